This is an optimization exercise on Yosys and OpenROAD, whose aim is small area and a short achievable clock period, not a production implementation.
At most, simulation tests tie the RTL to the original design; equivalence was not proved.
Order is by start time. A run may have started before the one above it ended, and the first run may already hold edits.
Not every run is shown, and edits may drop behaviour that the tests do not exercise.
The RTL of runs 1 to 5 and 8 to 10 was laid out without a check of its function.

`design.v`:
```
`timescale 1ns / 1ps
module dipole(clk_in, reset, clk_out, r_vga, g_vga, b_vga, h_sync, v_sync, h_c, v_c, cw, ccw, start, stop, led, led2);
	input clk_in;
	input reset;
	output reg clk_out;
	input cw;
	input ccw;
	input start;
	input stop;
	output reg [7:0] r_vga;
	output reg [7:0] g_vga;
	output reg [7:0] b_vga;
	output reg h_sync;
	output reg v_sync;
	output [9:0] h_c;
	output [9:0] v_c;
	output reg led;
	output reg led2;
	reg clk_op;
	parameter h_end = 800;
	parameter h_on = 640;
	parameter h_fp = 16;
	parameter h_bp = 48;
	parameter h_sp = 96;
	parameter h_p = 0;
	parameter v_end = 525;
	parameter v_on = 480;
	parameter v_fp = 10;
	parameter v_bp = 33;
	parameter v_sp = 2;
	parameter v_p = 0;
	parameter tick_div = 4;
	parameter second_div = 9;
	reg [9:0] h_count;
	reg [9:0] v_count;
	assign h_c = h_count;
	assign v_c = v_count;
	reg vga_out;
	reg circle;
	reg block1;
	reg block2;
	reg block3;
	reg block4;
	reg redball;
	reg blueball;
	always @ (posedge clk_in)
		begin
			if (reset)
				begin
					clk_out <= 1'b0;
					clk_op <= 1'b0;
				end
			else
				begin
					clk_out <= ~clk_out;
					clk_op <= ~clk_op;
				end
		end
	always @ (posedge clk_in)
		begin
			if (reset)
				begin
					h_count <= 0;
					v_count <= 0;
				end
			else if (!clk_op)
				begin
					if (h_count == (h_end - 1))
						begin
							h_count <= 0;
							if (v_count == (v_end - 1))
								v_count <= 0;
							else
								v_count <= v_count + 1;
						end
					else
						h_count <= h_count + 1;
				end
		end
	always @*
		begin
			if (h_count>=0 && h_count<h_on && v_count>=0 && v_count<v_on)
				vga_out = 1;
			else
				vga_out = 0;
			if (h_count >= (h_on + h_fp) && h_count < (h_on + h_fp + h_sp))
				h_sync = h_p;
			else
				h_sync = ~h_p;
			if (v_count >= (v_on + v_fp) && v_count < (v_on + v_fp + v_sp))
				v_sync = v_p;
			else
				v_sync = ~v_p;
		end
	reg a1,b1,c1,d1,e1,f1,g1;
	reg a1_rgb,b1_rgb,c1_rgb,d1_rgb,e1_rgb,f1_rgb,g1_rgb;
	reg a2,b2,c2,d2,e2,f2,g2;
	reg a2_rgb,b2_rgb,c2_rgb,d2_rgb,e2_rgb,f2_rgb,g2_rgb;
	reg a3,b3,c3,d3,e3,f3,g3;
	reg a3_rgb,b3_rgb,c3_rgb,d3_rgb,e3_rgb,f3_rgb,g3_rgb;
	reg a4,b4,c4,d4,e4,f4,g4;
	reg a4_rgb,b4_rgb,c4_rgb,d4_rgb,e4_rgb,f4_rgb,g4_rgb;
	reg T_rgb_T,T_rgb_I,S_rgb_b,S_rgb_l,S_rgb_m,S_rgb_r,S_rgb_t;
	always @ (posedge clk_in)
		begin
			if (reset)
				begin
					r_vga <= 8'b00000000;
					g_vga <= 8'b00000000;
					b_vga <= 8'b00000000;
				end
			else if (vga_out)
				begin
					if (block1 || block2 || block3 || block4)
						begin
							r_vga <= 8'b00000000;
							g_vga <= 8'b11111111;
							b_vga <= 8'b00000000;
						end
					else if (redball)
						begin
							r_vga <= 8'b11111111;
							g_vga <= 8'b00000000;
							b_vga <= 8'b00000000;
						end
					else if (blueball)
						begin
							r_vga <= 8'b00000000;
							g_vga <= 8'b00000000;
							b_vga <= 8'b11111111;
						end
					else if (circle || a1_rgb || b1_rgb || c1_rgb || d1_rgb || e1_rgb || f1_rgb || g1_rgb || a2_rgb || b2_rgb || c2_rgb || d2_rgb || e2_rgb || f2_rgb || g2_rgb ||
					a3_rgb || b3_rgb || c3_rgb || d3_rgb || e3_rgb || f3_rgb || g3_rgb ||a4_rgb || b4_rgb || c4_rgb || d4_rgb || e4_rgb || f4_rgb || g4_rgb || T_rgb_I || T_rgb_T ||
					S_rgb_b || S_rgb_l || S_rgb_m || S_rgb_r || S_rgb_t)
						begin
							r_vga <= 8'b11111111;
							g_vga <= 8'b11111111;
							b_vga <= 8'b11111111;
						end
					else
						begin
							r_vga <= 8'b00000000;
							g_vga <= 8'b00000000;
							b_vga <= 8'b00000000;
						end
				end
			else
				begin
					r_vga <= 8'b00000000;
					g_vga <= 8'b00000000;
					b_vga <= 8'b00000000;
				end
		end
	always @ (posedge clk_in)
		begin
			if (reset)
				begin
					{a1_rgb,b1_rgb,c1_rgb,d1_rgb,e1_rgb,f1_rgb,g1_rgb} <= 7'b0;
					{a2_rgb,b2_rgb,c2_rgb,d2_rgb,e2_rgb,f2_rgb,g2_rgb} <= 7'b0;
					{a3_rgb,b3_rgb,c3_rgb,d3_rgb,e3_rgb,f3_rgb,g3_rgb} <= 7'b0;
					{a4_rgb,b4_rgb,c4_rgb,d4_rgb,e4_rgb,f4_rgb,g4_rgb} <= 7'b0;
				end
			else
				begin
					if (a1==1) a1_rgb <= (h_count<=49 && h_count>=42 && v_count>=20 && v_count<=21);
					if (b1==1) b1_rgb <= (h_count<=51 && h_count>=50 && v_count>=22 && v_count<=29);
					if (c1==1) c1_rgb <= (h_count<=51 && h_count>=50 && v_count>=32 && v_count<=39);
					if (d1==1) d1_rgb <= (h_count<=49 && h_count>=42 && v_count>=40 && v_count<=41);
					if (e1==1) e1_rgb <= (h_count<=41 && h_count>=40 && v_count>=32 && v_count<=39);
					if (f1==1) f1_rgb <= (h_count<=41 && h_count>=40 && v_count>=22 && v_count<=29);
					if (g1==1) g1_rgb <= (h_count<=49 && h_count>=42 && v_count>=30 && v_count<=31);
					if (a2==1) a2_rgb <= (h_count<=69 && h_count>=62 && v_count>=20 && v_count<=21);
					if (b2==1) b2_rgb <= (h_count<=71 && h_count>=70 && v_count>=22 && v_count<=29);
					if (c2==1) c2_rgb <= (h_count<=71 && h_count>=70 && v_count>=32 && v_count<=39);
					if (d2==1) d2_rgb <= (h_count<=69 && h_count>=62 && v_count>=40 && v_count<=41);
					if (e2==1) e2_rgb <= (h_count<=61 && h_count>=60 && v_count>=32 && v_count<=39);
					if (f2==1) f2_rgb <= (h_count<=61 && h_count>=60 && v_count>=22 && v_count<=29);
					if (g2==1) g2_rgb <= (h_count<=69 && h_count>=62 && v_count>=30 && v_count<=31);
					if (a3==1) a3_rgb <= (h_count<=49 && h_count>=42 && v_count>=60 && v_count<=61);
					if (b3==1) b3_rgb <= (h_count<=51 && h_count>=50 && v_count>=62 && v_count<=69);
					if (c3==1) c3_rgb <= (h_count<=51 && h_count>=50 && v_count>=72 && v_count<=79);
					if (d3==1) d3_rgb <= (h_count<=49 && h_count>=42 && v_count>=80 && v_count<=81);
					if (e3==1) e3_rgb <= (h_count<=41 && h_count>=40 && v_count>=72 && v_count<=79);
					if (f3==1) f3_rgb <= (h_count<=41 && h_count>=40 && v_count>=62 && v_count<=69);
					if (g3==1) g3_rgb <= (h_count<=49 && h_count>=42 && v_count>=70 && v_count<=71);
					if (a4==1) a4_rgb <= (h_count<=69 && h_count>=62 && v_count>=60 && v_count<=61);
					if (b4==1) b4_rgb <= (h_count<=71 && h_count>=70 && v_count>=62 && v_count<=69);
					if (c4==1) c4_rgb <= (h_count<=71 && h_count>=70 && v_count>=72 && v_count<=79);
					if (d4==1) d4_rgb <= (h_count<=69 && h_count>=62 && v_count>=80 && v_count<=81);
					if (e4==1) e4_rgb <= (h_count<=61 && h_count>=60 && v_count>=72 && v_count<=79);
					if (f4==1) f4_rgb <= (h_count<=61 && h_count>=60 && v_count>=62 && v_count<=69);
					if (g4==1) g4_rgb <= (h_count<=69 && h_count>=62 && v_count>=70 && v_count<=71);
				end
		end
	always @ (posedge clk_in)
		begin
			if (reset)
				{T_rgb_T,T_rgb_I,S_rgb_b,S_rgb_l,S_rgb_m,S_rgb_r,S_rgb_t} <= 7'b0;
			else
				begin
					T_rgb_T <= (h_count<=32 && h_count>=20 && v_count>=20 && v_count<=22);
					T_rgb_I <= (h_count<=27 && h_count>=25 && v_count>=22 && v_count<=42);
					S_rgb_t <= (h_count<=32 && h_count>=20 && v_count>=60 && v_count<=62);
					S_rgb_l <= (h_count<=22 && h_count>=20 && v_count>=62 && v_count<=70);
					S_rgb_m <= (h_count<=32 && h_count>=20 && v_count>=70 && v_count<=72);
					S_rgb_r <= (h_count<=32 && h_count>=30 && v_count>=72 && v_count<=80);
					S_rgb_b <= (h_count<=32 && h_count>=20 && v_count>=80 && v_count<=82);
				end
		end
	reg zeroT,oneT,twoT,threeT,fourT,fiveT,sixT,sevenT,eightT,nineT,tenT,elevenT,twentyT,thirdteenT;
	always @ (posedge clk_in)
		begin
			if (reset)
				begin
					{a1,b1,c1,d1,e1,f1,g1} <= 7'b1111110;
					{a2,b2,c2,d2,e2,f2,g2} <= 7'b1111110;
					{a3,b3,c3,d3,e3,f3,g3} <= 7'b1111110;
					{a4,b4,c4,d4,e4,f4,g4} <= 7'b1111110;
				end
			else if	(zeroT)
				begin
				a1 <= 1; b1 <= 1; c1 <= 1; d1 <= 1; e1 <= 1; f1 <= 1; g1 <= 0;
				a2 <= 1; b2 <= 1; c2 <= 1; d2 <= 1; e2 <= 1; f2 <= 1; g2 <= 0;
				end
			else if (oneT)
				begin
				a1 <= 1; b1 <= 1; c1 <= 1;
				a2 <= 0; b2 <= 1; c2 <= 1;
				d1 <= 0; e1 <= 0; f1 <= 0; g1 <= 0;
				end
			else if (twoT)
				begin
				a1 <= 1; b1 <= 1; c1 <= 1; d1 <= 1; e1 <= 1; f1 <= 1; g1 <= 0;
				a2 <= 1; b2 <= 1; c2 <= 0; d2 <= 1; e2 <= 1; f2 <= 0; g2 <= 1;
				end
			else if (threeT)
				begin
				a1 <= 1; b1 <= 1; c1 <= 1; d1 <= 1; e1 <= 1; f1 <= 1; g1 <= 0;
				a2 <= 1; b2 <= 1; c2 <= 1; d2 <= 1; e2 <= 0; f2 <= 0; g2 <= 1;
				end
			else if (fourT)
				begin
				a1 <= 1; b1 <= 1; c1 <= 1; d1 <= 1; e1 <= 1; f1 <= 1; g1 <= 0;
				a2 <= 0; b2 <= 1; c2 <= 1; d2 <= 0; e2 <= 0; f2 <= 1; g2 <= 1;
				end
			else if (fiveT)
				begin
				a1 <= 1; b1 <= 1; c1 <= 1; d1 <= 1; e1 <= 1; f1 <= 1; g1 <= 0;
				a2 <= 1; b2 <= 0; c2 <= 1; d2 <= 1; e2 <= 0; f2 <= 1; g2 <= 1;
				end
			else if (sixT)
				begin
				a1 <= 1; b1 <= 1; c1 <= 1; d1 <= 1; e1 <= 1; f1 <= 1; g1 <= 0;
				a2 <= 1; b2 <= 0; c2 <= 1; d2 <= 1; e2 <= 1; f2 <= 1; g2 <= 1;
				end
			else if (sevenT)
				begin
				a1 <= 1; b1 <= 1; c1 <= 1; d1 <= 1; e1 <= 1; f1 <= 1; g1 <= 0;
				a2 <= 1; b2 <= 1; c2 <= 1; d2 <= 0; e2 <= 0; f2 <= 0; g2 <= 0;
				end
			else if (eightT)
				begin
				a1 <= 1; b1 <= 1; c1 <= 1; d1 <= 1; e1 <= 1; f1 <= 1; g1 <= 0;
				a2 <= 1; b2 <= 1; c2 <= 1; d2 <= 1; e2 <= 1; f2 <= 1; g2 <= 1;
				end
			else if (nineT)
				begin
				a1 <= 1; b1 <= 1; c1 <= 1; d1 <= 1; e1 <= 1; f1 <= 1; g1 <= 0;
				a2 <= 1; b2 <= 1; c2 <= 1; d2 <= 1; e2 <= 0; f2 <= 1; g2 <= 1;
				end
			else if (tenT)
				begin
				a1 <= 0; b1 <= 1; c1 <= 1; d1 <= 0; e1 <= 0; f1 <= 0;
				a2 <= 1; b2 <= 1; c2 <= 1; d2 <= 1; e2 <= 1; f2 <= 1; g2 <= 0;
				end
			else if (elevenT)
				begin
				a1 <= 0; b1 <= 1; c1 <= 1; d1 <= 0; e1 <= 0; f1 <= 0; g1 <= 0;
				a2 <= 0; b2 <= 1; c2 <= 1; d2 <= 0; e2 <= 0; f2 <= 0; g2 <= 0;
				end
			else if (twentyT)
				begin
				a1 <= 0; b1 <= 1; c1 <= 1; d1 <= 0; e1 <= 0; f1 <= 0; g1 <= 0;
				a2 <= 1; b2 <= 1; c2 <= 0; d2 <= 1; e2 <= 1; f2 <= 0; g2 <= 1;
				end
			else if (thirdteenT)
				begin
				a1 <= 0; b1 <= 1; c1 <= 1; d1 <= 0; e1 <= 0; f1 <= 0; g1 <= 0;
				a2 <= 1; b2 <= 1; c2 <= 1; d2 <= 1; e2 <= 0; f2 <= 0; g2 <= 1;
				end
			else
				begin
				a1 <= 1; a2 <= 1; a3 <= 1; a4 <= 1;
				b1 <= 1; b2 <= 1; b3 <= 1; b4 <= 1;
				c1 <= 1; c2 <= 1; c3 <= 1; c4 <= 1;
				d1 <= 1; d2 <= 1; d3 <= 1; d4 <= 1;
				e1 <= 1; e2 <= 1; e3 <= 1; e4 <= 1;
				f1 <= 1; f2 <= 1; f3 <= 1; f4 <= 1;
				g1 <= 0; g2 <= 0; g3 <= 0; g4 <= 0;
				end
		end
	reg [8:0] block1_x;
	reg [8:0] block2_x;
	reg [8:0] block3_x;
	reg [8:0] block4_x;
	wire [8:0] block_at_right = 390;
	wire [8:0] block_at_left = 250;
	wire [8:0] block_at_center = 320;
	reg [9:0] top_screen;
	wire [9:0] block1_y = top_screen[9:0] - 100;
	wire [9:0] block2_y = top_screen[9:0] - 250;
	wire [9:0] block3_y = top_screen[9:0] - 400;
	wire [9:0] block4_y = top_screen[9:0] - 500;
	wire [8:0] circle_mx = 320;
	wire [8:0] circle_my = 400;
	reg [9:0] redball_mx;
	reg [9:0] blueball_mx;
	reg [9:0] blueball_my;
	reg [9:0] redball_my;
	reg b_speed;
	reg circle_speed;
	reg clk_10000hz;
	reg mixed;
	reg [11:0] count1;
	reg [9:0] count2;
	reg [9:0] count3;
	wire tick_10000hz = (count1 >= tick_div) && !clk_10000hz;
	wire tick_b_speed = tick_10000hz && (count2 >= 99) && !b_speed;
	wire tick_mixed = tick_b_speed && (count3 >= second_div) && !mixed;
	wire tick_circle = tick_b_speed && !circle_speed;
	always @ (posedge clk_in)
		begin
			if (reset)
				begin
					count1 <= 0;
					clk_10000hz <= 0;
				end
			else if (count1 < tick_div)
				count1 <= count1 + 1;
			else
				begin
					count1 <= 0;
					clk_10000hz <= ~clk_10000hz;
				end
		end
	always @ (posedge clk_in)
		begin
			if (reset)
				begin
					count2 <= 0;
					b_speed <= 0;
				end
			else if (tick_10000hz)
				begin
					if (count2 < 99)
						count2 <= count2 + 1;
					else
						begin
							count2 <= 0;
							b_speed <= ~b_speed;
						end
				end
		end
	always @ (posedge clk_in)
		begin
			if (reset)
				begin
					count3 <= 0;
					mixed <= 0;
				end
			else if (tick_b_speed)
				begin
					if (count3 < second_div)
						count3 <= count3 + 1;
					else
						begin
							count3 <= 0;
							mixed <= ~mixed;
						end
				end
		end
	reg [3:0] block_rand;
	reg [4:0] second;
	reg on;
	reg rst;
	always @ (posedge clk_in)
		begin
			if (reset)
				begin
					block_rand <= 0;
					second <= 0;
				end
			else if (tick_mixed)
				begin
					block_rand <= (block_rand + 3) % 8;
					if (on == 1 && rst == 0)
						second <= second + 1;
					else if (on == 0 && rst == 1)
						second <= 0;
				end
		end
	always @ (posedge clk_in)
		begin
			if (reset)
				{zeroT,oneT,twoT,threeT,fourT,fiveT,sixT,sevenT,eightT,nineT,tenT,elevenT,twentyT,thirdteenT} <= 14'b0;
			else
				begin
					zeroT <= (second == 0);
					oneT <= (second == 1);
					twoT <= (second == 2);
					threeT <= (second == 3);
					fourT <= (second == 4);
					fiveT <= (second == 5);
					sixT <= (second == 6);
					sevenT <= (second == 7);
					eightT <= (second == 8);
					nineT <= (second == 9);
				end
		end
	always @ (posedge clk_in)
		begin
			if (reset)
				begin
					block1_x <= 0;
					block2_x <= 0;
					block3_x <= 0;
					block4_x <= 0;
				end
			else if (top_screen <20)
				begin
					case (block_rand)
						0:begin
							block1_x <= block_at_right;
							block2_x <= block_at_left;
							block3_x <= block_at_center;
							block4_x <= block_at_center;
						end
						1:begin
							block1_x <= block_at_left;
							block2_x <= block_at_right;
							block3_x <= block_at_right;
							block4_x <= block_at_left;
						end
						2:begin
							block1_x <= block_at_right;
							block2_x <= block_at_left;
							block3_x <= block_at_right;
							block4_x <= block_at_left;
						end
						3:begin
							block1_x <= block_at_left;
							block2_x <= block_at_right;
							block3_x <= block_at_left;
							block4_x <= block_at_right;
						end
						4:begin
							block1_x <= block_at_right;
							block2_x <= block_at_left;
							block3_x <= block_at_left;
							block4_x <= block_at_right;
						end
						5:begin
							block1_x <= block_at_left;
							block2_x <= block_at_right;
							block3_x <= block_at_center;
							block4_x <= block_at_center;
						end
						6:begin
							block1_x <= block_at_left;
							block2_x <= block_at_right;
							block3_x <= block_at_center;
							block4_x <= block_at_right;
						end
						7:begin
							block1_x <= block_at_right;
							block2_x <= block_at_left;
							block3_x <= block_at_left;
							block4_x <= block_at_center;
						end
						default:begin
						end
					endcase
				end
		end
	always @ (posedge clk_in)
		begin
			if (reset)
				begin
					block1 <= 0;
					block2 <= 0;
					block3 <= 0;
					block4 <= 0;
					circle <= 0;
					redball <= 0;
					blueball <= 0;
				end
			else
				begin
					block2 <= (h_count<=block2_x+70 && h_count>=block2_x-70 && v_count>=block2_y-20 && v_count<=block2_y+20);
					block1 <= (h_count<=block1_x+70 && h_count>=block1_x-70 && v_count>=block1_y-20 && v_count<=block1_y+20);
					block3 <= (h_count<=block3_x+20 && h_count>=block3_x-20 && v_count>=block3_y-20 && v_count<=block3_y+20);
					block4 <= (h_count<=block4_x+20 && h_count>=block4_x-20 && v_count>=block4_y-20 && v_count<=block4_y+20);
					circle <= (5041 >= ((((h_count-circle_mx)*(h_count-circle_mx)) + ((v_count-circle_my)*(v_count-circle_my)))) && (4761 <= ((h_count-circle_mx)*(h_count-circle_mx)) + ((v_count-circle_my)*(v_count-circle_my))));
					redball <= (225 >= ((h_count-redball_mx)*(h_count-redball_mx)) + ((v_count-redball_my)*(v_count-redball_my)));
					blueball <= (225 >= ((h_count - blueball_mx)*(h_count - blueball_mx) + (v_count - blueball_my)*(v_count - blueball_my)));
				end
		end
	reg [1:0] state;
	always @ (posedge clk_in)
		begin
			if (reset)
				begin
					top_screen <= 0;
					circle_speed <= 0;
				end
			else if (tick_b_speed)
				begin
					case (state)
						0: top_screen <= 0;
						1: top_screen <= top_screen + 3;
						2: top_screen <= top_screen + 6;
						3: top_screen <= top_screen + 9;
					endcase
					circle_speed <= ~circle_speed;
				end
		end
	always @ (posedge clk_in)
		begin
			if (reset)
				begin
					on <= 0;
					rst <= 0;
					led <= 0;
					led2 <= 0;
				end
			else if (!start)
				begin
					on <= 1;
					rst <= 0;
					led <= 1;
					led2 <= 0;
				end
			else if (!stop)
				begin
					rst <= 1;
					on <= 0;
					led2 <= 1;
					led <= 0;
				end
		end
	always @ (posedge clk_in)
		begin
			if (reset)
				state <= 0;
			else if (on == 1 && rst == 0)
				begin
					if (((redball_mx - 10 >= block1_x - 70) && (redball_mx - 10 <= block1_x + 70) && (redball_my - 10 <= block1_y + 20) && (redball_my + 10 >= block1_y - 20)) ||
					((blueball_mx - 10 >= block1_x - 70) && (blueball_mx - 10 <= block1_x + 70) && (blueball_my - 10 <= block1_y + 20) && (blueball_my + 10 >= block1_y - 20)) ||
					((redball_mx - 10 >= block3_x - 20) && (redball_mx - 10 <= block3_x + 20) && (redball_my - 10 <= block3_y + 20) && (redball_my + 10 >= block3_y - 20)) ||
					((blueball_mx - 10 >= block3_x - 20) && (blueball_mx - 10 <= block3_x + 20) && (blueball_my - 10 <= block3_y + 20) && (blueball_my + 10 >= block3_y - 20)) ||
					((redball_mx - 10 >= block2_x - 70) && (redball_mx - 10 <= block2_x + 70) && (redball_my - 10 <= block2_y + 20) && (redball_my + 10 >= block2_y - 20)) ||
					((blueball_mx - 10 >= block2_x - 70) && (blueball_mx - 10 <= block2_x + 70) && (blueball_my - 10 <= block2_y + 20) && (blueball_my + 10 >= block2_y - 20)) ||
					((redball_mx - 10 >= block4_x - 20) && (redball_mx - 10 <= block4_x + 20) && (redball_my - 10 <= block4_y + 20) && (redball_my + 10 >= block4_y - 20)) ||
					((blueball_mx - 10 >= block4_x - 20) && (blueball_mx - 10 <= block4_x + 20) && (blueball_my - 10 <= block4_y + 20) && (blueball_my + 10 >= block4_y - 20)))
						state <= 0;
					else if (second<=5)
						state <= 1;
					else if (second >= 6 && second <= 15)
						state <= 2;
					else if (second >= 16)
						state <= 3;
				end
			else if (on == 0 && rst == 1)
				state <= 0;
		end
	reg [12:0] y;
	reg [7:0] my;
	reg [7:0] my1;
	reg [7:0] my2;
	reg [7:0] my3;
	reg [7:0] my4;
	reg [7:0] my5;
	reg [7:0] my6;
	reg [8:0] mx;
	reg [9:0] n_redball_mx;
	reg [9:0] n_redball_my;
	reg [9:0] n_blueball_mx;
	reg [9:0] n_blueball_my;
	always @*
		begin
			n_redball_mx = redball_mx;
			n_redball_my = redball_my;
			n_blueball_mx = blueball_mx;
			n_blueball_my = blueball_my;
			mx = 0;
			y = 0;
			my6 = 0;
			my5 = 0;
			my4 = 0;
			my3 = 0;
			my2 = 0;
			my1 = 0;
			my = 0;
			if (!cw)
				begin
					if (redball_mx>=250 && redball_mx<=390)
						begin
							if (redball_mx == 250)
								begin
									n_redball_my = 375;
									n_redball_mx = 260;
									n_blueball_my = 425;
									n_blueball_mx = 380;
								end
							else if (redball_mx == 390)
								begin
									n_redball_my = 425;
									n_redball_mx = 380;
									n_blueball_my = 375;
									n_blueball_mx = 260;
								end
							else
								begin
									if (redball_my < 400 && redball_mx > 389)
										begin
											n_redball_my = 400;
											n_redball_mx = 390;
											n_blueball_my = 400;
											n_blueball_mx = 250;
										end
									else if (redball_my < 400 && redball_mx <= 389)
										begin
											mx = redball_mx + 10;
											y = 4900 - (320 - mx)*(320 - mx);
											my6 = 70 - (4900-y)/140;
											my5 = my6 - (my6*my6 - y)/(my6+my6);
											my4 = my5 - (my5*my5 - y)/(my5+my5);
											my3 = my4 - (my4*my4 - y)/(my4+my4);
											my2 = my3 - (my3*my3 - y)/(my3+my3);
											my1 = my2 - (my2*my2 - y)/(my2+my2);
											my = my1 - (my1*my1 - y)/(my1+my1);
											n_redball_my = 400 - my - (my*my-y)/(2*my);
											n_redball_mx = redball_mx + 10;
											n_blueball_mx = 640 - n_redball_mx;
											n_blueball_my = 800 - n_redball_my;
										end
									else if (redball_my > 400 && redball_mx < 251)
										begin
											n_redball_my = 400;
											n_redball_mx = 250;
											n_blueball_mx = 390;
											n_blueball_my = 400;
										end
									else if (redball_my > 400 && redball_mx >= 251)
										begin
											mx = redball_mx - 10;
											y = 4900 - (320 - mx)*(320 - mx);
											my6 = 70 - (4900-y)/140;
											my5 = my6 - (my6*my6 - y)/(my6+my6);
											my4 = my5 - (my5*my5 - y)/(my5+my5);
											my3 = my4 - (my4*my4 - y)/(my4+my4);
											my2 = my3 - (my3*my3 - y)/(my3+my3);
											my1 = my2 - (my2*my2 - y)/(my2+my2);
											my = my1 - (my1*my1 - y)/(my1+my1);
											n_redball_my = 400 + my - (my*my-y)/(2*my);
											n_redball_mx = redball_mx - 10;
											n_blueball_mx = 640 - n_redball_mx;
											n_blueball_my = 800 - n_redball_my;
										end
								end
						end
				end
			else if (!ccw)
				begin
					if (redball_mx>=250 && redball_mx<=390)
						begin
							if (redball_mx == 250)
								begin
									n_redball_my = 425;
									n_redball_mx = 260;
									n_blueball_my = 375;
									n_blueball_mx = 380;
								end
							else if (redball_mx == 390)
								begin
									n_redball_my = 375;
									n_redball_mx = 380;
									n_blueball_my = 425;
									n_blueball_mx = 260;
								end
							else
								begin
									if (redball_my < 400 && redball_mx < 251)
										begin
											n_redball_my = 400;
											n_redball_mx = 390;
											n_blueball_my = 400;
											n_blueball_mx = 250;
										end
									else if (redball_my < 400 && redball_mx >= 251)
										begin
											mx = redball_mx - 10;
											y = 4900 - (320 - mx)*(320 - mx);
											my6 = 70 - (4900-y)/140;
											my5 = my6 - (my6*my6 - y)/(my6+my6);
											my4 = my5 - (my5*my5 - y)/(my5+my5);
											my3 = my4 - (my4*my4 - y)/(my4+my4);
											my2 = my3 - (my3*my3 - y)/(my3+my3);
											my1 = my2 - (my2*my2 - y)/(my2+my2);
											my = my1 - (my1*my1 - y)/(my1+my1);
											n_redball_my = 400 - my - (my*my-y)/(2*my);
											n_redball_mx = redball_mx - 10;
											n_blueball_mx = 640 - n_redball_mx;
											n_blueball_my = 800 - n_redball_my;
										end
									else if (redball_my > 400 && redball_mx > 389)
										begin
											n_redball_my = 400;
											n_redball_mx = 250;
											n_blueball_mx = 390;
											n_blueball_my = 400;
										end
									else if (redball_my > 400 && redball_mx <= 389)
										begin
											mx = redball_mx + 10;
											y = 4900 - (320 - mx)*(320 - mx);
											my6 = 70 - (4900-y)/140;
											my5 = my6 - (my6*my6 - y)/(my6+my6);
											my4 = my5 - (my5*my5 - y)/(my5+my5);
											my3 = my4 - (my4*my4 - y)/(my4+my4);
											my2 = my3 - (my3*my3 - y)/(my3+my3);
											my1 = my2 - (my2*my2 - y)/(my2+my2);
											my = my1 - (my1*my1 - y)/(my1+my1);
											n_redball_my = 400 + my - (my*my-y)/(2*my);
											n_redball_mx = redball_mx + 10;
											n_blueball_mx = 640 - n_redball_mx;
											n_blueball_my = 800 - n_redball_my;
										end
								end
						end
				end
		end
	always @ (posedge clk_in)
		begin
			if (reset)
				begin
					redball_mx <= 250;
					redball_my <= 400;
					blueball_mx <= 390;
					blueball_my <= 400;
				end
			else if (tick_circle)
				begin
					redball_mx <= n_redball_mx;
					redball_my <= n_redball_my;
					blueball_mx <= n_blueball_mx;
					blueball_my <= n_blueball_my;
				end
		end
endmodule
```
`run.sh`:
```
#!/bin/bash
# synth_recipe.tcl (not shown) runs the flow's synth.tcl, then flattens the netlist and writes it again
# the make line also repeats each setting of config.mk as NAME=value (left out here)
make -C /OpenROAD-flow-scripts/flow DESIGN_CONFIG=/design/flow/config.mk WORK_HOME=/design/flow/orfs CLKGATE_MAP_FILE= SYNTH_SCRIPT=/design/flow/synth_recipe.tcl finish
```
`config.mk`:
```
export PLATFORM = sky130hd
export DESIGN_NAME = dipole
export DESIGN_NICKNAME = dipole
export VERILOG_FILES = /design/flow/design.v
export SDC_FILE = /design/flow/constraint.sdc
export NUM_CORES = 4
export LEC_CHECK = 0
export CAP_MARGIN = 20
export CORE_MARGIN = 2
export CORE_UTILIZATION = 40
export SLEW_MARGIN = 20
```
`constraint.sdc`:
```
create_clock -name core_clock -period 400.0 [get_ports {clk_in}]
set_input_delay 80.0000 -clock core_clock [delete_from_list [all_inputs] [get_ports {clk_in}]]
set_output_delay 80.0000 -clock core_clock [all_outputs]
set_load 0.01 [all_outputs]
```
==> flow_metrics.env, run 1 <==
export IMPL_cp_slowest_cell="nor3_1"
export IMPL_critPathTopFamily="compound AO/OA/AOI/OAI gates"
export IMPL_ys_types=168
export IMPL_antenna_found_initial=4
export IMPL_grtUsageTotal=0.227
export IMPL_tightest_slew_ps=1150
export IMPL_status="timing/DRC/antenna clean"
export IMPL_setup_viol=0
export IMPL_slew_headroom=0.227
export IMPL_grt_pass1_vias=133000
export IMPL_die_x_um=620
export IMPL_path_max_fanout=42
export IMPL_worstRegToRegCells=1285
export IMPL_instances_no_fill=24500
export IMPL_remaining_drc_errors=0
export IMPL_ctsResizeCount=0
export IMPL_drt_total_wl_um=443000
export IMPL_path_class="reg -> reg"
export IMPL_whs_endpoint="c2$_SDFF_PP1_"
export IMPL_critPathCapture="blueball_my[9]$_SDFFE_PP0P_"
export IMPL_ctsHoldBuffers=0
export IMPL_synth_simple_gate_area_frac=0.198
export IMPL_globalplace_congestion=0.940
export IMPL_maxCapViolations=0
export IMPL_synth_flop_cell="dfxtp_1"
export IMPL_postCtsSetupBuffers=0
export IMPL_syn_area_mm2=0.152
export IMPL_synth_cells=19600
export IMPL_ys_seq_elements=190
export IMPL_clk_latency_ps=530
export IMPL_grt_pass1_wl_um=717000
export IMPL_cpMostUsedCell="o21a_1"
export IMPL_wl_per_cell_um=18.1
export IMPL_seq_area_mm2=0.00381
export IMPL_fillCellCount=38600
export IMPL_r2r_slack_ps=111730
export IMPL_fin_ws_ps=111730
export IMPL_via_count=138000
export IMPL_synth_fa_ha_area_frac=0.390
export IMPL_hold_class="reg -> reg"
export IMPL_hold_ws_ps=451
export IMPL_seq_area_frac_synth=0.0251
export IMPL_cp_arrival_ps=288710
export IMPL_hold_viol_final=0
export IMPL_ioPinCount=55
export IMPL_num_rows=226
export IMPL_yosysWarnings=1
export IMPL_multi_input_area_mm2=0.137
export IMPL_drt_iter0_markers=9404
export IMPL_path_clk_slew_ps=90
export IMPL_grt_max_degree=62
export IMPL_setup_tns_ps=0
export IMPL_cp_depth=810
export IMPL_period_share=0.721
export IMPL_initial_core_util=0.401
export IMPL_cts_made_buffers=17
export IMPL_hold_path_depth=1
export IMPL_crit_path_end_kind="flop"
export IMPL_synth_top_family_by_area="adder cells"
export IMPL_layout_min_cycle_time_ps=288270
export IMPL_drive_above_1_share=0.0475
export IMPL_regToRegStartpoint="blueball_mx[1]$_SDFFE_PP1P_"
export IMPL_grt_overflow_total=0
export IMPL_place_hpwl_um=366000
export IMPL_post_place_ws_ps=113070
export IMPL_cts_sink_count=190
export IMPL_final_nets=23400
export IMPL_area_growth_pct=5.16
export IMPL_r2r_end="blueball_my[9]$_SDFFE_PP0P_"
export IMPL_worst_ep_required_time_ps=400430
export IMPL_cts_tree="yes"
export IMPL_startpoint="blueball_mx[1]$_SDFFE_PP1P_"
export IMPL_slowest_delay_ps=920
export IMPL_synth_edf_count=0
export IMPL_core_area_mm2=0.378
export IMPL_cts_htree_levels=4
export IMPL_avgSynthCellArea_um2=7.74
export IMPL_ant_nets=0
export IMPL_fmax_mhz=3.47
export IMPL_worst_path_buf_inv=50
export IMPL_dp_cells=24500
export IMPL_clock_root_buffer="clkbuf_16"
export IMPL_die_y_um=620
export IMPL_synth_mux_area_fraction=0.0242
export IMPL_startpoint_type="flop"
export IMPL_finClkSkew_ps=23.2
export IMPL_avgViaCountPerCell=5.64
export IMPL_cts_buffer_depth=2
export IMPL_final_max_slew_violation_count=0
export IMPL_async_flop_share=0
export IMPL_num_antenna_cells=0
export IMPL_synth_xor_area_frac=0.0655
export IMPL_synth_compound_area_frac=0.225
export IMPL_hp_start="twoT$_SDFF_PP0_"
export IMPL_dieArea_mm2=0.384
export IMPL_portBuffers=54
export IMPL_dr_pass1_iters=7
export IMPL_rsz0062_at_grt="false"
## through the flow
step | utilization | area (um^2)
detailed placement | 0.420 | 159000
CTS | 0.422 | 159000
finish | 0.422 | 159000
floorplan | - | 152000
global route | 0.422 | 159000
global placement | 0.420 | 159000
## flip-flops by register name, indices dropped and copies added (netlist names), 2 cells and up
| register | cells |
|---|---|
| v_count | 10 |
| redball_mx | 8 |
| block3_x | 5 |
| count3 | 10 |
| blueball_my | 9 |
| block_rand | 3 |
| h_count | 10 |
| blueball_mx | 10 |
| state | 2 |
| count2 | 10 |
| top_screen | 10 |
| block4_x | 5 |
| block2_x | 3 |
| count1 | 12 |
| redball_my | 10 |
| second | 5 |
## layout make-up
class,count,area share
sequential,190,0.0239
clock inverter,14,0.00129
tap,5016,0.0394
timing repair buffer,287,0.0143
inverter,2413,0.0569
clock buffer,18,0.00275
multi-input combinational,16600,0.861
## cell usage in the layout (no fill, tap or decap), drive strengths merged, types with 48 or more instances in the layout
cell type	instances
ha	2565
inv	2376
nor2	1626
nand2	1547
fa	1348
a21oi	1187
nor3	1001
o21a	881
o21ai	859
xnor2	781
o31ai	501
xor2	339
a21o	315
nand2b	298
nand3	286
nor2b	242
buf	233
nand4	217
and2	195
dfxtp	190
mux2	189
o21bai	164
or3	157
mux2i	151
a211oi	128
nor4	127
or2	120
a31oi	110
and3	102
o211ai	85
o22ai	70
conb	68
a21boi	54
clkdlybuf4s50	53
clkinv	50
o31a	48
## kinds of logic (layout without fill, tap and decap cells)
group / after synthesis / count (layout)
compound gates: 4999 / 4999
flops: 190 / 190
simple gates: 6154 / 6154
mux: 340 / 340
other cells: 2 / 68
fa+ha+maj: 3922 / 3922
xor+xnor: 1122 / 1122
buf+inv: 2855 / 2732
## routing by layer
metal	vias to the layer above	share of wire	track usage
met4	2	0.023	0.0477
li1	68900	-	-
met2	3049	0.47	0.392
met1	66100	0.47	0.309
met3	425	0.042	0.0138
met5	-	0.000027	0
## synthesized netlist by cell type, drive strengths merged, types with 195 or more instances
library cell / count / area share
ha: 2565 / 0.21
inv: 2368 / 0.059
nor2: 1626 / 0.040
nand2: 1547 / 0.038
fa: 1348 / 0.18
a21oi: 1187 / 0.040
nor3: 1001 / 0.034
o21a: 881 / 0.044
o21ai: 859 / 0.029
xnor2: 781 / 0.045
o31ai: 501 / 0.025
xor2: 339 / 0.020
a21o: 315 / 0.016
clkbuf: 311 / 0.0077
nand2b: 298 / 0.012
nand3: 286 / 0.0097
nor2b: 242 / 0.010
nand4: 217 / 0.0091
and2: 195 / 0.0081
Power of run 1 is not shown: the default activity estimate is doubtful for this run.
==> inputs of run 2 (changes only) <==
==> design.v (replaced) <==
`timescale 1ns / 1ps
module dipole(clk_in, reset, clk_out, r_vga, g_vga, b_vga, h_sync, v_sync, h_c, v_c, cw, ccw, start, stop, led, led2);
	input clk_in;
	input reset;
	output reg clk_out;
	input cw;
	input ccw;
	input start;
	input stop;
	output [7:0] r_vga;
	output [7:0] g_vga;
	output [7:0] b_vga;
	output h_sync;
	output v_sync;
	output [9:0] h_c;
	output [9:0] v_c;
	output led;
	output led2;
	reg [9:0] h_count;
	reg [9:0] v_count;
	reg [2:0] vm5;    
	reg [2:0] vd5;    
	assign h_c = h_count;
	assign v_c = v_count;
	wire h_last = h_count[9] & h_count[8] & (&h_count[4:0]);    
	wire v_last = v_count[9] & v_count[3] & v_count[2];         
	wire vm5_last = vm5[2];
	wire vd5_last = vd5[2];
	always @ (posedge clk_in)
		if (reset)
			clk_out <= 1'b0;
		else
			clk_out <= ~clk_out;
	always @ (posedge clk_in)
		begin
			if (reset)
				begin
					h_count <= 0;
					v_count <= 0;
					vm5 <= 0;
					vd5 <= 0;
				end
			else if (!clk_out)
				begin
					if (h_last)
						begin
							h_count <= 0;
							if (v_last)
								v_count <= 0;
							else
								v_count <= v_count + 1'b1;
							if (vm5_last)
								begin
									vm5 <= 0;
									vd5 <= vd5_last ? 3'd0 : vd5 + 1'b1;
								end
							else
								vm5 <= vm5 + 1'b1;
						end
					else
						h_count <= h_count + 1'b1;
				end
		end
	wire vga_out = (h_count < 640) && (v_count < 480);
	assign h_sync = ~(h_count >= 656 && h_count < 752);
	assign v_sync = ~(v_count >= 490 && v_count < 492);
	wire tick_b = !clk_out && (
		(vm5 == 3'd0 && h_count == 10'd497) ||
		(vm5 == 3'd1 && h_count == 10'd697) ||
		(vm5 == 3'd3 && h_count == 10'd97) ||
		(vm5 == 3'd4 && h_count == 10'd297));
	wire tick_circle = tick_b && (vm5 == 3'd0 || vm5 == 3'd3);
	wire tick_mixed = tick_b && vm5 == 3'd1 && vd5 == 3'd2;
	wire recent_mixed = (h_count == 10'd698) && vm5 == 3'd1 && vd5 == 3'd2;
	reg on;
	reg rst;
	assign led = on;
	assign led2 = rst;
	always @ (posedge clk_in)
		begin
			if (reset)
				begin
					on <= 0;
					rst <= 0;
				end
			else if (!start)
				begin
					on <= 1;
					rst <= 0;
				end
			else if (!stop)
				begin
					on <= 0;
					rst <= 1;
				end
		end
	reg [2:0] block_rand;
	reg [4:0] second;
	reg [4:0] second_prev;
	always @ (posedge clk_in)
		begin
			if (reset)
				begin
					block_rand <= 0;
					second <= 0;
					second_prev <= 0;
				end
			else if (tick_mixed)
				begin
					block_rand <= block_rand + 3'd3;
					second_prev <= second;
					if (on)
						second <= second + 1'b1;
					else if (rst)
						second <= 0;
				end
		end
	reg [9:0] top_screen;
	reg [1:0] state;
	reg [2:0] pat;
	reg pv;
	always @ (posedge clk_in)
		begin
			if (reset)
				top_screen <= 0;
			else if (tick_b)
				case (state)
					2'd0: top_screen <= 0;
					2'd1: top_screen <= top_screen + 10'd3;
					2'd2: top_screen <= top_screen + 10'd6;
					2'd3: top_screen <= top_screen + 10'd9;
				endcase
		end
	always @ (posedge clk_in)
		begin
			if (reset)
				begin
					pat <= 0;
					pv <= 0;
				end
			else if (top_screen < 20)
				begin
					pat <= block_rand;
					pv <= 1;
				end
		end
	wire b1r = (pat == 0) || (pat == 2) || (pat == 4) || (pat == 7);
	reg [1:0] b3x, b4x;
	always @*
		begin
			case (pat)
				3'd0: begin b3x = 2'd1; b4x = 2'd1; end
				3'd1: begin b3x = 2'd2; b4x = 2'd0; end
				3'd2: begin b3x = 2'd2; b4x = 2'd0; end
				3'd3: begin b3x = 2'd0; b4x = 2'd2; end
				3'd4: begin b3x = 2'd0; b4x = 2'd2; end
				3'd5: begin b3x = 2'd1; b4x = 2'd1; end
				3'd6: begin b3x = 2'd1; b4x = 2'd2; end
				default: begin b3x = 2'd0; b4x = 2'd1; end
			endcase
		end
	reg bs;
	reg [3:0] bi;
	reg be;
	reg [6:0] ball_y;    
	always @*
		case (bi)
			4'd0, 4'd14: ball_y = be ? 7'd0 : 7'd1;
			4'd1, 4'd13: ball_y = be ? 7'd25 : 7'd37;
			4'd2, 4'd12: ball_y = 7'd49;
			4'd3, 4'd11: ball_y = 7'd58;
			4'd4, 4'd10: ball_y = 7'd64;
			4'd5, 4'd9:  ball_y = 7'd68;
			default:     ball_y = 7'd70;
		endcase
	reg n_bs;
	reg [3:0] n_bi;
	reg n_be;
	wire up = (!cw && !bs) || (cw && !ccw && bs);    
	always @*
		begin
			n_bs = bs;
			n_bi = bi;
			n_be = be;
			if (!cw || !ccw)
				begin
					if (bi == 0)
						begin
							n_bi = 1;
							n_bs = cw;
							n_be = 1;
						end
					else if (bi == 14)
						begin
							n_bi = 13;
							n_bs = !cw;
							n_be = 1;
						end
					else
						begin
							n_bi = up ? bi + 1'b1 : bi - 1'b1;
							n_be = 0;
						end
				end
		end
	always @ (posedge clk_in)
		begin
			if (reset)
				begin
					bs <= 0;
					bi <= 0;
					be <= 1;
				end
			else if (tick_circle)
				begin
					bs <= n_bs;
					bi <= n_bi;
					be <= n_be;
				end
		end
	wire [9:0] red_mx = 10'd250 + bi * 10'd10;
	wire [9:0] blue_mx = 10'd390 - bi * 10'd10;
	wire [9:0] red_my = bs ? 10'd400 + ball_y : 10'd400 - ball_y;
	wire [9:0] blue_my = bs ? 10'd400 - ball_y : 10'd400 + ball_y;
	function xhit;
		input [9:0] mx;
		input wide;
		input [1:0] bx;
		begin
			if (wide)
				xhit = (bx == 0) ? (mx <= 330) : (mx >= 330);
			else
				case (bx)
					2'd0: xhit = (mx <= 280);
					2'd1: xhit = (mx >= 310 && mx <= 350);
					default: xhit = (mx >= 380);
				endcase
		end
	endfunction
	function [3:0] ywin;
		input [9:0] t;
		begin
			ywin[0] = (t >= 70 && t <= 130);
			ywin[1] = (t >= 220 && t <= 280);
			ywin[2] = (t >= 370 && t <= 430);
			ywin[3] = (t >= 470 && t <= 530);
		end
	endfunction
	wire [9:0] red_t = top_screen - red_my;
	wire [9:0] blue_t = top_screen - blue_my;
	wire [3:0] red_yw = ywin(red_t);
	wire [3:0] blue_yw = ywin(blue_t);
	wire coll = pv && (
		(xhit(red_mx, 1'b1, b1r ? 2'd2 : 2'd0) && red_yw[0]) ||
		(xhit(blue_mx, 1'b1, b1r ? 2'd2 : 2'd0) && blue_yw[0]) ||
		(xhit(red_mx, 1'b1, b1r ? 2'd0 : 2'd2) && red_yw[1]) ||
		(xhit(blue_mx, 1'b1, b1r ? 2'd0 : 2'd2) && blue_yw[1]) ||
		(xhit(red_mx, 1'b0, b3x) && red_yw[2]) ||
		(xhit(blue_mx, 1'b0, b3x) && blue_yw[2]) ||
		(xhit(red_mx, 1'b0, b4x) && red_yw[3]) ||
		(xhit(blue_mx, 1'b0, b4x) && blue_yw[3]));
	always @ (posedge clk_in)
		begin
			if (reset)
				state <= 0;
			else if (on)
				begin
					if (coll)
						state <= 0;
					else if (second <= 5)
						state <= 1;
					else if (second <= 15)
						state <= 2;
					else
						state <= 3;
				end
			else if (rst)
				state <= 0;
		end
	function hwin;
		input [9:0] h;
		input wide;
		input [1:0] bx;
		begin
			if (wide)
				hwin = (bx == 0) ? (h >= 180 && h <= 320) : (h >= 320 && h <= 460);
			else
				case (bx)
					2'd0: hwin = (h >= 230 && h <= 270);
					2'd1: hwin = (h >= 300 && h <= 340);
					default: hwin = (h >= 370 && h <= 410);
				endcase
		end
	endfunction
	wire [9:0] vz = v_count - top_screen;
	wire vw1 = (vz >= 904 && vz <= 944) && (top_screen >= 120 && top_screen <= 644);
	wire vw2 = (vz >= 754 && vz <= 794) && (top_screen >= 270 && top_screen <= 794);
	wire vw3 = (vz >= 604 && vz <= 644) && (top_screen >= 420 && top_screen <= 944);
	wire vw4 = (vz >= 504 && vz <= 544) && (top_screen >= 520 || top_screen <= 20);
	wire blocks = pv && (
		(hwin(h_count, 1'b1, b1r ? 2'd2 : 2'd0) && vw1) ||
		(hwin(h_count, 1'b1, b1r ? 2'd0 : 2'd2) && vw2) ||
		(hwin(h_count, 1'b0, b3x) && vw3) ||
		(hwin(h_count, 1'b0, b4x) && vw4));
	function ball_in;
		input [10:0] dx;
		input [10:0] dy;
		reg [3:0] ax, ay, lim;
		begin
			ax = dx[10] ? -dx[3:0] : dx[3:0];
			ay = dy[10] ? -dy[3:0] : dy[3:0];
			case (ay)
				4'd0: lim = 15;
				4'd1, 4'd2, 4'd3, 4'd4, 4'd5: lim = 14;
				4'd6, 4'd7: lim = 13;
				4'd8, 4'd9: lim = 12;
				4'd10: lim = 11;
				4'd11: lim = 10;
				4'd12: lim = 9;
				4'd13: lim = 7;
				4'd14: lim = 5;
				default: lim = 0;
			endcase
			ball_in = ((dx[10:4] == 7'h00) || (dx[10:4] == 7'h7f && dx[3:0] != 0)) &&
				((dy[10:4] == 7'h00) || (dy[10:4] == 7'h7f && dy[3:0] != 0)) &&
				(ax <= lim);
		end
	endfunction
	wire redball = ball_in({1'b0, h_count} - {1'b0, red_mx}, {1'b0, v_count} - {1'b0, red_my});
	wire blueball = ball_in({1'b0, h_count} - {1'b0, blue_mx}, {1'b0, v_count} - {1'b0, blue_my});
	wire [10:0] cdx = {1'b0, h_count} - 11'd320;
	wire [10:0] cdy = {1'b0, v_count} - 11'd400;
	wire [10:0] cax = cdx[10] ? -cdx : cdx;
	wire [10:0] cay = cdy[10] ? -cdy : cdy;
	wire [13:0] csum = cax[6:0] * cax[6:0] + cay[6:0] * cay[6:0];
	wire circle = (cax <= 71) && (cay <= 71) && (csum >= 4761) && (csum <= 5041);
	wire white = circle ||
		(h_count<=49 && h_count>=42 && v_count>=20 && v_count<=21) ||
		(h_count<=51 && h_count>=50 && v_count>=22 && v_count<=29) ||
		(h_count<=51 && h_count>=50 && v_count>=32 && v_count<=39) ||
		(h_count<=49 && h_count>=42 && v_count>=60 && v_count<=61) ||
		(h_count<=51 && h_count>=50 && v_count>=62 && v_count<=69) ||
		(h_count<=51 && h_count>=50 && v_count>=72 && v_count<=79) ||
		(h_count<=49 && h_count>=42 && v_count>=80 && v_count<=81) ||
		(h_count<=41 && h_count>=40 && v_count>=72 && v_count<=79) ||
		(h_count<=41 && h_count>=40 && v_count>=62 && v_count<=69) ||
		(h_count<=69 && h_count>=62 && v_count>=60 && v_count<=61) ||
		(h_count<=71 && h_count>=70 && v_count>=62 && v_count<=69) ||
		(h_count<=71 && h_count>=70 && v_count>=72 && v_count<=79) ||
		(h_count<=69 && h_count>=62 && v_count>=80 && v_count<=81) ||
		(h_count<=61 && h_count>=60 && v_count>=72 && v_count<=79) ||
		(h_count<=61 && h_count>=60 && v_count>=62 && v_count<=69) ||
		(h_count<=32 && h_count>=20 && v_count>=20 && v_count<=22) ||
		(h_count<=27 && h_count>=25 && v_count>=22 && v_count<=42) ||
		(h_count<=32 && h_count>=20 && v_count>=60 && v_count<=62) ||
		(h_count<=22 && h_count>=20 && v_count>=62 && v_count<=70) ||
		(h_count<=32 && h_count>=20 && v_count>=70 && v_count<=72) ||
		(h_count<=32 && h_count>=30 && v_count>=72 && v_count<=80) ||
		(h_count<=32 && h_count>=20 && v_count>=80 && v_count<=82);
	wire [4:0] shown = recent_mixed ? second_prev : second;
	wire seg_def1 = (shown != 1);
	wire seg_a2 = !(shown == 1 || shown == 4);
	wire seg_b2 = !(shown == 5 || shown == 6);
	wire seg_c2 = !(shown == 2);
	wire seg_d2 = !(shown == 4 || shown == 7);
	wire seg_e2 = !(shown == 3 || shown == 4 || shown == 5 || shown == 7 || shown == 9);
	wire seg_f2 = !(shown == 2 || shown == 3 || shown == 7);
	wire seg_g2 = (shown >= 2 && shown <= 6) || shown == 8 || shown == 9;
	reg def1_rgb, a2_rgb, b2_rgb, c2_rgb, d2_rgb, e2_rgb, f2_rgb, g2_rgb;
	reg blocks_q, red_q, blue_q, white_q;
	always @ (posedge clk_in)
		begin
			if (reset)
				begin
					{def1_rgb, a2_rgb, b2_rgb, c2_rgb, d2_rgb, e2_rgb, f2_rgb, g2_rgb} <= 8'b0;
					{blocks_q, red_q, blue_q, white_q} <= 4'b0;
				end
			else
				begin
					if (seg_def1) def1_rgb <= (h_count<=49 && h_count>=42 && v_count>=40 && v_count<=41) ||
						(h_count<=41 && h_count>=40 && v_count>=32 && v_count<=39) ||
						(h_count<=41 && h_count>=40 && v_count>=22 && v_count<=29);
					if (seg_a2) a2_rgb <= (h_count<=69 && h_count>=62 && v_count>=20 && v_count<=21);
					if (seg_b2) b2_rgb <= (h_count<=71 && h_count>=70 && v_count>=22 && v_count<=29);
					if (seg_c2) c2_rgb <= (h_count<=71 && h_count>=70 && v_count>=32 && v_count<=39);
					if (seg_d2) d2_rgb <= (h_count<=69 && h_count>=62 && v_count>=40 && v_count<=41);
					if (seg_e2) e2_rgb <= (h_count<=61 && h_count>=60 && v_count>=32 && v_count<=39);
					if (seg_f2) f2_rgb <= (h_count<=61 && h_count>=60 && v_count>=22 && v_count<=29);
					if (seg_g2) g2_rgb <= (h_count<=69 && h_count>=62 && v_count>=30 && v_count<=31);
					blocks_q <= blocks;
					red_q <= redball;
					blue_q <= blueball;
					white_q <= white;
				end
		end
	wire white_any = white_q || def1_rgb || a2_rgb || b2_rgb || c2_rgb || d2_rgb || e2_rgb || f2_rgb || g2_rgb;
	reg r_q, g_q, b_q;
	always @ (posedge clk_in)
		begin
			if (reset)
				{r_q, g_q, b_q} <= 3'b0;
			else if (vga_out)
				begin
					r_q <= !blocks_q && (red_q || (!blue_q && white_any));
					g_q <= blocks_q || (!red_q && !blue_q && white_any);
					b_q <= !blocks_q && !red_q && (blue_q || white_any);
				end
			else
				{r_q, g_q, b_q} <= 3'b0;
		end
	assign r_vga = {8{r_q}};
	assign g_vga = {8{g_q}};
	assign b_vga = {8{b_q}};
endmodule
==> flow_metrics.env, run 2 <==
export IMPL_status="timing/DRC/antenna clean"
export IMPL_worst_path_buf_inv=2
export IMPL_synth_edf_count=0
export IMPL_setup_viol=0
export IMPL_period_share=0.207
export IMPL_ant_nets=0
export IMPL_synth_cells=2015
export IMPL_grtUsageTotal=0.238
export IMPL_dp_cells=2438
export IMPL_synth_most_common_cell="nor2_1"
export IMPL_portBuffers=54
export IMPL_drive_above_1_share=0.0403
export IMPL_postCtsSetupBuffers=0
export IMPL_cts_sink_count=79
export IMPL_avgViaCountPerCell=5.98
export IMPL_fillCellCount=3743
export IMPL_drt_total_wl_um=46000
export IMPL_async_flop_share=0
export IMPL_seq_area_frac_synth=0.108
export IMPL_final_nets=2220
export IMPL_cts_buffer_depth=2
export IMPL_layout_min_cycle_time_ps=82680
export IMPL_cts_tree="yes"
export IMPL_die_x_um=196
export IMPL_dieArea_mm2=0.0383
export IMPL_yosysWarnings=1
export IMPL_setup_tns_ps=0
export IMPL_cts_made_buffers=9
export IMPL_synthTopCellsByCount="nor2_1 (214), ha_1 (176), inv_1 (156), a21oi_1 (152), nand2_1 (145)"
export IMPL_worstRegToRegCells=27
export IMPL_place_hpwl_um=35900
export IMPL_initial_core_util=0.404
export IMPL_area_growth_pct=6.80
export IMPL_synth_flop_cell="dfxtp_1"
export IMPL_hold_viol_final=0
export IMPL_startpoint_type="flop"
export IMPL_wl_per_cell_um=18.8
export IMPL_ys_seq_elements=79
export IMPL_antenna_found_initial=0
export IMPL_cp_arrival_ps=2680
export IMPL_slowest_delay_ps=700
export IMPL_via_count=14700
export IMPL_drt_iter0_markers=1401
export IMPL_ys_types=94
export IMPL_grt_pass1_vias=13600
export IMPL_final_max_slew_violation_count=0
export IMPL_regToRegStartpoint="h_count[7]$_SDFFE_PP0N_"
export IMPL_path_class="reg -> out"
export IMPL_die_y_um=196
export IMPL_final_cell_mix="nor2_1 (214), ha_1 (176), inv_1 (156)"
export IMPL_syn_area_mm2=0.0147
export IMPL_avgSynthCellArea_um2=7.30
export IMPL_fmax_mhz=12.1
export IMPL_core_area_mm2=0.0364
export IMPL_rsz0062_at_grt="false"
export IMPL_clk_latency_ps=370
export IMPL_reg_largest_list="h_count (10), top_screen (10), v_count (10)"
export IMPL_worst_ep_required_time_ps=320000
export IMPL_grt_max_degree=68
export IMPL_whs_endpoint="a2_rgb$_SDFFE_PP0N_"
export IMPL_cts_htree_levels=3
export IMPL_r2r_end="white_q$_SDFF_PP0_"
export IMPL_hold_path_depth=2
export IMPL_tightest_slew_ps=1030
export IMPL_layout_commonest_cell="nor2_1"
export IMPL_remaining_drc_errors=0
export IMPL_grt_overflow_total=0
export IMPL_maxCapViolations=0
export IMPL_grt_pass1_wl_um=73300
export IMPL_num_rows=70
export IMPL_slew_headroom=0.307
export IMPL_cp_slowest_cell="dfxtp_1"
export IMPL_instances_no_fill=2454
export IMPL_r2r_slack_ps=391130
export IMPL_synthTopCellsByArea="ha_1 (15%), dfxtp_1 (11%), fa_1 (7.8%)"
export IMPL_crit_path_end_kind="primary output"
export IMPL_path_clk_slew_ps=70
export IMPL_path_cells="inv_1 -> ha_1 -> nor2b_1 -> o21ai_0 -> clkdlybuf4s50_1"
export IMPL_yosys_area_top_type="ha_1"
export IMPL_yosys_area_top_type_share=0.150
export IMPL_num_antenna_cells=0
export IMPL_hold_class="reg -> reg"
export IMPL_hp_start="a2_rgb$_SDFFE_PP0N_"
export IMPL_clock_root_buffer="clkbuf_16"
export IMPL_dr_pass1_iters=6
export IMPL_globalplace_congestion=0.912
export IMPL_path_max_fanout=15
export IMPL_ctsResizeCount=0
export IMPL_ctsHoldBuffers=0
export IMPL_finClkSkew_ps=19.2
export IMPL_critPathTopFamily="buffers and inverters"
export IMPL_ioPinCount=55
[run 2: cell count changes after synthesis, sizes merged, moves of 269 or more]
cell    change
ha       -2389
inv      -2210
nor2     -1410
nand2    -1402
fa       -1291
a21oi    -1034
nor3      -930
o21a      -861
o21ai     -739
xnor2     -692
o31ai     -486
xor2      -304
a21o      -291
nand2b    -269
[run 2: area by class of cell]
class / count / area (um^2) / area share
multi-input combinational: 1657 / 11900 / 0.761
sequential: 79 / 1580 / 0.101
timing repair buffer: 75 / 693 / 0.0441
inverter: 159 / 597 / 0.0380
tap: 468 / 586 / 0.0373
clock buffer: 9 / 225 / 0.0143
clock inverter: 7 / 76.3 / 0.00486
[run 2: worst max-delay path by stage]
stage                             from      to  depth (start not counted)
3_5_place_dp   h_count[6]$_SDFFE_PP0N_  h_sync                          5
2_1_floorplan  h_count[6]$_SDFFE_PP0N_  h_sync                          5
5_1_grt        h_count[6]$_SDFFE_PP0N_  h_sync                          5
6_report       h_count[6]$_SDFFE_PP0N_  h_sync                          5
4_1_cts        h_count[6]$_SDFFE_PP0N_  h_sync                          5
3_3_place_gp   h_count[6]$_SDFFE_PP0N_  h_sync                          5
[run 2: worst reg2reg max path: stages, from the launching register on]
cell and delay [ps]:
dfxtp_1 740, inv_1 320, ha_1 420, nor2b_4 180
or2_0 340, a21oi_1 100, xnor2_1 620, inv_1 290
nand2_1 230, fa_1 440, fa_1 500, fa_1 510
inv_1 50, fa_1 470, inv_1 60, fa_1 500
fa_1 510, inv_1 40, ha_1 320, a21oi_1 220
nor2b_1 90, o31a_1 270, nor3_1 230, or2_2 170
mux2i_1 230, nand4_1 180, or4_1 620, a31oi_1 150
[run 2: per-layer routing]
layer / wire [um] / vias up / global-route usage
met2: 20500 / 509 / 0.382
met1: 21400 / 6980 / 0.337
met5: 0 / - / 0
met4: 1030 / 0 / 0.0629
met3: 3070 / 77 / 0.0299
li1: - / 7107 / -
[run 2: cells by family (layout without fill, tap and decap cells)]
kind of cell | after synthesis | after routing | share of synthesized area
simple gates | 728 | 728 | 0.248
fa+ha+maj | 235 | 235 | 0.229
compound gates | 537 | 537 | 0.237
xor+xnor | 124 | 124 | 0.0762
mux | 33 | 33 | 0.0231
buf+inv | 279 | 250 | 0.0801
flops | 79 | 79 | 0.108
[run 2: metrics by stage]
stage	utilization	hold WS (ps)	worst slack (ps)	instance area, um^2
detailed placement	0.423	451	317710	15400
floorplan	-	422	318460	14700
global route	0.431	481	317200	15700
finish	0.431	457	317320	15700
CTS	0.431	461	317290	15700
global placement	0.423	443	317740	15400
Power of run 2 is not shown: the default activity estimate is doubtful for this run.
==> inputs of run 3 (changes only) <==
==> design.v (replaced) <==
`timescale 1ns / 1ps
module dipole(clk_in, reset, clk_out, r_vga, g_vga, b_vga, h_sync, v_sync, h_c, v_c, cw, ccw, start, stop, led, led2);
	input clk_in;
	input reset;
	output reg clk_out;
	input cw;
	input ccw;
	input start;
	input stop;
	output [7:0] r_vga;
	output [7:0] g_vga;
	output [7:0] b_vga;
	output reg h_sync;
	output reg v_sync;
	output [9:0] h_c;
	output [9:0] v_c;
	output led;
	output led2;
	reg [9:0] h_count;
	reg [9:0] v_count;
	reg [2:0] vm5;    
	reg [2:0] vd5;    
	assign h_c = h_count;
	assign v_c = v_count;
	wire h_last = h_count[9] & h_count[8] & (&h_count[4:0]);    
	wire v_last = v_count[9] & v_count[3] & v_count[2];         
	wire h_step = !clk_out;
	wire v_step = h_step && h_last;
	always @ (posedge clk_in)
		if (reset)
			clk_out <= 1'b0;
		else
			clk_out <= ~clk_out;
	always @ (posedge clk_in)
		begin
			if (reset)
				begin
					h_count <= 0;
					v_count <= 0;
					vm5 <= 0;
					vd5 <= 0;
				end
			else if (h_step)
				begin
					if (h_last)
						begin
							h_count <= 0;
							if (v_last)
								v_count <= 0;
							else
								v_count <= v_count + 1'b1;
							if (vm5[2])
								begin
									vm5 <= 0;
									vd5 <= vd5[2] ? 3'd0 : vd5 + 1'b1;
								end
							else
								vm5 <= vm5 + 1'b1;
						end
					else
						h_count <= h_count + 1'b1;
				end
		end
	always @ (posedge clk_in)
		begin
			if (reset)
				begin
					h_sync <= 1'b1;
					v_sync <= 1'b1;
				end
			else
				begin
					if (h_step)
						h_sync <= ~(h_count >= 655 && h_count < 751);
					else
						h_sync <= ~(h_count >= 656 && h_count < 752);
					if (v_step)
						v_sync <= ~(v_count >= 489 && v_count < 491);
					else
						v_sync <= ~(v_count >= 490 && v_count < 492);
				end
		end
	wire vga_out = (h_count < 640) && (v_count < 480);
	wire tick_b = h_step && (
		(vm5 == 3'd0 && h_count == 10'd497) ||
		(vm5 == 3'd1 && h_count == 10'd697) ||
		(vm5 == 3'd3 && h_count == 10'd97) ||
		(vm5 == 3'd4 && h_count == 10'd297));
	wire tick_circle = tick_b && (vm5 == 3'd0 || vm5 == 3'd3);
	wire tick_mixed = tick_b && vm5 == 3'd1 && vd5 == 3'd2;
	reg on;
	reg rst;
	assign led = on;
	assign led2 = rst;
	always @ (posedge clk_in)
		begin
			if (reset)
				begin
					on <= 0;
					rst <= 0;
				end
			else if (!start)
				begin
					on <= 1;
					rst <= 0;
				end
			else if (!stop)
				begin
					on <= 0;
					rst <= 1;
				end
		end
	reg [2:0] block_rand;
	reg [4:0] second;
	always @ (posedge clk_in)
		begin
			if (reset)
				begin
					block_rand <= 0;
					second <= 0;
				end
			else if (tick_mixed)
				begin
					block_rand <= block_rand + 3'd3;
					if (on)
						second <= second + 1'b1;
					else if (rst)
						second <= 0;
				end
		end
	reg [9:0] top_screen;
	reg [1:0] state;
	reg [2:0] pat;
	reg pv;
	always @ (posedge clk_in)
		begin
			if (reset)
				top_screen <= 0;
			else if (tick_b)
				case (state)
					2'd0: top_screen <= 0;
					2'd1: top_screen <= top_screen + 10'd3;
					2'd2: top_screen <= top_screen + 10'd6;
					2'd3: top_screen <= top_screen + 10'd9;
				endcase
		end
	always @ (posedge clk_in)
		begin
			if (reset)
				begin
					pat <= 0;
					pv <= 0;
				end
			else if (top_screen < 20)
				begin
					pat <= block_rand;
					pv <= 1;
				end
		end
	wire b1r = (pat == 0) || (pat == 2) || (pat == 4) || (pat == 7);
	reg [1:0] b3x, b4x;
	always @*
		begin
			case (pat)
				3'd0: begin b3x = 2'd1; b4x = 2'd1; end
				3'd1: begin b3x = 2'd2; b4x = 2'd0; end
				3'd2: begin b3x = 2'd2; b4x = 2'd0; end
				3'd3: begin b3x = 2'd0; b4x = 2'd2; end
				3'd4: begin b3x = 2'd0; b4x = 2'd2; end
				3'd5: begin b3x = 2'd1; b4x = 2'd1; end
				3'd6: begin b3x = 2'd1; b4x = 2'd2; end
				default: begin b3x = 2'd0; b4x = 2'd1; end
			endcase
		end
	reg bs;
	reg [3:0] bi;
	reg be;
	reg [6:0] ball_y;
	always @*
		case (bi)
			4'd0, 4'd14: ball_y = be ? 7'd0 : 7'd1;
			4'd1, 4'd13: ball_y = be ? 7'd25 : 7'd37;
			4'd2, 4'd12: ball_y = 7'd49;
			4'd3, 4'd11: ball_y = 7'd58;
			4'd4, 4'd10: ball_y = 7'd64;
			4'd5, 4'd9:  ball_y = 7'd68;
			default:     ball_y = 7'd70;
		endcase
	reg [6:0] ball_x;
	always @*
		case (bi)
			4'd0, 4'd14: ball_x = 7'd70;
			4'd1, 4'd13: ball_x = 7'd60;
			4'd2, 4'd12: ball_x = 7'd50;
			4'd3, 4'd11: ball_x = 7'd40;
			4'd4, 4'd10: ball_x = 7'd30;
			4'd5, 4'd9:  ball_x = 7'd20;
			4'd6, 4'd8:  ball_x = 7'd10;
			default:     ball_x = 7'd0;
		endcase
	reg n_bs;
	reg [3:0] n_bi;
	reg n_be;
	wire right = bs ? (cw && !ccw) : !cw;
	always @*
		begin
			n_bs = bs;
			n_bi = bi;
			n_be = be;
			if (!cw || !ccw)
				begin
					if (bi == 0)
						begin
							n_bi = 1;
							n_bs = cw;
							n_be = 1;
						end
					else if (bi == 14)
						begin
							n_bi = 13;
							n_bs = !cw;
							n_be = 1;
						end
					else
						begin
							n_bi = right ? bi + 1'b1 : bi - 1'b1;
							n_be = 0;
						end
				end
		end
	always @ (posedge clk_in)
		begin
			if (reset)
				begin
					bs <= 0;
					bi <= 0;
					be <= 1;
				end
			else if (tick_circle)
				begin
					bs <= n_bs;
					bi <= n_bi;
					be <= n_be;
				end
		end
	wire [2:0] cp = h_count[2:0];
	wire cball = cp[0];
	wire [1:0] cblk = cp[2:1];
	wire [3:0] cix = cball ? 4'd14 - bi : bi;    
	wire cup = bs ^ cball;                        
	reg [1:0] cbx;
	always @*
		case (cblk)
			2'd0: cbx = b1r ? 2'd2 : 2'd0;
			2'd1: cbx = b1r ? 2'd0 : 2'd2;
			2'd2: cbx = b3x;
			default: cbx = b4x;
		endcase
	reg cxhit;
	always @*
		if (!cblk[1])
			cxhit = (cbx == 2'd0) ? (cix <= 8) : (cix >= 8);
		else
			case (cbx)
				2'd0: cxhit = (cix <= 3);
				2'd1: cxhit = (cix >= 6 && cix <= 10);
				default: cxhit = (cix >= 13);
			endcase
	wire [9:0] cu = cup ? top_screen - ball_y : top_screen + ball_y;
	reg cyhit;
	always @*
		case (cblk)
			2'd0: cyhit = (cu >= 470 && cu <= 530);
			2'd1: cyhit = (cu >= 620 && cu <= 680);
			2'd2: cyhit = (cu >= 770 && cu <= 830);
			default: cyhit = (cu >= 870 && cu <= 930);
		endcase
	wire chit = pv && cxhit && cyhit;
	reg cacc, coll;
	always @ (posedge clk_in)
		begin
			if (reset)
				begin
					cacc <= 0;
					coll <= 0;
				end
			else if (cp == 3'd7 && !clk_out)
				begin
					coll <= cacc || chit;
					cacc <= 0;
				end
			else
				cacc <= cacc || chit;
		end
	always @ (posedge clk_in)
		begin
			if (reset)
				state <= 0;
			else if (on)
				begin
					if (coll)
						state <= 0;
					else if (second <= 5)
						state <= 1;
					else if (second <= 15)
						state <= 2;
					else
						state <= 3;
				end
			else if (rst)
				state <= 0;
		end
	function hwin;
		input [9:0] h;
		input wide;
		input [1:0] bx;
		begin
			if (wide)
				hwin = (bx == 0) ? (h >= 180 && h <= 320) : (h >= 320 && h <= 460);
			else
				case (bx)
					2'd0: hwin = (h >= 230 && h <= 270);
					2'd1: hwin = (h >= 300 && h <= 340);
					default: hwin = (h >= 370 && h <= 410);
				endcase
		end
	endfunction
	wire [9:0] vz = v_count - top_screen;
	wire vw1 = (vz >= 904 && vz <= 944) && (top_screen >= 120 && top_screen <= 644);
	wire vw2 = (vz >= 754 && vz <= 794) && (top_screen >= 270 && top_screen <= 794);
	wire vw3 = (vz >= 604 && vz <= 644) && (top_screen >= 420 && top_screen <= 944);
	wire vw4 = (vz >= 504 && vz <= 544) && (top_screen >= 520 || top_screen <= 20);
	wire blocks = pv && (
		(hwin(h_count, 1'b1, b1r ? 2'd2 : 2'd0) && vw1) ||
		(hwin(h_count, 1'b1, b1r ? 2'd0 : 2'd2) && vw2) ||
		(hwin(h_count, 1'b0, b3x) && vw3) ||
		(hwin(h_count, 1'b0, b4x) && vw4));
	wire xneg = (h_count < 320);
	wire [6:0] dx7 = {~h_count[6], h_count[5:0]};           
	wire [6:0] cax = xneg ? -dx7 : dx7;                      
	wire xnear = (h_count >= 235 && h_count <= 405);
	wire yneg = (v_count < 400);
	wire [6:0] dy7 = v_count[6:0] - 7'd16;                   
	wire [6:0] cay = yneg ? -dy7 : dy7;                      
	wire ynear = (v_count >= 315 && v_count <= 485);
	reg [6:0] ring_lo, ring_hi;
	always @*
		case (cay)
			7'd0: begin ring_lo = 7'd69; ring_hi = 7'd71; end
			7'd1: begin ring_lo = 7'd69; ring_hi = 7'd70; end
			7'd2: begin ring_lo = 7'd69; ring_hi = 7'd70; end
			7'd3: begin ring_lo = 7'd69; ring_hi = 7'd70; end
			7'd4: begin ring_lo = 7'd69; ring_hi = 7'd70; end
			7'd5: begin ring_lo = 7'd69; ring_hi = 7'd70; end
			7'd6: begin ring_lo = 7'd69; ring_hi = 7'd70; end
			7'd7: begin ring_lo = 7'd69; ring_hi = 7'd70; end
			7'd8: begin ring_lo = 7'd69; ring_hi = 7'd70; end
			7'd9: begin ring_lo = 7'd69; ring_hi = 7'd70; end
			7'd10: begin ring_lo = 7'd69; ring_hi = 7'd70; end
			7'd11: begin ring_lo = 7'd69; ring_hi = 7'd70; end
			7'd12: begin ring_lo = 7'd68; ring_hi = 7'd69; end
			7'd13: begin ring_lo = 7'd68; ring_hi = 7'd69; end
			7'd14: begin ring_lo = 7'd68; ring_hi = 7'd69; end
			7'd15: begin ring_lo = 7'd68; ring_hi = 7'd69; end
			7'd16: begin ring_lo = 7'd68; ring_hi = 7'd69; end
			7'd17: begin ring_lo = 7'd67; ring_hi = 7'd68; end
			7'd18: begin ring_lo = 7'd67; ring_hi = 7'd68; end
			7'd19: begin ring_lo = 7'd67; ring_hi = 7'd68; end
			7'd20: begin ring_lo = 7'd67; ring_hi = 7'd68; end
			7'd21: begin ring_lo = 7'd66; ring_hi = 7'd67; end
			7'd22: begin ring_lo = 7'd66; ring_hi = 7'd67; end
			7'd23: begin ring_lo = 7'd66; ring_hi = 7'd67; end
			7'd24: begin ring_lo = 7'd65; ring_hi = 7'd66; end
			7'd25: begin ring_lo = 7'd65; ring_hi = 7'd66; end
			7'd26: begin ring_lo = 7'd64; ring_hi = 7'd66; end
			7'd27: begin ring_lo = 7'd64; ring_hi = 7'd65; end
			7'd28: begin ring_lo = 7'd64; ring_hi = 7'd65; end
			7'd29: begin ring_lo = 7'd63; ring_hi = 7'd64; end
			7'd30: begin ring_lo = 7'd63; ring_hi = 7'd64; end
			7'd31: begin ring_lo = 7'd62; ring_hi = 7'd63; end
			7'd32: begin ring_lo = 7'd62; ring_hi = 7'd63; end
			7'd33: begin ring_lo = 7'd61; ring_hi = 7'd62; end
			7'd34: begin ring_lo = 7'd61; ring_hi = 7'd62; end
			7'd35: begin ring_lo = 7'd60; ring_hi = 7'd61; end
			7'd36: begin ring_lo = 7'd59; ring_hi = 7'd61; end
			7'd37: begin ring_lo = 7'd59; ring_hi = 7'd60; end
			7'd38: begin ring_lo = 7'd58; ring_hi = 7'd59; end
			7'd39: begin ring_lo = 7'd57; ring_hi = 7'd59; end
			7'd40: begin ring_lo = 7'd57; ring_hi = 7'd58; end
			7'd41: begin ring_lo = 7'd56; ring_hi = 7'd57; end
			7'd42: begin ring_lo = 7'd55; ring_hi = 7'd57; end
			7'd43: begin ring_lo = 7'd54; ring_hi = 7'd56; end
			7'd44: begin ring_lo = 7'd54; ring_hi = 7'd55; end
			7'd45: begin ring_lo = 7'd53; ring_hi = 7'd54; end
			7'd46: begin ring_lo = 7'd52; ring_hi = 7'd54; end
			7'd47: begin ring_lo = 7'd51; ring_hi = 7'd53; end
			7'd48: begin ring_lo = 7'd50; ring_hi = 7'd52; end
			7'd49: begin ring_lo = 7'd49; ring_hi = 7'd51; end
			7'd50: begin ring_lo = 7'd48; ring_hi = 7'd50; end
			7'd51: begin ring_lo = 7'd47; ring_hi = 7'd49; end
			7'd52: begin ring_lo = 7'd46; ring_hi = 7'd48; end
			7'd53: begin ring_lo = 7'd45; ring_hi = 7'd47; end
			7'd54: begin ring_lo = 7'd43; ring_hi = 7'd46; end
			7'd55: begin ring_lo = 7'd42; ring_hi = 7'd44; end
			7'd56: begin ring_lo = 7'd41; ring_hi = 7'd43; end
			7'd57: begin ring_lo = 7'd39; ring_hi = 7'd42; end
			7'd58: begin ring_lo = 7'd38; ring_hi = 7'd40; end
			7'd59: begin ring_lo = 7'd36; ring_hi = 7'd39; end
			7'd60: begin ring_lo = 7'd35; ring_hi = 7'd37; end
			7'd61: begin ring_lo = 7'd33; ring_hi = 7'd36; end
			7'd62: begin ring_lo = 7'd31; ring_hi = 7'd34; end
			7'd63: begin ring_lo = 7'd29; ring_hi = 7'd32; end
			7'd64: begin ring_lo = 7'd26; ring_hi = 7'd30; end
			7'd65: begin ring_lo = 7'd24; ring_hi = 7'd28; end
			7'd66: begin ring_lo = 7'd21; ring_hi = 7'd26; end
			7'd67: begin ring_lo = 7'd17; ring_hi = 7'd23; end
			7'd68: begin ring_lo = 7'd12; ring_hi = 7'd20; end
			7'd69: begin ring_lo = 7'd0; ring_hi = 7'd16; end
			7'd70: begin ring_lo = 7'd0; ring_hi = 7'd11; end
			7'd71: begin ring_lo = 7'd0; ring_hi = 7'd0; end
			default: begin ring_lo = 7'd127; ring_hi = 7'd0; end
		endcase
	wire circle = xnear && ynear && (cax >= ring_lo) && (cax <= ring_hi) && (cax <= 71);
	wire red_sx = (bi >= 7) ? !xneg : xneg;      
	wire red_sy = bs ? !yneg : yneg;             
	wire [7:0] tx = {1'b0, cax} - {1'b0, ball_x};
	wire [7:0] ty = {1'b0, cay} - {1'b0, ball_y};
	wire nx_ok = (tx[7:4] == 4'h0) || (tx[7:4] == 4'hf && tx[3:0] != 0);
	wire ny_ok = (ty[7:4] == 4'h0) || (ty[7:4] == 4'hf && ty[3:0] != 0);
	wire [3:0] nx = tx[7] ? -tx[3:0] : tx[3:0];
	wire [3:0] ny = ty[7] ? -ty[3:0] : ty[3:0];
	wire fx_ok = (ball_x == 0) ? (cax <= 15) : (ball_x == 10) && (cax <= 5);
	wire fy_ok = (ball_y == 0) ? (cay <= 15) : (ball_y == 1) && (cay <= 14);
	wire [3:0] fx = (ball_x == 0) ? cax[3:0] : cax[3:0] + 4'd10;
	wire [3:0] fy = (ball_y == 0) ? cay[3:0] : cay[3:0] + 4'd1;
	function disc;
		input [3:0] ax;
		input [3:0] ay;
		reg [3:0] lim;
		begin
			case (ay)
				4'd0: lim = 15;
				4'd1, 4'd2, 4'd3, 4'd4, 4'd5: lim = 14;
				4'd6, 4'd7: lim = 13;
				4'd8, 4'd9: lim = 12;
				4'd10: lim = 11;
				4'd11: lim = 10;
				4'd12: lim = 9;
				4'd13: lim = 7;
				4'd14: lim = 5;
				default: lim = 0;
			endcase
			disc = (ax <= lim);
		end
	endfunction
	wire redball = xnear && ynear &&
		(red_sx ? nx_ok : fx_ok) && (red_sy ? ny_ok : fy_ok) &&
		disc(red_sx ? nx : fx, red_sy ? ny : fy);
	wire blueball = xnear && ynear &&
		(red_sx ? fx_ok : nx_ok) && (red_sy ? fy_ok : ny_ok) &&
		disc(red_sx ? fx : nx, red_sy ? fy : ny);
	wire fixed_white =
		(h_count<=49 && h_count>=42 && v_count>=20 && v_count<=21) ||
		(h_count<=51 && h_count>=50 && v_count>=22 && v_count<=29) ||
		(h_count<=51 && h_count>=50 && v_count>=32 && v_count<=39) ||
		(h_count<=49 && h_count>=42 && v_count>=60 && v_count<=61) ||
		(h_count<=51 && h_count>=50 && v_count>=62 && v_count<=69) ||
		(h_count<=51 && h_count>=50 && v_count>=72 && v_count<=79) ||
		(h_count<=49 && h_count>=42 && v_count>=80 && v_count<=81) ||
		(h_count<=41 && h_count>=40 && v_count>=72 && v_count<=79) ||
		(h_count<=41 && h_count>=40 && v_count>=62 && v_count<=69) ||
		(h_count<=69 && h_count>=62 && v_count>=60 && v_count<=61) ||
		(h_count<=71 && h_count>=70 && v_count>=62 && v_count<=69) ||
		(h_count<=71 && h_count>=70 && v_count>=72 && v_count<=79) ||
		(h_count<=69 && h_count>=62 && v_count>=80 && v_count<=81) ||
		(h_count<=61 && h_count>=60 && v_count>=72 && v_count<=79) ||
		(h_count<=61 && h_count>=60 && v_count>=62 && v_count<=69) ||
		(h_count<=32 && h_count>=20 && v_count>=20 && v_count<=22) ||
		(h_count<=27 && h_count>=25 && v_count>=22 && v_count<=42) ||
		(h_count<=32 && h_count>=20 && v_count>=60 && v_count<=62) ||
		(h_count<=22 && h_count>=20 && v_count>=62 && v_count<=70) ||
		(h_count<=32 && h_count>=20 && v_count>=70 && v_count<=72) ||
		(h_count<=32 && h_count>=30 && v_count>=72 && v_count<=80) ||
		(h_count<=32 && h_count>=20 && v_count>=80 && v_count<=82);
	wire seg_def1 = (second != 1);
	wire seg_a2 = !(second == 1 || second == 4);
	wire seg_b2 = !(second == 5 || second == 6);
	wire seg_c2 = !(second == 2);
	wire seg_d2 = !(second == 4 || second == 7);
	wire seg_e2 = !(second == 3 || second == 4 || second == 5 || second == 7 || second == 9);
	wire seg_f2 = !(second == 2 || second == 3 || second == 7);
	wire seg_g2 = (second >= 2 && second <= 6) || second == 8 || second == 9;
	wire digits =
		(seg_def1 && ((h_count<=49 && h_count>=42 && v_count>=40 && v_count<=41) ||
			(h_count<=41 && h_count>=40 && v_count>=32 && v_count<=39) ||
			(h_count<=41 && h_count>=40 && v_count>=22 && v_count<=29))) ||
		(seg_a2 && (h_count<=69 && h_count>=62 && v_count>=20 && v_count<=21)) ||
		(seg_b2 && (h_count<=71 && h_count>=70 && v_count>=22 && v_count<=29)) ||
		(seg_c2 && (h_count<=71 && h_count>=70 && v_count>=32 && v_count<=39)) ||
		(seg_d2 && (h_count<=69 && h_count>=62 && v_count>=40 && v_count<=41)) ||
		(seg_e2 && (h_count<=61 && h_count>=60 && v_count>=32 && v_count<=39)) ||
		(seg_f2 && (h_count<=61 && h_count>=60 && v_count>=22 && v_count<=29)) ||
		(seg_g2 && (h_count<=69 && h_count>=62 && v_count>=30 && v_count<=31));
	reg blocks_q, red_q, blue_q, white_q;
	always @ (posedge clk_in)
		begin
			if (reset)
				{blocks_q, red_q, blue_q, white_q} <= 4'b0;
			else
				begin
					blocks_q <= blocks;
					red_q <= redball;
					blue_q <= blueball;
					white_q <= circle || fixed_white || digits;
				end
		end
	reg r_q, g_q, b_q;
	always @ (posedge clk_in)
		begin
			if (reset || !vga_out)
				{r_q, g_q, b_q} <= 3'b0;
			else
				begin
					r_q <= !blocks_q && (red_q || (!blue_q && white_q));
					g_q <= blocks_q || (!red_q && !blue_q && white_q);
					b_q <= !blocks_q && !red_q && (blue_q || white_q);
				end
		end
	assign r_vga = {8{r_q}};
	assign g_vga = {8{g_q}};
	assign b_vga = {8{b_q}};
endmodule
--- a/config.mk
+++ b/config.mk
@@ -7,5 +7,6 @@
 export LEC_CHECK = 0
 export CAP_MARGIN = 20
 export CORE_MARGIN = 2
-export CORE_UTILIZATION = 40
+export CORE_UTILIZATION = 65
+export PLACE_DENSITY = 0.75
 export SLEW_MARGIN = 20
==> flow_metrics.env, run 3 <==
export IMPL_status="timing/DRC/antenna clean"
export IMPL_multi_input_area_mm2=0.00815
export IMPL_seq_area_mm2=0.00152
export IMPL_path_clk_slew_ps=70
export IMPL_async_flop_share=0
export IMPL_cts_made_buffers=9
export IMPL_num_antenna_cells=0
export IMPL_grt_max_degree=58
export IMPL_regToRegStartpoint="v_count[0]$_SDFFE_PP0P_"
export IMPL_maxCapViolations=0
export IMPL_cts_sink_count=76
export IMPL_yosys_area_top_type_share=0.145
export IMPL_cp_arrival_ps=82490
export IMPL_period_share=0.206
export IMPL_path_class="in -> reg"
export IMPL_rsz0062_at_grt="false"
export IMPL_synthTopCellsByCount="nor2_1 (161), a21oi_1 (122), ha_1 (111), nand2_1 (108), o21ai_0 (91)"
export IMPL_tightest_slew_ps=1040
export IMPL_setup_tns_ps=0
export IMPL_worstRegToRegCells=22
export IMPL_dr_pass1_iters=7
export IMPL_final_nets=1552
export IMPL_final_max_slew_violation_count=0
export IMPL_finClkSkew_ps=7.89
export IMPL_dp_cells=1635
export IMPL_fmax_mhz=12.2
export IMPL_cts_buffer_depth=2
export IMPL_place_hpwl_um=22200
export IMPL_ctsHoldBuffers=0
export IMPL_globalplace_congestion=0.987
export IMPL_hold_viol_final=0
export IMPL_ant_nets=0
export IMPL_hold_ws_ps=472
export IMPL_wl_per_cell_um=18.3
export IMPL_drt_total_wl_um=30200
export IMPL_die_y_um=131
export IMPL_reg_largest_list="h_count (10), top_screen (10), v_count (10)"
export IMPL_path_max_fanout=5
export IMPL_dpl_instance_area_mm2=0.0109
export IMPL_seq_area_frac_synth=0.145
export IMPL_cp_slowest_cell="clkdlybuf4s50_1"
export IMPL_synth_most_common_cell="nor2_1"
export IMPL_ys_types=89
export IMPL_drive_above_1_share=0.0516
export IMPL_slowest_delay_ps=470
export IMPL_synth_edf_count=0
export IMPL_ys_seq_elements=76
export IMPL_grtUsageTotal=0.351
export IMPL_die_x_um=131
export IMPL_clock_root_buffer="clkbuf_16"
export IMPL_hold_path_depth=1
export IMPL_clk_latency_ps=360
export IMPL_synth_cells=1456
export IMPL_setup_viol=0
export IMPL_synth_flop_cell="dfxtp_1"
export IMPL_ioPinCount=55
export IMPL_yosysWarnings=1
export IMPL_portBuffers=54
export IMPL_layout_min_cycle_time_ps=82240
export IMPL_syn_area_mm2=0.0105
export IMPL_via_count=10900
export IMPL_hp_start="red_q$_SDFF_PP0_"
export IMPL_whs_endpoint="b_q$_SDFF_PP0_"
export IMPL_ctsResizeCount=0
export IMPL_grt_pass1_wl_um=48000
export IMPL_layout_commonest_cell="nor2_1"
export IMPL_crit_path_end_kind="flop"
export IMPL_dieArea_mm2=0.0171
export IMPL_path_cells="clkdlybuf4s50_1 -> o21ai_0 -> xor2_1 -> nor3_1 -> a21oi_1 -> nor2_1 -> inv_1 -> ha_1 -> nor2b_1 -> a211o_1"
export IMPL_final_cell_mix="nor2_1 (161), a21oi_1 (122), ha_1 (111)"
export IMPL_avgSynthCellArea_um2=7.18
export IMPL_num_rows=46
export IMPL_remaining_drc_errors=0
export IMPL_area_growth_pct=6.89
export IMPL_hold_class="reg -> reg"
export IMPL_r2r_slack_ps=393700
export IMPL_cts_tree="yes"
export IMPL_cts_htree_levels=3
export IMPL_antenna_found_initial=0
export IMPL_instances_no_fill=1651
export IMPL_fillCellCount=1356
export IMPL_synthTopCellsByArea="dfxtp_1 (15%), ha_1 (13%), a21oi_1 (5.8%)"
export IMPL_slew_headroom=0.305
export IMPL_grt_overflow_total=0
export IMPL_yosys_area_top_type="dfxtp_1"
export IMPL_grt_pass1_vias=9627
export IMPL_fin_area_mm2=0.0112
export IMPL_drt_iter0_markers=1511
export IMPL_core_area_mm2=0.0158
export IMPL_avgViaCountPerCell=6.63
export IMPL_postCtsSetupBuffers=0
export IMPL_r2r_end="red_q$_SDFF_PP0_"
export IMPL_worst_ep_required_time_ps=400250
export IMPL_initial_core_util=0.661
export IMPL_startpoint_type="input pin"
## run 3: cell type report
class / instances / area share
multi-input combinational: 1196 / 0.729
sequential: 76 / 0.136
timing repair buffer: 68 / 0.0573
inverter: 79 / 0.0265
tap: 216 / 0.0242
clock buffer: 11 / 0.0217
clock inverter: 5 / 0.00548
## run 3: worst max-delay path, delay by kind of cell
| family | cells | cell delay, ps |
|---|---|---|
| AOI/OAI and AO/OA | 3 | 1050 |
| and+or+nand+nor | 3 | 330 |
| adders and majority gates | 1 | 260 |
| buffers and inverters | 2 | 640 |
| xor gates and xnor gates | 1 | 200 |
## run 3: layer usage
layer	routed length [um]	global-route usage	vias up
met4	993	0.156	0
met2	14000	0.574	528
met5	0	0	-
met1	13100	0.463	5094
li1	-	-	5241
met3	2110	0.0497	82
## run 3: through the flow
step / worst slack (ps) / utilization
2_1_floorplan: 318140 / -
3_3_place_gp: 317510 / 0.687
3_5_place_dp: 317430 / 0.687
4_1_cts: 317810 / 0.706
5_1_grt: 317570 / 0.706
6_report: 317760 / 0.706
## run 3: worst max-delay path by stage
stage | start | to | slack [ps] | cells after the start
after global routing | cw | ball_x[3]$_DFF_P_ | 317570 | 11
after CTS | cw | ball_x[3]$_DFF_P_ | 317810 | 11
after global placement | cw | ball_x[2]$_DFF_P_ | 317510 | 10
after floorplan | cw | ball_x[2]$_DFF_P_ | 318140 | 9
after detailed placement | cw | ball_x[3]$_DFF_P_ | 317430 | 11
final | cw | ball_x[2]$_DFF_P_ | 317760 | 10
## run 3: cells by family (layout without fill, tap and decap cells)
family,Yosys count,in the layout,synth area share
adder cells (fa/ha/maj),116,116,0.142
XOR/XNOR,80,80,0.0698
flip-flops,76,76,0.145
multiplexers,45,45,0.0451
AO/OA/AOI/OAI,445,445,0.279
AND/OR/NAND/NOR,510,510,0.242
buffers and inverters,184,163,0.0763
Power of run 3 is not shown: the default activity estimate is doubtful for this run.
==> inputs of run 4 (changes only) <==
--- a/config.mk
+++ b/config.mk
@@ -7,6 +7,5 @@
 export LEC_CHECK = 0
 export CAP_MARGIN = 20
 export CORE_MARGIN = 2
-export CORE_UTILIZATION = 65
-export PLACE_DENSITY = 0.75
+export CORE_UTILIZATION = 40
 export SLEW_MARGIN = 20
==> flow_metrics.env, run 4 <==
export IMPL_ioPinCount=55
export IMPL_rsz0062_at_grt="false"
export IMPL_crit_path_end_kind="flop"
export IMPL_ys_types=89
export IMPL_startpoint_type="input pin"
export IMPL_reg_largest_list="h_count (10), top_screen (10), v_count (10)"
export IMPL_remaining_drc_errors=0
export IMPL_setup_viol=0
export IMPL_portBuffers=54
export IMPL_place_hpwl_um=23700
export IMPL_r2r_end="red_q$_SDFF_PP0_"
export IMPL_yosys_area_top_type="dfxtp_1"
export IMPL_synth_cells=1456
export IMPL_drt_iter0_markers=953
export IMPL_ctsHoldBuffers=0
export IMPL_regToRegStartpoint="v_count[0]$_SDFFE_PP0P_"
export IMPL_r2r_slack_ps=393380
export IMPL_area_growth_pct=7.88
export IMPL_ant_nets=0
export IMPL_path_max_fanout=5
export IMPL_initial_core_util=0.405
export IMPL_ys_seq_elements=76
export IMPL_finClkSkew_ps=13.5
export IMPL_fmax_mhz=12.2
export IMPL_dr_pass1_iters=5
export IMPL_final_cell_mix="nor2_1 (161), a21oi_1 (122), ha_1 (111)"
export IMPL_whs_endpoint="vm5[1]$_SDFFE_PP0P_"
export IMPL_layout_commonest_cell="nor2_1"
export IMPL_dieArea_mm2=0.0275
export IMPL_hold_path_depth=2
export IMPL_tightest_slew_ps=1070
export IMPL_num_antenna_cells=0
export IMPL_yosysWarnings=1
export IMPL_synth_edf_count=0
export IMPL_globalplace_congestion=0.871
export IMPL_setup_tns_ps=0
export IMPL_antenna_found_initial=0
export IMPL_wl_per_cell_um=17.9
export IMPL_hold_class="reg -> reg"
export IMPL_cts_made_buffers=9
export IMPL_clock_root_buffer="clkbuf_16"
export IMPL_core_area_mm2=0.0258
export IMPL_worstRegToRegCells=22
export IMPL_ctsResizeCount=0
export IMPL_grtUsageTotal=0.228
export IMPL_worst_ep_required_time_ps=400210
export IMPL_cp_arrival_ps=82410
export IMPL_via_count=10500
export IMPL_layout_min_cycle_time_ps=82210
export IMPL_slew_headroom=0.287
export IMPL_postCtsSetupBuffers=0
export IMPL_hold_viol_final=0
export IMPL_synth_most_common_cell="nor2_1"
export IMPL_period_share=0.206
export IMPL_avgViaCountPerCell=5.98
export IMPL_cts_htree_levels=3
export IMPL_hp_start="vm5[1]$_SDFFE_PP0P_"
export IMPL_yosys_area_top_type_share=0.145
export IMPL_die_x_um=166
export IMPL_avgSynthCellArea_um2=7.18
export IMPL_drt_total_wl_um=31700
export IMPL_seq_area_frac_synth=0.145
export IMPL_syn_area_mm2=0.0105
export IMPL_final_nets=1548
export IMPL_path_clk_slew_ps=60
export IMPL_cts_buffer_depth=2
export IMPL_grt_max_degree=58
export IMPL_path_class="in -> reg"
export IMPL_clk_latency_ps=360
export IMPL_cts_tree="yes"
export IMPL_cts_sink_count=76
export IMPL_final_max_slew_violation_count=0
export IMPL_drive_above_1_share=0.0497
export IMPL_grt_pass1_vias=9730
export IMPL_num_rows=59
export IMPL_async_flop_share=0
export IMPL_synthTopCellsByArea="dfxtp_1 (15%), ha_1 (13%), a21oi_1 (5.8%)"
export IMPL_synthTopCellsByCount="nor2_1 (161), a21oi_1 (122), ha_1 (111), nand2_1 (108), o21ai_0 (91)"
export IMPL_maxCapViolations=0
export IMPL_die_y_um=166
export IMPL_grt_overflow_total=0
export IMPL_grt_pass1_wl_um=52000
export IMPL_status="timing/DRC/antenna clean"
export IMPL_synth_flop_cell="dfxtp_1"
run 4: logic make-up (layout without fill, tap and decap cells):
logic type	Yosys count	count (layout)	synth area share
buffers and inverters	184	157	0.0763
and+or+nand+nor	510	510	0.242
DFF	76	76	0.145
muxes	45	45	0.0451
adders and majority gates	116	116	0.142
AOI/OAI and AO/OA	445	445	0.279
xor gates and xnor gates	80	80	0.0698
run 4: worst max-delay path by stage:
stage,to,start,slack (ps),depth (start not counted)
2_1_floorplan,ball_x[2]$_DFF_P_,cw,318140,9
3_3_place_gp,ball_x[2]$_DFF_P_,cw,317490,10
3_5_place_dp,ball_x[3]$_DFF_P_,cw,317430,11
4_1_cts,ball_x[3]$_DFF_P_,cw,317800,11
5_1_grt,ball_x[3]$_DFF_P_,cw,317580,11
6_report,ball_x[3]$_DFF_P_,cw,317790,11
run 4: final cells by class:
cell class	instances	area, um^2
well taps	335	419
clock inverters	3	22.5
repair buffers	64	611
fillers	2653	14600
multi-input cells	1196	8160
clock buffers	11	253
inverters	79	297
flip-flops and latches	76	1520
run 4: critical path: stages:
cell             delay [ps]
clkdlybuf4s50_1         470
a211o_1                 370
or2_1                   250
nor3_1                  200
a21oi_1                 120
nor2_1                  210
inv_1                   120
ha_1                    190
or2_2                   280
a21oi_1                 130
a211oi_1                 60
run 4: layer usage:
metal | vias to the layer above | routed length, um | global-route usage
met5 | - | 0 | 0
met1 | 4940 | 14500 | 0.316
met4 | 0 | 377 | 0.0563
li1 | 5226 | - | -
met2 | 351 | 14900 | 0.373
met3 | 30 | 1860 | 0.0327
run 4: through the flow:
step	utilization	setup slack, ps	hold slack, ps	area (um^2)	cells
after CTS	0.437	317800	479	11300	1764
after global routing	0.437	317580	506	11300	1764
after detailed placement	0.426	317430	469	11000	1750
after floorplan	-	318140	422	10500	1456
final	0.437	317790	480	11300	1764
after global placement	0.426	317490	460	11000	1750
Power of run 4 is not shown: the default activity estimate is doubtful for this run.
==> inputs of run 5 (changes only) <==
==> flow/run.sh (new file) <==
#!/bin/bash
# Own layout flow: the standard synthesis, then the combinational logic is
# mapped again with a stronger ABC script (the flip-flops, their names and cell
# types are kept as the standard synthesis made them), then the standard
# layout from that netlist.
set -euo pipefail
W=$(pwd)
R=$W/orfs/results/$FLOW_PLATFORM/dipole/base
L=$W/orfs/logs/$FLOW_PLATFORM/dipole/base
LIB=$FLOW_HOME/platforms/$FLOW_PLATFORM/lib/sky130_fd_sc_hd__tt_025C_1v80.lib
YOSYS=$(command -v yosys || echo "$FLOW_HOME/../tools/install/yosys/bin/yosys")

bash standard.sh synth > "$W/flow_synth.log" 2>&1
cp -p "$R/1_2_yosys.v" "$W/standard_1_2_yosys.v"

# the platform's don't-use cells, as the standard synthesis passed them to ABC
DONTUSE=$(grep -o -- "-dont_use [A-Za-z0-9_]*" "$L/1_2_yosys.log" | sort -u | tr '\n' ' ')

LIB="$LIB" IN="$W/standard_1_2_yosys.v" OUT="$W/resyn_1_2_yosys.v" \
  ABCSCRIPT="$W/flow/resyn.abc" DONTUSE="$DONTUSE" \
  "$YOSYS" -c "$W/flow/resyn.tcl" > "$W/flow_resyn.log" 2>&1

cp "$W/resyn_1_2_yosys.v" "$R/1_2_yosys.v"
touch "$R/1_2_yosys.v"

bash standard.sh > "$W/flow_layout.log" 2>&1
==> flow/resyn.abc (new file) <==
strash
&get -n
&deepsyn -T 60
&put
&get -n
&dch -f
&nf -R 1000
&put
==> flow/resyn.tcl (new file) <==
# Map the combinational logic of the standard synthesis's netlist again,
# keeping every flip-flop instance (name and cell type) as it is.
yosys -import
set lib $::env(LIB)
read_liberty -ignore_miss_func $lib
foreach m {dfxtp_1 dfxtp_2 dfxtp_4 dfrtp_1 dfrtp_2 dfrtp_4 dfstp_1 dfstp_2 dfstp_4
           dfxbp_1 dfxbp_2 dfrbp_1 dfrbp_2 dfsbp_1 dfsbp_2 dfbbn_1 dfbbn_2 dfbbp_1
           dfrtn_1 edfxtp_1 edfxbp_1 dlxtp_1 dlxtn_1 dlxtn_2 dlxtn_4 dlxbn_1 dlxbn_2
           dlxbp_1 dlrtp_1 dlrtp_2 dlrtp_4 dlrtn_1 dlrtn_2 dlrtn_4 dlrbn_1 dlrbn_2
           dlrbp_1 dlrbp_2 sdfxtp_1 sdfxtp_2 sdfxtp_4 conb_1} {
  catch { blackbox sky130_fd_sc_hd__$m }
}
read_verilog $::env(IN)
hierarchy -check -top dipole
flatten
opt_clean -purge
tee -o $::env(OUT).before.stat stat
abc -script $::env(ABCSCRIPT) -liberty $lib {*}$::env(DONTUSE)
opt_clean -purge
setundef -zero
hilomap -singleton -hicell sky130_fd_sc_hd__conb_1 HI -locell sky130_fd_sc_hd__conb_1 LO
insbuf -buf sky130_fd_sc_hd__buf_4 A X
splitnets
opt_clean -purge
tee -o $::env(OUT).stat stat -liberty $lib
# the cells' own models (from read_liberty) are not written, only the design
write_verilog -noattr -nohex -nodec $::env(OUT)
==> standard.sh (new file) <==
#!/bin/bash
# synth_recipe.tcl (not shown) runs the flow's synth.tcl, then flattens the netlist and writes it again
# the make line also repeats each setting of config.mk as NAME=value (left out here)
make -C /OpenROAD-flow-scripts/flow DESIGN_CONFIG=/design/flow/config.mk WORK_HOME=/design/flow/orfs CLKGATE_MAP_FILE= SYNTH_SCRIPT=/design/flow/synth_recipe.tcl "${@:-finish}"
removed: run.sh
==> flow_metrics.env, run 5 <==
export IMPL_worstRegToRegCells=26
export IMPL_grt_pass1_vias=7316
export IMPL_cts_tree="yes"
export IMPL_die_x_um=139
export IMPL_wl_per_cell_um=18.0
export IMPL_area_growth_pct=13.1
export IMPL_drt_total_wl_um=24300
export IMPL_cts_htree_levels=3
export IMPL_antenna_found_initial=0
export IMPL_final_max_slew_violation_count=0
export IMPL_busiest_layer="met2"
export IMPL_hold_viol_final=0
export IMPL_avgSynthCellArea_um2=6.78
export IMPL_grt_overflow_total=0
export IMPL_hold_path_depth=1
export IMPL_path_clk_slew_ps=70
export IMPL_cts_buffer_depth=2
export IMPL_initial_core_util=0.406
export IMPL_worst_ep_required_time_ps=400290
export IMPL_reg_largest_list="h_count (10), top_screen (10), v_count (10)"
export IMPL_layout_min_cycle_time_ps=82120
export IMPL_period_share=0.205
export IMPL_startpoint="reset"
export IMPL_hold_class="reg -> reg"
export IMPL_num_antenna_cells=0
export IMPL_finClkSkew_ps=10.0
export IMPL_setup_viol=0
export IMPL_regToRegStartpoint="v_count[6]$_SDFFE_PP0P_"
export IMPL_path_class="in -> reg"
export IMPL_slew_headroom=0.242
export IMPL_remaining_drc_errors=0
export IMPL_clock_root_buffer="clkbuf_16"
export IMPL_core_area_mm2=0.0179
export IMPL_whs_endpoint="block_rand[2]$_SDFFE_PP0P_"
export IMPL_path_max_fanout=23
export IMPL_crit_path_end_kind="flop"
export IMPL_dr_pass1_iters=5
export IMPL_avgViaCountPerCell=6.10
export IMPL_drive_above_1_share=0.0322
export IMPL_grt_pass1_wl_um=38600
export IMPL_postCtsSetupBuffers=0
export IMPL_die_y_um=139
export IMPL_ctsHoldBuffers=0
export IMPL_cts_sink_count=76
export IMPL_portBuffers=54
export IMPL_r2r_end="blue_q$_SDFF_PP0_"
export IMPL_setup_tns_ps=0
export IMPL_syn_area_mm2=0.00727
export IMPL_dieArea_mm2=0.0193
export IMPL_clk_latency_ps=360
export IMPL_num_rows=49
export IMPL_cts_made_buffers=9
export IMPL_ctsResizeCount=0
export IMPL_startpoint_type="input pin"
export IMPL_layout_commonest_cell="nor2_1"
export IMPL_grt_max_degree=24
export IMPL_globalplace_congestion=0.960
export IMPL_final_nets=1119
export IMPL_yosysWarnings=1
export IMPL_ant_nets=0
export IMPL_ioPinCount=55
export IMPL_final_cell_mix="nor2_1 (169), nand2_1 (114), o21ai_0 (98)"
export IMPL_r2r_slack_ps=394160
export IMPL_fmax_mhz=12.2
export IMPL_maxCapViolations=0
export IMPL_grtUsageTotal=0.244
export IMPL_synth_cells=1072
export IMPL_grt_met1_usage=0.340
export IMPL_tightest_slew_ps=1130
export IMPL_met3_usage=0.0470
export IMPL_grt_use_met2=0.381
export IMPL_rsz0062_at_grt="false"
export IMPL_hp_start="block_rand[2]$_SDFFE_PP0P_"
export IMPL_place_hpwl_um=18000
export IMPL_status="timing/DRC/antenna clean"
export IMPL_cp_arrival_ps=82400
export IMPL_via_count=8216
export IMPL_drt_iter0_markers=897
run 5: cell count changes in the layout (fill, tap and decap cells not counted), moves of 13 or more:
cell      change
clkinv_1     +23
nand2b_1     -13
a21oi_1      -31
xnor2_1      +33
mux2i_1      -32
and2_0       +15
inv_1        -70
ha_1        -111
run 5: per-layer routing:
metal | up-vias | routed length, um
li1 | 3967 | -
met1 | 3800 | 10900
met2 | 378 | 10700
met3 | 71 | 1880
met4 | 0 | 767
met5 | - | 0
run 5: area by class of cell:
class	count	area (um^2)
clock buffer	9	225
clock inverter	7	81.3
fill	1898	9680
inverter	26	97.6
multi-input combinational	926	5320
sequential	76	1520
tap	229	287
timing repair buffer	74	691
run 5: worst max-delay path, cell delays in order:
cell and delay (ps):
clkdlybuf4s50_1 390, buf_4 220, nor2_1 240, o21ai_0 110, or4_1 460, a2111oi_0 590
o221ai_1 230, a21oi_1 160
run 5: metrics by stage:
step | setup slack [ps] | util | hold WS [ps] | cells | instance area, um^2
after global routing | 317640 | 0.460 | 474 | 1347 | 8230
after floorplan | 318360 | - | 417 | 1072 | 7270
after global placement | 317590 | 0.442 | 436 | 1331 | 7920
final | 317880 | 0.460 | 455 | 1347 | 8230
after CTS | 317870 | 0.460 | 454 | 1347 | 8230
after detailed placement | 317520 | 0.442 | 444 | 1331 | 7920
run 5: worst max path at each step:
stage / endpoint / cells past startpoint / slack [ps]
floorplan: ball_x[3]$_DFF_P_ / 8 / 318360
global placement: red_q$_SDFF_PP0_ / 8 / 317590
detailed placement: red_q$_SDFF_PP0_ / 8 / 317520
CTS: red_q$_SDFF_PP0_ / 8 / 317870
global route: red_q$_SDFF_PP0_ / 8 / 317640
finish: red_q$_SDFF_PP0_ / 8 / 317880
Power of run 5 is not shown: the default activity estimate is doubtful for this run.
==> inputs of run 6 (changes only) <==
--- a/design.v
+++ b/design.v
@@ -186,48 +186,16 @@
 			4'd5, 4'd9:  ball_y = 7'd68;
 			default:     ball_y = 7'd70;
 		endcase
-	reg [6:0] ball_x;
-	always @*
-		case (bi)
-			4'd0, 4'd14: ball_x = 7'd70;
-			4'd1, 4'd13: ball_x = 7'd60;
-			4'd2, 4'd12: ball_x = 7'd50;
-			4'd3, 4'd11: ball_x = 7'd40;
-			4'd4, 4'd10: ball_x = 7'd30;
-			4'd5, 4'd9:  ball_x = 7'd20;
-			4'd6, 4'd8:  ball_x = 7'd10;
-			default:     ball_x = 7'd0;
-		endcase
-	reg n_bs;
-	reg [3:0] n_bi;
-	reg n_be;
-	wire right = bs ? (cw && !ccw) : !cw;
-	always @*
-		begin
-			n_bs = bs;
-			n_bi = bi;
-			n_be = be;
-			if (!cw || !ccw)
-				begin
-					if (bi == 0)
-						begin
-							n_bi = 1;
-							n_bs = cw;
-							n_be = 1;
-						end
-					else if (bi == 14)
-						begin
-							n_bi = 13;
-							n_bs = !cw;
-							n_be = 1;
-						end
-					else
-						begin
-							n_bi = right ? bi + 1'b1 : bi - 1'b1;
-							n_be = 0;
-						end
-				end
-		end
+	wire [2:0] bk = bi[3] ? bi[2:0] + 3'd1 : ~bi[2:0];    
+	wire [6:0] ball_x = {bk, 1'b0} + {bk, 3'b000};
+	wire at_left = (bi == 0);
+	wire at_right = (bi == 14);
+	wire [3:0] bi_inc = bi + 1'b1;
+	wire [3:0] bi_dec = bi - 1'b1;
+	wire [5:0] st_cw = at_left ? {1'b0, 4'd1, 1'b1} : at_right ? {1'b1, 4'd13, 1'b1} :
+		{bs, bs ? bi_dec : bi_inc, 1'b0};
+	wire [5:0] st_ccw = at_left ? {1'b1, 4'd1, 1'b1} : at_right ? {1'b0, 4'd13, 1'b1} :
+		{bs, bs ? bi_inc : bi_dec, 1'b0};
 	always @ (posedge clk_in)
 		begin
 			if (reset)
@@ -238,9 +206,10 @@
 				end
 			else if (tick_circle)
 				begin
-					bs <= n_bs;
-					bi <= n_bi;
-					be <= n_be;
+					if (!cw)
+						{bs, bi, be} <= st_cw;
+					else if (!ccw)
+						{bs, bi, be} <= st_ccw;
 				end
 		end
 	wire [2:0] cp = h_count[2:0];
==> flow_metrics.env, run 6 <==
export IMPL_status="timing/DRC/antenna clean"
export IMPL_startpoint_type="input pin"
export IMPL_slowest_delay_ps=430
export IMPL_cts_htree_levels=3
export IMPL_area_growth_pct=12.6
export IMPL_slew_headroom=0.411
export IMPL_cts_sink_count=70
export IMPL_fin_ws_ps=317580
export IMPL_ctsHoldBuffers=0
export IMPL_maxCapViolations=0
export IMPL_antenna_found_initial=0
export IMPL_setup_viol=0
export IMPL_cp_slowest_cell="nor4_1"
export IMPL_portBuffers=54
export IMPL_yosysWarnings=1
export IMPL_drive_above_1_share=0.0274
export IMPL_final_max_slew_violation_count=0
export IMPL_ant_nets=0
export IMPL_drt_iter0_markers=958
export IMPL_reg_largest_list="h_count (10), top_screen (10), v_count (10)"
export IMPL_final_cell_mix="nor2_1 (165), nand2_1 (120), a21oi_1 (113)"
export IMPL_cts_tree="yes"
export IMPL_syn_area_mm2=0.00708
export IMPL_drt_total_wl_um=23500
export IMPL_dieArea_mm2=0.0188
export IMPL_worst_ep_required_time_ps=400290
export IMPL_cts_buffer_depth=2
export IMPL_r2r_end="coll$_SDFFE_PP0P_"
export IMPL_period_share=0.206
export IMPL_critPathCapture="red_q$_SDFF_PP0_"
export IMPL_ioPinCount=55
export IMPL_path_max_fanout=26
export IMPL_layout_commonest_cell="nor2_1"
export IMPL_synth_cells=1055
export IMPL_cp_arrival_ps=82710
export IMPL_hold_class="reg -> reg"
export IMPL_worstRegToRegCells=25
export IMPL_grtUsageTotal=0.252
export IMPL_path_clk_slew_ps=70
export IMPL_crit_path_end_kind="flop"
export IMPL_grt_pass1_vias=6966
export IMPL_cts_made_buffers=9
export IMPL_hold_ws_ps=464
export IMPL_path_cells="clkdlybuf4s50_1 -> buf_4 -> nor2_1 -> nand2_1 -> nor4_1 -> o2111ai_1 -> a31oi_1 -> o21ai_0 -> a221o_1 -> nor2_1 -> o221ai_1 -> a31o_1 -> a31oi_1"
export IMPL_tightest_slew_ps=873
export IMPL_setup_tns_ps=0
export IMPL_initial_core_util=0.409
export IMPL_fmax_mhz=12.1
export IMPL_globalplace_congestion=0.946
export IMPL_die_x_um=137
export IMPL_ctsResizeCount=0
export IMPL_path_class="in -> reg"
export IMPL_clock_root_buffer="clkbuf_16"
export IMPL_rsz0062_at_grt="false"
export IMPL_die_y_um=137
export IMPL_fillCellCount=1781
export IMPL_startpoint="reset"
export IMPL_hold_viol_final=0
export IMPL_finClkSkew_ps=10.6
export IMPL_grt_max_degree=29
export IMPL_grt_overflow_total=0
export IMPL_regToRegStartpoint="bi[3]$_SDFFE_PP0P_"
export IMPL_dr_pass1_iters=9
export IMPL_avgSynthCellArea_um2=6.71
export IMPL_grt_pass1_wl_um=37300
export IMPL_layout_min_cycle_time_ps=82420
export IMPL_final_nets=1096
export IMPL_via_count=7942
export IMPL_avgViaCountPerCell=6.02
export IMPL_core_area_mm2=0.0173
export IMPL_clk_latency_ps=350
export IMPL_remaining_drc_errors=0
export IMPL_place_hpwl_um=17700
export IMPL_num_rows=48
export IMPL_r2r_slack_ps=393750
export IMPL_num_antenna_cells=0
export IMPL_post_place_ws_ps=317230
export IMPL_postCtsSetupBuffers=0
export IMPL_wl_per_cell_um=17.8
## run 6: worst min-delay path by stage
| stage | startpoint | to | slack [ps] | depth (start not counted) |
|---|---|---|---|---|
| 4_1_cts | block_rand[2]$_SDFFE_PP0P_ | block_rand[2]$_SDFFE_PP0P_ | 470 | 1 |
| 5_1_grt | block_rand[2]$_SDFFE_PP0P_ | block_rand[2]$_SDFFE_PP0P_ | 490 | 1 |
| 2_1_floorplan | block_rand[2]$_SDFFE_PP0P_ | block_rand[2]$_SDFFE_PP0P_ | 420 | 1 |
| 6_report | block_rand[2]$_SDFFE_PP0P_ | block_rand[2]$_SDFFE_PP0P_ | 460 | 1 |
| 3_5_place_dp | block_rand[2]$_SDFFE_PP0P_ | block_rand[2]$_SDFFE_PP0P_ | 460 | 1 |
| 3_3_place_gp | block_rand[2]$_SDFFE_PP0P_ | block_rand[2]$_SDFFE_PP0P_ | 440 | 1 |
## run 6: final cells by class
cell class | instances | area (um^2) | share of cell area
flip-flops and latches | 70 | 1400 | 0.176
clock buffers | 9 | 225 | 0.0283
clock inverters | 7 | 67.6 | 0.00848
well taps | 225 | 282 | 0.0353
multi-input cells | 913 | 5240 | 0.658
inverters | 28 | 105 | 0.0132
repair buffers | 68 | 646 | 0.0810
## run 6: worst max-delay path: cells and delay by family
kind            cells  cell delay, ps
simple gates        4             840
buf+inv             2             620
compound gates      7            1230
## run 6: stage by stage
stage          instance area [um^2]  utilization  cells
6_report                       7970        0.461   1320
5_1_grt                        7970        0.461   1320
4_1_cts                        7970        0.461   1320
3_5_place_dp                   7670        0.444   1304
3_3_place_gp                   7670        0.444   1304
2_1_floorplan                  7080            -   1055
## run 6: metal layers
layer  vias up  GRT usage  part of all wire
li1       3908          -                 -
met1      3671      0.347              0.47
met2       319      0.405              0.45
met3        44     0.0315             0.057
met4         0     0.0830             0.028
met5         -          0                 0
Power of run 6 is not shown: the default activity estimate is doubtful for this run.
==> inputs of run 7 (changes only) <==
--- a/flow/run.sh
+++ b/flow/run.sh
@@ -23,4 +23,5 @@
 cp "$W/resyn_1_2_yosys.v" "$R/1_2_yosys.v"
 touch "$R/1_2_yosys.v"
 
-bash standard.sh > "$W/flow_layout.log" 2>&1
+# ports get the smallest buffer rather than a delay cell
+bash standard.sh "BUFFER_PORTS_ARGS=-buffer_cell sky130_fd_sc_hd__buf_1" finish > "$W/flow_layout.log" 2>&1
--- a/config.mk
+++ b/config.mk
@@ -7,5 +7,7 @@
 export LEC_CHECK = 0
 export CAP_MARGIN = 20
 export CORE_MARGIN = 2
-export CORE_UTILIZATION = 40
+export CORE_UTILIZATION = 60
+export CTS_BUF_LIST = sky130_fd_sc_hd__clkbuf_2 sky130_fd_sc_hd__clkbuf_4
+export PLACE_DENSITY = 0.7
 export SLEW_MARGIN = 20
==> flow_metrics.env, run 7 <==
export IMPL_place_hpwl_um=16400
export IMPL_clock_root_buffer="clkbuf_4"
export IMPL_fillCellCount=1143
export IMPL_avgSynthCellArea_um2=6.71
export IMPL_area_growth_pct=3.39
export IMPL_worst_ep_required_time_ps=400410
export IMPL_yosysWarnings=1
export IMPL_clk_latency_ps=470
export IMPL_via_count=7987
export IMPL_cts_htree_levels=3
export IMPL_cts_tree="yes"
export IMPL_grt_pass1_vias=6894
export IMPL_num_antenna_cells=0
export IMPL_finClkSkew_ps=19.0
export IMPL_avgViaCountPerCell=6.48
export IMPL_drive_above_1_share=0.0193
export IMPL_num_rows=39
export IMPL_path_max_fanout=26
export IMPL_final_nets=1091
export IMPL_grtUsageTotal=0.345
export IMPL_ioPinCount=55
export IMPL_cp_arrival_ps=82460
export IMPL_grt_pass1_wl_um=35500
export IMPL_die_y_um=113
export IMPL_startpoint_type="input pin"
export IMPL_dieArea_mm2=0.0127
export IMPL_dr_pass1_iters=6
export IMPL_hold_class="reg -> reg"
export IMPL_path_class="in -> reg"
export IMPL_ant_nets=0
export IMPL_core_area_mm2=0.0115
export IMPL_hold_viol_final=0
export IMPL_portBuffers=54
export IMPL_drt_total_wl_um=22000
export IMPL_maxCapViolations=0
export IMPL_postCtsSetupBuffers=0
export IMPL_regToRegStartpoint="bi[0]$_SDFFE_PP0P_"
export IMPL_globalplace_congestion=0.978
export IMPL_cts_made_buffers=9
export IMPL_cts_sink_count=70
export IMPL_setup_viol=0
export IMPL_drt_iter0_markers=1097
export IMPL_reg_largest_list="h_count (10), top_screen (10), v_count (10)"
export IMPL_path_clk_slew_ps=120
export IMPL_cts_buffer_depth=2
export IMPL_hp_start="block_rand[2]$_SDFFE_PP0P_"
export IMPL_final_max_slew_violation_count=0
export IMPL_grt_overflow_total=0
export IMPL_layout_commonest_cell="nor2_1"
export IMPL_status="timing/DRC/antenna clean"
export IMPL_period_share=0.205
export IMPL_setup_tns_ps=0
export IMPL_rsz0062_at_grt="false"
export IMPL_antenna_found_initial=0
export IMPL_syn_area_mm2=0.00708
export IMPL_wl_per_cell_um=17.8
export IMPL_initial_core_util=0.617
export IMPL_slew_headroom=0.364
export IMPL_remaining_drc_errors=0
export IMPL_ctsHoldBuffers=0
export IMPL_synth_cells=1055
export IMPL_fmax_mhz=12.2
export IMPL_grt_max_degree=30
export IMPL_tightest_slew_ps=950
export IMPL_startpoint="reset"
export IMPL_final_cell_mix="nor2_1 (165), nand2_1 (120), a21oi_1 (113)"
export IMPL_die_x_um=113
export IMPL_ctsResizeCount=0
export IMPL_crit_path_end_kind="flop"
export IMPL_layout_min_cycle_time_ps=82050
-- run 7: final cells by class --
| cell class | count | area, um^2 | area share |
|---|---|---|---|
| well taps | 143 | 179 | 0.0244 |
| multi-input cells | 913 | 5240 | 0.716 |
| repair buffers | 63 | 270 | 0.0369 |
| clock buffers | 9 | 67.6 | 0.00923 |
| inverters | 28 | 105 | 0.0144 |
| flip-flops and latches | 70 | 1400 | 0.191 |
| clock inverters | 6 | 53.8 | 0.00735 |
-- run 7: through the flow --
| step | utilization | std cells | worst slack [ps] | area (um^2) | hold WS (ps) |
|---|---|---|---|---|---|
| final | 0.638 | 1232 | 317950 | 7320 | 468 |
| after global routing | 0.638 | 1232 | 317800 | 7320 | 499 |
| after CTS | 0.638 | 1232 | 318030 | 7320 | 467 |
| after detailed placement | 0.628 | 1217 | 317540 | 7200 | 453 |
| after global placement | 0.628 | 1217 | 317580 | 7200 | 438 |
| after floorplan | - | 1055 | 318310 | 7080 | 424 |
-- run 7: worst paths after layout --
path,end,cells past startpoint,slack (ps)
min,block_rand[2]$_SDFFE_PP0P_,1,470
min reg2reg,block_rand[2]$_SDFFE_PP0P_,1,470
max,red_q$_SDFF_PP0_,13,317950
max reg2reg,coll$_SDFFE_PP0P_,24,393140
-- run 7: critical path, stage by stage --
cell and delay [ps]:
buf_1 70, buf_4 230, nor2_1 170, nand2_1 90, nor4_1 510, o2111ai_1 210
a31oi_1 180, o21ai_0 110, a221o_1 300, nor2_1 120, o221ai_1 130, a31o_1 210
a31oi_1 120
-- run 7: per-layer routing --
layer  vias to the layer above  global-route usage  wire (um)
li1                       3900                   -          -
met1                      3587               0.469       9480
met2                       416               0.527       9490
met3                        84              0.0610       1940
met4                         0               0.166       1070
met5                         -                   0          0
Power of run 7 is not shown: the default activity estimate is doubtful for this run.
==> inputs of run 8 (changes only) <==
--- a/design.v
+++ b/design.v
@@ -129,33 +129,30 @@
 				end
 		end
 	reg [9:0] top_screen;
-	reg [1:0] state;
+	reg go;    
 	reg [2:0] pat;
-	reg pv;
 	always @ (posedge clk_in)
 		begin
 			if (reset)
 				top_screen <= 0;
 			else if (tick_b)
-				case (state)
-					2'd0: top_screen <= 0;
-					2'd1: top_screen <= top_screen + 10'd3;
-					2'd2: top_screen <= top_screen + 10'd6;
-					2'd3: top_screen <= top_screen + 10'd9;
-				endcase
+				begin
+					if (!go)
+						top_screen <= 0;
+					else if (second <= 5)
+						top_screen <= top_screen + 10'd3;
+					else if (second <= 15)
+						top_screen <= top_screen + 10'd6;
+					else
+						top_screen <= top_screen + 10'd9;
+				end
 		end
 	always @ (posedge clk_in)
 		begin
 			if (reset)
-				begin
-					pat <= 0;
-					pv <= 0;
-				end
+				pat <= 0;
 			else if (top_screen < 20)
-				begin
-					pat <= block_rand;
-					pv <= 1;
-				end
+				pat <= block_rand;
 		end
 	wire b1r = (pat == 0) || (pat == 2) || (pat == 4) || (pat == 7);
 	reg [1:0] b3x, b4x;
@@ -212,7 +209,7 @@
 						{bs, bi, be} <= st_ccw;
 				end
 		end
-	wire [2:0] cp = h_count[2:0];
+	wire [2:0] cp = h_count[2:0] - 3'd2;
 	wire cball = cp[0];
 	wire [1:0] cblk = cp[2:1];
 	wire [3:0] cix = cball ? 4'd14 - bi : bi;    
@@ -244,41 +241,22 @@
 			2'd2: cyhit = (cu >= 770 && cu <= 830);
 			default: cyhit = (cu >= 870 && cu <= 930);
 		endcase
-	wire chit = pv && cxhit && cyhit;
-	reg cacc, coll;
+	wire chit = cxhit && cyhit;
+	reg cacc;
 	always @ (posedge clk_in)
 		begin
 			if (reset)
-				begin
-					cacc <= 0;
-					coll <= 0;
-				end
-			else if (cp == 3'd7 && !clk_out)
-				begin
-					coll <= cacc || chit;
-					cacc <= 0;
-				end
+				cacc <= 0;
+			else if (cp == 3'd0 && clk_out)
+				cacc <= chit;
 			else
 				cacc <= cacc || chit;
 		end
 	always @ (posedge clk_in)
-		begin
-			if (reset)
-				state <= 0;
-			else if (on)
-				begin
-					if (coll)
-						state <= 0;
-					else if (second <= 5)
-						state <= 1;
-					else if (second <= 15)
-						state <= 2;
-					else
-						state <= 3;
-				end
-			else if (rst)
-				state <= 0;
-		end
+		if (reset)
+			go <= 0;
+		else
+			go <= on && !(cacc || chit);
 	function hwin;
 		input [9:0] h;
 		input wide;
@@ -294,12 +272,12 @@
 				endcase
 		end
 	endfunction
-	wire [9:0] vz = v_count - top_screen;
-	wire vw1 = (vz >= 904 && vz <= 944) && (top_screen >= 120 && top_screen <= 644);
-	wire vw2 = (vz >= 754 && vz <= 794) && (top_screen >= 270 && top_screen <= 794);
-	wire vw3 = (vz >= 604 && vz <= 644) && (top_screen >= 420 && top_screen <= 944);
-	wire vw4 = (vz >= 504 && vz <= 544) && (top_screen >= 520 || top_screen <= 20);
-	wire blocks = pv && (
+	wire [10:0] vz = {1'b0, v_count} - {1'b0, top_screen};
+	wire vw1 = (top_screen >= 120) && (vz >= 11'd1928 && vz <= 11'd1968);
+	wire vw2 = (top_screen >= 270) && (vz >= 11'd1778 && vz <= 11'd1818);
+	wire vw3 = (top_screen >= 420) && (vz >= 11'd1628 && vz <= 11'd1668);
+	wire vw4 = ((top_screen >= 520) && (vz >= 11'd1528 && vz <= 11'd1568)) || (vz >= 11'd504 && vz <= 11'd544);
+	wire blocks = (
 		(hwin(h_count, 1'b1, b1r ? 2'd2 : 2'd0) && vw1) ||
 		(hwin(h_count, 1'b1, b1r ? 2'd0 : 2'd2) && vw2) ||
 		(hwin(h_count, 1'b0, b3x) && vw3) ||
@@ -312,84 +290,86 @@
 	wire [6:0] dy7 = v_count[6:0] - 7'd16;                   
 	wire [6:0] cay = yneg ? -dy7 : dy7;                      
 	wire ynear = (v_count >= 315 && v_count <= 485);
-	reg [6:0] ring_lo, ring_hi;
+	reg [6:0] ring_hi;
+	reg [4:0] ring_w;
 	always @*
 		case (cay)
-			7'd0: begin ring_lo = 7'd69; ring_hi = 7'd71; end
-			7'd1: begin ring_lo = 7'd69; ring_hi = 7'd70; end
-			7'd2: begin ring_lo = 7'd69; ring_hi = 7'd70; end
-			7'd3: begin ring_lo = 7'd69; ring_hi = 7'd70; end
-			7'd4: begin ring_lo = 7'd69; ring_hi = 7'd70; end
-			7'd5: begin ring_lo = 7'd69; ring_hi = 7'd70; end
-			7'd6: begin ring_lo = 7'd69; ring_hi = 7'd70; end
-			7'd7: begin ring_lo = 7'd69; ring_hi = 7'd70; end
-			7'd8: begin ring_lo = 7'd69; ring_hi = 7'd70; end
-			7'd9: begin ring_lo = 7'd69; ring_hi = 7'd70; end
-			7'd10: begin ring_lo = 7'd69; ring_hi = 7'd70; end
-			7'd11: begin ring_lo = 7'd69; ring_hi = 7'd70; end
-			7'd12: begin ring_lo = 7'd68; ring_hi = 7'd69; end
-			7'd13: begin ring_lo = 7'd68; ring_hi = 7'd69; end
-			7'd14: begin ring_lo = 7'd68; ring_hi = 7'd69; end
-			7'd15: begin ring_lo = 7'd68; ring_hi = 7'd69; end
-			7'd16: begin ring_lo = 7'd68; ring_hi = 7'd69; end
-			7'd17: begin ring_lo = 7'd67; ring_hi = 7'd68; end
-			7'd18: begin ring_lo = 7'd67; ring_hi = 7'd68; end
-			7'd19: begin ring_lo = 7'd67; ring_hi = 7'd68; end
-			7'd20: begin ring_lo = 7'd67; ring_hi = 7'd68; end
-			7'd21: begin ring_lo = 7'd66; ring_hi = 7'd67; end
-			7'd22: begin ring_lo = 7'd66; ring_hi = 7'd67; end
-			7'd23: begin ring_lo = 7'd66; ring_hi = 7'd67; end
-			7'd24: begin ring_lo = 7'd65; ring_hi = 7'd66; end
-			7'd25: begin ring_lo = 7'd65; ring_hi = 7'd66; end
-			7'd26: begin ring_lo = 7'd64; ring_hi = 7'd66; end
-			7'd27: begin ring_lo = 7'd64; ring_hi = 7'd65; end
-			7'd28: begin ring_lo = 7'd64; ring_hi = 7'd65; end
-			7'd29: begin ring_lo = 7'd63; ring_hi = 7'd64; end
-			7'd30: begin ring_lo = 7'd63; ring_hi = 7'd64; end
-			7'd31: begin ring_lo = 7'd62; ring_hi = 7'd63; end
-			7'd32: begin ring_lo = 7'd62; ring_hi = 7'd63; end
-			7'd33: begin ring_lo = 7'd61; ring_hi = 7'd62; end
-			7'd34: begin ring_lo = 7'd61; ring_hi = 7'd62; end
-			7'd35: begin ring_lo = 7'd60; ring_hi = 7'd61; end
-			7'd36: begin ring_lo = 7'd59; ring_hi = 7'd61; end
-			7'd37: begin ring_lo = 7'd59; ring_hi = 7'd60; end
-			7'd38: begin ring_lo = 7'd58; ring_hi = 7'd59; end
-			7'd39: begin ring_lo = 7'd57; ring_hi = 7'd59; end
-			7'd40: begin ring_lo = 7'd57; ring_hi = 7'd58; end
-			7'd41: begin ring_lo = 7'd56; ring_hi = 7'd57; end
-			7'd42: begin ring_lo = 7'd55; ring_hi = 7'd57; end
-			7'd43: begin ring_lo = 7'd54; ring_hi = 7'd56; end
-			7'd44: begin ring_lo = 7'd54; ring_hi = 7'd55; end
-			7'd45: begin ring_lo = 7'd53; ring_hi = 7'd54; end
-			7'd46: begin ring_lo = 7'd52; ring_hi = 7'd54; end
-			7'd47: begin ring_lo = 7'd51; ring_hi = 7'd53; end
-			7'd48: begin ring_lo = 7'd50; ring_hi = 7'd52; end
-			7'd49: begin ring_lo = 7'd49; ring_hi = 7'd51; end
-			7'd50: begin ring_lo = 7'd48; ring_hi = 7'd50; end
-			7'd51: begin ring_lo = 7'd47; ring_hi = 7'd49; end
-			7'd52: begin ring_lo = 7'd46; ring_hi = 7'd48; end
-			7'd53: begin ring_lo = 7'd45; ring_hi = 7'd47; end
-			7'd54: begin ring_lo = 7'd43; ring_hi = 7'd46; end
-			7'd55: begin ring_lo = 7'd42; ring_hi = 7'd44; end
-			7'd56: begin ring_lo = 7'd41; ring_hi = 7'd43; end
-			7'd57: begin ring_lo = 7'd39; ring_hi = 7'd42; end
-			7'd58: begin ring_lo = 7'd38; ring_hi = 7'd40; end
-			7'd59: begin ring_lo = 7'd36; ring_hi = 7'd39; end
-			7'd60: begin ring_lo = 7'd35; ring_hi = 7'd37; end
-			7'd61: begin ring_lo = 7'd33; ring_hi = 7'd36; end
-			7'd62: begin ring_lo = 7'd31; ring_hi = 7'd34; end
-			7'd63: begin ring_lo = 7'd29; ring_hi = 7'd32; end
-			7'd64: begin ring_lo = 7'd26; ring_hi = 7'd30; end
-			7'd65: begin ring_lo = 7'd24; ring_hi = 7'd28; end
-			7'd66: begin ring_lo = 7'd21; ring_hi = 7'd26; end
-			7'd67: begin ring_lo = 7'd17; ring_hi = 7'd23; end
-			7'd68: begin ring_lo = 7'd12; ring_hi = 7'd20; end
-			7'd69: begin ring_lo = 7'd0; ring_hi = 7'd16; end
-			7'd70: begin ring_lo = 7'd0; ring_hi = 7'd11; end
-			7'd71: begin ring_lo = 7'd0; ring_hi = 7'd0; end
-			default: begin ring_lo = 7'd127; ring_hi = 7'd0; end
+			7'd0: begin ring_hi = 7'd71; ring_w = 5'd2; end
+			7'd1: begin ring_hi = 7'd70; ring_w = 5'd1; end
+			7'd2: begin ring_hi = 7'd70; ring_w = 5'd1; end
+			7'd3: begin ring_hi = 7'd70; ring_w = 5'd1; end
+			7'd4: begin ring_hi = 7'd70; ring_w = 5'd1; end
+			7'd5: begin ring_hi = 7'd70; ring_w = 5'd1; end
+			7'd6: begin ring_hi = 7'd70; ring_w = 5'd1; end
+			7'd7: begin ring_hi = 7'd70; ring_w = 5'd1; end
+			7'd8: begin ring_hi = 7'd70; ring_w = 5'd1; end
+			7'd9: begin ring_hi = 7'd70; ring_w = 5'd1; end
+			7'd10: begin ring_hi = 7'd70; ring_w = 5'd1; end
+			7'd11: begin ring_hi = 7'd70; ring_w = 5'd1; end
+			7'd12: begin ring_hi = 7'd69; ring_w = 5'd1; end
+			7'd13: begin ring_hi = 7'd69; ring_w = 5'd1; end
+			7'd14: begin ring_hi = 7'd69; ring_w = 5'd1; end
+			7'd15: begin ring_hi = 7'd69; ring_w = 5'd1; end
+			7'd16: begin ring_hi = 7'd69; ring_w = 5'd1; end
+			7'd17: begin ring_hi = 7'd68; ring_w = 5'd1; end
+			7'd18: begin ring_hi = 7'd68; ring_w = 5'd1; end
+			7'd19: begin ring_hi = 7'd68; ring_w = 5'd1; end
+			7'd20: begin ring_hi = 7'd68; ring_w = 5'd1; end
+			7'd21: begin ring_hi = 7'd67; ring_w = 5'd1; end
+			7'd22: begin ring_hi = 7'd67; ring_w = 5'd1; end
+			7'd23: begin ring_hi = 7'd67; ring_w = 5'd1; end
+			7'd24: begin ring_hi = 7'd66; ring_w = 5'd1; end
+			7'd25: begin ring_hi = 7'd66; ring_w = 5'd1; end
+			7'd26: begin ring_hi = 7'd66; ring_w = 5'd2; end
+			7'd27: begin ring_hi = 7'd65; ring_w = 5'd1; end
+			7'd28: begin ring_hi = 7'd65; ring_w = 5'd1; end
+			7'd29: begin ring_hi = 7'd64; ring_w = 5'd1; end
+			7'd30: begin ring_hi = 7'd64; ring_w = 5'd1; end
+			7'd31: begin ring_hi = 7'd63; ring_w = 5'd1; end
+			7'd32: begin ring_hi = 7'd63; ring_w = 5'd1; end
+			7'd33: begin ring_hi = 7'd62; ring_w = 5'd1; end
+			7'd34: begin ring_hi = 7'd62; ring_w = 5'd1; end
+			7'd35: begin ring_hi = 7'd61; ring_w = 5'd1; end
+			7'd36: begin ring_hi = 7'd61; ring_w = 5'd2; end
+			7'd37: begin ring_hi = 7'd60; ring_w = 5'd1; end
+			7'd38: begin ring_hi = 7'd59; ring_w = 5'd1; end
+			7'd39: begin ring_hi = 7'd59; ring_w = 5'd2; end
+			7'd40: begin ring_hi = 7'd58; ring_w = 5'd1; end
+			7'd41: begin ring_hi = 7'd57; ring_w = 5'd1; end
+			7'd42: begin ring_hi = 7'd57; ring_w = 5'd2; end
+			7'd43: begin ring_hi = 7'd56; ring_w = 5'd2; end
+			7'd44: begin ring_hi = 7'd55; ring_w = 5'd1; end
+			7'd45: begin ring_hi = 7'd54; ring_w = 5'd1; end
+			7'd46: begin ring_hi = 7'd54; ring_w = 5'd2; end
+			7'd47: begin ring_hi = 7'd53; ring_w = 5'd2; end
+			7'd48: begin ring_hi = 7'd52; ring_w = 5'd2; end
+			7'd49: begin ring_hi = 7'd51; ring_w = 5'd2; end
+			7'd50: begin ring_hi = 7'd50; ring_w = 5'd2; end
+			7'd51: begin ring_hi = 7'd49; ring_w = 5'd2; end
+			7'd52: begin ring_hi = 7'd48; ring_w = 5'd2; end
+			7'd53: begin ring_hi = 7'd47; ring_w = 5'd2; end
+			7'd54: begin ring_hi = 7'd46; ring_w = 5'd3; end
+			7'd55: begin ring_hi = 7'd44; ring_w = 5'd2; end
+			7'd56: begin ring_hi = 7'd43; ring_w = 5'd2; end
+			7'd57: begin ring_hi = 7'd42; ring_w = 5'd3; end
+			7'd58: begin ring_hi = 7'd40; ring_w = 5'd2; end
+			7'd59: begin ring_hi = 7'd39; ring_w = 5'd3; end
+			7'd60: begin ring_hi = 7'd37; ring_w = 5'd2; end
+			7'd61: begin ring_hi = 7'd36; ring_w = 5'd3; end
+			7'd62: begin ring_hi = 7'd34; ring_w = 5'd3; end
+			7'd63: begin ring_hi = 7'd32; ring_w = 5'd3; end
+			7'd64: begin ring_hi = 7'd30; ring_w = 5'd4; end
+			7'd65: begin ring_hi = 7'd28; ring_w = 5'd4; end
+			7'd66: begin ring_hi = 7'd26; ring_w = 5'd5; end
+			7'd67: begin ring_hi = 7'd23; ring_w = 5'd6; end
+			7'd68: begin ring_hi = 7'd20; ring_w = 5'd8; end
+			7'd69: begin ring_hi = 7'd16; ring_w = 5'd16; end
+			7'd70: begin ring_hi = 7'd11; ring_w = 5'd11; end
+			7'd71: begin ring_hi = 7'd0; ring_w = 5'd0; end
+			default: begin ring_hi = 7'd0; ring_w = 5'd0; end
 		endcase
-	wire circle = xnear && ynear && (cax >= ring_lo) && (cax <= ring_hi) && (cax <= 71);
+	wire [7:0] ring_t = {1'b0, ring_hi} - {1'b0, cax};
+	wire circle = xnear && ynear && (cay <= 71) && !ring_t[7] && (ring_t[6:0] <= ring_w);
 	wire red_sx = (bi >= 7) ? !xneg : xneg;      
 	wire red_sy = bs ? !yneg : yneg;             
 	wire [7:0] tx = {1'b0, cax} - {1'b0, ball_x};
@@ -422,12 +402,15 @@
 			disc = (ax <= lim);
 		end
 	endfunction
-	wire redball = xnear && ynear &&
-		(red_sx ? nx_ok : fx_ok) && (red_sy ? ny_ok : fy_ok) &&
-		disc(red_sx ? nx : fx, red_sy ? ny : fy);
-	wire blueball = xnear && ynear &&
-		(red_sx ? fx_ok : nx_ok) && (red_sy ? fy_ok : ny_ok) &&
-		disc(red_sx ? fx : nx, red_sy ? fy : ny);
+	wire xdom = !(bi >= 6 && bi <= 8);
+	wire pick_red = xdom ? red_sx : red_sy;
+	wire near_x = xdom || (red_sx == pick_red);    
+	wire near_y = !xdom || (red_sy == pick_red);
+	wire in_ball = xnear && ynear &&
+		(near_x ? nx_ok : fx_ok) && (near_y ? ny_ok : fy_ok) &&
+		disc(near_x ? nx : fx, near_y ? ny : fy);
+	wire redball = in_ball && pick_red;
+	wire blueball = in_ball && !pick_red;
 	wire fixed_white =
 		(h_count<=49 && h_count>=42 && v_count>=20 && v_count<=21) ||
 		(h_count<=51 && h_count>=50 && v_count>=22 && v_count<=29) ||
@@ -470,29 +453,17 @@
 		(seg_e2 && (h_count<=61 && h_count>=60 && v_count>=32 && v_count<=39)) ||
 		(seg_f2 && (h_count<=61 && h_count>=60 && v_count>=22 && v_count<=29)) ||
 		(seg_g2 && (h_count<=69 && h_count>=62 && v_count>=30 && v_count<=31));
-	reg blocks_q, red_q, blue_q, white_q;
-	always @ (posedge clk_in)
-		begin
-			if (reset)
-				{blocks_q, red_q, blue_q, white_q} <= 4'b0;
-			else
-				begin
-					blocks_q <= blocks;
-					red_q <= redball;
-					blue_q <= blueball;
-					white_q <= circle || fixed_white || digits;
-				end
-		end
+	wire white = circle || fixed_white || digits;
 	reg r_q, g_q, b_q;
 	always @ (posedge clk_in)
 		begin
 			if (reset || !vga_out)
 				{r_q, g_q, b_q} <= 3'b0;
-			else
+			else if (!clk_out)
 				begin
-					r_q <= !blocks_q && (red_q || (!blue_q && white_q));
-					g_q <= blocks_q || (!red_q && !blue_q && white_q);
-					b_q <= !blocks_q && !red_q && (blue_q || white_q);
+					r_q <= !blocks && (redball || (!blueball && white));
+					g_q <= blocks || (!redball && !blueball && white);
+					b_q <= !blocks && !redball && (blueball || white);
 				end
 		end
 	assign r_vga = {8{r_q}};
--- a/config.mk
+++ b/config.mk
@@ -8,6 +8,6 @@
 export CAP_MARGIN = 20
 export CORE_MARGIN = 2
 export CORE_UTILIZATION = 60
-export CTS_BUF_LIST = sky130_fd_sc_hd__clkbuf_2 sky130_fd_sc_hd__clkbuf_4
+export CTS_BUF_LIST = sky130_fd_sc_hd__clkbuf_4
 export PLACE_DENSITY = 0.7
 export SLEW_MARGIN = 20
==> flow_metrics.env, run 8 <==
export IMPL_status="timing/DRC/antenna clean"
export IMPL_whs_endpoint="go$_SDFF_PP0_"
export IMPL_layout_min_cycle_time_ps=81490
export IMPL_drive_above_1_share=0.0199
export IMPL_ioPinCount=55
export IMPL_worstRegToRegCells=23
export IMPL_place_hpwl_um=15200
export IMPL_num_antenna_cells=0
export IMPL_grt_pass1_wl_um=32200
export IMPL_path_cells="buf_1"
export IMPL_r2r_end="go$_SDFF_PP0_"
export IMPL_num_rows=38
export IMPL_globalplace_congestion=1.01
export IMPL_layout_commonest_cell="nor2_1"
export IMPL_startpoint_type="flop"
export IMPL_via_count=7346
export IMPL_antenna_found_initial=0
export IMPL_cts_htree_levels=3
export IMPL_path_clk_slew_ps=120
export IMPL_fin_ws_ps=318520
export IMPL_hold_path_depth=1
export IMPL_tightest_slew_ps=976
export IMPL_die_y_um=109
export IMPL_ctsHoldBuffers=0
export IMPL_clock_root_buffer="clkbuf_4"
export IMPL_cts_made_buffers=9
export IMPL_slowest_delay_ps=830
export IMPL_rsz0062_at_grt="false"
export IMPL_fmax_mhz=12.3
export IMPL_clk_latency_ps=450
export IMPL_cp_depth=1
export IMPL_final_max_slew_violation_count=0
export IMPL_postCtsSetupBuffers=0
export IMPL_setup_tns_ps=0
export IMPL_worst_ep_required_time_ps=320000
export IMPL_grt_overflow_total=0
export IMPL_regToRegStartpoint="bi[0]$_SDFFE_PP0P_"
export IMPL_wl_per_cell_um=17.6
export IMPL_path_max_fanout=23
export IMPL_dr_pass1_iters=6
export IMPL_hold_class="reg -> reg"
export IMPL_crit_path_end_kind="primary output"
export IMPL_hold_viol_final=0
export IMPL_core_area_mm2=0.0107
export IMPL_hp_start="cacc$_SDFF_PP0_"
export IMPL_reg_largest_list="h_count (10), top_screen (10), v_count (10)"
export IMPL_period_share=0.204
export IMPL_path_class="reg -> out"
export IMPL_critPathTopFamily="flip-flops"
export IMPL_area_growth_pct=3.34
export IMPL_remaining_drc_errors=0
export IMPL_avgSynthCellArea_um2=6.72
export IMPL_post_place_ws_ps=318460
export IMPL_dieArea_mm2=0.0118
export IMPL_yosysWarnings=1
export IMPL_grt_max_degree=42
export IMPL_finClkSkew_ps=12.5
export IMPL_ctsResizeCount=0
export IMPL_avgViaCountPerCell=6.41
export IMPL_cts_sink_count=63
export IMPL_cp_slowest_cell="dfxtp_1"
export IMPL_final_cell_mix="nor2_1 (140), nand2_1 (110), a21oi_1 (72)"
export IMPL_r2r_slack_ps=393830
export IMPL_grt_pass1_vias=6574
export IMPL_initial_core_util=0.611
export IMPL_drt_iter0_markers=908
export IMPL_ant_nets=0
export IMPL_worst_path_buf_inv=1
export IMPL_cts_tree="yes"
export IMPL_final_nets=1007
export IMPL_die_x_um=109
export IMPL_drt_total_wl_um=20200
export IMPL_setup_viol=0
export IMPL_syn_area_mm2=0.00656
export IMPL_slew_headroom=0.347
export IMPL_maxCapViolations=0
export IMPL_portBuffers=54
export IMPL_cp_arrival_ps=1490
export IMPL_cts_buffer_depth=2
export IMPL_synth_cells=976
export IMPL_grtUsageTotal=0.345
==> run 8: metal layers <==
layer	global-route usage	part of all wire	vias to the layer above
li1	-	-	3540
met1	0.447	0.42	3348
met2	0.558	0.47	374
met3	0.0561	0.070	84
met4	0.161	0.042	0
met5	0	0	-
==> run 8: area by class of cell <==
class                           instances  area, um^2
Timing Repair Buffer                   58         234
Multi-Input combinational cell        842        4870
Sequential cell                        63        1260
Fill cell                            1016        3960
Tap cell                              140         175
Clock inverter                          7        72.6
Inverter                               27         101
Clock buffer                            9        67.6
==> run 8: how the worst max path moves through the flow <==
stage | start | endpoint
after global placement | reset | v_sync$_SDFF_PP1_
after CTS | v_count[2]$_SDFFE_PP0P_ | v_c[2]
after detailed placement | reset | v_sync$_SDFF_PP1_
final | v_count[2]$_SDFFE_PP0P_ | v_c[2]
after floorplan | cw | bi[2]$_SDFFE_PP0P_
after global routing | v_count[2]$_SDFFE_PP0P_ | v_c[2]
==> run 8: stage by stage <==
step | cells | hold slack [ps] | util | instance area (um^2)
CTS | 1146 | 465 | 0.631 | 6780
detailed placement | 1130 | 445 | 0.618 | 6640
floorplan | 976 | 397 | - | 6560
finish | 1146 | 464 | 0.631 | 6780
global placement | 1130 | 441 | 0.618 | 6640
global route | 1146 | 488 | 0.631 | 6780
Power of run 8 is not shown: the default activity estimate is doubtful for this run.
==> inputs of run 9 (changes only) <==
--- a/flow/run.sh
+++ b/flow/run.sh
@@ -23,5 +23,8 @@
 cp "$W/resyn_1_2_yosys.v" "$R/1_2_yosys.v"
 touch "$R/1_2_yosys.v"
 
-# ports get the smallest buffer rather than a delay cell
-bash standard.sh "BUFFER_PORTS_ARGS=-buffer_cell sky130_fd_sc_hd__buf_1" finish > "$W/flow_layout.log" 2>&1
+# ports get the smallest buffer rather than a delay cell; the clock tree uses
+# small buffers and no dummy loads
+bash standard.sh "BUFFER_PORTS_ARGS=-buffer_cell sky130_fd_sc_hd__buf_1" \
+  "CTS_ARGS=-sink_clustering_enable -repair_clock_nets -buf_list {sky130_fd_sc_hd__clkbuf_4 sky130_fd_sc_hd__clkbuf_8} -dont_use_dummy_load" \
+  finish > "$W/flow_layout.log" 2>&1
--- a/config.mk
+++ b/config.mk
@@ -7,7 +7,6 @@
 export LEC_CHECK = 0
 export CAP_MARGIN = 20
 export CORE_MARGIN = 2
-export CORE_UTILIZATION = 60
-export CTS_BUF_LIST = sky130_fd_sc_hd__clkbuf_4
-export PLACE_DENSITY = 0.7
+export CORE_UTILIZATION = 72
+export PLACE_DENSITY = 0.82
 export SLEW_MARGIN = 20
==> flow_metrics.env, run 9 <==
export IMPL_tightest_slew_ps=893
export IMPL_cts_htree_levels=3
export IMPL_syn_area_mm2=0.00656
export IMPL_die_y_um=99.5
export IMPL_layout_commonest_cell="nor2_1"
export IMPL_worst_path_buf_inv=1
export IMPL_multi_input_area_mm2=0.00487
export IMPL_cts_tree="yes"
export IMPL_ant_nets=0
export IMPL_place_hpwl_um=15000
export IMPL_postCtsSetupBuffers=0
export IMPL_avgViaCountPerCell=6.89
export IMPL_cts_buffer_depth=2
export IMPL_hold_ws_ps=460
export IMPL_reg_largest_list="h_count (10), top_screen (10), v_count (10)"
export IMPL_core_area_mm2=0.00876
export IMPL_final_nets=1006
export IMPL_final_cell_mix="nor2_1 (140), nand2_1 (110), a21oi_1 (72)"
export IMPL_ctsResizeCount=0
export IMPL_ctsHoldBuffers=0
export IMPL_path_max_fanout=23
export IMPL_fillCellCount=685
export IMPL_period_share=0.203
export IMPL_grt_max_degree=42
export IMPL_cp_arrival_ps=1360
export IMPL_antenna_found_initial=0
export IMPL_rsz0062_at_grt="false"
export IMPL_num_rows=34
export IMPL_synth_cells=976
export IMPL_dr_pass1_iters=6
export IMPL_cp_slowest_cell="dfxtp_1"
export IMPL_final_max_slew_violation_count=0
export IMPL_path_cells="buf_1"
export IMPL_regToRegStartpoint="bi[0]$_SDFFE_PP0P_"
export IMPL_portBuffers=54
export IMPL_via_count=7619
export IMPL_path_class="reg -> out"
export IMPL_initial_core_util=0.749
export IMPL_ioPinCount=55
export IMPL_num_antenna_cells=0
export IMPL_globalplace_congestion=1.11
export IMPL_fmax_mhz=12.3
export IMPL_slew_headroom=0.398
export IMPL_grtUsageTotal=0.407
export IMPL_avgSynthCellArea_um2=6.72
export IMPL_slowest_delay_ps=810
export IMPL_drive_above_1_share=0.0140
export IMPL_layout_min_cycle_time_ps=81360
export IMPL_grt_pass1_wl_um=33200
export IMPL_status="timing/DRC/antenna clean"
export IMPL_hold_class="reg -> reg"
export IMPL_clk_latency_ps=360
export IMPL_yosysWarnings=1
export IMPL_startpoint="v_count[2]$_SDFFE_PP0P_"
export IMPL_hold_viol_final=0
export IMPL_path_clk_slew_ps=80
export IMPL_cts_sink_count=63
export IMPL_grt_pass1_vias=7034
export IMPL_worst_ep_required_time_ps=320000
export IMPL_grt_overflow_total=0
export IMPL_die_x_um=99.5
export IMPL_cts_made_buffers=9
export IMPL_seq_area_mm2=0.00126
export IMPL_finClkSkew_ps=27.1
export IMPL_drt_iter0_markers=1102
export IMPL_dieArea_mm2=0.00989
export IMPL_setup_tns_ps=0
export IMPL_startpoint_type="flop"
export IMPL_hp_start="cacc$_SDFF_PP0_"
export IMPL_clock_root_buffer="clkbuf_8"
export IMPL_wl_per_cell_um=18.5
export IMPL_crit_path_end_kind="primary output"
export IMPL_area_growth_pct=2.44
export IMPL_postLayoutCoreUtil=0.767
export IMPL_setup_viol=0
export IMPL_critPathTopFamily="flip-flops"
export IMPL_drt_total_wl_um=20400
export IMPL_remaining_drc_errors=0
export IMPL_maxCapViolations=0
-- run 9: worst paths after layout --
kind                    to  slack (ps)  depth (start not counted)
min          go$_SDFF_PP0_         460                          1
min reg2reg  go$_SDFF_PP0_         460                          1
max                 v_c[2]      318640                          1
max reg2reg  go$_SDFF_PP0_      393690                         25
-- run 9: metal layers --
layer | part of all wire | wire length (um) | track usage
met2 | 0.46 | 9420 | 0.675
met5 | 0 | 0 | 0
met4 | 0.051 | 1050 | 0.204
met3 | 0.10 | 2090 | 0.0654
met1 | 0.39 | 7890 | 0.513
-- run 9: per-stage QoR --
| step | instance area (um^2) | worst slack (ps) | instances |
|---|---|---|---|
| finish | 6720 | 318640 | 1106 |
| global route | 6720 | 318590 | 1106 |
| CTS | 6720 | 318670 | 1106 |
| detailed placement | 6590 | 318510 | 1097 |
| global placement | 6590 | 318550 | 1097 |
| floorplan | 6560 | 319060 | 976 |
-- run 9: layout make-up --
| class | count | share of cell area |
|---|---|---|
| Multi-Input combinational cell | 842 | 0.725 |
| Sequential cell | 63 | 0.188 |
| Timing Repair Buffer | 57 | 0.0337 |
| Tap cell | 108 | 0.0201 |
| Clock buffer | 9 | 0.0184 |
| Inverter | 27 | 0.0151 |
Power of run 9 is not shown: the default activity estimate is doubtful for this run.
==> inputs of run 10 (changes only) <==
--- a/config.mk
+++ b/config.mk
@@ -7,6 +7,6 @@
 export LEC_CHECK = 0
 export CAP_MARGIN = 20
 export CORE_MARGIN = 2
-export CORE_UTILIZATION = 72
-export PLACE_DENSITY = 0.82
+export CORE_UTILIZATION = 60
+export PLACE_DENSITY = 0.7
 export SLEW_MARGIN = 20
==> flow_metrics.env, run 10 <==
export IMPL_wl_per_cell_um=17.8
export IMPL_final_cell_mix="nor2_1 (140), nand2_1 (110), a21oi_1 (72)"
export IMPL_clock_root_buffer="clkbuf_8"
export IMPL_cts_htree_levels=3
export IMPL_die_y_um=109
export IMPL_num_rows=38
export IMPL_drt_total_wl_um=20200
export IMPL_fmax_mhz=12.3
export IMPL_via_count=7342
export IMPL_worst_ep_required_time_ps=320000
export IMPL_hold_class="reg -> reg"
export IMPL_core_area_mm2=0.0107
export IMPL_clk_latency_ps=350
export IMPL_setup_viol=0
export IMPL_hold_path_depth=1
export IMPL_ctsHoldBuffers=0
export IMPL_final_nets=1007
export IMPL_ant_nets=0
export IMPL_slowest_delay_ps=800
export IMPL_critPathTopFamily="flip-flops"
export IMPL_final_max_slew_violation_count=0
export IMPL_cts_tree="yes"
export IMPL_path_class="reg -> out"
export IMPL_drt_iter0_markers=780
export IMPL_grt_pass1_wl_um=32100
export IMPL_ioPinCount=55
export IMPL_cts_made_buffers=9
export IMPL_startpoint_type="flop"
export IMPL_dieArea_mm2=0.0118
export IMPL_dr_pass1_iters=8
export IMPL_grt_use_met2=0.554
export IMPL_fin_area_mm2=0.00677
export IMPL_period_share=0.203
export IMPL_fillCellCount=1013
export IMPL_hp_start="cacc$_SDFF_PP0_"
export IMPL_area_growth_pct=3.09
export IMPL_r2r_end="go$_SDFF_PP0_"
export IMPL_worstRegToRegCells=23
export IMPL_synth_cells=976
export IMPL_r2r_slack_ps=393870
export IMPL_tightest_slew_ps=971
export IMPL_met3_usage=0.0488
export IMPL_hold_ws_ps=467
export IMPL_drive_above_1_share=0.0140
export IMPL_cp_slowest_cell="dfxtp_1"
export IMPL_postCtsSetupBuffers=0
export IMPL_grt_overflow_total=0
export IMPL_setup_tns_ps=0
export IMPL_regToRegStartpoint="bi[0]$_SDFFE_PP0P_"
export IMPL_globalplace_congestion=1.01
export IMPL_layout_commonest_cell="nor2_1"
export IMPL_path_clk_slew_ps=60
export IMPL_portBuffers=54
export IMPL_finClkSkew_ps=24.1
export IMPL_avgSynthCellArea_um2=6.72
export IMPL_place_hpwl_um=15200
export IMPL_die_x_um=109
export IMPL_cp_arrival_ps=1350
export IMPL_whs_endpoint="go$_SDFF_PP0_"
export IMPL_syn_area_mm2=0.00656
export IMPL_hold_viol_final=0
export IMPL_initial_core_util=0.611
export IMPL_avgViaCountPerCell=6.45
export IMPL_yosysWarnings=1
export IMPL_num_antenna_cells=0
export IMPL_crit_path_end_kind="primary output"
export IMPL_grtUsageTotal=0.342
export IMPL_dpl_instance_area_mm2=0.00664
export IMPL_cts_buffer_depth=2
export IMPL_path_max_fanout=23
export IMPL_grt_pass1_vias=6567
export IMPL_path_cells="buf_1"
export IMPL_layout_min_cycle_time_ps=81350
export IMPL_slew_headroom=0.350
export IMPL_status="timing/DRC/antenna clean"
export IMPL_rsz0062_at_grt="false"
export IMPL_remaining_drc_errors=0
export IMPL_grt_met1_usage=0.441
export IMPL_worst_path_buf_inv=1
export IMPL_grt_max_degree=42
export IMPL_reg_largest_list="h_count (10), top_screen (10), v_count (10)"
export IMPL_ctsResizeCount=0
export IMPL_busiest_layer="met2"
export IMPL_cts_sink_count=63
export IMPL_maxCapViolations=0
export IMPL_antenna_found_initial=0
[run 10: final cells by class]
type | instances | area (um^2) | area share
clock buffer | 9 | 124 | 0.0183
inverter | 27 | 101 | 0.0150
multi-input combinational | 842 | 4870 | 0.720
sequential | 63 | 1260 | 0.186
tap | 140 | 175 | 0.0259
timing repair buffer | 58 | 234 | 0.0346
[run 10: per-layer routing]
metal / up-vias / routed length (um)
met1: 3382 / 8440
met3: 76 / 1490
met5: - / 0
met2: 340 / 9350
li1: 3544 / -
met4: 0 / 943
[run 10: through the flow]
step           setup slack (ps)  instances  utilization
3_5_place_dp             318460       1130        0.618
5_1_grt                  318590       1139        0.630
4_1_cts                  318660       1139        0.630
6_report                 318650       1139        0.630
3_3_place_gp             318510       1130        0.618
2_1_floorplan            319060        976            -
[run 10: worst max path at each step]
stage,from,cells after the start,to
floorplan,cw,6,bi[2]$_SDFFE_PP0P_
global placement,reset,4,v_sync$_SDFF_PP1_
detailed placement,reset,4,v_sync$_SDFF_PP1_
CTS,v_count[2]$_SDFFE_PP0P_,1,v_c[2]
global route,v_count[2]$_SDFFE_PP0P_,1,v_c[2]
finish,v_count[2]$_SDFFE_PP0P_,1,v_c[2]
Power of run 10 is not shown: the default activity estimate is doubtful for this run.
==> inputs of run 11 (changes only) <==
--- a/design.v
+++ b/design.v
@@ -72,12 +72,8 @@
 				begin
 					if (h_step)
 						h_sync <= ~(h_count >= 655 && h_count < 751);
-					else
-						h_sync <= ~(h_count >= 656 && h_count < 752);
 					if (v_step)
 						v_sync <= ~(v_count >= 489 && v_count < 491);
-					else
-						v_sync <= ~(v_count >= 490 && v_count < 492);
 				end
 		end
 	wire vga_out = (h_count < 640) && (v_count < 480);
@@ -129,7 +125,8 @@
 				end
 		end
 	reg [9:0] top_screen;
-	reg go;    
+	reg cacc;           
+	wire go = !cacc;    
 	reg [2:0] pat;
 	always @ (posedge clk_in)
 		begin
@@ -242,21 +239,17 @@
 			default: cyhit = (cu >= 870 && cu <= 930);
 		endcase
 	wire chit = cxhit && cyhit;
-	reg cacc;
 	always @ (posedge clk_in)
 		begin
 			if (reset)
 				cacc <= 0;
 			else if (cp == 3'd0 && clk_out)
 				cacc <= chit;
+			else if (cp == 3'd7 && clk_out)
+				cacc <= cacc || chit || !on;
 			else
 				cacc <= cacc || chit;
 		end
-	always @ (posedge clk_in)
-		if (reset)
-			go <= 0;
-		else
-			go <= on && !(cacc || chit);
 	function hwin;
 		input [9:0] h;
 		input wide;
==> flow_metrics.env, run 11 <==
export IMPL_area_growth_pct=3.76
export IMPL_cts_tree="yes"
export IMPL_dieArea_mm2=0.0118
export IMPL_place_hpwl_um=15900
export IMPL_setup_viol=0
export IMPL_rsz0062_at_grt="false"
export IMPL_path_max_fanout=21
export IMPL_hold_viol_final=0
export IMPL_initial_core_util=0.611
export IMPL_drt_iter0_markers=902
export IMPL_ioPinCount=55
export IMPL_dr_pass1_iters=7
export IMPL_grt_pass1_wl_um=32800
export IMPL_grtUsageTotal=0.353
export IMPL_critPathTopFamily="flip-flops"
export IMPL_startpoint_type="flop"
export IMPL_clk_latency_ps=370
export IMPL_path_cells="buf_1"
export IMPL_fmax_mhz=12.3
export IMPL_cp_arrival_ps=1410
export IMPL_crit_path_end_kind="primary output"
export IMPL_post_place_ws_ps=318680
export IMPL_cts_htree_levels=3
export IMPL_die_x_um=109
export IMPL_slowest_delay_ps=840
export IMPL_period_share=0.204
export IMPL_worst_path_buf_inv=1
export IMPL_globalplace_congestion=1.01
export IMPL_avgViaCountPerCell=6.59
export IMPL_postLayoutCoreUtil=0.634
export IMPL_final_max_slew_violation_count=0
export IMPL_die_y_um=109
export IMPL_finClkSkew_ps=16.5
export IMPL_path_clk_slew_ps=80
export IMPL_drt_total_wl_um=21000
export IMPL_remaining_drc_errors=0
export IMPL_antenna_found_initial=0
export IMPL_via_count=7543
export IMPL_wl_per_cell_um=18.4
export IMPL_worst_ep_required_time_ps=320000
export IMPL_path_class="reg -> out"
export IMPL_final_nets=1012
export IMPL_instances_no_fill=1144
export IMPL_status="timing/DRC/antenna clean"
export IMPL_setup_tns_ps=0
export IMPL_cts_sink_count=62
export IMPL_final_cell_mix="nor2_1 (139), nand2_1 (116), xnor2_1 (82)"
export IMPL_cts_buffer_depth=2
export IMPL_slew_headroom=0.314
export IMPL_clock_root_buffer="clkbuf_8"
export IMPL_ctsResizeCount=0
export IMPL_avgSynthCellArea_um2=6.76
export IMPL_cts_made_buffers=9
export IMPL_maxCapViolations=0
export IMPL_grt_overflow_total=0
export IMPL_yosysWarnings=1
export IMPL_layout_commonest_cell="nor2_1"
export IMPL_core_area_mm2=0.0108
export IMPL_reg_largest_list="h_count (10), top_screen (10), v_count (10)"
export IMPL_num_antenna_cells=0
export IMPL_syn_area_mm2=0.00659
export IMPL_grt_pass1_vias=6506
export IMPL_cp_slowest_cell="dfxtp_1"
export IMPL_tightest_slew_ps=1020
export IMPL_fin_ws_ps=318590
export IMPL_hold_class="reg -> reg"
export IMPL_portBuffers=54
export IMPL_synth_cells=975
export IMPL_drive_above_1_share=0.0199
export IMPL_ctsHoldBuffers=0
export IMPL_layout_min_cycle_time_ps=81410
export IMPL_ant_nets=0
export IMPL_grt_max_degree=35
export IMPL_num_rows=38
export IMPL_postCtsSetupBuffers=0
export IMPL_dp_cells=1135
-- run 11: routing by layer --
layer	global-route usage	up-vias	share of wire
li1	-	3524	-
met1	0.467	3491	0.41
met2	0.569	456	0.45
met3	0.0610	72	0.10
met4	0.142	0	0.031
met5	0	-	0
-- run 11: final timing paths --
check,start,to,slack [ps],cells past startpoint
max,v_count[0]$_SDFFE_PP0P_,v_c[0],318590,1
min,block_rand[1]$_SDFFE_PP0P_,block_rand[1]$_SDFFE_PP0P_,500,1
max reg2reg,bi[0]$_SDFFE_PP0P_,cacc$_SDFF_PP0_,392710,23
min reg2reg,block_rand[1]$_SDFFE_PP0P_,block_rand[1]$_SDFFE_PP0P_,500,1
-- run 11: per-stage QoR --
step	hold WS [ps]	instance area, um^2
after global placement	463	6720
after floorplan	442	6590
final	503	6840
after global routing	513	6840
after detailed placement	489	6720
after CTS	501	6840
-- run 11: worst reg2reg max path: cells and delay by family (launching register included) --
kind | cells | cell delay (ps)
muxes | 2 | 770
AOI/OAI and AO/OA | 9 | 3050
and+or+nand+nor | 8 | 1630
xor gates and xnor gates | 4 | 1160
DFF | 1 | 600
-- run 11: cell type report --
type	instances	area [um^2]
Clock buffer	9	124
Fill cell	1026	3950
Inverter	22	82.6
Multi-Input combinational cell	847	4940
Sequential cell	62	1240
Tap cell	140	175
Timing Repair Buffer	64	278
Power of run 11 is not shown: the default activity estimate is doubtful for this run.
==> inputs of run 12 (changes only) <==
--- a/design.v
+++ b/design.v
@@ -277,7 +277,7 @@
 		(hwin(h_count, 1'b0, b4x) && vw4));
 	wire xneg = (h_count < 320);
 	wire [6:0] dx7 = {~h_count[6], h_count[5:0]};           
-	wire [6:0] cax = xneg ? -dx7 : dx7;                      
+	wire [6:0] xo = dx7 ^ {7{xneg}};                         
 	wire xnear = (h_count >= 235 && h_count <= 405);
 	wire yneg = (v_count < 400);
 	wire [6:0] dy7 = v_count[6:0] - 7'd16;                   
@@ -361,19 +361,20 @@
 			7'd71: begin ring_hi = 7'd0; ring_w = 5'd0; end
 			default: begin ring_hi = 7'd0; ring_w = 5'd0; end
 		endcase
-	wire [7:0] ring_t = {1'b0, ring_hi} - {1'b0, cax};
+	wire [7:0] ring_t = {1'b0, ring_hi} + {1'b1, ~xo} + {7'd0, !xneg};
 	wire circle = xnear && ynear && (cay <= 71) && !ring_t[7] && (ring_t[6:0] <= ring_w);
 	wire red_sx = (bi >= 7) ? !xneg : xneg;      
 	wire red_sy = bs ? !yneg : yneg;             
-	wire [7:0] tx = {1'b0, cax} - {1'b0, ball_x};
+	wire [6:0] ball_xn = xneg ? ball_x - 7'd1 : ball_x;      
+	wire [7:0] tx = {1'b0, xo} - {ball_xn == 7'h7f, ball_xn};   
 	wire [7:0] ty = {1'b0, cay} - {1'b0, ball_y};
 	wire nx_ok = (tx[7:4] == 4'h0) || (tx[7:4] == 4'hf && tx[3:0] != 0);
 	wire ny_ok = (ty[7:4] == 4'h0) || (ty[7:4] == 4'hf && ty[3:0] != 0);
 	wire [3:0] nx = tx[7] ? -tx[3:0] : tx[3:0];
 	wire [3:0] ny = ty[7] ? -ty[3:0] : ty[3:0];
-	wire fx_ok = (ball_x == 0) ? (cax <= 15) : (ball_x == 10) && (cax <= 5);
+	wire fx_ok = (ball_x == 0) ? (xo <= (xneg ? 14 : 15)) : (ball_x == 10) && (xo <= (xneg ? 4 : 5));
 	wire fy_ok = (ball_y == 0) ? (cay <= 15) : (ball_y == 1) && (cay <= 14);
-	wire [3:0] fx = (ball_x == 0) ? cax[3:0] : cax[3:0] + 4'd10;
+	wire [3:0] fx = xo[3:0] + (xneg ? 4'd1 : 4'd0) + ((ball_x == 0) ? 4'd0 : 4'd10);
 	wire [3:0] fy = (ball_y == 0) ? cay[3:0] : cay[3:0] + 4'd1;
 	function disc;
 		input [3:0] ax;
--- a/flow/run.sh
+++ b/flow/run.sh
@@ -26,5 +26,5 @@
 # ports get the smallest buffer rather than a delay cell; the clock tree uses
 # small buffers and no dummy loads
 bash standard.sh "BUFFER_PORTS_ARGS=-buffer_cell sky130_fd_sc_hd__buf_1" \
-  "CTS_ARGS=-sink_clustering_enable -repair_clock_nets -buf_list {sky130_fd_sc_hd__clkbuf_4 sky130_fd_sc_hd__clkbuf_8} -dont_use_dummy_load" \
+  "CTS_ARGS=-sink_clustering_enable -repair_clock_nets -buf_list {sky130_fd_sc_hd__clkbuf_4} -sink_clustering_size 8 -sink_clustering_max_diameter 50 -dont_use_dummy_load" \
   finish > "$W/flow_layout.log" 2>&1
==> flow_metrics.env, run 12 <==
export IMPL_dieArea_mm2=0.0116
export IMPL_maxCapViolations=0
export IMPL_final_cell_mix="nor2_1 (132), nand2_1 (118), a21oi_1 (97)"
export IMPL_slowest_delay_ps=870
export IMPL_ioPinCount=55
export IMPL_grt_max_degree=31
export IMPL_avgSynthCellArea_um2=6.65
export IMPL_setup_viol=0
export IMPL_remaining_drc_errors=0
export IMPL_worst_ep_required_time_ps=320000
export IMPL_final_max_slew_violation_count=0
export IMPL_core_area_mm2=0.0104
export IMPL_path_clk_slew_ps=90
export IMPL_clock_root_buffer="clkbuf_4"
export IMPL_slew_headroom=0.360
export IMPL_syn_area_mm2=0.00645
export IMPL_finClkSkew_ps=48.9
export IMPL_tightest_slew_ps=950
export IMPL_cp_arrival_ps=1490
export IMPL_hold_viol_final=0
export IMPL_drt_total_wl_um=21500
export IMPL_cp_slowest_cell="dfxtp_1"
export IMPL_grt_overflow_total=0
export IMPL_place_hpwl_um=16100
export IMPL_setup_tns_ps=0
export IMPL_layout_min_cycle_time_ps=81490
export IMPL_wl_per_cell_um=19.0
export IMPL_crit_path_end_kind="primary output"
export IMPL_ctsHoldBuffers=0
export IMPL_clk_latency_ps=420
export IMPL_die_x_um=108
export IMPL_final_nets=1007
export IMPL_area_growth_pct=2.87
export IMPL_ctsResizeCount=0
export IMPL_reg_largest_list="h_count (10), top_screen (10), v_count (10)"
export IMPL_postCtsSetupBuffers=0
export IMPL_status="timing/DRC/antenna clean"
export IMPL_critPathTopFamily="flip-flops"
export IMPL_hold_class="reg -> reg"
export IMPL_grt_pass1_wl_um=34600
export IMPL_worst_path_buf_inv=1
export IMPL_fmax_mhz=12.3
export IMPL_portBuffers=54
export IMPL_die_y_um=108
export IMPL_yosysWarnings=1
export IMPL_avgViaCountPerCell=6.74
export IMPL_cts_sink_count=62
export IMPL_cts_htree_levels=3
export IMPL_startpoint_type="flop"
export IMPL_grtUsageTotal=0.373
export IMPL_path_cells="buf_1"
export IMPL_cts_tree="yes"
export IMPL_dr_pass1_iters=6
export IMPL_cts_buffer_depth=2
export IMPL_num_rows=37
export IMPL_r2r_slack_ps=392960
export IMPL_globalplace_congestion=0.999
export IMPL_period_share=0.204
export IMPL_ant_nets=0
export IMPL_grt_pass1_vias=7046
export IMPL_synth_cells=970
export IMPL_rsz0062_at_grt="false"
export IMPL_num_antenna_cells=0
export IMPL_antenna_found_initial=0
export IMPL_drive_above_1_share=0.0190
export IMPL_layout_commonest_cell="nor2_1"
export IMPL_path_max_fanout=21
export IMPL_path_class="reg -> out"
export IMPL_initial_core_util=0.622
export IMPL_via_count=7653
export IMPL_cts_made_buffers=9
export IMPL_drt_iter0_markers=931
## run 12: cell count changes in the layout (fill, tap and decap cells not counted), moves of 8 or more
cell | before | now
a21oi_1 | 70 | 97
xnor2_1 | 82 | 54
clkinv_1 | 22 | 30
maj3_1 | 13 | 3
clkbuf_4 | 0 | 9
clkbuf_8 | 9 | 0
nand3_1 | 37 | 26
## run 12: layout make-up
| type | count | area [um^2] |
|---|---|---|
| Multi-Input combinational cell | 834 | 4770 |
| Timing Repair Buffer | 64 | 278 |
| Tap cell | 136 | 170 |
| Fill cell | 981 | 3730 |
| Clock buffer | 9 | 67.6 |
| Sequential cell | 62 | 1240 |
| Inverter | 30 | 113 |
## run 12: layer usage
layer	vias up	track usage	share of wire
met5	-	0	0
met4	0	0.183	0.039
met3	78	0.0678	0.11
met2	486	0.588	0.45
met1	3525	0.488	0.40
li1	3564	-	-
## run 12: path summary, 6_finish.rpt
path / startpoint / to / cells after the start
max reg2reg: v_count[6]$_SDFFE_PP0P_ / r_q$_SDFFE_PP0N_ / 26
max: v_count[7]$_SDFFE_PP0P_ / v_c[7] / 1
min reg2reg: block_rand[2]$_SDFFE_PP0P_ / block_rand[2]$_SDFFE_PP0P_ / 1
min: block_rand[2]$_SDFFE_PP0P_ / block_rand[2]$_SDFFE_PP0P_ / 1
## run 12: stage by stage
step | setup slack, ps | instance area, um^2 | hold WS, ps | instances | util
2_1_floorplan | 318820 | 6450 | 427 | 970 | -
3_3_place_gp | 318540 | 6570 | 442 | 1126 | 0.633
4_1_cts | 318520 | 6640 | 463 | 1135 | 0.640
3_5_place_dp | 318310 | 6570 | 451 | 1126 | 0.633
6_report | 318510 | 6640 | 459 | 1135 | 0.640
5_1_grt | 318430 | 6640 | 484 | 1135 | 0.640
Power of run 12 is not shown: the default activity estimate is doubtful for this run.
==> inputs of run 13 (changes only) <==
--- a/flow/run.sh
+++ b/flow/run.sh
@@ -26,5 +26,5 @@
 # ports get the smallest buffer rather than a delay cell; the clock tree uses
 # small buffers and no dummy loads
 bash standard.sh "BUFFER_PORTS_ARGS=-buffer_cell sky130_fd_sc_hd__buf_1" \
-  "CTS_ARGS=-sink_clustering_enable -repair_clock_nets -buf_list {sky130_fd_sc_hd__clkbuf_4} -sink_clustering_size 8 -sink_clustering_max_diameter 50 -dont_use_dummy_load" \
+  "CTS_ARGS=-sink_clustering_enable -repair_clock_nets -buf_list {sky130_fd_sc_hd__clkbuf_4} -root_buf sky130_fd_sc_hd__clkbuf_8 -dont_use_dummy_load" \
   finish > "$W/flow_layout.log" 2>&1
==> flow_metrics.env, run 13 <==
export IMPL_status="timing/DRC/antenna clean"
export IMPL_r2r_slack_ps=392980
export IMPL_avgSynthCellArea_um2=6.65
export IMPL_path_max_fanout=21
export IMPL_ant_nets=0
export IMPL_clock_root_buffer="clkbuf_8"
export IMPL_cts_buffer_depth=2
export IMPL_initial_core_util=0.622
export IMPL_slew_headroom=0.333
export IMPL_hold_path_depth=1
export IMPL_globalplace_congestion=0.999
export IMPL_final_nets=1007
export IMPL_fin_ws_ps=318590
export IMPL_worst_ep_required_time_ps=320000
export IMPL_drive_above_1_share=0.0190
export IMPL_postLayoutCoreUtil=0.645
export IMPL_setup_tns_ps=0
export IMPL_worstRegToRegCells=26
export IMPL_grtUsageTotal=0.376
export IMPL_cts_made_buffers=9
export IMPL_dr_pass1_iters=6
export IMPL_tightest_slew_ps=990
export IMPL_drt_total_wl_um=21700
export IMPL_num_rows=37
export IMPL_regToRegStartpoint="v_count[6]$_SDFFE_PP0P_"
export IMPL_drt_iter0_markers=870
export IMPL_post_place_ws_ps=318310
export IMPL_core_area_mm2=0.0104
export IMPL_antenna_found_initial=0
export IMPL_avgViaCountPerCell=6.80
export IMPL_finClkSkew_ps=31.0
export IMPL_grt_max_degree=31
export IMPL_cts_sink_count=62
export IMPL_busiest_layer="met2"
export IMPL_dp_cells=1126
export IMPL_grt_use_met2=0.597
export IMPL_crit_path_end_kind="primary output"
export IMPL_slowest_delay_ps=850
export IMPL_reg_largest_list="h_count (10), top_screen (10), v_count (10)"
export IMPL_die_y_um=108
export IMPL_via_count=7715
export IMPL_dieArea_mm2=0.0116
export IMPL_final_cell_mix="nor2_1 (132), nand2_1 (118), a21oi_1 (97)"
export IMPL_clk_latency_ps=350
export IMPL_remaining_drc_errors=0
export IMPL_rsz0062_at_grt="false"
export IMPL_r2r_end="r_q$_SDFFE_PP0N_"
export IMPL_final_max_slew_violation_count=0
export IMPL_num_antenna_cells=0
export IMPL_ctsHoldBuffers=0
export IMPL_worst_path_buf_inv=1
export IMPL_area_growth_pct=3.74
export IMPL_ioPinCount=55
export IMPL_hold_class="reg -> reg"
export IMPL_die_x_um=108
export IMPL_cts_tree="yes"
export IMPL_period_share=0.204
export IMPL_layout_min_cycle_time_ps=81410
export IMPL_met3_usage=0.0823
export IMPL_whs_endpoint="block_rand[2]$_SDFFE_PP0P_"
export IMPL_path_class="reg -> out"
export IMPL_cp_slowest_cell="dfxtp_1"
export IMPL_hp_start="block_rand[2]$_SDFFE_PP0P_"
export IMPL_instances_no_fill=1135
export IMPL_maxCapViolations=0
export IMPL_grt_pass1_vias=7064
export IMPL_grt_met1_usage=0.486
export IMPL_cts_htree_levels=3
export IMPL_setup_viol=0
export IMPL_grt_overflow_total=0
export IMPL_wl_per_cell_um=19.1
export IMPL_critPathTopFamily="flip-flops"
export IMPL_fillCellCount=975
export IMPL_fmax_mhz=12.3
export IMPL_path_clk_slew_ps=60
export IMPL_layout_commonest_cell="nor2_1"
export IMPL_path_cells="buf_1"
export IMPL_cp_arrival_ps=1410
export IMPL_postCtsSetupBuffers=0
export IMPL_syn_area_mm2=0.00645
export IMPL_place_hpwl_um=16100
export IMPL_ctsResizeCount=0
export IMPL_synth_cells=970
export IMPL_startpoint_type="flop"
export IMPL_grt_pass1_wl_um=34800
export IMPL_portBuffers=54
export IMPL_hold_viol_final=0
export IMPL_yosysWarnings=1
## run 13: layout make-up
| cell class | count | area [um^2] | area share |
|---|---|---|---|
| Inverter | 30 | 113 | 0.0168 |
| Timing Repair Buffer | 64 | 278 | 0.0415 |
| Clock buffer | 9 | 124 | 0.0185 |
| Tap cell | 136 | 170 | 0.0254 |
| Multi-Input combinational cell | 834 | 4770 | 0.712 |
| Sequential cell | 62 | 1240 | 0.185 |
## run 13: worst max-delay path by stage
| stage | cells after the start | slack (ps) | end | startpoint |
|---|---|---|---|---|
| floorplan | 7 | 318820 | bi[3]$_SDFFE_PP0P_ | ccw |
| global placement | 9 | 318540 | second[4]$_SDFFE_PP0P_ | reset |
| global route | 1 | 318510 | v_c[4] | v_count[4]$_SDFFE_PP0P_ |
| CTS | 1 | 318610 | v_c[7] | v_count[7]$_SDFFE_PP0P_ |
| finish | 1 | 318590 | v_c[7] | v_count[7]$_SDFFE_PP0P_ |
| detailed placement | 9 | 318310 | second[4]$_SDFFE_PP0P_ | reset |
## run 13: per-layer routing
layer	up-vias	routed length (um)
li1	3560	-
met2	499	9830
met5	-	0
met1	3584	8600
met3	72	2530
met4	0	748
## run 13: stage by stage
stage               hold WS (ps)  instance area, um^2
detailed placement           451                 6570
CTS                          459                 6690
global route                 479                 6690
floorplan                    427                 6450
finish                       459                 6690
global placement             442                 6570
Power of run 13 is not shown: the default activity estimate is doubtful for this run.
==> inputs of run 14 (changes only) <==
--- a/config.mk
+++ b/config.mk
@@ -5,8 +5,9 @@
 export SDC_FILE = /design/flow/constraint.sdc
 export NUM_CORES = 4
 export LEC_CHECK = 0
-export CAP_MARGIN = 20
+export CAP_MARGIN = 10
 export CORE_MARGIN = 2
 export CORE_UTILIZATION = 60
+export GPL_TIMING_DRIVEN = 0
 export PLACE_DENSITY = 0.7
-export SLEW_MARGIN = 20
+export SLEW_MARGIN = 10
==> flow_metrics.env, run 14 <==
export IMPL_status="timing/DRC/antenna clean"
export IMPL_period_share=0.204
export IMPL_final_cell_mix="nor2_1 (132), nand2_1 (118), a21oi_1 (97)"
export IMPL_clk_latency_ps=360
export IMPL_path_max_fanout=25
export IMPL_final_max_slew_violation_count=0
export IMPL_yosysWarnings=1
export IMPL_worst_ep_required_time_ps=320000
export IMPL_hold_ws_ps=465
export IMPL_place_hpwl_um=14700
export IMPL_setup_tns_ps=0
export IMPL_layout_commonest_cell="nor2_1"
export IMPL_avgViaCountPerCell=6.31
export IMPL_drt_total_wl_um=19800
export IMPL_clock_root_buffer="clkbuf_8"
export IMPL_num_antenna_cells=0
export IMPL_drive_above_1_share=0.0542
export IMPL_antenna_found_initial=0
export IMPL_final_nets=1042
export IMPL_reg_largest_list="h_count (10), top_screen (10), v_count (10)"
export IMPL_grtUsageTotal=0.342
export IMPL_num_rows=37
export IMPL_cts_buffer_depth=2
export IMPL_grt_max_degree=31
export IMPL_via_count=7388
export IMPL_synth_cells=970
export IMPL_hold_class="reg -> reg"
export IMPL_ctsHoldBuffers=0
export IMPL_fmax_mhz=12.2
export IMPL_crit_path_end_kind="primary output"
export IMPL_grt_overflow_total=0
export IMPL_startpoint_type="flop"
export IMPL_setup_viol=0
export IMPL_remaining_drc_errors=0
export IMPL_syn_area_mm2=0.00645
export IMPL_slew_headroom=0.324
export IMPL_ctsResizeCount=0
export IMPL_cts_tree="yes"
export IMPL_dieArea_mm2=0.0116
export IMPL_portBuffers=54
export IMPL_die_x_um=108
export IMPL_initial_core_util=0.622
export IMPL_core_area_mm2=0.0104
export IMPL_cts_htree_levels=3
export IMPL_postLayoutCoreUtil=0.672
export IMPL_tightest_slew_ps=1010
export IMPL_die_y_um=108
export IMPL_postCtsSetupBuffers=0
export IMPL_cts_made_buffers=9
export IMPL_hold_viol_final=0
export IMPL_ant_nets=0
export IMPL_rsz0062_at_grt="false"
export IMPL_cts_sink_count=62
export IMPL_dr_pass1_iters=5
export IMPL_grt_pass1_vias=6358
export IMPL_maxCapViolations=0
export IMPL_layout_min_cycle_time_ps=81720
export IMPL_area_growth_pct=7.95
export IMPL_drt_iter0_markers=759
export IMPL_finClkSkew_ps=22.1
export IMPL_path_clk_slew_ps=60
export IMPL_globalplace_congestion=1.01
export IMPL_grt_pass1_wl_um=31400
export IMPL_cp_arrival_ps=1720
export IMPL_wl_per_cell_um=16.9
export IMPL_avgSynthCellArea_um2=6.65
export IMPL_path_class="reg -> out"
export IMPL_ioPinCount=55
[run 14: cell type report]
type                    instances  area, um^2
fillers                      1014        3410
multi-input cells             834        4770
plain buffers                  44         330
well taps                     136         170
flip-flops and latches         62        1240
inverters                      30         113
repair buffers                 55         211
clock buffers                   9         124
[run 14: path summary, 6_finish.rpt]
kind / cells past startpoint / from / slack, ps / end
setup / recovery: 2 / h_count[2]$_SDFFE_PP0N_ / 318280 / h_c[2]
hold / removal: 1 / block_rand[2]$_SDFFE_PP0P_ / 460 / block_rand[2]$_SDFFE_PP0P_
setup reg to reg: 26 / v_count[5]$_SDFFE_PP0P_ / 393010 / r_q$_SDFFE_PP0N_
hold reg to reg: 1 / block_rand[2]$_SDFFE_PP0P_ / 460 / block_rand[2]$_SDFFE_PP0P_
[run 14: stage by stage]
| step | setup slack (ps) | instances | instance area [um^2] |
|---|---|---|---|
| after floorplan | 318820 | 970 | 6450 |
| after global placement | 317710 | 1160 | 6820 |
| after detailed placement | 318130 | 1160 | 6830 |
| after CTS | 318300 | 1169 | 6950 |
| after global routing | 318200 | 1170 | 6960 |
| final | 318280 | 1170 | 6960 |
[run 14: critical path, cell delays in order (launching register included)]
cell	delay, ps
dfxtp_1	990
buf_4	240
buf_1	150
[run 14: per-layer routing]
metal  wire length [um]  global-route usage
met1               8640               0.468
met2               8510               0.526
met5                  0                   0
met4                542               0.127
met3               2090              0.0732
Power of run 14 is not shown: the default activity estimate is doubtful for this run.
==> inputs of run 15 (changes only) <==
--- a/flow/run.sh
+++ b/flow/run.sh
@@ -26,5 +26,5 @@
 # ports get the smallest buffer rather than a delay cell; the clock tree uses
 # small buffers and no dummy loads
 bash standard.sh "BUFFER_PORTS_ARGS=-buffer_cell sky130_fd_sc_hd__buf_1" \
-  "CTS_ARGS=-sink_clustering_enable -repair_clock_nets -buf_list {sky130_fd_sc_hd__clkbuf_4} -root_buf sky130_fd_sc_hd__clkbuf_8 -dont_use_dummy_load" \
+  "CTS_ARGS=-sink_clustering_enable -repair_clock_nets -buf_list {sky130_fd_sc_hd__clkbuf_4} -dont_use_dummy_load" \
   finish > "$W/flow_layout.log" 2>&1
==> config.mk (replaced) <==
export PLATFORM = sky130hd
export DESIGN_NAME = dipole
export DESIGN_NICKNAME = dipole
export VERILOG_FILES = /design/flow/design.v
export SDC_FILE = /design/flow/constraint.sdc
export NUM_CORES = 4
export LEC_CHECK = 0
export CAP_MARGIN = 20
export CORE_MARGIN = 2
export CORE_UTILIZATION = 60
export PLACE_DENSITY = 0.7
export SLEW_MARGIN = 20
==> flow_metrics.env, run 15 <==
export IMPL_status="timing/DRC/antenna clean"
export IMPL_dr_pass1_iters=6
export IMPL_initial_core_util=0.622
export IMPL_cts_buffer_depth=2
export IMPL_path_clk_slew_ps=90
export IMPL_cp_arrival_ps=1490
export IMPL_grt_pass1_wl_um=34600
export IMPL_critPathTopFamily="flip-flops"
export IMPL_path_max_fanout=21
export IMPL_worst_ep_required_time_ps=320000
export IMPL_clk_latency_ps=420
export IMPL_final_nets=1007
export IMPL_remaining_drc_errors=0
export IMPL_wl_per_cell_um=19.0
export IMPL_ctsHoldBuffers=0
export IMPL_worst_path_buf_inv=1
export IMPL_portBuffers=54
export IMPL_layout_min_cycle_time_ps=81490
export IMPL_slew_headroom=0.360
export IMPL_cts_tree="yes"
export IMPL_place_hpwl_um=16100
export IMPL_num_rows=37
export IMPL_hold_class="reg -> reg"
export IMPL_path_cells="buf_1"
export IMPL_ant_nets=0
export IMPL_fillCellCount=981
export IMPL_setup_tns_ps=0
export IMPL_grt_pass1_vias=7046
export IMPL_finClkSkew_ps=48.9
export IMPL_clock_root_buffer="clkbuf_4"
export IMPL_num_antenna_cells=0
export IMPL_globalplace_congestion=0.999
export IMPL_slowest_delay_ps=870
export IMPL_drt_total_wl_um=21500
export IMPL_antenna_found_initial=0
export IMPL_maxCapViolations=0
export IMPL_fmax_mhz=12.3
export IMPL_die_y_um=108
export IMPL_tightest_slew_ps=950
export IMPL_avgViaCountPerCell=6.74
export IMPL_worstRegToRegCells=26
export IMPL_startpoint_type="flop"
export IMPL_layout_commonest_cell="nor2_1"
export IMPL_core_area_mm2=0.0104
export IMPL_cts_htree_levels=3
export IMPL_syn_area_mm2=0.00645
export IMPL_reg_largest_list="h_count (10), top_screen (10), v_count (10)"
export IMPL_drive_above_1_share=0.0190
export IMPL_avgSynthCellArea_um2=6.65
export IMPL_area_growth_pct=2.87
export IMPL_postCtsSetupBuffers=0
export IMPL_final_cell_mix="nor2_1 (132), nand2_1 (118), a21oi_1 (97)"
export IMPL_drt_iter0_markers=931
export IMPL_die_x_um=108
export IMPL_grt_overflow_total=0
export IMPL_grt_max_degree=31
export IMPL_final_max_slew_violation_count=0
export IMPL_hold_path_depth=1
export IMPL_regToRegStartpoint="v_count[6]$_SDFFE_PP0P_"
export IMPL_hp_start="block_rand[2]$_SDFFE_PP0P_"
export IMPL_dieArea_mm2=0.0116
export IMPL_via_count=7653
export IMPL_rsz0062_at_grt="false"
export IMPL_path_class="reg -> out"
export IMPL_cp_slowest_cell="dfxtp_1"
export IMPL_hold_viol_final=0
export IMPL_ioPinCount=55
export IMPL_synth_cells=970
export IMPL_cts_made_buffers=9
export IMPL_period_share=0.204
export IMPL_grtUsageTotal=0.373
export IMPL_yosysWarnings=1
export IMPL_cts_sink_count=62
export IMPL_startpoint="v_count[7]$_SDFFE_PP0P_"
export IMPL_crit_path_end_kind="primary output"
export IMPL_setup_viol=0
export IMPL_ctsResizeCount=0
export IMPL_cp_depth=1
-- run 15: path summary, 6_finish.rpt --
path / slack [ps] / to
worst max-delay path: 318510 / v_c[7]
worst min-delay path: 460 / block_rand[2]$_SDFFE_PP0P_
worst max register to register: 392960 / r_q$_SDFFE_PP0N_
worst min register to register: 460 / block_rand[2]$_SDFFE_PP0P_
-- run 15: metal layers --
layer | vias up | GRT usage | wire [um]
met5 | - | 0 | 0
met4 | 0 | 0.183 | 836
met3 | 78 | 0.0678 | 2420
met2 | 486 | 0.588 | 9650
met1 | 3525 | 0.488 | 8630
li1 | 3564 | - | -
-- run 15: through the flow --
stage / worst slack [ps] / hold WS (ps) / instance area (um^2) / util / std cells
floorplan: 318820 / 427 / 6450 / - / 970
global placement: 318540 / 442 / 6570 / 0.633 / 1126
detailed placement: 318310 / 451 / 6570 / 0.633 / 1126
CTS: 318520 / 463 / 6640 / 0.640 / 1135
global route: 318430 / 484 / 6640 / 0.640 / 1135
finish: 318510 / 459 / 6640 / 0.640 / 1135
-- run 15: final cells by class --
| type | instances | area, um^2 | share of cell area |
|---|---|---|---|
| repair buffers | 64 | 278 | 0.0419 |
| multi-input cells | 834 | 4770 | 0.718 |
| inverters | 30 | 113 | 0.0170 |
| flip-flops and latches | 62 | 1240 | 0.187 |
| clock buffers | 9 | 67.6 | 0.0102 |
| well taps | 136 | 170 | 0.0256 |
Power of run 15 is not shown: the default activity estimate is doubtful for this run.

port drivers added, routing unchanged:
No port has a modelled driver above. Below, the same layouts with a new extraction and two added sets of constraints.
Step 1 (the two cells are an assumption about what drives the block):
set clk [get_ports {clk_in}]
set_driving_cell -lib_cell sky130_fd_sc_hd__clkbuf_16 $clk
set_driving_cell -lib_cell sky130_fd_sc_hd__buf_2 [delete_from_list [all_inputs] $clk]
Step 2 moves the port delays by t, midway between the first and last clock arrival at a register: inputs arrive t later, outputs are due t later. That takes back most of the time a late clock gives input paths.
Three values: ideal ports, drivers, drivers and shift; two values: the first two.
| run | t, ns | setup WS [ns] | hold WS [ns] | worst slew at a driven data input, ns | pins driven straight from the clock port |
|---|---|---|---|---|---|
| run 1 | 0.593 | 111.726 / 111.726 / 111.726 | 0.451 / 0.451 / 0.451 | 0.04 | 1 |
| run 2 | 0.413 | 317.316 / 317.265 / 317.678 | 0.457 / 0.457 / 0.457 | 0.03 | 1 |
| run 3 | 0.405 | 317.762 / 317.789 / 317.384 | 0.472 / 0.472 / 0.472 | 0.03 | 1 |
| run 4 | 0.397 | 317.794 / 317.821 / 317.424 | 0.480 / 0.480 / 0.480 | 0.04 | 1 |
| run 5 | 0.394 | 317.882 / 317.905 / 317.511 | 0.455 / 0.455 / 0.455 | 0.04 | 1 |
| run 6 | 0.393 | 317.580 / 317.603 / 317.210 | 0.464 / 0.464 / 0.464 | 0.03 | 1 |
| run 7 | 0.498 | 317.951 / 317.967 / 317.469 | 0.468 / 0.468 / 0.468 | 0.03 | 1 |
| run 8 | 0.475 | 318.515 / 318.479 / 318.435 | 0.464 / 0.464 / 0.464 | 0.03 | 1 |
| run 9 | 0.381 | 318.636 / 318.603 / 318.451 | 0.460 / 0.460 / 0.460 | 0.03 | 1 |
| run 10 | 0.372 | 318.654 / 318.618 / 318.452 | 0.467 / 0.467 / 0.467 | 0.03 | 1 |
| run 11 | 0.398 | 318.588 / 318.551 / 318.629 | 0.503 / 0.503 / 0.503 | 0.03 | 1 |
| run 12 | 0.432 | 318.512 / 318.479 / 318.243 | 0.459 / 0.459 / 0.459 | 0.04 | 1 |
| run 13 | 0.374 | 318.586 / 318.550 / 318.229 | 0.459 / 0.459 / 0.459 | 0.04 | 1 |
| run 14 | 0.384 | 318.276 / 318.238 / 318.084 | 0.465 / 0.465 / 0.465 | 0.03 | 1 |
| run 15 | 0.432 | 318.512 / 318.479 / 318.243 | 0.459 / 0.459 / 0.459 | 0.04 | 1 |
After both steps setup and hold are still met in every run listed. The setup slack of run 7, which loses most, moves by +0.016 ns with the drivers and by -0.482 ns with both steps.
